Context: an optimization exercise on an open-source flow, tuned for small area. The choices shown serve that exercise and are no tape-out recipe.
In this exercise RTL edits were held to simulation tests only and were not proved equivalent to the original.
Order is by start time. A run may have started before the one above it ended, and the first run may already hold edits.
Not every run is shown, and edits may drop behaviour that the tests do not exercise.
The clock port is modelled as an ideal driver; clocking choices that lean on that would not hold on a real chip.
Power and IR drop assume default switching activity.

**config.mk**
```make
export PLATFORM = sky130hd
export DESIGN_NAME = rgb2ycbcr
export DESIGN_NICKNAME = rgb2ycbcr
export VERILOG_FILES = /design/flow/design.v
export SDC_FILE = /design/flow/constraint.sdc
export NUM_CORES = 4
export LEC_CHECK = 0
export CAP_MARGIN = 20
export CORE_MARGIN = 2
export CORE_UTILIZATION = 40
export SLEW_MARGIN = 20
```
**constraint.sdc**
```tcl
create_clock -name core_clock -period 6.0 [get_ports {clk}]
set_input_delay 1.2000 -clock core_clock [delete_from_list [all_inputs] [get_ports {clk}]]
set_output_delay 1.2000 -clock core_clock [all_outputs]
set_load 0.01 [all_outputs]
```
**design.v**
```verilog
`timescale 1ns / 1ps
module delay_single #(
    parameter N = 4
)
(
    input clk,
    input [N-1:0] d,
    output [N-1:0] q
    );
reg [N-1:0]val;
always @(posedge clk)
begin
    val<=d;
end
assign q=val;
endmodule
`timescale 1ns / 1ps
module delay_line # (
    parameter N = 4,
    parameter DELAY = 4
)
(
    input [N-1:0] idata,
    input clk,
    output [N-1:0] odata
    );
    wire [N-1:0] tdata [DELAY:0];
    assign tdata[0] = idata;
    genvar i;
    generate
        if (DELAY == 0) begin
            assign odata = idata;
        end 
        else begin
            for (i = 0; i < DELAY; i = i + 1) begin
                delay_single #(
                .N(N)
                )
                delay1
                (
                .clk(clk),
                .d(tdata[i]),
                .q(tdata[i+1])
                );
              end
              assign odata = tdata[DELAY];
         end
    endgenerate
endmodule
`timescale 1ns / 1ps
module MULT (
    input                     CLK,
    input  signed [17:0]      A,
    input  signed [17:0]      B,
    output signed [35:0]      P
);
reg signed [17:0] a_r;
reg signed [17:0] b_r;
reg signed [35:0] p_1;
reg signed [35:0] p_2;
always @(posedge CLK) begin
    a_r <= A;
    b_r <= B;
    p_1 <= a_r * b_r;
    p_2 <= p_1;
end
assign P = p_2;
endmodule
`timescale 1ns / 1ps
module ADD (
    input  signed [8:0] A,
    input  signed [8:0] B,
    input               CLK,
    output signed [8:0] S
);
reg signed [8:0] s_r;
always @(posedge CLK) begin
    s_r <= A + B;
end
assign S = s_r;
endmodule
`timescale 1ns / 1ps
module rgb2ycbcr(
    input clk,
    input de_in,
    input Hsync_in,
    input Vsync_in,
    input [23:0] pixel_RGB,
    output de_out,
    output Hsync_out,
    output Vsync_out,
    output [23:0] pixel_YCbCr
);
wire signed [17:0] R;
wire signed [17:0] G;
wire signed [17:0] B;
wire signed [17:0] M11;
wire signed [17:0] M12;
wire signed [17:0] M13;
wire signed [17:0] M21;
wire signed [17:0] M22;
wire signed [17:0] M23;
wire signed [17:0] M31;
wire signed [17:0] M32;
wire signed [17:0] M33;
wire signed [35:0] R_MUL_M11;
wire signed [35:0] G_MUL_M12;
wire signed [35:0] B_MUL_M13;
wire signed [35:0] R_MUL_M21;
wire signed [35:0] G_MUL_M22;
wire signed [35:0] B_MUL_M23;
wire signed [35:0] R_MUL_M31;
wire signed [35:0] G_MUL_M32;
wire signed [35:0] B_MUL_M33;
wire signed [8:0] Y_ADD_11_12;
wire signed [8:0] Y_ADD_13_delay;
wire signed [8:0] Y_final;
wire signed [8:0] Cb_ADD_21_22;
wire signed [8:0] Cb_ADD_23_const;
wire signed [8:0] Cb_final;
wire signed [8:0] Cr_ADD_31_32;
wire signed [8:0] Cr_ADD_33_const;
wire signed [8:0] Cr_final;
wire signed [8:0] const_128;
assign R = {10'b0,pixel_RGB[23:16]};
assign G = {10'b0,pixel_RGB[15:8]};
assign B = {10'b0,pixel_RGB[7:0]};
assign M11 = 18'b001001100100010111;
assign M12 = 18'b010010110010001011; 
assign M13 = 18'b000011101001011110;
assign M21 = 18'b111010100110011011;
assign M22 = 18'b110101011001100101;
assign M23 = 18'b010000000000000000;
assign M31 = 18'b010000000000000000;
assign M32 = 18'b110010100110100010;
assign M33 = 18'b111101011001011110;
assign const_128 = 9'b010000000;
MULT RM11 (
    .CLK(clk),
    .A(R),
    .B(M11),
    .P(R_MUL_M11)
);
MULT GM12 (
    .CLK(clk),
    .A(G),
    .B(M12),
    .P(G_MUL_M12)
);
MULT BM13 (
    .CLK(clk),
    .A(B),
    .B(M13),
    .P(B_MUL_M13)
);
MULT RM21 (
    .CLK(clk),
    .A(R),
    .B(M21),
    .P(R_MUL_M21)
);
MULT GM22 (
    .CLK(clk),
    .A(G),
    .B(M22),
    .P(G_MUL_M22)
);
MULT BM23 (
    .CLK(clk),
    .A(B),
    .B(M23),
    .P(B_MUL_M23)
);
MULT RM31 (
    .CLK(clk),
    .A(R),
    .B(M31),
    .P(R_MUL_M31)
);
MULT GM32 (
    .CLK(clk),
    .A(G),
    .B(M32),
    .P(G_MUL_M32)
);
MULT BM33 (
    .CLK(clk),
    .A(B),
    .B(M33),
    .P(B_MUL_M33)
);
ADD ADD_Y1 (  
    .A({R_MUL_M11[35], R_MUL_M11[24:17]}),
    .B({G_MUL_M12[35], G_MUL_M12[24:17]}),
    .CLK(clk),
    .S(Y_ADD_11_12)
  );
delay_line #(
    .N(9),
    .DELAY(1)
    ) Y2_delay (
    .idata({B_MUL_M13[35], B_MUL_M13[24:17]}),
    .clk(clk),
    .odata(Y_ADD_13_delay)
);
ADD ADD_Y_final (
    .A(Y_ADD_11_12),
    .B(Y_ADD_13_delay),
    .CLK(clk),
    .S(Y_final)
);
ADD ADD_Cb1(  
    .A({R_MUL_M21[35], R_MUL_M21[24:17]}),
    .B({G_MUL_M22[35], G_MUL_M22[24:17]}),
    .CLK(clk),
    .S(Cb_ADD_21_22)
  );
ADD ADD_Cb2(
    .A({B_MUL_M23[35], B_MUL_M23[24:17]}),
    .B(const_128),
    .CLK(clk),
    .S(Cb_ADD_23_const)
);
ADD ADD_Cb_final (
    .A(Cb_ADD_21_22),
    .B(Cb_ADD_23_const),
    .CLK(clk),
    .S(Cb_final)
);
ADD ADD_Cr1 (  
    .A({R_MUL_M31[35], R_MUL_M31[24:17]}),
    .B({G_MUL_M32[35], G_MUL_M32[24:17]}),
    .CLK(clk),
    .S(Cr_ADD_31_32)
  );
ADD ADD_Cr2 (
    .A({B_MUL_M33[35], B_MUL_M33[24:17]}),
    .B(const_128),
    .CLK(clk),
    .S(Cr_ADD_33_const)
);
ADD ADD_Cr_final (
    .A(Cr_ADD_31_32),
    .B(Cr_ADD_33_const),
    .CLK(clk),
    .S(Cr_final)
);
assign pixel_YCbCr = {Y_final[7:0], Cb_final[7:0], Cr_final[7:0]};
delay_line #(
    .N(3),
    .DELAY(5)  
    ) sync_delay (
    .idata({de_in, Hsync_in, Vsync_in}),
    .clk(clk),
    .odata({de_out, Hsync_out, Vsync_out})
);
endmodule
```
**run.sh**
```bash
#!/bin/bash
# synth_recipe.tcl (not shown) runs the flow's synth.tcl, then flattens the netlist and writes it again
# the make line also repeats each setting of config.mk as NAME=value (left out here)
make -C /OpenROAD-flow-scripts/flow DESIGN_CONFIG=/design/flow/config.mk WORK_HOME=/design/flow/orfs CLKGATE_MAP_FILE= SYNTH_SCRIPT=/design/flow/synth_recipe.tcl finish
```
==> run summary, run 1 <==
status=complete, no violations; Layout fillers=4329; final hold violations=0; die area=48990 um2; Total GRT Usage=15.61%; post-route ant nets=0; pwr/cell area=around 450 nW/um2; sequential share of the synthesized area=25.11%; FP Rows=between 70 and 80; Worst path slowest cell=dfxtp_1; CTS tree=yes; Slew HR=52.56%; syn nets=2428; Initial Utilization=between 40% and 50%; ys async rst share=0%; vias in the first global route=12570; Netlist cell types=53; min Tclk post-route=5.058 ns; htree depth=1; hold_buf cts=0; Layout Utilization=between 40 and 50%; Seq cells post-synth=237; Via-to-Cell Ratio=4.687; first-pass GRT wire length=62270 um; worst hold path type=flip-flop to flip-flop; Initial DRC Count=between 400 and 500; initial antenna violation count=1; clock root cell=clkbuf_16; area grow syn2layout=12.47%; Critical Path Fanout Max=10; Startpoint Class=flip-flop; IO buf count=between 50 and 60; drt first pass iters=4; Worst setup EP type=flip-flop; Die X=221.3 um; crit path DAT=5.56 ns; CTS sink count=237; Setup TNS=0 ns; ANT cells=0; IO Count=55; Worst EP required=~6.5 ns; die height=221.3 um; Placer Congestion=0.8803; Worst path max stage delay=roughly 0.67 ns; GRT overflow=0; Post-synth EDFFs=0; Core ar.=46560 um2; routed len/inst=14.79 um; Max Freq=197.7 MHz; clock-pin transition on the worst setup and hold timing paths=0.07 ns; IR drop worst, VDD=266.6 uV; Syn Area/Cell=~11 um2; Worst Skew=0.01955 ns; WL final=36970 um; final count of negative-setup-slack endpoints=0; unrepaired setup endpoints after global routing=false; dpl hpwl=30760 um; Leakage Power=11.16 nW; Remaining DRCs=0; total of max-cap violations=0; clk buf depth=3; share of cells above drive strength 1=3.962%; Num CTS Buffers=28; CP Class=flip-flop to flip-flop; Syn Std Cell Area=between 15000 and 20000 um2; clock latency (worst-skew pair)=approximately 0.56 ns; vias=11720; Layout Nets=2526; PostCTS Resize Cnt=0; main flop type after synthesis=dfxtp_1; Most common cell on crit path=fa_1; largest net degree at the start of global routing=15; Slew @ Worst Pin=0.7042 ns; critical path cell sequence=fa_1, fa_1, inv_1, fa_1, inv_1, fa_1, ha_1, and4_2, a221o_1, a21oi_2, nor2b_2, o41a_1, or4_1, nand3_1; post-CTS setup buffers=0; Synthesis Warnings=6; Max Slew Vio Count=0; cell count after synthesis=1775; Tcrit/Tclk final=84.30%
## per-layer routing
metal	vias up	routed length (um)	global-route usage [%]
met3	50	1141	1.912
met1	5668	17560	21.05
met4	0	754	3.724
met5	-	0	0
met2	141	17510	26.64
li1	5859	-	-
## metrics by stage
step | cell area (um2) | hold WS, ns | power (mW) | setup slack [ns] | instances
after floorplan | 18890 | 0.3096 | 6.420 | 1.211 | 1775
after global placement | 20300 | 0.3109 | 7.721 | 1.002 | 2450
after detailed placement | 20300 | 0.3121 | 7.825 | 0.9191 | 2450
after CTS | 21250 | 0.3122 | 9.668 | 0.8941 | 2500
after global routing | 21250 | 0.3275 | 10.52 | 0.6559 | 2500
final | 21250 | 0.3124 | 9.482 | 0.9418 | 2500
## synthesized netlist by cell type, drive strengths merged, types with 2 or more instances
cell	n	area, um2
inv	477	1790
ha	407	5092
dfxtp	237	4745
fa	218	4364
xnor2	67	586.8
a21oi	66	334.1
a21o	39	294.0
nor2	38	142.6
o21ai	29	145.1
xor2	25	219.0
o21bai	23	172.7
nand2	14	52.55
nand3	12	60.06
nor3	12	60.06
o21a	12	90.09
nand4	9	56.30
or2	9	56.30
and3	6	37.54
a2111oi	5	43.79
a211oi	5	37.54
and2	5	31.28
nor2b	5	33.78
and4	4	36.29
nand2b	4	25.02
o31ai	4	30.03
a21boi	3	22.52
a31oi	3	18.77
nand4b	3	26.28
nor4	3	18.77
o2111ai	3	26.28
a211o	2	17.52
a221o	2	20.02
a221oi	2	17.52
a31o	2	17.52
and4b	2	20.02
o211ai	2	15.01
o22ai	2	12.51
o31a	2	17.52
or3	2	12.51
## path summary, 6_finish.rpt
kind | from | end | slack (ns) | cells after the start
worst max-delay path | GM32.a_r[2] | GM22.p_1[24] | 0.94 | 14
worst min-delay path | BM23.p_1[21] | BM23.p_2[21] | 0.31 | 0
worst max register to register | GM32.a_r[2] | GM22.p_1[24] | 0.94 | 14
worst min register to register | BM23.p_1[21] | BM23.p_2[21] | 0.31 | 0
## area by class of cell
type	count	area, um2	area share [%]
tap	607	759.5	3.574
multi-input combinational	1061	12360	58.16
inverter	477	1790	8.426
clock inverter	11	138.9	0.6536
timing repair buffer	68	645.6	3.038
clock buffer	39	812.0	3.821
sequential	237	4745	22.33
## cell usage in the layout, fill, tap and decap left out, drive strengths merged, types with 6 or more instances in the layout
cell type	n
dfxtp	237
a21o	39
o21a	12
nor2	38
nor3	12
or2	9
nand4	9
fa	218
xnor2	67
nand2	14
clkbuf	39
buf	14
and3	6
clkdlybuf4s50	54
a21oi	66
xor2	25
inv	480
ha	407
o21ai	29
o21bai	23
nand3	12
## critical path: cells and delay by family (launching register included)
family / cells / cell delay [ns]
buf+inv: 2 / 0.11
flops: 1 / 0.67
simple gates: 4 / 0.87
compound gates: 3 / 0.86
fa+ha+maj: 5 / 2.47
## state kept, by name, summed over array words and instances (netlist names), 8 cells and up
register                               count
ADD_Cb1.s_r                                8
GM22.p_1                                   8
GM32.p_1                                   8
RM21.p_2                                   8
RM21.p_1                                   8
GM32.a_r                                   8
ADD_Cr_final.s_r                           8
ADD_Cr2.s_r                                8
GM12.p_2                                   8
BM33.a_r                                   8
ADD_Y_final.s_r                            8
ADD_Y1.s_r                                 8
GM22.p_2                                   8
sync_delay.genblk1.genblk1.delay1.val     15
ADD_Cr1.s_r                                8
GM12.p_1                                   8
GM32.p_2                                   8
ADD_Cb_final.s_r                           8
RM31.a_r                                   8
## report_power, final
part	leakage [nW]	total, mW	internal [mW]	switching [mW]
Sequential	2.00	2.48	2.24	0.235
Clock	0.457	1.72	1.03	0.688
Combinational	8.71	5.28	2.46	2.82
Total	11.2	9.48	5.74	3.74
## logic make-up after synthesis
group / synth area share (%)
adders and majority gates: 50.05
AOI/OAI and AO/OA: 7.510
xor gates and xnor gates: 4.265
and+or+nand+nor: 3.583
buffers and inverters: 9.477
DFF: 25.11
==> run 2: changes to the inputs <==
==> design.v (replaced) <==
module rgb2ycbcr(
    input clk,
    input de_in,
    input Hsync_in,
    input Vsync_in,
    input [23:0] pixel_RGB,
    output de_out,
    output Hsync_out,
    output Vsync_out,
    output [23:0] pixel_YCbCr
);
reg [26:0] s1, s2, s3, s4, s5;
wire [7:0] y, cb, cr;
always @(posedge clk) begin
    s1 <= {de_in, Hsync_in, Vsync_in, pixel_RGB};
    s2 <= s1;
    s3 <= s2;
    s4 <= s3;
    s5 <= {s4[26:24], y, cb, cr};
end
ycc_core core (.R(s4[23:16]), .G(s4[15:8]), .B(s4[7:0]), .Y(y), .Cb(cb), .Cr(cr));
assign {de_out, Hsync_out, Vsync_out, pixel_YCbCr} = s5;
endmodule
module ycc_core(input [7:0] R, input [7:0] G, input [7:0] B, output [7:0] Y, output [7:0] Cb, output [7:0] Cr);
wire w1, w2, w3, w4, w5, w6, w7, w8, w9, w10, w11, w12, w13, w14, w15, w16, w17, w18, w19, w20, w21, w22, w23, w24, w25, w26, w27, w28, w29, w30, w31, w32, w33, w34, w35, w36, w37, w38, w39, w40, w41, w42, w43, w44, w45, w46, w47, w48, w49, w50, w51, w52, w53, w54, w55, w56, w57, w58, w59, w60, w61, w62, w63, w64, w65, w66, w67, w68, w69, w70, w71, w72, w73, w74, w75, w76, w77, w78, w79, w80, w81, w82, w83, w84, w85, w86, w87, w88, w89, w90, w91, w92, w93, w94, w95, w96, w97, w98, w99, w100, w101, w102, w103, w104, w105, w106, w107, w108, w109, w110, w111, w112, w113, w114, w115, w116, w117, w118, w119, w120, w121, w122, w123, w124, w125, w126, w127, w128, w129, w130, w131, w132, w133, w134, w135, w136, w137, w138, w139, w140, w141, w142, w143, w144, w145, w146, w147, w148, w149, w150, w151, w152, w153, w154, w155, w156, w157, w158, w159, w160, w161, w162, w163, w164, w165, w166, w167, w168, w169, w170, w171, w172, w173, w174, w175, w176, w177, w178, w179, w180, w181, w182, w183, w184, w185, w186, w187, w188, w189, w190, w191, w192, w193, w194, w195, w196, w197, w198, w199, w200, w201, w202, w203, w204, w205, w206, w207, w208, w209, w210, w211, w212, w213, w214, w215, w216, w217, w218, w219, w220, w221, w222, w223, w224, w225, w226, w227, w228, w229, w230, w231, w232, w233, w234, w235, w236, w237, w238, w239, w240, w241, w242, w243, w244, w245, w246, w247, w248, w249, w250, w251, w252, w253, w254, w255, w256, w257, w258, w259, w260, w261, w262, w263, w264, w265, w266, w267, w268, w269, w270, w271, w272, w273, w274, w275, w276, w277, w278, w279, w280, w281, w282, w283, w284, w285, w286, w287, w288, w289, w290, w291, w292, w293, w294, w295, w296, w297, w298, w299, w300, w301, w302, w303, w304, w305, w306, w307, w308, w309, w310, w311, w312, w313, w314, w315, w316, w317, w318, w319, w320, w321, w322, w323, w324, w325, w326, w327, w328, w329, w330, w331, w332, w333, w334, w335, w336, w337, w338, w339, w340, w341, w342, w343, w344, w345, w346, w347, w348, w349, w350, w351, w352, w353, w354, w355, w356, w357, w358, w359, w360, w361, w362, w363, w364, w365, w366, w367, w368, w369, w370, w371, w372, w373, w374, w375, w376, w377, w378, w379, w380, w381, w382, w383, w384, w385, w386, w387, w388, w389, w390, w391, w392, w393, w394, w395, w396, w397, w398, w399, w400, w401, w402, w403, w404, w405, w406;
fa_cell u2 (.a(R[1]), .b(R[4]), .c(R[7]), .s(w1), .co(w2));
fa_cell u4 (.a(R[0]), .b(R[1]), .c(R[2]), .s(w3), .co(w4));
fa_cell u6 (.a(R[5]), .b(w2), .c(w3), .s(w5), .co(w6));
fa_cell u8 (.a(R[2]), .b(R[3]), .c(R[6]), .s(w7), .co(w8));
fa_cell u10 (.a(w4), .b(w7), .c(w6), .s(w9), .co(w10));
fa_cell u12 (.a(R[0]), .b(R[3]), .c(R[4]), .s(w11), .co(w12));
fa_cell u14 (.a(R[7]), .b(w8), .c(w11), .s(w13), .co(w14));
assign w15 = w10 & w13;
fa_cell u17 (.a(R[1]), .b(R[4]), .c(R[5]), .s(w16), .co(w17));
fa_cell u19 (.a(w12), .b(w16), .c(w14), .s(w18), .co(w19));
assign w20 = w15 & w18;
assign w21 = G[1] & 1'b1;
assign w22 = G[2] ^ G[5] ^ 1'b1;
assign w23 = (G[2] & G[5]) | (G[2] & 1'b1) | (G[5] & 1'b1);
assign w24 = w21 & w22;
fa_cell u26 (.a(G[0]), .b(G[2]), .c(G[3]), .s(w25), .co(w26));
fa_cell u28 (.a(G[6]), .b(w23), .c(w25), .s(w27), .co(w28));
assign w29 = w24 & w27;
fa_cell u31 (.a(G[1]), .b(G[3]), .c(G[4]), .s(w30), .co(w31));
fa_cell u33 (.a(G[7]), .b(w26), .c(w30), .s(w32), .co(w33));
fa_cell u35 (.a(w28), .b(w32), .c(w29), .s(w34), .co(w35));
fa_cell u37 (.a(G[2]), .b(G[4]), .c(G[5]), .s(w36), .co(w37));
fa_cell u39 (.a(w31), .b(w36), .c(w33), .s(w38), .co(w39));
assign w40 = w35 & w38;
fa_cell u42 (.a(G[0]), .b(G[3]), .c(G[5]), .s(w41), .co(w42));
fa_cell u44 (.a(G[6]), .b(w37), .c(w41), .s(w43), .co(w44));
fa_cell u46 (.a(w43), .b(w39), .c(w40), .s(w45), .co(w46));
assign w47 = B[6] & B[7];
fa_cell u49 (.a(~B[1]), .b(~B[2]), .c(B[6]), .s(w48), .co(w49));
assign w50 = w47 & w48;
fa_cell u52 (.a(~B[3]), .b(B[4]), .c(B[7]), .s(w51), .co(w52));
fa_cell u54 (.a(w49), .b(w51), .c(w50), .s(w53), .co(w54));
assign w55 = B[0] ^ B[5] ^ 1'b1;
assign w56 = (B[0] & B[5]) | (B[0] & 1'b1) | (B[5] & 1'b1);
fa_cell u58 (.a(w52), .b(w55), .c(w54), .s(w57), .co(w58));
fa_cell u60 (.a(B[1]), .b(~B[4]), .c(B[6]), .s(w59), .co(w60));
fa_cell u62 (.a(w56), .b(w59), .c(w58), .s(w61), .co(w62));
fa_cell u64 (.a(B[2]), .b(~B[5]), .c(B[7]), .s(w63), .co(w64));
fa_cell u66 (.a(w60), .b(w63), .c(w62), .s(w65), .co(w66));
fa_cell u68 (.a(R[2]), .b(R[5]), .c(R[6]), .s(w67), .co(w68));
fa_cell u70 (.a(G[1]), .b(G[4]), .c(G[6]), .s(w69), .co(w70));
fa_cell u72 (.a(G[7]), .b(B[3]), .c(~B[6]), .s(w71), .co(w72));
fa_cell u74 (.a(w17), .b(w42), .c(w64), .s(w73), .co(w74));
fa_cell u76 (.a(w67), .b(w69), .c(w71), .s(w75), .co(w76));
fa_cell u78 (.a(w44), .b(w73), .c(w75), .s(w77), .co(w78));
fa_cell u80 (.a(w19), .b(w77), .c(w20), .s(w79), .co(w80));
fa_cell u82 (.a(w46), .b(w66), .c(w79), .s(w81), .co(w82));
fa_cell u84 (.a(R[3]), .b(R[6]), .c(R[7]), .s(w83), .co(w84));
fa_cell u86 (.a(G[2]), .b(G[5]), .c(G[7]), .s(w85), .co(w86));
fa_cell u88 (.a(B[4]), .b(~B[7]), .c(w68), .s(w87), .co(w88));
fa_cell u90 (.a(w70), .b(w72), .c(w83), .s(w89), .co(w90));
fa_cell u92 (.a(w85), .b(w74), .c(w76), .s(w91), .co(w92));
fa_cell u94 (.a(w87), .b(w89), .c(w78), .s(w93), .co(w94));
fa_cell u96 (.a(w91), .b(w93), .c(w80), .s(w95), .co(w96));
ha_cell u98 (.a(w82), .b(w95), .s(w97), .co(w98));
fa_cell u100 (.a(R[4]), .b(R[7]), .c(G[3]), .s(w99), .co(w100));
assign w101 = G[6] ^ B[5] ^ 1'b1;
assign w102 = (G[6] & B[5]) | (G[6] & 1'b1) | (B[5] & 1'b1);
fa_cell u104 (.a(w84), .b(w86), .c(w99), .s(w103), .co(w104));
fa_cell u106 (.a(w101), .b(w88), .c(w90), .s(w105), .co(w106));
fa_cell u108 (.a(w103), .b(w92), .c(w105), .s(w107), .co(w108));
fa_cell u110 (.a(w94), .b(w107), .c(w96), .s(w109), .co(w110));
ha_cell u112 (.a(w98), .b(w109), .s(w111), .co(w112));
fa_cell u114 (.a(R[5]), .b(G[4]), .c(G[7]), .s(w113), .co(w114));
assign w115 = B[6] ^ 1'b1 ^ w100;
assign w116 = (B[6] & 1'b1) | (B[6] & w100) | (1'b1 & w100);
fa_cell u118 (.a(w102), .b(w113), .c(w104), .s(w117), .co(w118));
fa_cell u120 (.a(w115), .b(w106), .c(w117), .s(w119), .co(w120));
fa_cell u122 (.a(w108), .b(w119), .c(w110), .s(w121), .co(w122));
ha_cell u124 (.a(w112), .b(w121), .s(w123), .co(w124));
fa_cell u126 (.a(R[6]), .b(G[5]), .c(B[7]), .s(w125), .co(w126));
assign w127 = 1'b1 ^ w114 ^ w125;
assign w128 = (1'b1 & w114) | (1'b1 & w125) | (w114 & w125);
fa_cell u130 (.a(w116), .b(w127), .c(w118), .s(w129), .co(w130));
fa_cell u132 (.a(w120), .b(w129), .c(w122), .s(w131), .co(w132));
ha_cell u134 (.a(w124), .b(w131), .s(w133), .co(w134));
assign w135 = R[7] ^ G[6] ^ 1'b1;
assign w136 = (R[7] & G[6]) | (R[7] & 1'b1) | (G[6] & 1'b1);
fa_cell u138 (.a(w126), .b(w135), .c(w128), .s(w137), .co(w138));
fa_cell u140 (.a(w137), .b(w130), .c(w132), .s(w139), .co(w140));
ha_cell u142 (.a(w134), .b(w139), .s(w141), .co(w142));
assign w143 = G[7] ^ 1'b1 ^ w136;
assign w144 = (G[7] & 1'b1) | (G[7] & w136) | (1'b1 & w136);
fa_cell u146 (.a(w143), .b(w138), .c(w140), .s(w145), .co(w146));
ha_cell u148 (.a(w142), .b(w145), .s(w147), .co(w148));
assign w149 = 1'b1 ^ w144 ^ w146;
assign w150 = w148 ^ w149;
fa_cell u152 (.a(R[0]), .b(R[1]), .c(R[3]), .s(w151), .co(w152));
assign w153 = ~R[4] & w151;
fa_cell u155 (.a(R[1]), .b(R[2]), .c(R[3]), .s(w154), .co(w155));
fa_cell u157 (.a(~R[5]), .b(R[6]), .c(R[7]), .s(w156), .co(w157));
fa_cell u159 (.a(w152), .b(w154), .c(w156), .s(w158), .co(w159));
assign w160 = w153 & w158;
assign w161 = R[0] ^ R[2] ^ 1'b1;
assign w162 = (R[0] & R[2]) | (R[0] & 1'b1) | (R[2] & 1'b1);
fa_cell u164 (.a(w155), .b(w157), .c(w161), .s(w163), .co(w164));
fa_cell u166 (.a(w159), .b(w163), .c(w160), .s(w165), .co(w166));
fa_cell u168 (.a(R[1]), .b(R[3]), .c(R[4]), .s(w167), .co(w168));
assign w169 = R[6] ^ 1'b1 ^ w162;
assign w170 = (R[6] & 1'b1) | (R[6] & w162) | (1'b1 & w162);
fa_cell u172 (.a(w167), .b(w164), .c(w169), .s(w171), .co(w172));
assign w173 = w166 & w171;
fa_cell u175 (.a(R[2]), .b(R[4]), .c(R[5]), .s(w174), .co(w175));
assign w176 = R[6] ^ R[7] ^ 1'b1;
assign w177 = (R[6] & R[7]) | (R[6] & 1'b1) | (R[7] & 1'b1);
fa_cell u179 (.a(w168), .b(w174), .c(w176), .s(w178), .co(w179));
fa_cell u181 (.a(w170), .b(w178), .c(w172), .s(w180), .co(w181));
assign w182 = w173 & w180;
fa_cell u184 (.a(G[1]), .b(G[3]), .c(G[5]), .s(w183), .co(w184));
assign w185 = 1'b1 & w183;
fa_cell u187 (.a(G[0]), .b(G[2]), .c(G[4]), .s(w186), .co(w187));
fa_cell u189 (.a(G[5]), .b(w184), .c(w186), .s(w188), .co(w189));
assign w190 = w185 & w188;
assign w191 = G[1] ^ G[3] ^ 1'b1;
assign w192 = (G[1] & G[3]) | (G[1] & 1'b1) | (G[3] & 1'b1);
fa_cell u194 (.a(w187), .b(w191), .c(w189), .s(w193), .co(w194));
assign w195 = w190 & w193;
fa_cell u197 (.a(G[0]), .b(G[2]), .c(G[4]), .s(w196), .co(w197));
assign w198 = G[6] ^ 1'b1 ^ w192;
assign w199 = (G[6] & 1'b1) | (G[6] & w192) | (1'b1 & w192);
fa_cell u201 (.a(w196), .b(w198), .c(w194), .s(w200), .co(w201));
assign w202 = w195 & w200;
fa_cell u204 (.a(G[1]), .b(G[3]), .c(G[5]), .s(w203), .co(w204));
assign w205 = G[7] ^ 1'b1 ^ w197;
assign w206 = (G[7] & 1'b1) | (G[7] & w197) | (1'b1 & w197);
fa_cell u208 (.a(w203), .b(w199), .c(w205), .s(w207), .co(w208));
fa_cell u210 (.a(w207), .b(w201), .c(w202), .s(w209), .co(w210));
fa_cell u212 (.a(R[3]), .b(R[5]), .c(R[7]), .s(w211), .co(w212));
fa_cell u214 (.a(G[2]), .b(G[4]), .c(G[6]), .s(w213), .co(w214));
fa_cell u216 (.a(~B[1]), .b(w175), .c(w177), .s(w215), .co(w216));
fa_cell u218 (.a(w204), .b(w211), .c(w213), .s(w217), .co(w218));
fa_cell u220 (.a(w179), .b(w206), .c(w215), .s(w219), .co(w220));
fa_cell u222 (.a(w217), .b(w208), .c(w219), .s(w221), .co(w222));
fa_cell u224 (.a(w181), .b(w221), .c(w182), .s(w223), .co(w224));
ha_cell u226 (.a(w210), .b(w223), .s(w225), .co(w226));
fa_cell u228 (.a(R[4]), .b(R[6]), .c(G[3]), .s(w227), .co(w228));
fa_cell u230 (.a(G[5]), .b(G[7]), .c(~B[2]), .s(w229), .co(w230));
fa_cell u232 (.a(w212), .b(w214), .c(w227), .s(w231), .co(w232));
fa_cell u234 (.a(w229), .b(w216), .c(w218), .s(w233), .co(w234));
fa_cell u236 (.a(w231), .b(w220), .c(w233), .s(w235), .co(w236));
fa_cell u238 (.a(w222), .b(w235), .c(w224), .s(w237), .co(w238));
ha_cell u240 (.a(w226), .b(w237), .s(w239), .co(w240));
fa_cell u242 (.a(R[5]), .b(R[7]), .c(G[4]), .s(w241), .co(w242));
fa_cell u244 (.a(G[6]), .b(~B[3]), .c(w228), .s(w243), .co(w244));
fa_cell u246 (.a(w230), .b(w241), .c(w232), .s(w245), .co(w246));
fa_cell u248 (.a(w243), .b(w234), .c(w245), .s(w247), .co(w248));
fa_cell u250 (.a(w236), .b(w247), .c(w238), .s(w249), .co(w250));
ha_cell u252 (.a(w240), .b(w249), .s(w251), .co(w252));
fa_cell u254 (.a(R[6]), .b(G[5]), .c(G[7]), .s(w253), .co(w254));
fa_cell u256 (.a(~B[4]), .b(w242), .c(w253), .s(w255), .co(w256));
fa_cell u258 (.a(w244), .b(w255), .c(w246), .s(w257), .co(w258));
fa_cell u260 (.a(w248), .b(w257), .c(w250), .s(w259), .co(w260));
ha_cell u262 (.a(w252), .b(w259), .s(w261), .co(w262));
fa_cell u264 (.a(R[7]), .b(G[6]), .c(~B[5]), .s(w263), .co(w264));
fa_cell u266 (.a(w254), .b(w263), .c(w256), .s(w265), .co(w266));
fa_cell u268 (.a(w265), .b(w258), .c(w260), .s(w267), .co(w268));
ha_cell u270 (.a(w262), .b(w267), .s(w269), .co(w270));
fa_cell u272 (.a(G[7]), .b(~B[6]), .c(w264), .s(w271), .co(w272));
fa_cell u274 (.a(w271), .b(w266), .c(w268), .s(w273), .co(w274));
ha_cell u276 (.a(w270), .b(w273), .s(w275), .co(w276));
fa_cell u278 (.a(~B[7]), .b(w272), .c(w274), .s(w277), .co(w278));
ha_cell u280 (.a(w276), .b(w277), .s(w279), .co(w280));
assign w281 = 1'b1 ^ w278 ^ w280;
fa_cell u283 (.a(~G[0]), .b(~G[1]), .c(G[5]), .s(w282), .co(w283));
assign w284 = 1'b1 & w282;
fa_cell u286 (.a(~G[3]), .b(G[6]), .c(G[7]), .s(w285), .co(w286));
assign w287 = 1'b1 ^ w283 ^ w285;
assign w288 = (1'b1 & w283) | (1'b1 & w285) | (w283 & w285);
assign w289 = w284 & w287;
fa_cell u291 (.a(~G[0]), .b(~G[2]), .c(~G[4]), .s(w290), .co(w291));
assign w292 = G[7] ^ 1'b1 ^ w286;
assign w293 = (G[7] & 1'b1) | (G[7] & w286) | (1'b1 & w286);
fa_cell u295 (.a(w290), .b(w288), .c(w292), .s(w294), .co(w295));
assign w296 = w289 & w294;
fa_cell u298 (.a(~G[1]), .b(~G[3]), .c(~G[5]), .s(w297), .co(w298));
fa_cell u300 (.a(w291), .b(w297), .c(w293), .s(w299), .co(w300));
fa_cell u302 (.a(w295), .b(w299), .c(w296), .s(w301), .co(w302));
fa_cell u304 (.a(~G[2]), .b(~G[4]), .c(~G[6]), .s(w303), .co(w304));
fa_cell u306 (.a(w298), .b(w303), .c(w300), .s(w305), .co(w306));
assign w307 = w302 & w305;
fa_cell u309 (.a(G[0]), .b(~G[3]), .c(~G[5]), .s(w308), .co(w309));
fa_cell u311 (.a(~G[7]), .b(w304), .c(w308), .s(w310), .co(w311));
fa_cell u313 (.a(w310), .b(w306), .c(w307), .s(w312), .co(w313));
fa_cell u315 (.a(B[2]), .b(B[4]), .c(B[7]), .s(w314), .co(w315));
assign w316 = 1'b1 & w314;
assign w317 = B[3] ^ B[4] ^ 1'b1;
assign w318 = (B[3] & B[4]) | (B[3] & 1'b1) | (B[4] & 1'b1);
fa_cell u320 (.a(w315), .b(w317), .c(w316), .s(w319), .co(w320));
assign w321 = B[0] ^ B[2] ^ 1'b1;
assign w322 = (B[0] & B[2]) | (B[0] & 1'b1) | (B[2] & 1'b1);
fa_cell u324 (.a(w318), .b(w321), .c(w320), .s(w323), .co(w324));
fa_cell u326 (.a(B[1]), .b(B[3]), .c(B[5]), .s(w325), .co(w326));
assign w327 = B[7] ^ 1'b1 ^ w322;
assign w328 = (B[7] & 1'b1) | (B[7] & w322) | (1'b1 & w322);
fa_cell u330 (.a(w325), .b(w327), .c(w324), .s(w329), .co(w330));
fa_cell u332 (.a(B[2]), .b(B[4]), .c(B[6]), .s(w331), .co(w332));
assign w333 = B[7] ^ 1'b1 ^ w326;
assign w334 = (B[7] & 1'b1) | (B[7] & w326) | (1'b1 & w326);
fa_cell u336 (.a(w331), .b(w328), .c(w333), .s(w335), .co(w336));
assign w337 = w330 & w335;
assign w338 = B[3] ^ B[5] ^ 1'b1;
assign w339 = (B[3] & B[5]) | (B[3] & 1'b1) | (B[5] & 1'b1);
fa_cell u341 (.a(w332), .b(w338), .c(w334), .s(w340), .co(w341));
fa_cell u343 (.a(w336), .b(w340), .c(w337), .s(w342), .co(w343));
fa_cell u345 (.a(G[1]), .b(~G[4]), .c(~G[6]), .s(w344), .co(w345));
fa_cell u347 (.a(B[4]), .b(B[6]), .c(~R[1]), .s(w346), .co(w347));
fa_cell u349 (.a(w309), .b(w339), .c(w344), .s(w348), .co(w349));
fa_cell u351 (.a(w346), .b(w311), .c(w348), .s(w350), .co(w351));
fa_cell u353 (.a(w341), .b(w350), .c(w313), .s(w352), .co(w353));
ha_cell u355 (.a(w343), .b(w352), .s(w354), .co(w355));
fa_cell u357 (.a(G[2]), .b(~G[5]), .c(~G[7]), .s(w356), .co(w357));
fa_cell u359 (.a(B[5]), .b(B[7]), .c(~R[2]), .s(w358), .co(w359));
fa_cell u361 (.a(w345), .b(w347), .c(w356), .s(w360), .co(w361));
fa_cell u363 (.a(w358), .b(w349), .c(w360), .s(w362), .co(w363));
fa_cell u365 (.a(w351), .b(w362), .c(w353), .s(w364), .co(w365));
ha_cell u367 (.a(w355), .b(w364), .s(w366), .co(w367));
fa_cell u369 (.a(G[3]), .b(~G[6]), .c(B[6]), .s(w368), .co(w369));
assign w370 = ~R[3] ^ 1'b1 ^ w357;
assign w371 = (~R[3] & 1'b1) | (~R[3] & w357) | (1'b1 & w357);
fa_cell u373 (.a(w359), .b(w368), .c(w361), .s(w372), .co(w373));
fa_cell u375 (.a(w370), .b(w363), .c(w372), .s(w374), .co(w375));
fa_cell u377 (.a(w374), .b(w365), .c(w367), .s(w376), .co(w377));
fa_cell u379 (.a(G[4]), .b(~G[7]), .c(B[7]), .s(w378), .co(w379));
assign w380 = ~R[4] ^ 1'b1 ^ w369;
assign w381 = (~R[4] & 1'b1) | (~R[4] & w369) | (1'b1 & w369);
fa_cell u383 (.a(w378), .b(w371), .c(w380), .s(w382), .co(w383));
fa_cell u385 (.a(w373), .b(w382), .c(w375), .s(w384), .co(w385));
ha_cell u387 (.a(w377), .b(w384), .s(w386), .co(w387));
fa_cell u389 (.a(G[5]), .b(~R[5]), .c(w379), .s(w388), .co(w389));
fa_cell u391 (.a(w381), .b(w388), .c(w383), .s(w390), .co(w391));
fa_cell u393 (.a(w390), .b(w385), .c(w387), .s(w392), .co(w393));
assign w394 = G[6] ^ ~R[6] ^ 1'b1;
assign w395 = (G[6] & ~R[6]) | (G[6] & 1'b1) | (~R[6] & 1'b1);
fa_cell u397 (.a(w394), .b(w389), .c(w391), .s(w396), .co(w397));
ha_cell u399 (.a(w393), .b(w396), .s(w398), .co(w399));
assign w400 = G[7] ^ ~R[7] ^ 1'b1;
assign w401 = (G[7] & ~R[7]) | (G[7] & 1'b1) | (~R[7] & 1'b1);
fa_cell u403 (.a(w395), .b(w400), .c(w397), .s(w402), .co(w403));
ha_cell u405 (.a(w399), .b(w402), .s(w404), .co(w405));
assign w406 = w401 ^ w403 ^ w405;
assign Y = {w150, w147, w141, w133, w123, w111, w97, w81};
assign Cb = {w281, w279, w275, w269, w261, w251, w239, w225} ^ 8'h7f;
assign Cr = {w406, w404, w398, w392, w386, w376, w366, w354} ^ 8'h7f;
endmodule
module fa_cell(input a, input b, input c, output s, output co);
assign s = a ^ b ^ c;
assign co = (a & b) | (a & c) | (b & c);
endmodule
module ha_cell(input a, input b, output s, output co);
assign s = a ^ b;
assign co = a & b;
endmodule
--- a/config.mk
+++ b/config.mk
@@ -10,2 +10,4 @@
 export CORE_UTILIZATION = 40
 export SLEW_MARGIN = 20
+export SYNTH_HIERARCHICAL = 1
+export SYNTH_MINIMUM_KEEP_SIZE = 0
==> run 2 against run 1 <==
Combinational power fell by 78%. Power fell by 65%. Count of clock-buffer cells in the layout is 21 lower. Largest cell class unchanged. Clock skew fell by 0.0087 ns. Sequential cell count is 102 lower. Synthesized cell count is 76% lower. Sequential share of layout area up 11 points. Core utilization grew 4.0 points. Critical path depth did not move. Highest routed layer unchanged. Worst hold slack better by 0.0084 ns. Largest power group unchanged. Critical path type unchanged. Die area shrank 64%. Critical endpoint is now s5[15]. Final area is 61% lower.
==> run summary, run 2 <==
status=complete, no violations; Combinational Power Share=35.3%; Layout Utilization=around half; largest net degree at the start of global routing=17; Core ar.=16520 um2; Max Freq=roughly 170 MHz; routed len/inst=approximately 15 um; final instance area=8200 um2; Slew HR=56.78%; DP Area=7592 um2; total power=3.312 mW; Layout Nets=733; Total GRT Usage=14.65%; Initial Utilization=between 40% and 50%; htree depth=4; clock power share=31.5%; switching power=~1.0 mW; ys async rst share=0%; post-route ant nets=0; Worst path slowest cell=fa_1; Worst setup EP type=flip-flop; IO Count=between 50 and 60; vias=3103; total of max-cap violations=0; Slew @ Worst Pin=0.6473 ns; IR drop worst, VDD=between 200 and 250 uV; Synthesis Warnings=7; IO buf count=54; Netlist cell types=12; top-count cell post-synth=fa_1; Initial DRC Count=just over 80; die height=133.6 um; WL final=11050 um; clk buf depth=2; Int Pwr=2.296 mW; clock-pin transition on the worst setup and hold timing paths=0.07 ns; Seq cells post-synth=between 100 and 150; ranking of synthesized cells by area=fa_1, dfxtp_1, ha_1, inv_1, buf_4; list of most frequent post-synthesis cells=fa_1, dfxtp_1, inv_1; FP Rows=47; pwr/cell area=approximately 400 nW/um2; Switching Fraction=30.67%; most frequent cells in the layout=fa_1, dfxtp_1, inv_1, clkdlybuf4s50_1, ha_1; syn nets=652; initial antenna violation count=0; worst hold path type=flip-flop to flip-flop; sequential share of the synthesized area=40.24%; crit path DAT=6.06 ns; final count of negative-setup-slack endpoints=0; Post-synth EDFFs=0; Syn Std Cell Area=approximately 6700 um2; area grow syn2layout=22.09%; share of cells above drive strength 1=between 10% and 20%; critical path cell sequence=fa_1, fa_1, fa_1, fa_1, and3_1, fa_1, fa_1, fa_1, fa_1, fa_1, fa_1, fa_1, ha_1, xnor2_1; Syn Area/Cell=15.48 um2; CTS tree=yes; GRT overflow=0; Layout fillers=1389; CTS sink count=135; clock root cell=clkbuf_16; Yosys top cell area share=about 44%; final hold violations=0; die area=17840 um2; Remaining DRCs=0; Startpoint Class=flip-flop; Worst path max stage delay=0.51 ns; unrepaired setup endpoints after global routing=false; Worst Skew=0.01088 ns; Reg power frac=33.1%; Max Slew Vio Count=0; Setup TNS=0 ns; Num CTS Buffers=17; Leakage Power=approximately 3.7 nW; Worst EP required=6.30 ns; drt first pass iters=4; main flop type after synthesis=dfxtp_1; vias in the first global route=3714; Most common cell on crit path=fa_1; first-pass GRT wire length=around 19000 um; min Tclk post-route=5.759 ns; ANT cells=0; cell count after synthesis=approximately 430; CP Class=flip-flop to flip-flop; Critical Path Fanout Max=7; Placer Congestion=0.8529; Die X=133.6 um; commonest non-fill, non-tap cell in the layout=fa_1; dpl hpwl=approximately 9000 um; Via-to-Cell Ratio=around 4.1; clock latency (worst-skew pair)=about 0.42 ns; largest area contributor in the netlist=fa_1; Tcrit/Tclk final=between 90% and 100%
run 2: cell types whose count changed after synthesis, sizes merged, moves of 14 or more:
cell    delta
nand2     -14
a21oi     -66
nor2      -38
inv      -391
a21o      -39
o21ai     -29
xor2      -25
ha       -365
xnor2     -66
fa        -70
o21bai    -23
dfxtp    -102
run 2: stage by stage:
stage          cells  worst slack [ns]  hold WS (ns)
6_report         748            0.2412        0.3208
5_1_grt          748           0.02561        0.3284
4_1_cts          748            0.1510        0.3194
3_5_place_dp     716            0.1733        0.3121
3_3_place_gp     716            0.2358        0.3096
2_1_floorplan    434            0.1459        0.3096
run 2: kinds of logic after synthesis:
logic type    after synthesis  share of synthesized area, %
flops                     135                         40.24
xor+xnor                    3                        0.8196
fa+ha+maj                 190                         51.94
simple gates               10                         1.081
buf+inv                    96                         5.924
run 2: power by group through the flow:
stage	logic [mW]	registers, mW	clock network [mW]
after floorplan	0.917	1.16	0
after global placement	1.19	1.12	0
after detailed placement	1.21	1.12	0
after CTS	1.22	1.10	1.08
after global routing	1.41	1.11	1.12
final	1.17	1.10	1.04
run 2: area by class of cell:
type                    instances  area [um2]  area share (%)
multi-input cells             203        3616           44.10
flip-flops and latches        135        2706           33.00
repair buffers                 72       675.6           8.239
clock buffers                  18       439.2           5.356
inverters                      86       322.8           3.937
well taps                     220       275.3           3.357
clock inverters                14       165.2           2.014
run 2: repair_timing:
| item | in CTS | in global routing |
|---|---|---|
| endpoints found under the setup margin | 0 | 3 |
| buffers inserted | 0 | 0 |
| hold buffers | 0 | 0 |
| gates resized for setup | 0 | 3 |
run 2: critical path: cells and delay by family, from the launching register on:
family	cells	cell delay, ns
adder cells (fa/ha/maj)	12	4.85
XOR/XNOR	1	0.12
flip-flops	1	0.46
AND/OR/NAND/NOR	1	0.22
run 2: worst paths after layout:
check / depth (start not counted) / to / slack [ns] / startpoint
setup / recovery: 14 / s5[15] / 0.24 / s4[17]
hold / removal: 0 / s2[9] / 0.32 / s1[9]
setup reg to reg: 14 / s5[15] / 0.24 / s4[17]
hold reg to reg: 0 / s2[9] / 0.32 / s1[9]
run 2: metal layers:
| metal | wire (um) | track usage (%) | share of wire [%] |
|---|---|---|---|
| met1 | 4684 | 17.76 | 42 |
| met2 | 5696 | 24.46 | 52 |
| met3 | 348 | 3.615 | 3.1 |
| met4 | 325 | 7.388 | 2.9 |
| met5 | 0 | 0 | 0 |
run 2: Yosys stat by module, one instance, submodules excluded:
module / flip-flops and latches / cell area [um2]
rgb2ycbcr: 135 / 2703
ycc_core: 0 / 825.8
fa_cell: 0 / 20.02
ha_cell: 0 / 12.51
==> run 3: changes to the inputs <==
==> design.v (replaced) <==
module rgb2ycbcr(
    input clk,
    input de_in,
    input Hsync_in,
    input Vsync_in,
    input [23:0] pixel_RGB,
    output de_out,
    output Hsync_out,
    output Vsync_out,
    output [23:0] pixel_YCbCr
);
reg [26:0] s1, s2, s3, s4, s5;
wire [7:0] y, cb, cr;
always @(posedge clk) begin
    s1 <= {de_in, Hsync_in, Vsync_in, pixel_RGB};
    s2 <= s1;
    s3 <= s2;
    s4 <= s3;
    s5 <= {s4[26:24], y, cb, cr};
end
ycc_core core (.R(s4[23:16]), .G(s4[15:8]), .B(s4[7:0]), .Y(y), .Cb(cb), .Cr(cr));
assign {de_out, Hsync_out, Vsync_out, pixel_YCbCr} = s5;
endmodule
module ycc_core(input [7:0] R, input [7:0] G, input [7:0] B, output [7:0] Y, output [7:0] Cb, output [7:0] Cr);
wire [7:0] nR, nG, nB;
wire w1, w2, w3, w4, w5, w6, w7, w8, w9, w10, w11, w12, w13, w14, w15, w16, w17, w18, w19, w20, w21, w22, w23, w24, w25, w26, w27, w28, w29, w30, w31, w32, w33, w34, w35, w36, w37, w38, w39, w40, w41, w42, w43, w44, w45, w46, w47, w48, w49, w50, w51, w52, w53, w54, w55, w56, w57, w58, w59, w60, w61, w62, w63, w64, w65, w67, w68, w69, w70, w71, w72, w73, w74, w75, w76, w77, w78, w79, w80, w81, w83, w84, w85, w86, w87, w88, w89, w90, w91, w92, w93, w94, w95, w96, w97, w98, w99, w100, w101, w102, w103, w104, w105, w106, w107, w108, w109, w110, w111, w112, w113, w114, w115, w116, w117, w118, w119, w120, w121, w123, w125, w127, w129, w131, w132, w133, w135, w136, w137, w138, w139, w140, w141, w142, w143, w144, w145, w146, w147, w148, w149, w150, w151, w152, w153, w154, w155, w156, w157, w158, w159, w160, w161, w162, w163, w164, w165, w166, w167, w168, w169, w170, w171, w172, w173, w174, w175, w176, w177, w178, w179, w180, w181, w182, w183, w184, w186, w187, w188, w189, w190, w191, w192, w193, w194, w195, w196, w197, w198, w199, w200, w201, w202, w203, w204, w205, w206, w207, w208, w209, w210, w211, w212, w213, w214, w215, w216, w217, w218, w219, w220, w221, w222, w223, w224, w225, w226, w227, w228, w229, w230, w231, w232, w234, w236, w238, w240, w242, w244, w245, w246, w248, w249, w250, w251, w252, w253, w254, w255, w256, w257, w258, w259, w260, w261, w262, w263, w264, w265, w266, w267, w268, w269, w270, w271, w272, w273, w274, w275, w276, w277, w278, w279, w280, w281, w282, w283, w284, w285, w286, w287, w288, w289, w290, w291, w292, w293, w294, w295, w296, w297, w298, w300, w301, w302, w303, w304, w305, w306, w307, w308, w309, w310, w312, w313, w314, w315, w316, w317, w318, w319, w320, w321, w322, w323, w324, w325, w326, w327, w328, w329, w330, w331, w332, w333, w334, w335, w336, w337, w338, w339, w340, w342, w344, w346, w348, w350, w351, w352;
c_inv8 ir (.a(R), .y(nR));
c_inv8 ig (.a(G), .y(nG));
c_inv8 ib (.a(B), .y(nB));
c_fa u2 (.a(R[0]), .b(R[1]), .c(R[2]), .s(w1), .co(w2));
c_fa u4 (.a(R[2]), .b(R[3]), .c(R[6]), .s(w3), .co(w4));
c_fa u6 (.a(R[0]), .b(R[3]), .c(R[4]), .s(w5), .co(w6));
c_fa u8 (.a(R[1]), .b(R[4]), .c(R[5]), .s(w7), .co(w8));
c_ha u10 (.a(R[7]), .b(w4), .s(w9), .co(w10));
c_ha u12 (.a(w6), .b(w7), .s(w11), .co(w12));
c_maj3 u13 (.a(R[4]), .b(R[7]), .c(R[1]), .y(w13));
c_maj3 u14 (.a(R[5]), .b(w1), .c(w13), .y(w14));
c_maj3 u15 (.a(w2), .b(w3), .c(w14), .y(w15));
c_maj3 u16 (.a(w9), .b(w5), .c(w15), .y(w16));
c_maj3 u17 (.a(w10), .b(w11), .c(w16), .y(w17));
c_ha u19 (.a(G[0]), .b(G[6]), .s(w18), .co(w19));
c_xnor2 u20 (.a(G[7]), .b(nG[2]), .y(w20));
c_or2 u21 (.a(G[7]), .b(nG[2]), .y(w21));
c_fa u23 (.a(G[1]), .b(nG[3]), .c(nG[5]), .s(w22), .co(w23));
c_fa u25 (.a(G[0]), .b(G[2]), .c(nG[4]), .s(w24), .co(w25));
c_ha u27 (.a(nG[4]), .b(w19), .s(w26), .co(w27));
c_ha u29 (.a(w21), .b(w22), .s(w28), .co(w29));
c_fa u31 (.a(nG[6]), .b(w23), .c(w24), .s(w30), .co(w31));
c_and2 u32 (.a(G[5]), .b(nG[2]), .y(w32));
c_or2 u33 (.a(nG[3]), .b(w32), .y(w33));
c_maj3 u34 (.a(nG[1]), .b(w18), .c(w33), .y(w34));
c_maj3 u35 (.a(w26), .b(w20), .c(w34), .y(w35));
c_maj3 u36 (.a(w27), .b(w28), .c(w35), .y(w36));
c_maj3 u37 (.a(w29), .b(w30), .c(w36), .y(w37));
c_xnor2 u38 (.a(B[4]), .b(nB[2]), .y(w38));
c_or2 u39 (.a(B[4]), .b(nB[2]), .y(w39));
c_fa u41 (.a(B[0]), .b(B[5]), .c(B[7]), .s(w40), .co(w41));
c_fa u43 (.a(B[1]), .b(B[6]), .c(nB[4]), .s(w42), .co(w43));
c_fa u45 (.a(B[2]), .b(B[7]), .c(nB[5]), .s(w44), .co(w45));
c_or2 u46 (.a(nB[1]), .b(B[2]), .y(w46));
c_maj3 u47 (.a(B[6]), .b(nB[7]), .c(w46), .y(w47));
c_maj3 u48 (.a(w38), .b(nB[3]), .c(w47), .y(w48));
c_maj3 u49 (.a(w39), .b(w40), .c(w48), .y(w49));
c_maj3 u50 (.a(w41), .b(w42), .c(w49), .y(w50));
c_maj3 u51 (.a(w43), .b(w44), .c(w50), .y(w51));
c_fa u53 (.a(R[2]), .b(R[5]), .c(R[6]), .s(w52), .co(w53));
c_fa u55 (.a(G[1]), .b(G[3]), .c(B[3]), .s(w54), .co(w55));
c_fa u57 (.a(nG[5]), .b(nG[7]), .c(nB[6]), .s(w56), .co(w57));
c_fa u59 (.a(w8), .b(w52), .c(w54), .s(w58), .co(w59));
c_fa u61 (.a(w25), .b(w45), .c(w56), .s(w60), .co(w61));
c_fa u63 (.a(w12), .b(w58), .c(w31), .s(w62), .co(w63));
c_fa u65 (.a(w60), .b(w62), .c(w37), .s(w64), .co(w65));
c_fa u67 (.a(w17), .b(w51), .c(w64), .s(Y[0]), .co(w67));
c_xnor2 u68 (.a(R[3]), .b(R[6]), .y(w68));
c_or2 u69 (.a(R[3]), .b(R[6]), .y(w69));
c_fa u71 (.a(R[7]), .b(G[2]), .c(G[4]), .s(w70), .co(w71));
c_fa u73 (.a(B[4]), .b(nG[6]), .c(nB[7]), .s(w72), .co(w73));
c_fa u75 (.a(w68), .b(w53), .c(w55), .s(w74), .co(w75));
c_fa u77 (.a(w70), .b(w57), .c(w72), .s(w76), .co(w77));
c_fa u79 (.a(w59), .b(w74), .c(w61), .s(w78), .co(w79));
c_fa u81 (.a(w76), .b(w63), .c(w78), .s(w80), .co(w81));
c_fa u83 (.a(w80), .b(w65), .c(w67), .s(Y[1]), .co(w83));
c_fa u85 (.a(R[4]), .b(R[7]), .c(G[3]), .s(w84), .co(w85));
c_fa u87 (.a(G[5]), .b(B[5]), .c(nG[7]), .s(w86), .co(w87));
c_fa u89 (.a(w69), .b(w71), .c(w84), .s(w88), .co(w89));
c_fa u91 (.a(w73), .b(w86), .c(w75), .s(w90), .co(w91));
c_fa u93 (.a(w88), .b(w77), .c(w90), .s(w92), .co(w93));
c_fa u95 (.a(w79), .b(w92), .c(w81), .s(w94), .co(w95));
c_fa u97 (.a(R[5]), .b(G[4]), .c(G[6]), .s(w96), .co(w97));
c_fa u99 (.a(B[6]), .b(w85), .c(w96), .s(w98), .co(w99));
c_fa u101 (.a(w87), .b(w89), .c(w98), .s(w100), .co(w101));
c_fa u103 (.a(w91), .b(w100), .c(w93), .s(w102), .co(w103));
c_xnor2 u104 (.a(R[6]), .b(G[5]), .y(w104));
c_or2 u105 (.a(R[6]), .b(G[5]), .y(w105));
c_fa u107 (.a(G[7]), .b(B[7]), .c(w104), .s(w106), .co(w107));
c_fa u109 (.a(w97), .b(w106), .c(w99), .s(w108), .co(w109));
c_fa u111 (.a(w108), .b(w101), .c(w103), .s(w110), .co(w111));
c_xnor2 u112 (.a(R[7]), .b(G[6]), .y(w112));
c_or2 u113 (.a(R[7]), .b(G[6]), .y(w113));
c_fa u115 (.a(w105), .b(w112), .c(w107), .s(w114), .co(w115));
c_fa u117 (.a(w114), .b(w109), .c(w111), .s(w116), .co(w117));
c_xnor2 u118 (.a(G[7]), .b(w113), .y(w118));
c_or2 u119 (.a(G[7]), .b(w113), .y(w119));
c_fa u121 (.a(w118), .b(w115), .c(w117), .s(w120), .co(w121));
c_ha u123 (.a(w94), .b(w83), .s(Y[2]), .co(w123));
c_fa u125 (.a(w102), .b(w95), .c(w123), .s(Y[3]), .co(w125));
c_ha u127 (.a(w110), .b(w125), .s(Y[4]), .co(w127));
c_ha u129 (.a(w116), .b(w127), .s(Y[5]), .co(w129));
c_ha u131 (.a(w120), .b(w129), .s(Y[6]), .co(w131));
c_xor2 u132 (.a(w119), .b(w121), .y(w132));
c_inv u133 (.a(w132), .y(w133));
c_xor2 u134 (.a(w133), .b(w131), .y(Y[7]));
c_xnor2 u135 (.a(R[2]), .b(R[4]), .y(w135));
c_or2 u136 (.a(R[2]), .b(R[4]), .y(w136));
c_fa u138 (.a(R[1]), .b(R[3]), .c(R[5]), .s(w137), .co(w138));
c_fa u140 (.a(R[6]), .b(R[7]), .c(nR[0]), .s(w139), .co(w140));
c_fa u142 (.a(R[3]), .b(R[5]), .c(nR[1]), .s(w141), .co(w142));
c_ha u144 (.a(w135), .b(w138), .s(w143), .co(w144));
c_fa u146 (.a(w136), .b(w140), .c(w141), .s(w145), .co(w146));
c_and2 u147 (.a(R[0]), .b(R[2]), .y(w147));
c_maj3 u148 (.a(R[1]), .b(R[3]), .c(w147), .y(w148));
c_maj3 u149 (.a(R[2]), .b(R[4]), .c(w148), .y(w149));
c_maj3 u150 (.a(R[7]), .b(w137), .c(w149), .y(w150));
c_maj3 u151 (.a(w143), .b(w139), .c(w150), .y(w151));
c_maj3 u152 (.a(w144), .b(w145), .c(w151), .y(w152));
c_xnor2 u153 (.a(G[4]), .b(nG[1]), .y(w153));
c_or2 u154 (.a(G[4]), .b(nG[1]), .y(w154));
c_ha u156 (.a(G[4]), .b(nG[0]), .s(w155), .co(w156));
c_fa u158 (.a(G[4]), .b(nG[1]), .c(nG[3]), .s(w157), .co(w158));
c_xnor2 u159 (.a(nG[0]), .b(nG[2]), .y(w159));
c_or2 u160 (.a(nG[0]), .b(nG[2]), .y(w160));
c_fa u162 (.a(nG[3]), .b(nG[5]), .c(nG[7]), .s(w161), .co(w162));
c_ha u164 (.a(nG[5]), .b(w156), .s(w163), .co(w164));
c_fa u166 (.a(nG[6]), .b(w159), .c(w158), .s(w165), .co(w166));
c_fa u168 (.a(w160), .b(w153), .c(w161), .s(w167), .co(w168));
c_or2 u169 (.a(G[6]), .b(G[5]), .y(w169));
c_and2 u170 (.a(G[7]), .b(w169), .y(w170));
c_maj3 u171 (.a(nG[2]), .b(w155), .c(w170), .y(w171));
c_maj3 u172 (.a(w163), .b(w157), .c(w171), .y(w172));
c_maj3 u173 (.a(w164), .b(w165), .c(w172), .y(w173));
c_maj3 u174 (.a(w166), .b(w167), .c(w173), .y(w174));
c_fa u176 (.a(R[4]), .b(R[6]), .c(B[1]), .s(w175), .co(w176));
c_fa u178 (.a(nR[2]), .b(nG[2]), .c(nG[6]), .s(w177), .co(w178));
c_fa u180 (.a(w154), .b(w175), .c(w142), .s(w179), .co(w180));
c_fa u182 (.a(w162), .b(w177), .c(w146), .s(w181), .co(w182));
c_fa u184 (.a(w168), .b(w179), .c(w181), .s(w183), .co(w184));
c_fa u186 (.a(w174), .b(w152), .c(w183), .s(Cb[0]), .co(w186));
c_fa u188 (.a(R[5]), .b(R[7]), .c(G[4]), .s(w187), .co(w188));
c_fa u190 (.a(B[2]), .b(nR[3]), .c(nG[3]), .s(w189), .co(w190));
c_fa u192 (.a(nG[5]), .b(nG[7]), .c(w176), .s(w191), .co(w192));
c_fa u194 (.a(w187), .b(w178), .c(w189), .s(w193), .co(w194));
c_fa u196 (.a(w191), .b(w180), .c(w193), .s(w195), .co(w196));
c_fa u198 (.a(w182), .b(w195), .c(w184), .s(w197), .co(w198));
c_fa u200 (.a(R[6]), .b(B[3]), .c(nR[4]), .s(w199), .co(w200));
c_fa u202 (.a(nG[6]), .b(w188), .c(w190), .s(w201), .co(w202));
c_fa u204 (.a(w199), .b(w192), .c(w194), .s(w203), .co(w204));
c_fa u206 (.a(w201), .b(w203), .c(w196), .s(w205), .co(w206));
c_xnor2 u207 (.a(R[7]), .b(B[4]), .y(w207));
c_or2 u208 (.a(R[7]), .b(B[4]), .y(w208));
c_fa u210 (.a(nR[5]), .b(nG[4]), .c(nG[5]), .s(w209), .co(w210));
c_fa u212 (.a(nG[7]), .b(w207), .c(w200), .s(w211), .co(w212));
c_fa u214 (.a(w209), .b(w202), .c(w211), .s(w213), .co(w214));
c_fa u216 (.a(w204), .b(w213), .c(w206), .s(w215), .co(w216));
c_fa u218 (.a(B[5]), .b(nR[6]), .c(nG[6]), .s(w217), .co(w218));
c_fa u220 (.a(w208), .b(w210), .c(w217), .s(w219), .co(w220));
c_fa u222 (.a(w212), .b(w219), .c(w214), .s(w221), .co(w222));
c_xnor2 u223 (.a(B[6]), .b(nR[7]), .y(w223));
c_or2 u224 (.a(B[6]), .b(nR[7]), .y(w224));
c_fa u226 (.a(nG[7]), .b(w223), .c(w218), .s(w225), .co(w226));
c_fa u228 (.a(w220), .b(w225), .c(w222), .s(w227), .co(w228));
c_xnor2 u229 (.a(B[7]), .b(w224), .y(w229));
c_or2 u230 (.a(B[7]), .b(w224), .y(w230));
c_fa u232 (.a(w229), .b(w226), .c(w228), .s(w231), .co(w232));
c_ha u234 (.a(w186), .b(w197), .s(Cb[1]), .co(w234));
c_fa u236 (.a(w205), .b(w198), .c(w234), .s(Cb[2]), .co(w236));
c_ha u238 (.a(w215), .b(w236), .s(Cb[3]), .co(w238));
c_fa u240 (.a(w221), .b(w216), .c(w238), .s(Cb[4]), .co(w240));
c_ha u242 (.a(w227), .b(w240), .s(Cb[5]), .co(w242));
c_ha u244 (.a(w231), .b(w242), .s(Cb[6]), .co(w244));
c_xor2 u245 (.a(w230), .b(w232), .y(w245));
c_inv u246 (.a(w245), .y(w246));
c_xor2 u247 (.a(w246), .b(w244), .y(Cb[7]));
c_fa u249 (.a(G[0]), .b(G[1]), .c(G[3]), .s(w248), .co(w249));
c_xnor2 u250 (.a(G[2]), .b(G[4]), .y(w250));
c_or2 u251 (.a(G[2]), .b(G[4]), .y(w251));
c_fa u253 (.a(G[3]), .b(G[5]), .c(G[7]), .s(w252), .co(w253));
c_ha u255 (.a(G[2]), .b(G[4]), .s(w254), .co(w255));
c_fa u257 (.a(G[5]), .b(nG[7]), .c(w248), .s(w256), .co(w257));
c_fa u259 (.a(G[6]), .b(w250), .c(w249), .s(w258), .co(w259));
c_fa u261 (.a(nG[0]), .b(w251), .c(w252), .s(w260), .co(w261));
c_and2 u262 (.a(nG[5]), .b(nG[6]), .y(w262));
c_or2 u263 (.a(G[7]), .b(w262), .y(w263));
c_maj3 u264 (.a(G[3]), .b(nG[0]), .c(w263), .y(w264));
c_or2 u265 (.a(w254), .b(w264), .y(w265));
c_maj3 u266 (.a(w255), .b(w256), .c(w265), .y(w266));
c_maj3 u267 (.a(w257), .b(w258), .c(w266), .y(w267));
c_maj3 u268 (.a(w259), .b(w260), .c(w267), .y(w268));
c_xnor2 u269 (.a(B[7]), .b(nB[1]), .y(w269));
c_or2 u270 (.a(B[7]), .b(nB[1]), .y(w270));
c_ha u272 (.a(nB[0]), .b(nB[2]), .s(w271), .co(w272));
c_fa u274 (.a(nB[3]), .b(nB[5]), .c(w269), .s(w273), .co(w274));
c_fa u276 (.a(nB[2]), .b(nB[4]), .c(nB[6]), .s(w275), .co(w276));
c_fa u278 (.a(nB[3]), .b(nB[5]), .c(nB[7]), .s(w277), .co(w278));
c_ha u280 (.a(w270), .b(w275), .s(w279), .co(w280));
c_ha u282 (.a(w276), .b(w277), .s(w281), .co(w282));
c_maj3 u283 (.a(B[4]), .b(nB[7]), .c(nB[2]), .y(w283));
c_and2 u284 (.a(nB[3]), .b(w283), .y(w284));
c_maj3 u285 (.a(nB[4]), .b(w271), .c(w284), .y(w285));
c_maj3 u286 (.a(w272), .b(w273), .c(w285), .y(w286));
c_maj3 u287 (.a(w279), .b(w274), .c(w286), .y(w287));
c_maj3 u288 (.a(w280), .b(w281), .c(w287), .y(w288));
c_xnor2 u289 (.a(G[4]), .b(G[6]), .y(w289));
c_or2 u290 (.a(G[4]), .b(G[6]), .y(w290));
c_fa u292 (.a(R[1]), .b(nG[1]), .c(nB[4]), .s(w291), .co(w292));
c_fa u294 (.a(nB[6]), .b(w289), .c(w253), .s(w293), .co(w294));
c_fa u296 (.a(w278), .b(w291), .c(w282), .s(w295), .co(w296));
c_fa u298 (.a(w261), .b(w293), .c(w295), .s(w297), .co(w298));
c_fa u300 (.a(w297), .b(w288), .c(w268), .s(Cr[0]), .co(w300));
c_xnor2 u301 (.a(G[5]), .b(G[7]), .y(w301));
c_or2 u302 (.a(G[5]), .b(G[7]), .y(w302));
c_fa u304 (.a(R[2]), .b(nG[2]), .c(nB[5]), .s(w303), .co(w304));
c_fa u306 (.a(nB[7]), .b(w290), .c(w301), .s(w305), .co(w306));
c_fa u308 (.a(w292), .b(w303), .c(w305), .s(w307), .co(w308));
c_fa u310 (.a(w294), .b(w296), .c(w307), .s(w309), .co(w310));
c_fa u312 (.a(w298), .b(w309), .c(w300), .s(Cr[1]), .co(w312));
c_fa u314 (.a(G[6]), .b(R[3]), .c(nG[3]), .s(w313), .co(w314));
c_fa u316 (.a(nB[6]), .b(w302), .c(w304), .s(w315), .co(w316));
c_fa u318 (.a(w313), .b(w306), .c(w315), .s(w317), .co(w318));
c_fa u320 (.a(w308), .b(w317), .c(w310), .s(w319), .co(w320));
c_xnor2 u321 (.a(G[7]), .b(R[4]), .y(w321));
c_or2 u322 (.a(G[7]), .b(R[4]), .y(w322));
c_fa u324 (.a(nG[4]), .b(nB[7]), .c(w321), .s(w323), .co(w324));
c_fa u326 (.a(w314), .b(w323), .c(w316), .s(w325), .co(w326));
c_fa u328 (.a(w318), .b(w325), .c(w320), .s(w327), .co(w328));
c_fa u330 (.a(R[5]), .b(nG[5]), .c(w322), .s(w329), .co(w330));
c_fa u332 (.a(w324), .b(w329), .c(w326), .s(w331), .co(w332));
c_xnor2 u333 (.a(R[6]), .b(nG[6]), .y(w333));
c_or2 u334 (.a(R[6]), .b(nG[6]), .y(w334));
c_fa u336 (.a(w333), .b(w330), .c(w332), .s(w335), .co(w336));
c_xnor2 u337 (.a(R[7]), .b(nG[7]), .y(w337));
c_or2 u338 (.a(R[7]), .b(nG[7]), .y(w338));
c_fa u340 (.a(w334), .b(w337), .c(w336), .s(w339), .co(w340));
c_ha u342 (.a(w319), .b(w312), .s(Cr[2]), .co(w342));
c_ha u344 (.a(w327), .b(w342), .s(Cr[3]), .co(w344));
c_fa u346 (.a(w331), .b(w328), .c(w344), .s(Cr[4]), .co(w346));
c_ha u348 (.a(w335), .b(w346), .s(Cr[5]), .co(w348));
c_ha u350 (.a(w339), .b(w348), .s(Cr[6]), .co(w350));
c_xor2 u351 (.a(w338), .b(w340), .y(w351));
c_inv u352 (.a(w351), .y(w352));
c_xor2 u353 (.a(w352), .b(w350), .y(Cr[7]));
endmodule
module c_inv8(input [7:0] a, output [7:0] y);
assign y = ~a;
endmodule
module c_and2(input a, input b, output y);
assign y = a & b;
endmodule
module c_fa(input a, input b, input c, output s, output co);
assign s = a ^ b ^ c;
assign co = (a & b) | (a & c) | (b & c);
endmodule
module c_ha(input a, input b, output s, output co);
assign s = a ^ b;
assign co = a & b;
endmodule
module c_inv(input a, output y);
assign y = ~a;
endmodule
module c_maj3(input a, input b, input c, output y);
assign y = (a & b) | (a & c) | (b & c);
endmodule
module c_or2(input a, input b, output y);
assign y = a | b;
endmodule
module c_xnor2(input a, input b, output y);
assign y = ~(a ^ b);
endmodule
module c_xor2(input a, input b, output y);
assign y = a ^ b;
endmodule
==> flow/run.sh (new file) <==
#!/bin/bash
# Layout flow: the standard flow (standard.sh) with smaller port buffers and a
# clock tree without dummy loads. Each step's full log stays in orfs/logs/; make's
# own output goes to flow_make.log in the work folder.
set -euo pipefail
export BUFFER_PORTS_ARGS="-buffer_cell sky130_fd_sc_hd__buf_1"
export CTS_ARGS='-sink_clustering_enable -repair_clock_nets -dont_use_dummy_load -root_buf sky130_fd_sc_hd__clkbuf_8 -buf_list {sky130_fd_sc_hd__clkbuf_4 sky130_fd_sc_hd__clkbuf_8} -sink_clustering_size 25 -sink_clustering_max_diameter 60'
bash standard.sh finish > flow_make.log 2>&1
==> standard.sh (new file) <==
#!/bin/bash
# synth_recipe.tcl (not shown) runs the flow's synth.tcl, then flattens the netlist and writes it again
# the make line also repeats each setting of config.mk as NAME=value (left out here)
make -C /OpenROAD-flow-scripts/flow DESIGN_CONFIG=/design/flow/config.mk WORK_HOME=/design/flow/orfs CLKGATE_MAP_FILE= SYNTH_SCRIPT=/design/flow/synth_recipe.tcl "${@:-finish}"
removed: run.sh
==> run 3 against run 2 <==
Clock power shrank 51%. Fmax up 13%. Core utilization fell by 3.9 points. Count of clock-buffer cells in the layout down 1. Largest cell class unchanged. Critical endpoint is now s5[23]. Final area shrank 18%. Register-to-register slack improved by 0.65 ns. Via count shrank 9.1%. Power is 22% lower. Synthesized area fell by 10%. Critical path depth grew 2.
==> run summary, run 3 <==
status=complete, no violations; Netlist cell types=9; GRT overflow=0; Crit. Startpoint=s4[10]; area grow syn2layout=11.19%; total of max-cap violations=0; Setup WS pre-CTS=0.8483 ns; crit path DAT=5.40 ns; pwr/cell area=383.6 nW/um2; Worst Skew=0.02791 ns; IR drop worst, VDD=239.6 uV; Placer Congestion=0.8325; switching power=0.8248 mW; Slew @ Worst Pin=0.8243 ns; drt first pass iters=4; Critical Path Fanout Max=8; clock power share=19.9%; ys async rst share=0%; Worst setup EP type=flip-flop; WL final=approximately 9900 um; Startpoint Class=flip-flop; top-count cell post-synth=dfxtp_1; hold_buf cts=0; cell count after synthesis=380; first-pass GRT wire length=between 15000 and 20000 um; Worst path max stage delay=0.53 ns; Worst path slowest cell=dfxtp_1; htree depth=4; final instance area=around 6700 um2; CTS tree=yes; Inst Count DP=619; FF-to-FF path depth=16; IO Count=55; reg2reg end=s5[23]; vias in the first global route=3339; PostCTS Resize Cnt=0; Post-synth EDFFs=0; die area=between 15000 and 20000 um2; Tcrit/Tclk final=a little under nine tenths; final hold violations=0; Crit path max-delay family=adder cells; Worst EP required=6.29 ns; Layout Utilization=45.76%; die height=126.8 um; commonest non-fill, non-tap cell in the layout=dfxtp_1; share of cells above drive strength 1=11.06%; post-CTS setup buffers=0; Initial DRC Count=115; critical path cell sequence=inv_1, and2_1, or2_1, maj3_2, maj3_2, maj3_2, maj3_2, fa_1, fa_1, fa_1, ha_1, fa_1, ha_1, ha_1, ha_1, xor2_1; Slew HR=44.97%; clock-pin transition on the worst setup and hold timing paths=0.07 ns; syn nets=540; largest net degree at the start of global routing=17; Yosys top cell area share=around 45%; Reg power frac=43.1%; Int Pwr=1.746 mW; CP Class=flip-flop to flip-flop; dpl hpwl=7925 um; Syn Std Cell Area=6027 um2; Remaining DRCs=0; CTS sink count=between 100 and 150; main flop type after synthesis=dfxtp_1; sequential share of the synthesized area=between 40% and 50%; Reg2Reg Setup Slack=about 0.89 ns; Combinational Power Share=about 37%; Synthesis Warnings=7; Initial Utilization=about 41%; Worst Setup EP=s5[23]; Non-Filler Instances=636; Setup TNS=0 ns; most frequent cells in the layout=dfxtp_1, fa_1, buf_1, maj3_2, inv_1; Max Slew Vio Count=0; unrepaired setup endpoints after global routing=false; Switching Fraction=32.09%; ranking of synthesized cells by area=dfxtp_1, fa_1, maj3_2, ha_1, xnor2_1; worst hold path type=flip-flop to flip-flop; clk buf depth=2; CP Buf/Inv Count=1; Num CTS Buffers=17; Via-to-Cell Ratio=around 4.4; clock root cell=clkbuf_8; Core ar.=14640 um2; total power=approximately 2.6 mW; Seq cells post-synth=135; Syn Area/Cell=around 16 um2; DP Area=6467 um2; Die X=126.8 um; min Tclk post-route=5.109 ns; clock latency (worst-skew pair)=0.43 ns; reg-to-reg startpoint=s4[10]; Final WS setup=0.8910 ns; ANT cells=0; final count of negative-setup-slack endpoints=0; Layout Nets=~610; Total GRT Usage=around 14%; FP Rows=between 40 and 50; Max Freq=195.7 MHz; number of cells on the critical path=16; Hold Path Cell Cnt=0; initial antenna violation count=0; list of most frequent post-synthesis cells=dfxtp_1, fa_1, maj3_2; hold slack=0.3102 ns; vias=~2800; routed len/inst=15.58 um; IO buf count=54; post-route ant nets=0; Leakage Power=2.679 nW; largest area contributor in the netlist=dfxtp_1
-- run 3: power by group through the flow --
stage               combinational [mW]  clock, mW  sequential (mW)
floorplan                        0.589          0             1.16
global placement                 0.977          0             1.13
detailed placement               0.976          0             1.13
CTS                              0.993      0.543             1.11
global route                      1.11      0.578             1.12
finish                           0.951      0.511             1.11
-- run 3: layout make-up --
cell class	instances	area (um2)
timing repair buffer	55	210.2
tap	184	230.2
clock buffer	17	234.0
multi-input combinational	218	3223
fill	1323	7943
inverter	27	101.3
sequential	135	2703
-- run 3: worst min-delay path by stage --
stage / slack (ns) / startpoint / to
4_1_cts: 0.31 / s1[8] / s2[8]
6_report: 0.31 / s1[8] / s2[8]
3_3_place_gp: 0.31 / s1[18] / s2[18]
5_1_grt: 0.32 / s1[8] / s2[8]
3_5_place_dp: 0.31 / s1[25] / s2[25]
2_1_floorplan: 0.31 / s1[0] / s2[0]
-- run 3: logic make-up (layout without fill, tap and decap cells) --
logic type | Yosys count | in the layout | synth area share (%)
adders and majority gates | 164 | 164 | 46.83
DFF | 135 | 135 | 44.84
and+or+nand+nor | 29 | 29 | 3.010
buffers and inverters | 27 | 99 | 1.682
xor gates and xnor gates | 25 | 25 | 3.633
-- run 3: modules after synthesis (local to each module, per instance), a selection --
module	copies in the design	cells	flops+latches	area, um2
c_maj3	32	1	0	11.26
c_xor2	6	1	0	8.758
c_ha	24	1	0	12.51
c_fa	108	1	0	20.02
c_or2	24	1	0	6.256
c_and2	5	1	0	6.256
c_inv8	3	8	0	30.03
c_inv	3	1	0	3.754
rgb2ycbcr	1	135	135	2703
c_xnor2	19	1	0	8.758
-- run 3: routing by layer --
layer / vias up / GRT usage (%) / share of wire (%)
li1: 1315 / - / -
met1: 1445 / 17.42 / 44
met2: 51 / 23.53 / 52
met3: 10 / 4.429 / 3.3
met4: 0 / 4.525 / 1.0
met5: - / 0 / 0
==> run 4: changes to the inputs <==
--- a/config.mk
+++ b/config.mk
@@ -9,4 +9,5 @@
 export CORE_MARGIN = 2
 export CORE_UTILIZATION = 40
+export GPL_TIMING_DRIVEN = 0
 export SLEW_MARGIN = 20
 export SYNTH_HIERARCHICAL = 1
==> run 4 against run 3 <==
Final area down 0.11%. Worst hold slack worse by 0.0016 ns. Synthesized area unchanged. Sequential cell count unchanged. Highest routed layer unchanged.
==> run summary, run 4 <==
Max Freq=187.7 MHz; Post-synth EDFFs=0; IR drop worst, VDD=319.8 uV; Hold Path Cell Cnt=0; Tcrit/Tclk final=88.81%; Total GRT Usage=13.68%; clock latency (worst-skew pair)=0.42 ns; CTS sink count=about 140; cell count after synthesis=380; Die X=~130 um; die area=roughly 16000 um2; first-pass GRT wire length=16350 um; xor/xnor share of the synthesized area=roughly 3.6%; worst hold path type=flip-flop to flip-flop; list of most frequent post-synthesis cells=dfxtp_1, fa_1, maj3_2; drt first pass iters=4; ANT cells=0; Initial DRC Count=112; total power=~2.6 mW; unrepaired setup endpoints after global routing=false; clock root cell=clkbuf_8; mux share of post-synthesis cell area=0%; ranking of synthesized cells by area=dfxtp_1, fa_1, maj3_2, ha_1, xnor2_1; die height=126.8 um; top-count cell post-synth=dfxtp_1; dpl hpwl=7489 um; Synth Area in Adders=46.83%; Leakage Power=roughly 2.7 nW; pwr/cell area=385.4 nW/um2; Synthesis Warnings=7; PostCTS Resize Cnt=0; clock-pin transition on the worst setup and hold timing paths=0.08 ns; Core ar.=14640 um2; Placer Congestion=0.8037; FP Rows=44; Worst setup EP type=flip-flop; CP Class=flip-flop to flip-flop; Slew HR=47.33%; vias=2796; Remaining DRCs=0; WL final=9459 um; most frequent cells in the layout=dfxtp_1, fa_1, buf_1, maj3_2, inv_1; main flop type after synthesis=dfxtp_1; total of max-cap violations=0; Max Slew Vio Count=0; Layout Nets=between 600 and 700; DP Area=6460 um2; Seq cells post-synth=135; Num CTS Buffers=17; Via-to-Cell Ratio=roughly 4.4; hold slack=0.3086 ns; Critical Path Fanout Max=10; final hold violations=0; routed len/inst=14.90 um; htree depth=4; Worst Skew=between 0.03 and 0.04 ns; commonest non-fill, non-tap cell in the layout=dfxtp_1; largest net degree at the start of global routing=17; syn nets=540; Worst EP required=around 6.3 ns; Initial Utilization=41.16%; crit path DAT=5.63 ns; share of cells above drive strength 1=10.86%; min Tclk post-route=5.329 ns; Slew @ Worst Pin=0.7890 ns; Compound-Gate Fraction of Synth Area=0%; IO buf count=54; Setup TNS=0 ns; Netlist cell types=9; FF-to-FF path depth=16; sequential share of the synthesized area=44.84%; clk buf depth=2; post-route ant nets=0; Yosys top cell area share=44.84%; initial antenna violation count=0; Startpoint Class=flip-flop; Simple-Gate Fraction of Synth Area=3.010%; ys async rst share=0%; largest area contributor in the netlist=dfxtp_1; GRT overflow=0; largest family of logic cells by synthesized area=adder cells; final count of negative-setup-slack endpoints=0; vias in the first global route=3247; Syn Area/Cell=15.86 um2; CTS tree=yes; hold_buf cts=0; IO Count=55; final instance area=about 6700 um2; area grow syn2layout=11.06%; Syn Std Cell Area=6027 um2; post-CTS setup buffers=0; status=complete, no violations
run 4: cell counts after synthesis:
Identical to the previous run, type by type.
run 4: per-stage QoR:
| stage | setup slack (ns) | std cells | utilization (%) |
|---|---|---|---|
| 5_1_grt | 0.3619 | 635 | 45.71 |
| 3_3_place_gp | 0.7290 | 618 | 44.11 |
| 2_1_floorplan | 1.238 | 380 | - |
| 4_1_cts | 0.5842 | 635 | 45.71 |
| 3_5_place_dp | 0.6245 | 618 | 44.11 |
| 6_report | 0.6711 | 635 | 45.71 |
run 4: per-layer routing:
metal / wire length [um] / GRT usage [%] / share of wire [%] / up-vias
met4: 129 / 4.848 / 1.4 / 0
li1: - / - / - / 1313
met2: 4762 / 22.58 / 50 / 48
met1: 4271 / 17.34 / 45 / 1427
met5: 0 / 0 / 0 / -
met3: 295 / 3.922 / 3.1 / 8
run 4: final timing paths:
path / start / to / slack (ns)
worst min register to register: s3[21] / s4[21] / 0.31
worst max-delay path: s4[14] / s5[7] / 0.67
worst max register to register: s4[14] / s5[7] / 0.67
worst min-delay path: s3[21] / s4[21] / 0.31
run 4: Yosys stat by module (local to each module, per instance), a selection:
| module | cells | flip-flops and latches |
|---|---|---|
| c_xnor2 | 1 | 0 |
| c_maj3 | 1 | 0 |
| rgb2ycbcr | 135 | 135 |
| c_or2 | 1 | 0 |
| c_xor2 | 1 | 0 |
| c_and2 | 1 | 0 |
| c_inv | 1 | 0 |
| c_ha | 1 | 0 |
| c_inv8 | 8 | 0 |
| c_fa | 1 | 0 |
run 4: logic make-up after synthesis:
logic type               after synthesis
XOR/XNOR                              25
adder cells (fa/ha/maj)              164
buffers and inverters                 27
flip-flops                           135
AND/OR/NAND/NOR                       29
run 4: worst max-delay path: stages (launching register included):
cell     delay [ns]
dfxtp_1        0.68
inv_1          0.42
and2_1         0.26
or2_1          0.23
maj3_2         0.29
or2_1          0.23
maj3_2         0.31
maj3_2         0.31
maj3_2         0.32
fa_1           0.40
fa_1           0.39
ha_1           0.20
ha_1           0.22
fa_1           0.38
ha_1           0.20
ha_1           0.19
xor2_1         0.17
run 4: where the power goes:
part | total [mW] | switching, mW | internal [mW]
logic | 0.966 | 0.509 | 0.457
registers | 1.11 | 0.0576 | 1.05
clock network | 0.508 | 0.260 | 0.248
total | 2.58 | 0.827 | 1.75
run 4: area by class of cell:
class | instances | area (um2)
clock buffers | 17 | 234.0
fillers | 1344 | 7950
inverters | 27 | 101.3
multi-input cells | 218 | 3223
flip-flops and latches | 135 | 2703
well taps | 184 | 230.2
repair buffers | 54 | 202.7
==> run 5: changes to the inputs <==
==> design.v (replaced) <==
module rgb2ycbcr(
    input clk,
    input de_in,
    input Hsync_in,
    input Vsync_in,
    input [23:0] pixel_RGB,
    output de_out,
    output Hsync_out,
    output Vsync_out,
    output [23:0] pixel_YCbCr
);
reg [26:0] s1, s2, s3, s4, s5;
wire [7:0] y, cb, cr;
always @(posedge clk) begin
    s1 <= {de_in, Hsync_in, Vsync_in, pixel_RGB};
    s2 <= s1;
    s3 <= s2;
    s4 <= s3;
    s5 <= {s4[26:24], y, cb, cr};
end
ycc_core core (.R(s4[23:16]), .G(s4[15:8]), .B(s4[7:0]), .Y(y), .Cb(cb), .Cr(cr));
assign {de_out, Hsync_out, Vsync_out, pixel_YCbCr} = s5;
endmodule
module ycc_core(input [7:0] R, input [7:0] G, input [7:0] B, output [7:0] Y, output [7:0] Cb, output [7:0] Cr);
wire [7:0] nR, nG, nB;
wire w1, w2, w3, w4, w5, w6, w7, w8, w9, w10, w11, w12, w13, w14, w15, w16, w17, w18, w19, w20, w21, w22, w23, w24, w25, w26, w27, w28, w29, w30, w31, w32, w33, w34, w35, w36, w37, w38, w39, w40, w41, w42, w43, w44, w45, w46, w47, w48, w49, w50, w51, w52, w53, w54, w55, w56, w57, w58, w59, w60, w61, w62, w63, w64, w65, w66, w67, w68, w69, w70, w71, w72, w73, w74, w75, w76, w77, w78, w79, w80, w81, w82, w83, w84, w85, w86, w87, w88, w89, w90, w91, w92, w93, w94, w95, w96, w97, w98, w99, w100, w101, w102, w103, w104, w105, w106, w107, w108, w109, w110, w111, w112, w113, w114, w115, w116, w117, w119, w121, w123, w125, w127, w129, w131, w132, w133, w135, w136, w137, w138, w139, w140, w141, w142, w143, w144, w145, w146, w147, w148, w149, w150, w151, w152, w153, w154, w155, w156, w157, w158, w159, w160, w161, w162, w163, w164, w165, w166, w167, w168, w169, w170, w171, w172, w173, w174, w175, w176, w177, w178, w179, w180, w181, w182, w183, w184, w186, w187, w188, w189, w190, w191, w192, w193, w194, w195, w196, w197, w198, w199, w200, w201, w202, w203, w204, w205, w206, w207, w208, w209, w210, w211, w212, w213, w214, w215, w216, w217, w218, w219, w220, w221, w222, w223, w224, w225, w226, w227, w228, w229, w230, w232, w234, w236, w238, w240, w242, w243, w244, w246, w247, w248, w249, w250, w251, w252, w253, w254, w255, w256, w257, w258, w259, w260, w261, w262, w263, w264, w265, w266, w267, w268, w269, w270, w271, w272, w273, w274, w275, w276, w277, w278, w279, w280, w281, w282, w283, w284, w285, w286, w287, w288, w289, w290, w291, w292, w293, w294, w295, w296, w298, w299, w300, w301, w302, w303, w304, w305, w306, w307, w308, w310, w311, w312, w313, w314, w315, w316, w317, w318, w319, w320, w321, w322, w323, w324, w325, w326, w327, w328, w329, w330, w331, w332, w333, w334, w335, w336, w337, w338, w340, w342, w344, w346, w348, w349, w350;
c_inv8 ir (.a(R), .y(nR));
c_inv8 ig (.a(G), .y(nG));
c_inv8 ib (.a(B), .y(nB));
c_xnor2 u1 (.a(R[0]), .b(R[3]), .y(w1));
c_or2 u2 (.a(R[0]), .b(R[3]), .y(w2));
c_fa u4 (.a(R[0]), .b(R[1]), .c(R[2]), .s(w3), .co(w4));
c_fa u6 (.a(R[2]), .b(R[3]), .c(R[6]), .s(w5), .co(w6));
c_fa u8 (.a(R[7]), .b(nR[4]), .c(w1), .s(w7), .co(w8));
c_fa u10 (.a(R[1]), .b(nR[5]), .c(w2), .s(w9), .co(w10));
c_maj3 u11 (.a(R[1]), .b(R[7]), .c(R[4]), .y(w11));
c_maj3 u12 (.a(w3), .b(R[5]), .c(w11), .y(w12));
c_maj3 u13 (.a(w4), .b(w5), .c(w12), .y(w13));
c_maj3 u14 (.a(w6), .b(w7), .c(w13), .y(w14));
c_maj3 u15 (.a(w8), .b(w9), .c(w14), .y(w15));
c_ha u17 (.a(G[0]), .b(G[6]), .s(w16), .co(w17));
c_xnor2 u18 (.a(G[7]), .b(nG[2]), .y(w18));
c_or2 u19 (.a(G[7]), .b(nG[2]), .y(w19));
c_fa u21 (.a(G[1]), .b(nG[3]), .c(nG[5]), .s(w20), .co(w21));
c_fa u23 (.a(G[0]), .b(G[2]), .c(nG[4]), .s(w22), .co(w23));
c_ha u25 (.a(nG[4]), .b(w17), .s(w24), .co(w25));
c_ha u27 (.a(w19), .b(w20), .s(w26), .co(w27));
c_fa u29 (.a(nG[6]), .b(w21), .c(w22), .s(w28), .co(w29));
c_and2 u30 (.a(G[5]), .b(nG[2]), .y(w30));
c_or2 u31 (.a(nG[3]), .b(w30), .y(w31));
c_maj3 u32 (.a(nG[1]), .b(w16), .c(w31), .y(w32));
c_maj3 u33 (.a(w24), .b(w18), .c(w32), .y(w33));
c_maj3 u34 (.a(w25), .b(w26), .c(w33), .y(w34));
c_maj3 u35 (.a(w27), .b(w28), .c(w34), .y(w35));
c_xnor2 u36 (.a(B[0]), .b(nB[4]), .y(w36));
c_or2 u37 (.a(B[0]), .b(nB[4]), .y(w37));
c_fa u39 (.a(B[1]), .b(nB[5]), .c(nB[6]), .s(w38), .co(w39));
c_ha u41 (.a(nB[2]), .b(nB[3]), .s(w40), .co(w41));
c_fa u43 (.a(nB[5]), .b(nB[7]), .c(w36), .s(w42), .co(w43));
c_fa u45 (.a(nB[7]), .b(w37), .c(w38), .s(w44), .co(w45));
c_fa u47 (.a(B[2]), .b(nB[6]), .c(w39), .s(w46), .co(w47));
c_or2 u48 (.a(B[2]), .b(nB[1]), .y(w48));
c_maj3 u49 (.a(B[6]), .b(nB[7]), .c(w48), .y(w49));
c_maj3 u50 (.a(w40), .b(nB[4]), .c(w49), .y(w50));
c_maj3 u51 (.a(w41), .b(w42), .c(w50), .y(w51));
c_maj3 u52 (.a(w43), .b(w44), .c(w51), .y(w52));
c_maj3 u53 (.a(w45), .b(w46), .c(w52), .y(w53));
c_fa u55 (.a(R[2]), .b(R[4]), .c(R[6]), .s(w54), .co(w55));
c_fa u57 (.a(G[1]), .b(G[3]), .c(B[3]), .s(w56), .co(w57));
c_fa u59 (.a(nG[5]), .b(nG[7]), .c(nB[7]), .s(w58), .co(w59));
c_fa u61 (.a(w54), .b(w56), .c(w23), .s(w60), .co(w61));
c_fa u63 (.a(w58), .b(w10), .c(w47), .s(w62), .co(w63));
c_fa u65 (.a(w29), .b(w60), .c(w62), .s(w64), .co(w65));
c_fa u67 (.a(w35), .b(w15), .c(w64), .s(w66), .co(w67));
c_fa u69 (.a(R[3]), .b(R[5]), .c(R[6]), .s(w68), .co(w69));
c_fa u71 (.a(G[2]), .b(G[4]), .c(B[4]), .s(w70), .co(w71));
c_fa u73 (.a(nR[7]), .b(nG[6]), .c(w55), .s(w72), .co(w73));
c_fa u75 (.a(w57), .b(w68), .c(w70), .s(w74), .co(w75));
c_fa u77 (.a(w59), .b(w72), .c(w61), .s(w76), .co(w77));
c_fa u79 (.a(w74), .b(w63), .c(w76), .s(w78), .co(w79));
c_fa u81 (.a(w65), .b(w78), .c(w67), .s(w80), .co(w81));
c_fa u83 (.a(R[4]), .b(G[3]), .c(G[5]), .s(w82), .co(w83));
c_fa u85 (.a(B[5]), .b(nG[7]), .c(w69), .s(w84), .co(w85));
c_fa u87 (.a(w71), .b(w82), .c(w73), .s(w86), .co(w87));
c_fa u89 (.a(w75), .b(w84), .c(w86), .s(w88), .co(w89));
c_fa u91 (.a(w77), .b(w88), .c(w79), .s(w90), .co(w91));
c_fa u93 (.a(R[5]), .b(R[7]), .c(G[4]), .s(w92), .co(w93));
c_fa u95 (.a(G[6]), .b(B[6]), .c(w83), .s(w94), .co(w95));
c_fa u97 (.a(w92), .b(w85), .c(w94), .s(w96), .co(w97));
c_fa u99 (.a(w87), .b(w96), .c(w89), .s(w98), .co(w99));
c_xnor2 u100 (.a(R[6]), .b(G[5]), .y(w100));
c_or2 u101 (.a(R[6]), .b(G[5]), .y(w101));
c_fa u103 (.a(G[7]), .b(B[7]), .c(w100), .s(w102), .co(w103));
c_fa u105 (.a(w93), .b(w102), .c(w95), .s(w104), .co(w105));
c_fa u107 (.a(w104), .b(w97), .c(w99), .s(w106), .co(w107));
c_xnor2 u108 (.a(R[7]), .b(G[6]), .y(w108));
c_or2 u109 (.a(R[7]), .b(G[6]), .y(w109));
c_fa u111 (.a(w101), .b(w108), .c(w103), .s(w110), .co(w111));
c_fa u113 (.a(w110), .b(w105), .c(w107), .s(w112), .co(w113));
c_xnor2 u114 (.a(G[7]), .b(w109), .y(w114));
c_or2 u115 (.a(G[7]), .b(w109), .y(w115));
c_fa u117 (.a(w114), .b(w111), .c(w113), .s(w116), .co(w117));
c_ha u119 (.a(w53), .b(w66), .s(Y[0]), .co(w119));
c_ha u121 (.a(w80), .b(w119), .s(Y[1]), .co(w121));
c_fa u123 (.a(w90), .b(w81), .c(w121), .s(Y[2]), .co(w123));
c_fa u125 (.a(w98), .b(w91), .c(w123), .s(Y[3]), .co(w125));
c_ha u127 (.a(w106), .b(w125), .s(Y[4]), .co(w127));
c_ha u129 (.a(w112), .b(w127), .s(Y[5]), .co(w129));
c_ha u131 (.a(w116), .b(w129), .s(Y[6]), .co(w131));
c_xor2 u132 (.a(w115), .b(w117), .y(w132));
c_inv u133 (.a(w132), .y(w133));
c_xor2 u134 (.a(w133), .b(w131), .y(Y[7]));
c_fa u136 (.a(R[2]), .b(R[4]), .c(R[6]), .s(w135), .co(w136));
c_ha u138 (.a(R[2]), .b(nR[0]), .s(w137), .co(w138));
c_fa u140 (.a(R[5]), .b(nR[6]), .c(nR[7]), .s(w139), .co(w140));
c_fa u142 (.a(nR[0]), .b(nR[1]), .c(nR[3]), .s(w141), .co(w142));
c_fa u144 (.a(nR[1]), .b(nR[3]), .c(w135), .s(w143), .co(w144));
c_fa u146 (.a(R[5]), .b(R[7]), .c(w136), .s(w145), .co(w146));
c_and2 u147 (.a(R[5]), .b(nR[7]), .y(w147));
c_or2 u148 (.a(w137), .b(w147), .y(w148));
c_maj3 u149 (.a(w138), .b(w139), .c(w148), .y(w149));
c_maj3 u150 (.a(w140), .b(w141), .c(w149), .y(w150));
c_maj3 u151 (.a(w142), .b(w143), .c(w150), .y(w151));
c_maj3 u152 (.a(w144), .b(w145), .c(w151), .y(w152));
c_xnor2 u153 (.a(G[4]), .b(nG[1]), .y(w153));
c_or2 u154 (.a(G[4]), .b(nG[1]), .y(w154));
c_ha u156 (.a(G[4]), .b(nG[0]), .s(w155), .co(w156));
c_fa u158 (.a(G[4]), .b(nG[1]), .c(nG[3]), .s(w157), .co(w158));
c_xnor2 u159 (.a(nG[0]), .b(nG[2]), .y(w159));
c_or2 u160 (.a(nG[0]), .b(nG[2]), .y(w160));
c_fa u162 (.a(nG[3]), .b(nG[5]), .c(nG[7]), .s(w161), .co(w162));
c_ha u164 (.a(nG[5]), .b(w156), .s(w163), .co(w164));
c_fa u166 (.a(nG[6]), .b(w159), .c(w158), .s(w165), .co(w166));
c_fa u168 (.a(w160), .b(w153), .c(w161), .s(w167), .co(w168));
c_or2 u169 (.a(G[6]), .b(G[5]), .y(w169));
c_and2 u170 (.a(G[7]), .b(w169), .y(w170));
c_maj3 u171 (.a(nG[2]), .b(w155), .c(w170), .y(w171));
c_maj3 u172 (.a(w163), .b(w157), .c(w171), .y(w172));
c_maj3 u173 (.a(w164), .b(w165), .c(w172), .y(w173));
c_maj3 u174 (.a(w166), .b(w167), .c(w173), .y(w174));
c_fa u176 (.a(R[4]), .b(B[1]), .c(nR[2]), .s(w175), .co(w176));
c_fa u178 (.a(nR[3]), .b(nR[6]), .c(nG[2]), .s(w177), .co(w178));
c_fa u180 (.a(nG[6]), .b(w154), .c(w162), .s(w179), .co(w180));
c_fa u182 (.a(w175), .b(w177), .c(w146), .s(w181), .co(w182));
c_fa u184 (.a(w168), .b(w179), .c(w181), .s(w183), .co(w184));
c_fa u186 (.a(w174), .b(w183), .c(w152), .s(Cb[0]), .co(w186));
c_fa u188 (.a(R[7]), .b(G[4]), .c(B[2]), .s(w187), .co(w188));
c_fa u190 (.a(nR[5]), .b(nR[6]), .c(nG[3]), .s(w189), .co(w190));
c_fa u192 (.a(nG[5]), .b(nG[7]), .c(w187), .s(w191), .co(w192));
c_fa u194 (.a(w176), .b(w178), .c(w189), .s(w193), .co(w194));
c_fa u196 (.a(w180), .b(w191), .c(w193), .s(w195), .co(w196));
c_fa u198 (.a(w182), .b(w195), .c(w184), .s(w197), .co(w198));
c_fa u200 (.a(B[3]), .b(nR[4]), .c(nR[5]), .s(w199), .co(w200));
c_fa u202 (.a(nG[6]), .b(w188), .c(w190), .s(w201), .co(w202));
c_fa u204 (.a(w199), .b(w192), .c(w194), .s(w203), .co(w204));
c_fa u206 (.a(w201), .b(w203), .c(w196), .s(w205), .co(w206));
c_fa u208 (.a(R[7]), .b(B[4]), .c(nR[6]), .s(w207), .co(w208));
c_fa u210 (.a(nG[4]), .b(nG[5]), .c(nG[7]), .s(w209), .co(w210));
c_fa u212 (.a(w200), .b(w207), .c(w209), .s(w211), .co(w212));
c_fa u214 (.a(w202), .b(w211), .c(w204), .s(w213), .co(w214));
c_xnor2 u215 (.a(B[5]), .b(nG[6]), .y(w215));
c_or2 u216 (.a(B[5]), .b(nG[6]), .y(w216));
c_fa u218 (.a(w215), .b(w208), .c(w210), .s(w217), .co(w218));
c_fa u220 (.a(w212), .b(w217), .c(w214), .s(w219), .co(w220));
c_xnor2 u221 (.a(B[6]), .b(nR[7]), .y(w221));
c_or2 u222 (.a(B[6]), .b(nR[7]), .y(w222));
c_fa u224 (.a(nG[7]), .b(w216), .c(w221), .s(w223), .co(w224));
c_fa u226 (.a(w223), .b(w218), .c(w220), .s(w225), .co(w226));
c_xnor2 u227 (.a(B[7]), .b(w222), .y(w227));
c_or2 u228 (.a(B[7]), .b(w222), .y(w228));
c_fa u230 (.a(w227), .b(w224), .c(w226), .s(w229), .co(w230));
c_ha u232 (.a(w197), .b(w186), .s(Cb[1]), .co(w232));
c_fa u234 (.a(w205), .b(w198), .c(w232), .s(Cb[2]), .co(w234));
c_fa u236 (.a(w206), .b(w213), .c(w234), .s(Cb[3]), .co(w236));
c_ha u238 (.a(w219), .b(w236), .s(Cb[4]), .co(w238));
c_ha u240 (.a(w225), .b(w238), .s(Cb[5]), .co(w240));
c_ha u242 (.a(w229), .b(w240), .s(Cb[6]), .co(w242));
c_xor2 u243 (.a(w228), .b(w230), .y(w243));
c_inv u244 (.a(w243), .y(w244));
c_xor2 u245 (.a(w244), .b(w242), .y(Cb[7]));
c_fa u247 (.a(G[0]), .b(G[1]), .c(G[3]), .s(w246), .co(w247));
c_xnor2 u248 (.a(G[2]), .b(G[4]), .y(w248));
c_or2 u249 (.a(G[2]), .b(G[4]), .y(w249));
c_fa u251 (.a(G[3]), .b(G[5]), .c(G[7]), .s(w250), .co(w251));
c_ha u253 (.a(G[2]), .b(G[4]), .s(w252), .co(w253));
c_fa u255 (.a(G[5]), .b(nG[7]), .c(w246), .s(w254), .co(w255));
c_fa u257 (.a(G[6]), .b(w248), .c(w247), .s(w256), .co(w257));
c_fa u259 (.a(nG[0]), .b(w249), .c(w250), .s(w258), .co(w259));
c_and2 u260 (.a(nG[5]), .b(nG[6]), .y(w260));
c_or2 u261 (.a(G[7]), .b(w260), .y(w261));
c_maj3 u262 (.a(G[3]), .b(nG[0]), .c(w261), .y(w262));
c_or2 u263 (.a(w252), .b(w262), .y(w263));
c_maj3 u264 (.a(w253), .b(w254), .c(w263), .y(w264));
c_maj3 u265 (.a(w255), .b(w256), .c(w264), .y(w265));
c_maj3 u266 (.a(w257), .b(w258), .c(w265), .y(w266));
c_xnor2 u267 (.a(B[7]), .b(nB[1]), .y(w267));
c_or2 u268 (.a(B[7]), .b(nB[1]), .y(w268));
c_ha u270 (.a(nB[0]), .b(nB[2]), .s(w269), .co(w270));
c_fa u272 (.a(nB[3]), .b(nB[5]), .c(w267), .s(w271), .co(w272));
c_fa u274 (.a(nB[2]), .b(nB[4]), .c(nB[6]), .s(w273), .co(w274));
c_fa u276 (.a(nB[3]), .b(nB[5]), .c(nB[7]), .s(w275), .co(w276));
c_ha u278 (.a(w268), .b(w273), .s(w277), .co(w278));
c_ha u280 (.a(w274), .b(w275), .s(w279), .co(w280));
c_maj3 u281 (.a(B[4]), .b(nB[7]), .c(nB[2]), .y(w281));
c_and2 u282 (.a(nB[3]), .b(w281), .y(w282));
c_maj3 u283 (.a(nB[4]), .b(w269), .c(w282), .y(w283));
c_maj3 u284 (.a(w270), .b(w271), .c(w283), .y(w284));
c_maj3 u285 (.a(w277), .b(w272), .c(w284), .y(w285));
c_maj3 u286 (.a(w278), .b(w279), .c(w285), .y(w286));
c_xnor2 u287 (.a(G[4]), .b(G[6]), .y(w287));
c_or2 u288 (.a(G[4]), .b(G[6]), .y(w288));
c_fa u290 (.a(R[1]), .b(nG[1]), .c(nB[4]), .s(w289), .co(w290));
c_fa u292 (.a(nB[6]), .b(w287), .c(w251), .s(w291), .co(w292));
c_fa u294 (.a(w276), .b(w289), .c(w280), .s(w293), .co(w294));
c_fa u296 (.a(w259), .b(w291), .c(w293), .s(w295), .co(w296));
c_fa u298 (.a(w295), .b(w286), .c(w266), .s(Cr[0]), .co(w298));
c_xnor2 u299 (.a(G[5]), .b(G[7]), .y(w299));
c_or2 u300 (.a(G[5]), .b(G[7]), .y(w300));
c_fa u302 (.a(R[2]), .b(nG[2]), .c(nB[5]), .s(w301), .co(w302));
c_fa u304 (.a(nB[7]), .b(w288), .c(w299), .s(w303), .co(w304));
c_fa u306 (.a(w290), .b(w301), .c(w303), .s(w305), .co(w306));
c_fa u308 (.a(w292), .b(w294), .c(w305), .s(w307), .co(w308));
c_fa u310 (.a(w296), .b(w307), .c(w298), .s(Cr[1]), .co(w310));
c_fa u312 (.a(G[6]), .b(R[3]), .c(nG[3]), .s(w311), .co(w312));
c_fa u314 (.a(nB[6]), .b(w300), .c(w302), .s(w313), .co(w314));
c_fa u316 (.a(w311), .b(w304), .c(w313), .s(w315), .co(w316));
c_fa u318 (.a(w306), .b(w315), .c(w308), .s(w317), .co(w318));
c_xnor2 u319 (.a(G[7]), .b(R[4]), .y(w319));
c_or2 u320 (.a(G[7]), .b(R[4]), .y(w320));
c_fa u322 (.a(nG[4]), .b(nB[7]), .c(w319), .s(w321), .co(w322));
c_fa u324 (.a(w312), .b(w321), .c(w314), .s(w323), .co(w324));
c_fa u326 (.a(w316), .b(w323), .c(w318), .s(w325), .co(w326));
c_fa u328 (.a(R[5]), .b(nG[5]), .c(w320), .s(w327), .co(w328));
c_fa u330 (.a(w322), .b(w327), .c(w324), .s(w329), .co(w330));
c_xnor2 u331 (.a(R[6]), .b(nG[6]), .y(w331));
c_or2 u332 (.a(R[6]), .b(nG[6]), .y(w332));
c_fa u334 (.a(w331), .b(w328), .c(w330), .s(w333), .co(w334));
c_xnor2 u335 (.a(R[7]), .b(nG[7]), .y(w335));
c_or2 u336 (.a(R[7]), .b(nG[7]), .y(w336));
c_fa u338 (.a(w332), .b(w335), .c(w334), .s(w337), .co(w338));
c_ha u340 (.a(w317), .b(w310), .s(Cr[2]), .co(w340));
c_ha u342 (.a(w325), .b(w340), .s(Cr[3]), .co(w342));
c_fa u344 (.a(w329), .b(w326), .c(w342), .s(Cr[4]), .co(w344));
c_ha u346 (.a(w333), .b(w344), .s(Cr[5]), .co(w346));
c_ha u348 (.a(w337), .b(w346), .s(Cr[6]), .co(w348));
c_xor2 u349 (.a(w336), .b(w338), .y(w349));
c_inv u350 (.a(w349), .y(w350));
c_xor2 u351 (.a(w350), .b(w348), .y(Cr[7]));
endmodule
module c_inv8(input [7:0] a, output [7:0] y);
assign y = ~a;
endmodule
module c_and2(input a, input b, output y);
assign y = a & b;
endmodule
module c_fa(input a, input b, input c, output s, output co);
assign s = a ^ b ^ c;
assign co = (a & b) | (a & c) | (b & c);
endmodule
module c_ha(input a, input b, output s, output co);
assign s = a ^ b;
assign co = a & b;
endmodule
module c_inv(input a, output y);
assign y = ~a;
endmodule
module c_maj3(input a, input b, input c, output y);
assign y = (a & b) | (a & c) | (b & c);
endmodule
module c_or2(input a, input b, output y);
assign y = a | b;
endmodule
module c_xnor2(input a, input b, output y);
assign y = ~(a ^ b);
endmodule
module c_xor2(input a, input b, output y);
assign y = a ^ b;
endmodule
==> flow/run.sh (replaced) <==
#!/bin/bash
# Layout flow: the standard flow (standard.sh) in three parts.
#  1. standard synthesis; majority gates mapped to the x1 drive cell.
#  2. floorplan, placement and clock tree with small port buffers and no dummy loads.
#  3. clock buffers downsized where the clock slew allows, then routing and finish.
# Every tool's full output stays in its own log: orfs/logs/ (ORFS steps), flow_*.log here.
set -euo pipefail
export BUFFER_PORTS_ARGS="-buffer_cell sky130_fd_sc_hd__buf_1"
export CTS_ARGS='-sink_clustering_enable -repair_clock_nets -dont_use_dummy_load -root_buf sky130_fd_sc_hd__clkbuf_8 -buf_list {sky130_fd_sc_hd__clkbuf_8} -sink_clustering_size 25 -sink_clustering_max_diameter 60'
R=orfs/results/$FLOW_PLATFORM/rgb2ycbcr/base
bash standard.sh synth > flow_synth.log 2>&1
sed -i 's/sky130_fd_sc_hd__maj3_2 /sky130_fd_sc_hd__maj3_1 /' $R/1_2_yosys.v
bash standard.sh cts > flow_cts.log 2>&1
openroad -no_init -exit flow/clkdown.tcl > flow_clkdown.log 2>&1
bash standard.sh finish > flow_finish.log 2>&1
==> flow/clkdown.tcl (new file) <==
# Downsize clock-tree buffers to clkbuf_4 where the flip-flop clock slew stays low.
set R orfs/results/$::env(FLOW_PLATFORM)/rgb2ycbcr/base
read_liberty $::env(FLOW_HOME)/platforms/sky130hd/lib/sky130_fd_sc_hd__tt_025C_1v80.lib
read_db $R/4_cts.odb
read_sdc $R/4_cts.sdc
source $::env(FLOW_HOME)/platforms/sky130hd/setRC.tcl
set_propagated_clock [all_clocks]
estimate_parasitics -placement
proc worst_clk_slew {} {
  set w 0.0
  foreach pin [get_pins -hierarchical */CLK] {
    foreach rf {rise fall} {
      set s [get_property $pin slew_max]
      if {$s > $w} { set w $s }
    }
  }
  return $w
}
set small [get_lib_cells sky130_fd_sc_hd__clkbuf_4]
set limit 0.115
puts "worst clock slew before: [worst_clk_slew]"
foreach inst [get_cells *] {
  set m [get_property $inst ref_name]
  if {$m ne "sky130_fd_sc_hd__clkbuf_8"} { continue }
  set name [get_full_name $inst]
  replace_cell $inst $small
  estimate_parasitics -placement
  set w [worst_clk_slew]
  if {$w > $limit} {
    replace_cell $inst [get_lib_cells sky130_fd_sc_hd__clkbuf_8]
    estimate_parasitics -placement
    puts "keep $name (slew $w)"
  } else {
    puts "down $name (slew $w)"
  }
}
puts "worst clock slew after: [worst_clk_slew]"
write_db $R/4_cts.odb
==> run 5 against run 4 <==
Critical path type unchanged. Sequential power barely moved. Largest cell class unchanged. Global-route usage fell by 0.29 points. First-iteration DRC count fell by 20%. Routed wire length fell by 0.11%. Worst hold slack got worse by 0.0075 ns. Clock power fell by 22%. Fmax fell by 3.3%. Largest power group unchanged. Final area fell by 2.3%. Clock skew fell by 0.0044 ns. Via count fell by 0.32%. Power fell by 6.6%. Sequential share of layout area rose by 0.94 points.
==> run summary, run 5 <==
Seq cells post-synth=135; final count of negative-setup-slack endpoints=0; GRT overflow=0; Synthesis Warnings=7; ANT cells=0; htree depth=4; Setup TNS=0 ns; Worst EP required=6.37 ns; Netlist cell types=9; Reg2Reg Setup Slack=0.49 ns; Worst path slowest cell=dfxtp_1; FF-to-FF path depth=16; reg-to-reg startpoint=s4[13]; WL final=9449 um; routed len/inst=between 10 and 15 um; clock root cell=clkbuf_8; Slew @ Worst Pin=0.7333 ns; CP Class=flip-flop to flip-flop; main flop type after synthesis=dfxtp_1; min Tclk post-route=5.509 ns; Post-synth EDFFs=0; clock-pin transition on the worst setup and hold timing paths=0.09 ns; largest net degree at the start of global routing=17; Leakage Power=2.595 nW; first-pass GRT wire length=15880 um; drt first pass iters=4; ys async rst share=0%; HP Start=s3[8]; Startpoint Class=flip-flop; Layout Nets=611; Max Freq=181.5 MHz; vias in the first global route=3143; die height=126.2 um; Max Slew Vio Count=0; Remaining DRCs=0; area grow syn2layout=9.602%; Initial Utilization=between 40 and 50%; IO buf count=54; clock latency (worst-skew pair)=0.50 ns; crit path DAT=5.88 ns; Worst setup EP type=flip-flop; Core ar.=14530 um2; initial antenna violation count=0; Critical Path Fanout Max=10; clk buf depth=2; Tcrit/Tclk final=91.82%; final hold violations=0; syn nets=roughly 540; Hold Path Cell Cnt=0; commonest non-fill, non-tap cell in the layout=dfxtp_1; Syn Area/Cell=roughly 16 um2; list of most frequent post-synthesis cells=dfxtp_1, fa_1, maj3_2; CTS sink count=between 100 and 150; Worst path max stage delay=~0.70 ns; CTS tree=yes; cell count after synthesis=378; pwr/cell area=368.2 nW/um2; Non-Filler Instances=633; post-route ant nets=0; IO Count=55; Num CTS Buffers=17; Syn Std Cell Area=5968 um2; Inst Count DP=between 600 and 700; die area=approximately 16000 um2; CP Buf/Inv Count=1; vias=2787; PostCTS Resize Cnt=0; most frequent cells in the layout=dfxtp_1, fa_1, buf_1, maj3_1, inv_1; Crit path max-delay family=adder cells; total of max-cap violations=0; Worst Skew=between 0.03 and 0.04 ns; top-count cell post-synth=dfxtp_1; Yosys top cell area share=44.99%; critical path cell sequence=inv_1, and2_1, or2_1, maj3_1, or2_1, maj3_1, maj3_1, maj3_1, fa_1, fa_1, ha_1, ha_1, fa_1, ha_1, ha_1, xor2_1; Via-to-Cell Ratio=4.403; IR drop worst, VDD=232.4 uV; Initial DRC Count=90; largest area contributor in the netlist=dfxtp_1; worst hold path type=flip-flop to flip-flop; post-CTS setup buffers=0; reg2reg end=s5[7]; Slew HR=51.04%; Total GRT Usage=between 10% and 20%; Worst Hold Endpoint=s4[8]; hold_buf cts=0; FP Rows=44; Placer Congestion=0.8199; ranking of synthesized cells by area=dfxtp_1, fa_1, maj3_2, ha_1, xnor2_1; YS chip area=6007 um2; sequential share of the synthesized area=44.99%; share of cells above drive strength 1=roughly 3.8%; status=complete, no violations; unrepaired setup endpoints after global routing=false; number of cells on the critical path=16; dpl hpwl=7486 um; Die X=126.2 um; Layout fillers=1345
==> run 5: cell types whose count changed after synthesis <==
cell,delta
xnor2_1,-1
maj3_2,-1
==> run 5: Yosys stat by module, one instance, submodules excluded, excerpt <==
module / cells inside / flip-flops and latches / times used
c_xor2: 1 / 0 / 6
c_or2: 1 / 0 / 24
c_and2: 1 / 0 / 5
rgb2ycbcr: 135 / 135 / 1
c_inv8: 8 / 0 / 3
c_ha: 1 / 0 / 24
c_xnor2: 1 / 0 / 18
c_maj3: 1 / 0 / 31
==> run 5: worst max path at each step <==
| stage | start | end | slack (ns) |
|---|---|---|---|
| floorplan | s4[10] | s5[23] | 0.95 |
| global placement | s4[14] | s5[7] | 0.51 |
| detailed placement | s4[15] | s5[23] | 0.49 |
| CTS | s4[14] | s5[7] | 0.47 |
| global route | s4[14] | s5[7] | 0.22 |
| finish | s4[13] | s5[7] | 0.49 |
==> run 5: logic make-up after synthesis <==
family,count (synthesis),share of synthesized area (%)
buffers and inverters,27,1.687
flip-flops,135,44.99
AND/OR/NAND/NOR,29,3.020
adder cells (fa/ha/maj),163,46.80
XOR/XNOR,24,3.499
==> run 5: layout make-up <==
| type | count | area (um2) | area share [%] |
|---|---|---|---|
| multi-input combinational | 216 | 3164 | 48.37 |
| timing repair buffer | 54 | 202.7 | 3.099 |
| tap | 184 | 230.2 | 3.520 |
| inverter | 27 | 101.3 | 1.549 |
| sequential | 135 | 2703 | 41.32 |
| clock buffer | 17 | 140.1 | 2.142 |
==> run 5: layer usage <==
metal  part of all wire (%)  vias to the layer above  global-route usage, %
li1                       -                     1305                      -
met1                     43                     1426                  16.82
met2                     51                       48                  22.07
met3                    3.8                        8                  3.823
met4                    1.4                        0                  5.042
met5                      0                        -                      0
==> run 5: power by group <==
part | total (mW) | leakage [nW] | switching [mW] | internal, mW
registers | 1.10 | 1.14 | 0.0554 | 1.05
clock network | 0.397 | 0.0834 | 0.254 | 0.143
logic | 0.910 | 1.37 | 0.483 | 0.427
total | 2.41 | 2.60 | 0.793 | 1.62
==> run 5: through the flow <==
step           power [mW]  setup slack (ns)  util (%)  cell area [um2]  hold WS (ns)
3_5_place_dp        2.071            0.4890     44.04             6401        0.3121
2_1_floorplan       1.724            0.9534         -             5968        0.3096
4_1_cts             2.611            0.4657     45.65             6635        0.3098
5_1_grt             2.660            0.2154     45.01             6541        0.3070
3_3_place_gp        2.055            0.5083     44.04             6401        0.3099
6_report            2.409            0.4910     45.01             6541        0.3011
==> run 6: changes to the inputs <==
==> design.v (replaced) <==
module rgb2ycbcr(
    input clk,
    input de_in,
    input Hsync_in,
    input Vsync_in,
    input [23:0] pixel_RGB,
    output de_out,
    output Hsync_out,
    output Vsync_out,
    output [23:0] pixel_YCbCr
);
reg [26:0] s1, s2, s3, s4, s5;
wire [7:0] y, cb, cr;
always @(posedge clk) begin
    s1 <= {de_in, Hsync_in, Vsync_in, pixel_RGB};
    s2 <= s1;
    s3 <= s2;
    s4 <= s3;
    s5 <= {s4[26:24], y, cb, cr};
end
ycc_core core (.R(s4[23:16]), .G(s4[15:8]), .B(s4[7:0]), .Y(y), .Cb(cb), .Cr(cr));
assign {de_out, Hsync_out, Vsync_out, pixel_YCbCr} = s5;
endmodule
module ycc_core(input [7:0] R, input [7:0] G, input [7:0] B, output [7:0] Y, output [7:0] Cb, output [7:0] Cr);
wire [7:0] nR, nG, nB;
wire w1, w2, w3, w4, w5, w6, w7, w8, w9, w10, w11, w12, w13, w14, w15, w16, w17, w18, w19, w20, w21, w22, w23, w24, w25, w26, w27, w28, w29, w30, w31, w32, w33, w34, w35, w36, w37, w38, w39, w40, w41, w42, w43, w44, w45, w46, w47, w48, w49, w50, w51, w52, w53, w54, w55, w56, w57, w58, w59, w60, w61, w62, w63, w64, w65, w66, w67, w68, w69, w70, w71, w72, w73, w74, w75, w76, w77, w78, w79, w80, w81, w82, w83, w84, w85, w86, w87, w88, w89, w90, w91, w92, w93, w94, w95, w96, w97, w98, w99, w100, w101, w102, w103, w104, w105, w106, w107, w108, w109, w110, w112, w114, w116, w118, w120, w122, w124, w125, w126, w128, w129, w130, w131, w132, w133, w134, w135, w136, w137, w138, w139, w140, w141, w142, w143, w144, w145, w146, w147, w148, w149, w150, w151, w152, w153, w154, w155, w156, w157, w158, w159, w160, w161, w162, w163, w164, w165, w166, w167, w168, w169, w170, w171, w172, w173, w174, w175, w176, w177, w178, w179, w180, w181, w182, w183, w184, w185, w186, w187, w188, w189, w190, w191, w192, w193, w194, w195, w196, w197, w198, w199, w200, w201, w202, w203, w204, w205, w206, w207, w208, w209, w210, w211, w212, w213, w214, w215, w217, w219, w221, w223, w225, w227, w229, w230, w231, w233, w234, w235, w236, w237, w238, w239, w240, w241, w242, w243, w244, w245, w246, w247, w248, w249, w250, w251, w252, w253, w254, w255, w256, w257, w258, w259, w260, w261, w262, w263, w264, w265, w266, w267, w268, w269, w270, w271, w272, w273, w274, w275, w276, w277, w278, w279, w280, w281, w283, w284, w285, w286, w287, w288, w289, w290, w291, w292, w293, w295, w296, w297, w298, w299, w300, w301, w302, w303, w304, w305, w306, w307, w308, w309, w310, w311, w312, w313, w314, w315, w316, w317, w318, w319, w320, w321, w322, w323, w325, w327, w329, w331, w333, w334, w335;
c_inv8 ir (.a(R), .y(nR));
c_inv8 ig (.a(G), .y(nG));
c_inv8 ib (.a(B), .y(nB));
c_xnor2 u1 (.a(R[0]), .b(R[3]), .y(w1));
c_or2 u2 (.a(R[0]), .b(R[3]), .y(w2));
c_fa u4 (.a(R[0]), .b(R[1]), .c(R[2]), .s(w3), .co(w4));
c_fa u6 (.a(R[2]), .b(R[3]), .c(R[6]), .s(w5), .co(w6));
c_fa u8 (.a(R[7]), .b(nR[4]), .c(w1), .s(w7), .co(w8));
c_fa u10 (.a(R[1]), .b(nR[5]), .c(w2), .s(w9), .co(w10));
c_maj3 u11 (.a(R[1]), .b(R[7]), .c(R[4]), .y(w11));
c_maj3 u12 (.a(w3), .b(R[5]), .c(w11), .y(w12));
c_maj3 u13 (.a(w4), .b(w5), .c(w12), .y(w13));
c_maj3 u14 (.a(w6), .b(w7), .c(w13), .y(w14));
c_maj3 u15 (.a(w8), .b(w9), .c(w14), .y(w15));
c_fa u17 (.a(G[1]), .b(G[3]), .c(G[7]), .s(w16), .co(w17));
c_fa u19 (.a(G[0]), .b(G[2]), .c(G[3]), .s(w18), .co(w19));
c_ha u21 (.a(G[0]), .b(G[3]), .s(w20), .co(w21));
c_fa u23 (.a(nG[2]), .b(nG[4]), .c(w16), .s(w22), .co(w23));
c_ha u25 (.a(nG[5]), .b(w17), .s(w24), .co(w25));
c_fa u27 (.a(G[4]), .b(nG[6]), .c(w18), .s(w26), .co(w27));
c_maj3 u28 (.a(G[1]), .b(G[5]), .c(nG[2]), .y(w28));
c_maj3 u29 (.a(w20), .b(G[6]), .c(w28), .y(w29));
c_maj3 u30 (.a(w21), .b(w22), .c(w29), .y(w30));
c_maj3 u31 (.a(w23), .b(w24), .c(w30), .y(w31));
c_maj3 u32 (.a(w25), .b(w26), .c(w31), .y(w32));
c_xnor2 u33 (.a(B[4]), .b(nB[2]), .y(w33));
c_or2 u34 (.a(B[4]), .b(nB[2]), .y(w34));
c_fa u36 (.a(B[0]), .b(B[5]), .c(B[7]), .s(w35), .co(w36));
c_fa u38 (.a(B[1]), .b(B[6]), .c(nB[4]), .s(w37), .co(w38));
c_fa u40 (.a(B[2]), .b(B[7]), .c(nB[5]), .s(w39), .co(w40));
c_or2 u41 (.a(nB[1]), .b(B[2]), .y(w41));
c_maj3 u42 (.a(B[6]), .b(nB[7]), .c(w41), .y(w42));
c_maj3 u43 (.a(w33), .b(nB[3]), .c(w42), .y(w43));
c_maj3 u44 (.a(w34), .b(w35), .c(w43), .y(w44));
c_maj3 u45 (.a(w36), .b(w37), .c(w44), .y(w45));
c_maj3 u46 (.a(w38), .b(w39), .c(w45), .y(w46));
c_fa u48 (.a(R[2]), .b(R[4]), .c(R[6]), .s(w47), .co(w48));
c_fa u50 (.a(G[1]), .b(G[4]), .c(B[3]), .s(w49), .co(w50));
c_fa u52 (.a(nG[5]), .b(nG[7]), .c(nB[6]), .s(w51), .co(w52));
c_fa u54 (.a(w19), .b(w47), .c(w49), .s(w53), .co(w54));
c_fa u56 (.a(w40), .b(w51), .c(w10), .s(w55), .co(w56));
c_fa u58 (.a(w27), .b(w53), .c(w55), .s(w57), .co(w58));
c_fa u60 (.a(w57), .b(w15), .c(w32), .s(w59), .co(w60));
c_fa u62 (.a(R[3]), .b(R[5]), .c(R[6]), .s(w61), .co(w62));
c_fa u64 (.a(G[2]), .b(B[4]), .c(nR[7]), .s(w63), .co(w64));
c_fa u66 (.a(nG[6]), .b(nB[7]), .c(w48), .s(w65), .co(w66));
c_fa u68 (.a(w50), .b(w61), .c(w52), .s(w67), .co(w68));
c_fa u70 (.a(w63), .b(w54), .c(w65), .s(w69), .co(w70));
c_fa u72 (.a(w67), .b(w56), .c(w69), .s(w71), .co(w72));
c_fa u74 (.a(w58), .b(w71), .c(w60), .s(w73), .co(w74));
c_fa u76 (.a(R[4]), .b(G[3]), .c(G[5]), .s(w75), .co(w76));
c_fa u78 (.a(B[5]), .b(nG[7]), .c(w62), .s(w77), .co(w78));
c_fa u80 (.a(w75), .b(w64), .c(w66), .s(w79), .co(w80));
c_fa u82 (.a(w77), .b(w68), .c(w79), .s(w81), .co(w82));
c_fa u84 (.a(w70), .b(w72), .c(w81), .s(w83), .co(w84));
c_fa u86 (.a(R[5]), .b(R[7]), .c(G[4]), .s(w85), .co(w86));
c_fa u88 (.a(G[6]), .b(B[6]), .c(w76), .s(w87), .co(w88));
c_fa u90 (.a(w85), .b(w78), .c(w87), .s(w89), .co(w90));
c_fa u92 (.a(w80), .b(w89), .c(w82), .s(w91), .co(w92));
c_xnor2 u93 (.a(R[6]), .b(G[5]), .y(w93));
c_or2 u94 (.a(R[6]), .b(G[5]), .y(w94));
c_fa u96 (.a(G[7]), .b(B[7]), .c(w93), .s(w95), .co(w96));
c_fa u98 (.a(w86), .b(w95), .c(w88), .s(w97), .co(w98));
c_fa u100 (.a(w97), .b(w90), .c(w92), .s(w99), .co(w100));
c_xnor2 u101 (.a(R[7]), .b(G[6]), .y(w101));
c_or2 u102 (.a(R[7]), .b(G[6]), .y(w102));
c_fa u104 (.a(w94), .b(w101), .c(w96), .s(w103), .co(w104));
c_fa u106 (.a(w103), .b(w98), .c(w100), .s(w105), .co(w106));
c_xnor2 u107 (.a(G[7]), .b(w102), .y(w107));
c_or2 u108 (.a(G[7]), .b(w102), .y(w108));
c_fa u110 (.a(w107), .b(w104), .c(w106), .s(w109), .co(w110));
c_ha u112 (.a(w46), .b(w59), .s(Y[0]), .co(w112));
c_ha u114 (.a(w73), .b(w112), .s(Y[1]), .co(w114));
c_fa u116 (.a(w83), .b(w74), .c(w114), .s(Y[2]), .co(w116));
c_fa u118 (.a(w84), .b(w91), .c(w116), .s(Y[3]), .co(w118));
c_ha u120 (.a(w99), .b(w118), .s(Y[4]), .co(w120));
c_ha u122 (.a(w105), .b(w120), .s(Y[5]), .co(w122));
c_ha u124 (.a(w109), .b(w122), .s(Y[6]), .co(w124));
c_xor2 u125 (.a(w108), .b(w110), .y(w125));
c_inv u126 (.a(w125), .y(w126));
c_xor2 u127 (.a(w126), .b(w124), .y(Y[7]));
c_fa u129 (.a(R[3]), .b(R[6]), .c(nR[0]), .s(w128), .co(w129));
c_fa u131 (.a(R[7]), .b(nR[2]), .c(nR[3]), .s(w130), .co(w131));
c_fa u133 (.a(R[5]), .b(R[6]), .c(nR[2]), .s(w132), .co(w133));
c_fa u135 (.a(nR[1]), .b(nR[2]), .c(w128), .s(w134), .co(w135));
c_fa u137 (.a(nR[1]), .b(nR[4]), .c(w129), .s(w136), .co(w137));
c_fa u139 (.a(nR[4]), .b(nR[5]), .c(w130), .s(w138), .co(w139));
c_and2 u140 (.a(R[5]), .b(nR[7]), .y(w140));
c_maj3 u141 (.a(R[4]), .b(nR[6]), .c(w140), .y(w141));
c_maj3 u142 (.a(w132), .b(nR[7]), .c(w141), .y(w142));
c_maj3 u143 (.a(w133), .b(w134), .c(w142), .y(w143));
c_maj3 u144 (.a(w135), .b(w136), .c(w143), .y(w144));
c_maj3 u145 (.a(w137), .b(w138), .c(w144), .y(w145));
c_fa u147 (.a(G[5]), .b(nG[0]), .c(nG[2]), .s(w146), .co(w147));
c_xnor2 u148 (.a(nG[0]), .b(nG[2]), .y(w148));
c_or2 u149 (.a(nG[0]), .b(nG[2]), .y(w149));
c_fa u151 (.a(G[5]), .b(nG[1]), .c(nG[3]), .s(w150), .co(w151));
c_fa u153 (.a(nG[4]), .b(nG[6]), .c(w146), .s(w152), .co(w153));
c_fa u155 (.a(nG[1]), .b(nG[3]), .c(nG[7]), .s(w154), .co(w155));
c_ha u157 (.a(w147), .b(w154), .s(w156), .co(w157));
c_and2 u158 (.a(G[6]), .b(G[7]), .y(w158));
c_maj3 u159 (.a(G[5]), .b(G[7]), .c(w158), .y(w159));
c_maj3 u160 (.a(nG[4]), .b(w148), .c(w159), .y(w160));
c_maj3 u161 (.a(w149), .b(w150), .c(w160), .y(w161));
c_maj3 u162 (.a(w151), .b(w152), .c(w161), .y(w162));
c_maj3 u163 (.a(w156), .b(w153), .c(w162), .y(w163));
c_fa u165 (.a(G[5]), .b(B[1]), .c(nR[3]), .s(w164), .co(w165));
c_fa u167 (.a(nR[5]), .b(nR[6]), .c(nG[2]), .s(w166), .co(w167));
c_fa u169 (.a(nG[4]), .b(nG[6]), .c(w131), .s(w168), .co(w169));
c_fa u171 (.a(w155), .b(w164), .c(w166), .s(w170), .co(w171));
c_fa u173 (.a(R[7]), .b(B[2]), .c(nR[4]), .s(w172), .co(w173));
c_fa u175 (.a(nR[6]), .b(nG[3]), .c(nG[7]), .s(w174), .co(w175));
c_fa u177 (.a(w157), .b(w168), .c(w139), .s(w176), .co(w177));
c_fa u179 (.a(w165), .b(w167), .c(w172), .s(w178), .co(w179));
c_fa u181 (.a(G[5]), .b(B[3]), .c(nR[5]), .s(w180), .co(w181));
c_fa u183 (.a(nG[4]), .b(nG[6]), .c(w173), .s(w182), .co(w183));
c_fa u185 (.a(R[7]), .b(B[4]), .c(nR[6]), .s(w184), .co(w185));
c_fa u187 (.a(w174), .b(w169), .c(w171), .s(w186), .co(w187));
c_fa u189 (.a(w175), .b(w180), .c(w179), .s(w188), .co(w189));
c_fa u191 (.a(nG[7]), .b(w181), .c(w184), .s(w190), .co(w191));
c_xnor2 u192 (.a(B[5]), .b(nG[5]), .y(w192));
c_or2 u193 (.a(B[5]), .b(nG[5]), .y(w193));
c_xnor2 u194 (.a(B[6]), .b(nR[7]), .y(w194));
c_or2 u195 (.a(B[6]), .b(nR[7]), .y(w195));
c_fa u197 (.a(w170), .b(w176), .c(w163), .s(w196), .co(w197));
c_fa u199 (.a(w178), .b(w177), .c(w186), .s(w198), .co(w199));
c_fa u201 (.a(w182), .b(w187), .c(w188), .s(w200), .co(w201));
c_fa u203 (.a(w183), .b(w190), .c(w189), .s(w202), .co(w203));
c_fa u205 (.a(nG[6]), .b(w192), .c(w185), .s(w204), .co(w205));
c_fa u207 (.a(nG[7]), .b(w193), .c(w194), .s(w206), .co(w207));
c_xnor2 u208 (.a(B[7]), .b(w195), .y(w208));
c_or2 u209 (.a(B[7]), .b(w195), .y(w209));
c_fa u211 (.a(w204), .b(w191), .c(w203), .s(w210), .co(w211));
c_fa u213 (.a(w206), .b(w205), .c(w211), .s(w212), .co(w213));
c_fa u215 (.a(w208), .b(w207), .c(w213), .s(w214), .co(w215));
c_ha u217 (.a(w145), .b(w196), .s(Cb[0]), .co(w217));
c_fa u219 (.a(w198), .b(w197), .c(w217), .s(Cb[1]), .co(w219));
c_fa u221 (.a(w199), .b(w200), .c(w219), .s(Cb[2]), .co(w221));
c_fa u223 (.a(w201), .b(w202), .c(w221), .s(Cb[3]), .co(w223));
c_ha u225 (.a(w210), .b(w223), .s(Cb[4]), .co(w225));
c_ha u227 (.a(w212), .b(w225), .s(Cb[5]), .co(w227));
c_ha u229 (.a(w214), .b(w227), .s(Cb[6]), .co(w229));
c_xor2 u230 (.a(w209), .b(w215), .y(w230));
c_inv u231 (.a(w230), .y(w231));
c_xor2 u232 (.a(w231), .b(w229), .y(Cb[7]));
c_fa u234 (.a(G[0]), .b(G[1]), .c(G[3]), .s(w233), .co(w234));
c_xnor2 u235 (.a(G[2]), .b(G[4]), .y(w235));
c_or2 u236 (.a(G[2]), .b(G[4]), .y(w236));
c_fa u238 (.a(G[3]), .b(G[5]), .c(G[7]), .s(w237), .co(w238));
c_ha u240 (.a(G[2]), .b(G[4]), .s(w239), .co(w240));
c_fa u242 (.a(G[5]), .b(nG[7]), .c(w233), .s(w241), .co(w242));
c_fa u244 (.a(G[6]), .b(w235), .c(w234), .s(w243), .co(w244));
c_fa u246 (.a(nG[0]), .b(w236), .c(w237), .s(w245), .co(w246));
c_and2 u247 (.a(nG[5]), .b(nG[6]), .y(w247));
c_or2 u248 (.a(G[7]), .b(w247), .y(w248));
c_maj3 u249 (.a(G[3]), .b(nG[0]), .c(w248), .y(w249));
c_or2 u250 (.a(w239), .b(w249), .y(w250));
c_maj3 u251 (.a(w240), .b(w241), .c(w250), .y(w251));
c_maj3 u252 (.a(w242), .b(w243), .c(w251), .y(w252));
c_maj3 u253 (.a(w244), .b(w245), .c(w252), .y(w253));
c_xnor2 u254 (.a(B[3]), .b(nB[2]), .y(w254));
c_or2 u255 (.a(B[3]), .b(nB[2]), .y(w255));
c_fa u257 (.a(B[3]), .b(nB[0]), .c(nB[2]), .s(w256), .co(w257));
c_fa u259 (.a(B[7]), .b(nB[1]), .c(nB[5]), .s(w258), .co(w259));
c_fa u261 (.a(nB[4]), .b(nB[6]), .c(w254), .s(w260), .co(w261));
c_xnor2 u262 (.a(nB[5]), .b(nB[7]), .y(w262));
c_or2 u263 (.a(nB[5]), .b(nB[7]), .y(w263));
c_ha u265 (.a(w255), .b(w262), .s(w264), .co(w265));
c_maj3 u266 (.a(B[4]), .b(nB[2]), .c(nB[7]), .y(w266));
c_or2 u267 (.a(B[3]), .b(w266), .y(w267));
c_maj3 u268 (.a(nB[4]), .b(w256), .c(w267), .y(w268));
c_maj3 u269 (.a(w257), .b(w258), .c(w268), .y(w269));
c_maj3 u270 (.a(w259), .b(w260), .c(w269), .y(w270));
c_maj3 u271 (.a(w264), .b(w261), .c(w270), .y(w271));
c_fa u273 (.a(G[4]), .b(G[6]), .c(R[1]), .s(w272), .co(w273));
c_fa u275 (.a(nG[1]), .b(nB[3]), .c(nB[4]), .s(w274), .co(w275));
c_fa u277 (.a(nB[6]), .b(w263), .c(w238), .s(w276), .co(w277));
c_fa u279 (.a(w272), .b(w265), .c(w274), .s(w278), .co(w279));
c_fa u281 (.a(w246), .b(w276), .c(w278), .s(w280), .co(w281));
c_fa u283 (.a(w280), .b(w271), .c(w253), .s(Cr[0]), .co(w283));
c_xnor2 u284 (.a(G[5]), .b(G[7]), .y(w284));
c_or2 u285 (.a(G[5]), .b(G[7]), .y(w285));
c_fa u287 (.a(R[2]), .b(nG[2]), .c(nB[5]), .s(w286), .co(w287));
c_fa u289 (.a(nB[7]), .b(w284), .c(w273), .s(w288), .co(w289));
c_fa u291 (.a(w275), .b(w286), .c(w277), .s(w290), .co(w291));
c_fa u293 (.a(w288), .b(w279), .c(w290), .s(w292), .co(w293));
c_fa u295 (.a(w281), .b(w292), .c(w283), .s(Cr[1]), .co(w295));
c_fa u297 (.a(G[6]), .b(R[3]), .c(nG[3]), .s(w296), .co(w297));
c_fa u299 (.a(nB[6]), .b(w285), .c(w287), .s(w298), .co(w299));
c_fa u301 (.a(w296), .b(w289), .c(w298), .s(w300), .co(w301));
c_fa u303 (.a(w291), .b(w300), .c(w293), .s(w302), .co(w303));
c_xnor2 u304 (.a(G[7]), .b(R[4]), .y(w304));
c_or2 u305 (.a(G[7]), .b(R[4]), .y(w305));
c_fa u307 (.a(nG[4]), .b(nB[7]), .c(w304), .s(w306), .co(w307));
c_fa u309 (.a(w297), .b(w306), .c(w299), .s(w308), .co(w309));
c_fa u311 (.a(w301), .b(w308), .c(w303), .s(w310), .co(w311));
c_fa u313 (.a(R[5]), .b(nG[5]), .c(w305), .s(w312), .co(w313));
c_fa u315 (.a(w307), .b(w312), .c(w309), .s(w314), .co(w315));
c_xnor2 u316 (.a(R[6]), .b(nG[6]), .y(w316));
c_or2 u317 (.a(R[6]), .b(nG[6]), .y(w317));
c_fa u319 (.a(w316), .b(w313), .c(w315), .s(w318), .co(w319));
c_xnor2 u320 (.a(R[7]), .b(nG[7]), .y(w320));
c_or2 u321 (.a(R[7]), .b(nG[7]), .y(w321));
c_fa u323 (.a(w317), .b(w320), .c(w319), .s(w322), .co(w323));
c_ha u325 (.a(w302), .b(w295), .s(Cr[2]), .co(w325));
c_ha u327 (.a(w310), .b(w325), .s(Cr[3]), .co(w327));
c_fa u329 (.a(w314), .b(w311), .c(w327), .s(Cr[4]), .co(w329));
c_ha u331 (.a(w318), .b(w329), .s(Cr[5]), .co(w331));
c_ha u333 (.a(w322), .b(w331), .s(Cr[6]), .co(w333));
c_xor2 u334 (.a(w321), .b(w323), .y(w334));
c_inv u335 (.a(w334), .y(w335));
c_xor2 u336 (.a(w335), .b(w333), .y(Cr[7]));
endmodule
module c_inv8(input [7:0] a, output [7:0] y);
assign y = ~a;
endmodule
module c_and2(input a, input b, output y);
assign y = a & b;
endmodule
module c_fa(input a, input b, input c, output s, output co);
assign s = a ^ b ^ c;
assign co = (a & b) | (a & c) | (b & c);
endmodule
module c_ha(input a, input b, output s, output co);
assign s = a ^ b;
assign co = a & b;
endmodule
module c_inv(input a, output y);
assign y = ~a;
endmodule
module c_maj3(input a, input b, input c, output y);
assign y = (a & b) | (a & c) | (b & c);
endmodule
module c_or2(input a, input b, output y);
assign y = a | b;
endmodule
module c_xnor2(input a, input b, output y);
assign y = ~(a ^ b);
endmodule
module c_xor2(input a, input b, output y);
assign y = a ^ b;
endmodule
==> run 6 against run 5 <==
Non-clock buffer count did not move. Largest cell class unchanged. Highest routed layer unchanged. Still clean. First-iteration DRC count up 58%. Routed wire length up 1.1%. Die area is 1.3% lower. Worst hold slack improved by 0.013 ns. Combinational power down 6.9%. Via count shrank 0.90%. Synthesized cell count is 2.6% lower. Count of clock-buffer cells in the layout unchanged. Largest power group unchanged.
==> run summary, run 6 <==
status=complete, no violations; routed len/inst=around 15 um; Via-to-Cell Ratio=4.433; largest net degree at the start of global routing=17; Layout Nets=596; vias=2762; Worst EP required=6.42 ns; Syn Area/Cell=16.00 um2; Inst Count DP=606; main flop type after synthesis=dfxtp_1; drt first pass iters=5; pwr/cell area=364.9 nW/um2; Non-Filler Instances=623; Yosys top cell area share=around 46%; largest area contributor in the netlist=dfxtp_1; die height=approximately 130 um; Max Slew Vio Count=0; clock-pin transition on the worst setup and hold timing paths=0.09 ns; worst hold path type=flip-flop to flip-flop; hold_buf cts=0; Layout fillers=between 1000 and 1500; clock latency (worst-skew pair)=0.52 ns; Worst setup EP type=flip-flop; Core ar.=14480 um2; first-pass GRT wire length=between 15000 and 20000 um; PostCTS Resize Cnt=0; Die X=about 130 um; Tcrit/Tclk final=93.43%; post-route ant nets=0; post-CTS setup buffers=0; YS chip area=5931 um2; Max Freq=178.4 MHz; FP Rows=44; Worst Skew=a little under 0.02 ns; ys async rst share=0%; Remaining DRCs=0; syn nets=523; CTS sink count=135; Slew @ Worst Pin=0.6536 ns; dpl hpwl=between 7000 and 8000 um; top-count cell post-synth=dfxtp_1; CTS tree=yes; Setup TNS=0 ns; Netlist cell types=9; Num CTS Buffers=17; IO Count=55; Startpoint Class=flip-flop; Placer Congestion=0.8201; min Tclk post-route=5.606 ns; unrepaired setup endpoints after global routing=false; ANT cells=0; CP Buf/Inv Count=1; share of cells above drive strength 1=4.100%; Initial Utilization=around 40%; Crit path max-delay family=adder cells; ranking of synthesized cells by area=dfxtp_1, fa_1, maj3_2, ha_1, xnor2_1; IR drop worst, VDD=164.6 uV; CP Class=flip-flop to flip-flop; final hold violations=0; Worst path slowest cell=dfxtp_1; final count of negative-setup-slack endpoints=0; die area=approximately 16000 um2; Reg2Reg Setup Slack=~0.4 ns; crit path DAT=6.03 ns; htree depth=4; clk buf depth=2; cell count after synthesis=368; clock root cell=clkbuf_8; total power=roughly 2.4 mW; commonest non-fill, non-tap cell in the layout=dfxtp_1; area grow syn2layout=9.860%; vias in the first global route=3250; Initial DRC Count=142; total of max-cap violations=0; Seq cells post-synth=roughly 140; WL final=9553 um; Total GRT Usage=14.04%; IO buf count=54; Leakage Power=between 2 and 3 nW; Synthesis Warnings=7; Critical Path Fanout Max=9; list of most frequent post-synthesis cells=dfxtp_1, fa_1, maj3_2; Layout Utilization=between 40% and 50%; Worst path max stage delay=about 0.7 ns; Syn Std Cell Area=slightly below 6000 um2; Slew HR=around 56%; sequential share of the synthesized area=45.57%; most frequent cells in the layout=dfxtp_1, fa_1, buf_1, maj3_1, inv_1; initial antenna violation count=0; GRT overflow=0; Post-synth EDFFs=0; critical path cell sequence=inv_1, and2_1, or2_1, maj3_1, or2_1, maj3_1, maj3_1, maj3_1, fa_1, fa_1, ha_1, ha_1, fa_1, ha_1, ha_1, xor2_1
[run 6: cell count changes after synthesis]
cell / previous run / this run
xnor2_1: 18 / 16
fa_1: 108 / 109
maj3_2: 31 / 34
and2_1: 5 / 3
ha_1: 24 / 18
or2_1: 24 / 20
[run 6: area by class of cell]
cell class / instances / area (um2) / area share [%]
multi-input cells: 206 / 3084 / 47.68
flip-flops and latches: 135 / 2704 / 41.80
well taps: 184 / 230.2 / 3.559
repair buffers: 54 / 202.7 / 3.133
clock buffers: 17 / 146.4 / 2.263
inverters: 27 / 101.3 / 1.567
[run 6: worst paths after layout]
kind | end | startpoint | cells after the start
worst min register to register | s3[5] | s2[5] | 0
worst min-delay path | s3[5] | s2[5] | 0
worst max register to register | s5[7] | s4[14] | 16
worst max-delay path | s5[7] | s4[14] | 16
[run 6: metal layers]
metal / vias to the layer above / part of all wire (%) / GRT usage (%)
li1: 1274 / - / -
met1: 1428 / 44 / 17.69
met2: 48 / 50 / 23.08
met3: 12 / 3.7 / 3.851
met4: 0 / 1.5 / 5.686
met5: - / 0 / 0
[run 6: kinds of logic after synthesis]
logic type	share of synthesized area (%)
adder cells (fa/ha/maj)	47.05
flip-flops	45.57
buffers and inverters	1.709
AND/OR/NAND/NOR	2.426
XOR/XNOR	3.249
[run 6: power by group]
| part | internal (mW) | switching, mW |
|---|---|---|
| sequential | 1.04 | 0.0559 |
| combinational | 0.400 | 0.447 |
| clock | 0.150 | 0.264 |
| total | 1.59 | 0.767 |
[run 6: per-module statistics from Yosys, one instance, submodules excluded, excerpt]
module	times used	flip-flops and latches	cells	area, um2
rgb2ycbcr	1	135	135	2703
c_inv8	3	0	8	30.03
c_fa	109	0	1	20.02
c_ha	18	0	1	12.51
c_maj3	34	0	1	11.26
c_xnor2	16	0	1	8.758
c_xor2	6	0	1	8.758
c_and2	3	0	1	6.256
c_or2	20	0	1	6.256
c_inv	3	0	1	3.754
[run 6: worst reg2reg max path, cell delays in order, from the launching register on]
cell and delay (ns):
dfxtp_1 0.70, inv_1 0.48, and2_1 0.26, or2_1 0.22, maj3_1 0.35, or2_1 0.23
maj3_1 0.35, maj3_1 0.36, maj3_1 0.38, fa_1 0.38, fa_1 0.38, ha_1 0.21
ha_1 0.22, fa_1 0.38, ha_1 0.20, ha_1 0.20, xor2_1 0.21
[run 6: metrics by stage]
step / hold WS (ns) / cell area (um2) / setup slack [ns]
4_1_cts: 0.3172 / 6555 / 0.1769
3_5_place_dp: 0.3121 / 6321 / 0.2139
2_1_floorplan: 0.3096 / 5888 / 0.8971
6_report: 0.3142 / 6469 / 0.3940
3_3_place_gp: 0.3097 / 6321 / 0.2301
5_1_grt: 0.3145 / 6469 / 0.03962
==> run 7: changes to the inputs <==
==> design.v (replaced) <==
module rgb2ycbcr(
    input clk,
    input de_in,
    input Hsync_in,
    input Vsync_in,
    input [23:0] pixel_RGB,
    output de_out,
    output Hsync_out,
    output Vsync_out,
    output [23:0] pixel_YCbCr
);
reg [26:0] s1, s2, s3, s4, s5;
wire [7:0] y, cb, cr;
always @(posedge clk) begin
    s1 <= {de_in, Hsync_in, Vsync_in, pixel_RGB};
    s2 <= s1;
    s3 <= s2;
    s4 <= s3;
    s5 <= {s4[26:24], y, cb, cr};
end
ycc_core core (.R(s4[23:16]), .G(s4[15:8]), .B(s4[7:0]), .Y(y), .Cb(cb), .Cr(cr));
assign {de_out, Hsync_out, Vsync_out, pixel_YCbCr} = s5;
endmodule
module ycc_core(input [7:0] R, input [7:0] G, input [7:0] B, output [7:0] Y, output [7:0] Cb, output [7:0] Cr);
wire [7:0] nR, nG, nB;
wire w1, w2, w3, w4, w5, w6, w7, w8, w9, w10, w11, w12, w13, w14, w15, w16, w17, w18, w19, w20, w21, w22, w23, w24, w25, w26, w27, w28, w29, w30, w31, w32, w33, w34, w35, w36, w37, w38, w39, w40, w41, w42, w43, w44, w45, w46, w47, w48, w49, w50, w51, w52, w53, w54, w55, w56, w57, w58, w59, w60, w61, w62, w64, w65, w66, w67, w68, w69, w70, w71, w72, w73, w74, w75, w76, w77, w78, w79, w80, w81, w82, w83, w84, w85, w86, w87, w88, w89, w90, w91, w92, w93, w94, w95, w96, w97, w98, w99, w100, w101, w102, w103, w104, w105, w106, w107, w108, w109, w110, w111, w112, w114, w116, w118, w120, w122, w124, w125, w127, w128, w129, w130, w131, w132, w133, w134, w135, w136, w137, w138, w139, w140, w141, w142, w143, w144, w145, w146, w147, w148, w149, w150, w151, w152, w153, w154, w155, w156, w157, w158, w159, w160, w161, w162, w163, w164, w165, w166, w167, w168, w169, w170, w171, w172, w173, w174, w175, w176, w177, w178, w179, w180, w181, w182, w183, w184, w185, w186, w187, w188, w189, w190, w191, w192, w193, w194, w195, w196, w197, w198, w199, w200, w201, w202, w203, w204, w205, w206, w207, w208, w209, w210, w211, w212, w213, w214, w216, w218, w220, w222, w224, w226, w228, w229, w231, w232, w233, w234, w235, w236, w237, w238, w239, w240, w241, w242, w243, w244, w245, w246, w247, w248, w249, w250, w251, w252, w253, w254, w255, w256, w257, w258, w259, w260, w261, w262, w263, w264, w265, w266, w267, w268, w269, w270, w271, w272, w273, w274, w275, w276, w277, w278, w279, w281, w282, w283, w284, w285, w286, w287, w288, w289, w290, w291, w293, w294, w295, w296, w297, w298, w299, w301, w302, w303, w304, w305, w306, w307, w308, w309, w310, w311, w312, w313, w314, w315, w316, w317, w318, w319, w320, w321, w323, w325, w327, w329, w330;
c_inv8 ir (.a(R), .y(nR));
c_inv8 ig (.a(G), .y(nG));
c_inv8 ib (.a(B), .y(nB));
c_fa u2 (.a(R[0]), .b(R[1]), .c(R[2]), .s(w1), .co(w2));
c_fa u4 (.a(R[2]), .b(R[3]), .c(R[6]), .s(w3), .co(w4));
c_fa u6 (.a(R[0]), .b(R[3]), .c(R[4]), .s(w5), .co(w6));
c_fa u8 (.a(R[1]), .b(R[4]), .c(R[5]), .s(w7), .co(w8));
c_ha u10 (.a(R[7]), .b(w4), .s(w9), .co(w10));
c_ha u12 (.a(w6), .b(w7), .s(w11), .co(w12));
c_maj3 u13 (.a(R[1]), .b(R[4]), .c(R[7]), .y(w13));
c_maj3 u14 (.a(R[5]), .b(w1), .c(w13), .y(w14));
c_maj3 u15 (.a(w2), .b(w3), .c(w14), .y(w15));
c_maj3 u16 (.a(w9), .b(w5), .c(w15), .y(w16));
c_maj3 u17 (.a(w10), .b(w11), .c(w16), .y(w17));
c_fa u19 (.a(G[1]), .b(G[3]), .c(G[7]), .s(w18), .co(w19));
c_fa u21 (.a(G[0]), .b(G[2]), .c(G[3]), .s(w20), .co(w21));
c_ha u23 (.a(G[0]), .b(G[3]), .s(w22), .co(w23));
c_fa u25 (.a(nG[2]), .b(nG[4]), .c(w18), .s(w24), .co(w25));
c_ha u27 (.a(nG[5]), .b(w19), .s(w26), .co(w27));
c_fa u29 (.a(G[4]), .b(nG[6]), .c(w20), .s(w28), .co(w29));
c_maj3 u30 (.a(G[1]), .b(G[5]), .c(nG[2]), .y(w30));
c_maj3 u31 (.a(w22), .b(G[6]), .c(w30), .y(w31));
c_maj3 u32 (.a(w23), .b(w24), .c(w31), .y(w32));
c_maj3 u33 (.a(w25), .b(w26), .c(w32), .y(w33));
c_maj3 u34 (.a(w27), .b(w28), .c(w33), .y(w34));
c_xnor2 u35 (.a(B[4]), .b(nB[2]), .y(w35));
c_or2 u36 (.a(B[4]), .b(nB[2]), .y(w36));
c_fa u38 (.a(B[0]), .b(B[5]), .c(B[7]), .s(w37), .co(w38));
c_fa u40 (.a(B[1]), .b(B[6]), .c(nB[4]), .s(w39), .co(w40));
c_fa u42 (.a(B[2]), .b(B[7]), .c(nB[5]), .s(w41), .co(w42));
c_or2 u43 (.a(nB[1]), .b(B[2]), .y(w43));
c_maj3 u44 (.a(B[6]), .b(nB[7]), .c(w43), .y(w44));
c_maj3 u45 (.a(w35), .b(nB[3]), .c(w44), .y(w45));
c_maj3 u46 (.a(w36), .b(w37), .c(w45), .y(w46));
c_maj3 u47 (.a(w38), .b(w39), .c(w46), .y(w47));
c_maj3 u48 (.a(w40), .b(w41), .c(w47), .y(w48));
c_fa u50 (.a(R[2]), .b(R[5]), .c(G[1]), .s(w49), .co(w50));
c_fa u52 (.a(G[4]), .b(B[3]), .c(nR[6]), .s(w51), .co(w52));
c_fa u54 (.a(nG[5]), .b(nG[7]), .c(nB[6]), .s(w53), .co(w54));
c_fa u56 (.a(w8), .b(w21), .c(w49), .s(w55), .co(w56));
c_fa u58 (.a(w42), .b(w51), .c(w53), .s(w57), .co(w58));
c_fa u60 (.a(w12), .b(w29), .c(w55), .s(w59), .co(w60));
c_fa u62 (.a(w57), .b(w59), .c(w17), .s(w61), .co(w62));
c_fa u64 (.a(w34), .b(w48), .c(w61), .s(Y[0]), .co(w64));
c_fa u66 (.a(R[3]), .b(G[2]), .c(B[4]), .s(w65), .co(w66));
c_fa u68 (.a(nR[7]), .b(nG[6]), .c(nB[7]), .s(w67), .co(w68));
c_fa u70 (.a(w50), .b(w65), .c(w52), .s(w69), .co(w70));
c_fa u72 (.a(w54), .b(w67), .c(w56), .s(w71), .co(w72));
c_fa u74 (.a(w58), .b(w69), .c(w71), .s(w73), .co(w74));
c_fa u76 (.a(w60), .b(w73), .c(w62), .s(w75), .co(w76));
c_fa u78 (.a(R[4]), .b(R[6]), .c(G[3]), .s(w77), .co(w78));
c_fa u80 (.a(G[5]), .b(B[5]), .c(nG[7]), .s(w79), .co(w80));
c_fa u82 (.a(w66), .b(w77), .c(w68), .s(w81), .co(w82));
c_fa u84 (.a(w79), .b(w70), .c(w81), .s(w83), .co(w84));
c_fa u86 (.a(w72), .b(w83), .c(w74), .s(w85), .co(w86));
c_fa u88 (.a(R[5]), .b(R[7]), .c(G[4]), .s(w87), .co(w88));
c_fa u90 (.a(G[6]), .b(B[6]), .c(w78), .s(w89), .co(w90));
c_fa u92 (.a(w87), .b(w80), .c(w89), .s(w91), .co(w92));
c_fa u94 (.a(w82), .b(w91), .c(w84), .s(w93), .co(w94));
c_xnor2 u95 (.a(R[6]), .b(G[5]), .y(w95));
c_or2 u96 (.a(R[6]), .b(G[5]), .y(w96));
c_fa u98 (.a(G[7]), .b(B[7]), .c(w95), .s(w97), .co(w98));
c_fa u100 (.a(w88), .b(w97), .c(w90), .s(w99), .co(w100));
c_fa u102 (.a(w99), .b(w92), .c(w94), .s(w101), .co(w102));
c_xnor2 u103 (.a(R[7]), .b(G[6]), .y(w103));
c_or2 u104 (.a(R[7]), .b(G[6]), .y(w104));
c_fa u106 (.a(w96), .b(w103), .c(w98), .s(w105), .co(w106));
c_fa u108 (.a(w105), .b(w100), .c(w102), .s(w107), .co(w108));
c_xnor2 u109 (.a(G[7]), .b(w104), .y(w109));
c_or2 u110 (.a(G[7]), .b(w104), .y(w110));
c_fa u112 (.a(w109), .b(w106), .c(w108), .s(w111), .co(w112));
c_ha u114 (.a(w64), .b(w75), .s(Y[1]), .co(w114));
c_fa u116 (.a(w85), .b(w76), .c(w114), .s(Y[2]), .co(w116));
c_fa u118 (.a(w93), .b(w86), .c(w116), .s(Y[3]), .co(w118));
c_ha u120 (.a(w101), .b(w118), .s(Y[4]), .co(w120));
c_ha u122 (.a(w107), .b(w120), .s(Y[5]), .co(w122));
c_ha u124 (.a(w111), .b(w122), .s(Y[6]), .co(w124));
c_xor2 u125 (.a(w110), .b(w112), .y(w125));
c_xnor2 u126 (.a(w125), .b(w124), .y(Y[7]));
c_fa u128 (.a(nR[1]), .b(nR[2]), .c(nR[3]), .s(w127), .co(w128));
c_fa u130 (.a(R[7]), .b(nR[0]), .c(nR[2]), .s(w129), .co(w130));
c_fa u132 (.a(nR[4]), .b(nR[5]), .c(nR[6]), .s(w131), .co(w132));
c_fa u134 (.a(R[1]), .b(R[3]), .c(R[5]), .s(w133), .co(w134));
c_fa u136 (.a(nR[4]), .b(nR[6]), .c(w129), .s(w135), .co(w136));
c_fa u138 (.a(w130), .b(w131), .c(w127), .s(w137), .co(w138));
c_and2 u139 (.a(R[2]), .b(R[6]), .y(w139));
c_maj3 u140 (.a(R[1]), .b(R[3]), .c(w139), .y(w140));
c_maj3 u141 (.a(R[2]), .b(R[4]), .c(w140), .y(w141));
c_maj3 u142 (.a(w133), .b(R[7]), .c(w141), .y(w142));
c_maj3 u143 (.a(w134), .b(w135), .c(w142), .y(w143));
c_maj3 u144 (.a(w136), .b(w137), .c(w143), .y(w144));
c_fa u146 (.a(G[5]), .b(nG[0]), .c(nG[2]), .s(w145), .co(w146));
c_xnor2 u147 (.a(nG[0]), .b(nG[2]), .y(w147));
c_or2 u148 (.a(nG[0]), .b(nG[2]), .y(w148));
c_fa u150 (.a(G[5]), .b(nG[1]), .c(nG[3]), .s(w149), .co(w150));
c_fa u152 (.a(nG[4]), .b(nG[6]), .c(w145), .s(w151), .co(w152));
c_fa u154 (.a(nG[1]), .b(nG[3]), .c(nG[7]), .s(w153), .co(w154));
c_ha u156 (.a(w146), .b(w153), .s(w155), .co(w156));
c_and2 u157 (.a(G[6]), .b(G[7]), .y(w157));
c_maj3 u158 (.a(G[5]), .b(G[7]), .c(w157), .y(w158));
c_maj3 u159 (.a(nG[4]), .b(w147), .c(w158), .y(w159));
c_maj3 u160 (.a(w148), .b(w149), .c(w159), .y(w160));
c_maj3 u161 (.a(w150), .b(w151), .c(w160), .y(w161));
c_maj3 u162 (.a(w155), .b(w152), .c(w161), .y(w162));
c_fa u164 (.a(G[5]), .b(B[1]), .c(nR[3]), .s(w163), .co(w164));
c_fa u166 (.a(nR[5]), .b(nG[2]), .c(nG[4]), .s(w165), .co(w166));
c_fa u168 (.a(nG[6]), .b(w132), .c(w128), .s(w167), .co(w168));
c_fa u170 (.a(w154), .b(w163), .c(w165), .s(w169), .co(w170));
c_fa u172 (.a(R[7]), .b(B[2]), .c(nR[4]), .s(w171), .co(w172));
c_fa u174 (.a(nR[6]), .b(nG[3]), .c(nG[7]), .s(w173), .co(w174));
c_fa u176 (.a(w156), .b(w167), .c(w138), .s(w175), .co(w176));
c_fa u178 (.a(w164), .b(w166), .c(w171), .s(w177), .co(w178));
c_fa u180 (.a(G[5]), .b(B[3]), .c(nR[5]), .s(w179), .co(w180));
c_fa u182 (.a(nG[4]), .b(nG[6]), .c(w172), .s(w181), .co(w182));
c_fa u184 (.a(R[7]), .b(B[4]), .c(nR[6]), .s(w183), .co(w184));
c_fa u186 (.a(w173), .b(w168), .c(w170), .s(w185), .co(w186));
c_fa u188 (.a(w174), .b(w179), .c(w178), .s(w187), .co(w188));
c_fa u190 (.a(nG[7]), .b(w180), .c(w183), .s(w189), .co(w190));
c_xnor2 u191 (.a(B[5]), .b(nG[5]), .y(w191));
c_or2 u192 (.a(B[5]), .b(nG[5]), .y(w192));
c_xnor2 u193 (.a(B[6]), .b(nR[7]), .y(w193));
c_or2 u194 (.a(B[6]), .b(nR[7]), .y(w194));
c_fa u196 (.a(w169), .b(w175), .c(w144), .s(w195), .co(w196));
c_fa u198 (.a(w177), .b(w176), .c(w185), .s(w197), .co(w198));
c_fa u200 (.a(w181), .b(w186), .c(w187), .s(w199), .co(w200));
c_fa u202 (.a(w182), .b(w189), .c(w188), .s(w201), .co(w202));
c_fa u204 (.a(nG[6]), .b(w191), .c(w184), .s(w203), .co(w204));
c_fa u206 (.a(nG[7]), .b(w192), .c(w193), .s(w205), .co(w206));
c_xnor2 u207 (.a(B[7]), .b(w194), .y(w207));
c_or2 u208 (.a(B[7]), .b(w194), .y(w208));
c_fa u210 (.a(w203), .b(w190), .c(w202), .s(w209), .co(w210));
c_fa u212 (.a(w205), .b(w204), .c(w210), .s(w211), .co(w212));
c_fa u214 (.a(w207), .b(w206), .c(w212), .s(w213), .co(w214));
c_ha u216 (.a(w162), .b(w195), .s(Cb[0]), .co(w216));
c_fa u218 (.a(w197), .b(w196), .c(w216), .s(Cb[1]), .co(w218));
c_fa u220 (.a(w198), .b(w199), .c(w218), .s(Cb[2]), .co(w220));
c_fa u222 (.a(w200), .b(w201), .c(w220), .s(Cb[3]), .co(w222));
c_ha u224 (.a(w209), .b(w222), .s(Cb[4]), .co(w224));
c_ha u226 (.a(w211), .b(w224), .s(Cb[5]), .co(w226));
c_ha u228 (.a(w213), .b(w226), .s(Cb[6]), .co(w228));
c_xor2 u229 (.a(w208), .b(w214), .y(w229));
c_xnor2 u230 (.a(w229), .b(w228), .y(Cb[7]));
c_fa u232 (.a(G[0]), .b(G[2]), .c(G[4]), .s(w231), .co(w232));
c_fa u234 (.a(G[1]), .b(G[5]), .c(nG[7]), .s(w233), .co(w234));
c_fa u236 (.a(G[2]), .b(G[4]), .c(G[6]), .s(w235), .co(w236));
c_fa u238 (.a(G[5]), .b(G[7]), .c(nG[0]), .s(w237), .co(w238));
c_ha u240 (.a(nG[3]), .b(w235), .s(w239), .co(w240));
c_ha u242 (.a(w236), .b(w237), .s(w241), .co(w242));
c_and2 u243 (.a(nG[5]), .b(nG[6]), .y(w243));
c_or2 u244 (.a(G[7]), .b(w243), .y(w244));
c_maj3 u245 (.a(G[0]), .b(nG[3]), .c(w244), .y(w245));
c_maj3 u246 (.a(nG[3]), .b(w231), .c(w245), .y(w246));
c_maj3 u247 (.a(w232), .b(w233), .c(w246), .y(w247));
c_maj3 u248 (.a(w239), .b(w234), .c(w247), .y(w248));
c_maj3 u249 (.a(w240), .b(w241), .c(w248), .y(w249));
c_xnor2 u250 (.a(B[3]), .b(nB[4]), .y(w250));
c_or2 u251 (.a(B[3]), .b(nB[4]), .y(w251));
c_fa u253 (.a(B[3]), .b(nB[0]), .c(nB[2]), .s(w252), .co(w253));
c_fa u255 (.a(B[7]), .b(nB[1]), .c(nB[5]), .s(w254), .co(w255));
c_fa u257 (.a(B[3]), .b(B[6]), .c(nB[2]), .s(w256), .co(w257));
c_fa u259 (.a(B[6]), .b(nB[5]), .c(nB[7]), .s(w258), .co(w259));
c_ha u261 (.a(nB[4]), .b(w255), .s(w260), .co(w261));
c_ha u263 (.a(w257), .b(w258), .s(w262), .co(w263));
c_maj3 u264 (.a(B[7]), .b(nB[2]), .c(nB[4]), .y(w264));
c_maj3 u265 (.a(nB[7]), .b(w250), .c(w264), .y(w265));
c_maj3 u266 (.a(w251), .b(w252), .c(w265), .y(w266));
c_maj3 u267 (.a(w253), .b(w254), .c(w266), .y(w267));
c_maj3 u268 (.a(w260), .b(w256), .c(w267), .y(w268));
c_maj3 u269 (.a(w261), .b(w262), .c(w268), .y(w269));
c_fa u271 (.a(G[3]), .b(G[4]), .c(G[6]), .s(w270), .co(w271));
c_fa u273 (.a(R[1]), .b(nG[1]), .c(nB[3]), .s(w272), .co(w273));
c_fa u275 (.a(nB[4]), .b(w270), .c(w238), .s(w274), .co(w275));
c_fa u277 (.a(w259), .b(w272), .c(w242), .s(w276), .co(w277));
c_fa u279 (.a(w263), .b(w274), .c(w276), .s(w278), .co(w279));
c_fa u281 (.a(w278), .b(w269), .c(w249), .s(Cr[0]), .co(w281));
c_fa u283 (.a(G[5]), .b(G[7]), .c(B[6]), .s(w282), .co(w283));
c_fa u285 (.a(R[2]), .b(nG[2]), .c(nB[5]), .s(w284), .co(w285));
c_fa u287 (.a(nB[7]), .b(w271), .c(w282), .s(w286), .co(w287));
c_fa u289 (.a(w273), .b(w284), .c(w275), .s(w288), .co(w289));
c_fa u291 (.a(w286), .b(w277), .c(w288), .s(w290), .co(w291));
c_fa u293 (.a(w279), .b(w290), .c(w281), .s(Cr[1]), .co(w293));
c_fa u295 (.a(G[6]), .b(R[3]), .c(nG[3]), .s(w294), .co(w295));
c_fa u297 (.a(w283), .b(w285), .c(w294), .s(w296), .co(w297));
c_fa u299 (.a(w287), .b(w296), .c(w289), .s(w298), .co(w299));
c_fa u301 (.a(w291), .b(w298), .c(w293), .s(Cr[2]), .co(w301));
c_xnor2 u302 (.a(G[7]), .b(R[4]), .y(w302));
c_or2 u303 (.a(G[7]), .b(R[4]), .y(w303));
c_fa u305 (.a(nG[4]), .b(nB[6]), .c(nB[7]), .s(w304), .co(w305));
c_fa u307 (.a(w302), .b(w295), .c(w304), .s(w306), .co(w307));
c_fa u309 (.a(w297), .b(w306), .c(w299), .s(w308), .co(w309));
c_fa u311 (.a(R[5]), .b(nG[5]), .c(w303), .s(w310), .co(w311));
c_fa u313 (.a(w305), .b(w310), .c(w307), .s(w312), .co(w313));
c_xnor2 u314 (.a(R[6]), .b(nG[6]), .y(w314));
c_or2 u315 (.a(R[6]), .b(nG[6]), .y(w315));
c_fa u317 (.a(w314), .b(w311), .c(w313), .s(w316), .co(w317));
c_xnor2 u318 (.a(R[7]), .b(nG[7]), .y(w318));
c_or2 u319 (.a(R[7]), .b(nG[7]), .y(w319));
c_fa u321 (.a(w315), .b(w318), .c(w317), .s(w320), .co(w321));
c_ha u323 (.a(w308), .b(w301), .s(Cr[3]), .co(w323));
c_fa u325 (.a(w312), .b(w309), .c(w323), .s(Cr[4]), .co(w325));
c_ha u327 (.a(w316), .b(w325), .s(Cr[5]), .co(w327));
c_ha u329 (.a(w320), .b(w327), .s(Cr[6]), .co(w329));
c_xor2 u330 (.a(w319), .b(w321), .y(w330));
c_xnor2 u331 (.a(w330), .b(w329), .y(Cr[7]));
endmodule
module c_inv8(input [7:0] a, output [7:0] y);
assign y = ~a;
endmodule
module c_and2(input a, input b, output y);
assign y = a & b;
endmodule
module c_fa(input a, input b, input c, output s, output co);
assign s = a ^ b ^ c;
assign co = (a & b) | (a & c) | (b & c);
endmodule
module c_ha(input a, input b, output s, output co);
assign s = a ^ b;
assign co = a & b;
endmodule
module c_maj3(input a, input b, input c, output y);
assign y = (a & b) | (a & c) | (b & c);
endmodule
module c_or2(input a, input b, output y);
assign y = a | b;
endmodule
module c_xnor2(input a, input b, output y);
assign y = ~(a ^ b);
endmodule
module c_xor2(input a, input b, output y);
assign y = a ^ b;
endmodule
==> run 7 against run 6 <==
Largest power group unchanged. Largest cell class unchanged. Final cell count fell by 0.96%. Die area fell by 0.30%. Still clean. Sequential cell count did not move.
==> run summary, run 7 <==
Syn Area/Cell=about 16 um2; CTS sink count=135; Core ar.=14420 um2; drt first pass iters=4; clock latency (worst-skew pair)=0.53 ns; Netlist cell types=9; sequential share of the synthesized area=45.69%; Via-to-Cell Ratio=4.391; Initial Utilization=40.69%; share of cells above drive strength 1=a little under 5%; final instance area=6462 um2; area grow syn2layout=10.10%; ANT cells=0; routed len/inst=14.54 um; largest area contributor in the netlist=dfxtp_1; vias in the first global route=3053; Inst Count DP=598; largest net degree at the start of global routing=17; Max Freq=179.5 MHz; final hold violations=0; Worst EP required=6.42 ns; Non-Filler Instances=approximately 620; most frequent cells in the layout=dfxtp_1, fa_1, buf_1, maj3_1, inv_1; clk buf depth=2; Critical Path Fanout Max=13; Total GRT Usage=a little over an eighth; CTS tree=yes; IR drop worst, VDD=207.2 uV; Initial DRC Count=70; crit path DAT=5.99 ns; Layout Nets=roughly 600; Placer Congestion=0.8621; main flop type after synthesis=dfxtp_1; top-count cell post-synth=dfxtp_1; die area=15660 um2; Seq cells post-synth=135; Leakage Power=about 2.5 nW; first-pass GRT wire length=~15000 um; vias=about 2700; GRT overflow=0; htree depth=4; pwr/cell area=358.6 nW/um2; DP Area=6302 um2; total of max-cap violations=0; Remaining DRCs=0; post-route ant nets=0; IO Count=55; Num CTS Buffers=17; FP Rows=between 40 and 50; Max Slew Vio Count=0; WL final=approximately 9000 um; Post-synth EDFFs=0; initial antenna violation count=0; CP Class=flip-flop to flip-flop; ranking of synthesized cells by area=dfxtp_1, fa_1, maj3_2, ha_1, xnor2_1; Slew HR=48.88%; status=complete, no violations; min Tclk post-route=5.572 ns; syn nets=518; Die X=125.1 um; dpl hpwl=6952 um; Syn Std Cell Area=5869 um2; Tcrit/Tclk final=around 93%; die height=125.1 um; clock root cell=clkbuf_8; unrepaired setup endpoints after global routing=false; hold slack=about 0.30 ns; Worst setup EP type=flip-flop; commonest non-fill, non-tap cell in the layout=dfxtp_1; YS chip area=roughly 5900 um2; Yosys top cell area share=45.69%; worst hold path type=flip-flop to flip-flop; Slew @ Worst Pin=roughly 0.77 ns; list of most frequent post-synthesis cells=dfxtp_1, fa_1, maj3_2; IO buf count=54; ys async rst share=0%; cell count after synthesis=360; Startpoint Class=flip-flop; Synthesis Warnings=7; Worst Skew=between 0.03 and 0.04 ns; clock-pin transition on the worst setup and hold timing paths=0.10 ns; final count of negative-setup-slack endpoints=0
[run 7: cell count changes after synthesis]
cell / delta
xnor2_1: -1
xor2_1: -3
or2_1: -6
inv_1: -3
fa_1: +1
maj3_2: +2
ha_1: +2
[run 7: logic make-up (layout without fill, tap and decap cells)]
family / Yosys count / in the layout / share of synthesized area [%]
xor+xnor: 18 / 18 / 2.666
fa+ha+maj: 166 / 166 / 48.32
buf+inv: 24 / 97 / 1.523
flops: 135 / 135 / 45.69
simple gates: 17 / 17 / 1.798
[run 7: final timing paths]
check	from	endpoint	slack [ns]	depth (start not counted)
max	s4[13]	s5[7]	0.43	16
min reg2reg	s3[24]	s4[24]	0.30	0
max reg2reg	s4[13]	s5[7]	0.43	16
min	s3[24]	s4[24]	0.30	0
[run 7: worst max-delay path, cell delays in order, from the launching register on]
cell	delay (ns)
dfxtp_2	0.62
inv_1	0.28
and2_1	0.23
or2_1	0.22
maj3_1	0.35
maj3_1	0.36
maj3_1	0.36
maj3_1	0.36
maj3_1	0.40
fa_1	0.39
fa_1	0.39
fa_1	0.37
ha_1	0.20
fa_1	0.37
ha_1	0.20
ha_1	0.19
xnor2_1	0.18
[run 7: Yosys stat by module, one instance, submodules excluded, excerpt]
module,cells,area (um2),copies in the design
c_xor2,1,8.758,3
c_or2,1,6.256,14
c_xnor2,1,8.758,15
rgb2ycbcr,135,2703,1
c_maj3,1,11.26,36
c_and2,1,6.256,3
[run 7: per-stage QoR]
step / utilization (%) / power [mW] / setup TNS, ns / setup WS, ns
final: 44.80 / 2.318 / 0 / 0.4275
after global routing: 44.80 / 2.581 / 0 / 0.1469
after CTS: 45.32 / 2.518 / 0 / 0.2616
after detailed placement: 43.69 / 1.986 / -0.02399 / -0.02399
after global placement: 43.69 / 1.970 / -0.03255 / -0.03255
after floorplan: - / 1.701 / 0 / 0.5474
[run 7: layer usage]
| metal | global-route usage, % | routed length (um) |
|---|---|---|
| met1 | 16.13 | 3834 |
| met2 | 21.39 | 4669 |
| met3 | 3.894 | 316 |
| met4 | 6.078 | 153 |
| met5 | 0 | 0 |
[run 7: area by class of cell]
cell class	instances	area [um2]
multi-input combinational	201	3077
timing repair buffer	56	217.7
inverter	24	93.84
sequential	135	2704
fill	1341	7961
tap	184	230.2
clock buffer	17	140.1
[run 7: report_power, final]
part | switching [mW] | internal [mW] | total (mW) | leakage, nW
Clock | 0.253 | 0.143 | 0.396 | 0.0834
Sequential | 0.0556 | 1.04 | 1.10 | 1.14
Combinational | 0.428 | 0.394 | 0.822 | 1.31
Total | 0.736 | 1.58 | 2.32 | 2.54
[run 7: repair_timing]
item                                    in CTS  in global routing
resized for setup                            1                  1
setup buffers                                0                  2
endpoints found under the setup margin       1                  1
hold buffers                                 0                  0

==> afterwards: timing with drivers on the ports <==
How much do the figures lean on ideal ports? The routed layouts below were timed once more, with nothing changed but the port constraints. Step 1 assumes that a clkbuf_16 drives the clock port and a buf_2 every other input. Step 2 also shifts input and output timing later by t, the mid clock arrival at the registers, as if the neighbouring blocks saw the same clock. Slacks: no drivers / after step 1 / after step 2; pairs: no drivers / after step 1.
| run | t (ns) | slack for setup (ns) | worst setup path at the end | pins driven straight from the clock port |
|---|---|---|---|---|
| run 1 | 0.597 | 0.942 / 0.942 / 0.942 | register to register | 1 |
| run 2 | 0.453 | 0.241 / 0.241 / 0.241 | register to register | 1 |
| run 3 | 0.453 | 0.891 / 0.891 / 0.891 | register to register | 1 |
| run 4 | 0.441 | 0.671 / 0.671 / 0.671 | register to register | 1 |
| run 5 | 0.525 | 0.491 / 0.491 / 0.491 | register to register | 1 |
| run 6 | 0.546 | 0.394 / 0.394 / 0.394 | register to register | 1 |
| run 7 | 0.545 | 0.428 / 0.428 / 0.428 | register to register | 1 |
After both steps setup and hold are still met in every run listed.
